Context: an optimization exercise on an open-source flow, tuned for small area and a short achievable clock period. The choices shown serve that exercise and are no tape-out recipe. Where RTL was checked, it was by simulation tests only, not by an equivalence proof against the original. Order is by start time. A run may have started before the one above it ended, and the first run may already hold edits. Some runs may be left out. An edit can pass the tests and still lose a function that they never use. No functional check of the RTL was part of runs 3 to 9. No activity file was given, so power comes from the tool's default toggle rates.

===== flow/design.v =====
module Programcounter(
  input         clock,
  input         reset,
  input  [31:0] io_in,
  output [31:0] io_pcout,
  output [31:0] io_pc4
);
  reg [31:0] reg_;  
  assign io_pcout = reg_;  
  assign io_pc4 = $signed(reg_) + 32'sh4;  
  always @(posedge clock) begin
    if (reset) begin  
      reg_ <= -32'sh4;  
    end else begin
      reg_ <= io_in;  
    end
  end
endmodule
module InstructionFetch(
  input  [31:0] io_address,
  output [31:0] io_instruction,
  input         io_stall,
  output        io_coreInstrReq_valid,
  output [31:0] io_coreInstrReq_bits_addrRequest,
  output [3:0]  io_coreInstrReq_bits_activeByteLane,
  output        io_coreInstrReq_bits_isWrite,
  output        io_coreInstrResp_ready,
  input  [31:0] io_coreInstrResp_bits_dataResponse
);
  assign io_instruction = io_stall ? 32'h0 : io_coreInstrResp_bits_dataResponse;  
  assign io_coreInstrReq_valid = io_stall ? 1'h0 : 1'h1;  
  assign io_coreInstrReq_bits_addrRequest = io_stall ? 32'h0 : io_address;  
  assign io_coreInstrReq_bits_activeByteLane = io_stall ? 4'h0 : 4'hf;  
  assign io_coreInstrReq_bits_isWrite = 1'h0;  
  assign io_coreInstrResp_ready = io_stall ? 1'h0 : 1'h1;  
endmodule
module Alu(
  input  [31:0] io_op1,
  input  [31:0] io_op2,
  input  [4:0]  io_aluctrl,
  output [31:0] io_aluout
);
  wire [31:0] _io_aluout_T_1 = io_op1 + io_op2;  
  wire [31:0] _io_aluout_T_3 = io_op1 - io_op2;  
  wire [31:0] _io_aluout_T_4 = io_op1 & io_op2;  
  wire [31:0] _io_aluout_T_5 = io_op1 | io_op2;  
  wire [31:0] _io_aluout_T_6 = io_op1 ^ io_op2;  
  wire  _T_16 = io_op1 < io_op2;  
  wire [62:0] _GEN_13 = {{31'd0}, io_op1};  
  wire [62:0] _io_aluout_T_8 = _GEN_13 << io_op2[4:0];  
  wire  _T_24 = io_aluctrl == 5'h5;  
  wire [31:0] shift = io_op1 >> io_op2[4:0];  
  wire [31:0] _GEN_2 = io_aluctrl == 5'h1f ? io_op1 : 32'h0;  
  wire [31:0] _GEN_3 = io_aluctrl == 5'hd | _T_24 ? shift : _GEN_2;  
  wire [31:0] _GEN_4 = io_aluctrl == 5'h5 | io_aluctrl == 5'h5 ? shift : _GEN_3;  
  wire [31:0] _GEN_5 = io_aluctrl == 5'h3 | io_aluctrl == 5'h3 ? {{31'd0}, _T_16} : _GEN_4;  
  wire [62:0] _GEN_6 = io_aluctrl == 5'h1 | io_aluctrl == 5'h1 ? _io_aluout_T_8 : {{31'd0}, _GEN_5};  
  wire [62:0] _GEN_7 = io_aluctrl == 5'h2 | io_aluctrl == 5'h2 ? {{62'd0}, _T_16} : _GEN_6;  
  wire [62:0] _GEN_8 = io_aluctrl == 5'h4 | io_aluctrl == 5'h4 ? {{31'd0}, _io_aluout_T_6} : _GEN_7;  
  wire [62:0] _GEN_9 = io_aluctrl == 5'h6 | io_aluctrl == 5'h6 ? {{31'd0}, _io_aluout_T_5} : _GEN_8;  
  wire [62:0] _GEN_10 = io_aluctrl == 5'h7 | io_aluctrl == 5'h7 ? {{31'd0}, _io_aluout_T_4} : _GEN_9;  
  wire [62:0] _GEN_11 = io_aluctrl == 5'h8 ? {{31'd0}, _io_aluout_T_3} : _GEN_10;  
  wire [62:0] _GEN_12 = io_aluctrl == 5'h0 | io_aluctrl == 5'h0 ? {{31'd0}, _io_aluout_T_1} : _GEN_11;  
  assign io_aluout = _GEN_12[31:0];
endmodule
module Alucontrol(
  input  [2:0] io_Aluop,
  input  [6:0] io_func7,
  input  [2:0] io_func3,
  output [4:0] io_aluctrl
);
  wire [10:0] _io_aluctrl_T = {1'h0,io_func7,io_func3};  
  wire [3:0] _io_aluctrl_T_1 = {1'h0,io_func3};  
  wire [4:0] _io_aluctrl_T_2 = {2'h2,io_func3};  
  wire [4:0] _GEN_1 = io_Aluop == 3'h2 ? _io_aluctrl_T_2 : 5'h0;  
  wire [4:0] _GEN_2 = io_Aluop == 3'h3 ? 5'h1f : _GEN_1;  
  wire [4:0] _GEN_3 = io_Aluop == 3'h5 | io_Aluop == 3'h4 ? 5'h0 : _GEN_2;  
  wire [4:0] _GEN_4 = io_Aluop == 3'h1 ? {{1'd0}, _io_aluctrl_T_1} : _GEN_3;  
  wire [10:0] _GEN_5 = io_Aluop == 3'h0 ? _io_aluctrl_T : {{6'd0}, _GEN_4};  
  assign io_aluctrl = _GEN_5[4:0];
endmodule
module Branchcontrol(
  input  [31:0] io_RS1,
  input  [31:0] io_RS2,
  input  [2:0]  io_func3,
  output        io_branchctrl
);
  wire  _T_1 = $signed(io_RS1) == $signed(io_RS2);  
  wire  _T_3 = $signed(io_RS1) != $signed(io_RS2);  
  wire  _T_5 = $signed(io_RS1) < $signed(io_RS2);  
  wire  _T_7 = $signed(io_RS1) >= $signed(io_RS2);  
  wire  _T_11 = io_RS1 < io_RS2;  
  wire  _T_15 = io_RS1 >= io_RS2;  
  wire  _GEN_6 = io_func3 == 3'h7 & _T_15;  
  wire  _GEN_7 = io_func3 == 3'h6 ? _T_11 : _GEN_6;  
  wire  _GEN_8 = io_func3 == 3'h5 ? _T_7 : _GEN_7;  
  wire  _GEN_9 = io_func3 == 3'h4 ? _T_5 : _GEN_8;  
  wire  _GEN_10 = io_func3 == 3'h1 ? _T_3 : _GEN_9;  
  assign io_branchctrl = io_func3 == 3'h0 ? _T_1 : _GEN_10;  
endmodule
module BranchForwardingUnit(
  input  [4:0] io_RS1,
  input  [4:0] io_RS2
);
endmodule
module ControlDecoder(
  input  [6:0] io_opcode,
  output       io_MemWrite,
  output       io_MemRead,
  output       io_Branch,
  output       io_RegWrite,
  output       io_Mem2Reg,
  output [1:0] io_Ex_sel,
  output [2:0] io_Aluop,
  output [1:0] io_opA,
  output       io_opB
);
  wire [1:0] _GEN_2 = 7'h17 == io_opcode ? 2'h2 : 2'h0;  
  wire [2:0] _GEN_3 = 7'h17 == io_opcode ? 3'h6 : 3'h7;  
  wire  _GEN_5 = 7'h37 == io_opcode | 7'h17 == io_opcode;  
  wire [1:0] _GEN_6 = 7'h37 == io_opcode ? 2'h2 : _GEN_2;  
  wire [2:0] _GEN_7 = 7'h37 == io_opcode ? 3'h6 : _GEN_3;  
  wire  _GEN_9 = 7'h67 == io_opcode | _GEN_5;  
  wire [1:0] _GEN_10 = 7'h67 == io_opcode ? 2'h0 : _GEN_6;  
  wire [2:0] _GEN_11 = 7'h67 == io_opcode ? 3'h3 : _GEN_7;  
  wire [1:0] _GEN_12 = 7'h67 == io_opcode ? 2'h1 : _GEN_6;  
  wire  _GEN_15 = 7'h6f == io_opcode | _GEN_9;  
  wire [1:0] _GEN_16 = 7'h6f == io_opcode ? 2'h0 : _GEN_10;  
  wire [2:0] _GEN_17 = 7'h6f == io_opcode ? 3'h3 : _GEN_11;  
  wire [1:0] _GEN_18 = 7'h6f == io_opcode ? 2'h1 : _GEN_12;  
  wire  _GEN_19 = 7'h6f == io_opcode ? 1'h0 : _GEN_9;  
  wire  _GEN_23 = 7'h63 == io_opcode ? 1'h0 : _GEN_15;  
  wire [1:0] _GEN_24 = 7'h63 == io_opcode ? 2'h0 : _GEN_16;  
  wire [2:0] _GEN_25 = 7'h63 == io_opcode ? 3'h2 : _GEN_17;  
  wire [1:0] _GEN_26 = 7'h63 == io_opcode ? 2'h0 : _GEN_18;  
  wire  _GEN_27 = 7'h63 == io_opcode ? 1'h0 : _GEN_19;  
  wire  _GEN_31 = 7'h3 == io_opcode ? 1'h0 : 7'h63 == io_opcode;  
  wire  _GEN_32 = 7'h3 == io_opcode | _GEN_23;  
  wire [1:0] _GEN_33 = 7'h3 == io_opcode ? 2'h0 : _GEN_24;  
  wire [2:0] _GEN_34 = 7'h3 == io_opcode ? 3'h4 : _GEN_25;  
  wire [1:0] _GEN_35 = 7'h3 == io_opcode ? 2'h0 : _GEN_26;  
  wire  _GEN_36 = 7'h3 == io_opcode | _GEN_27;  
  wire  _GEN_39 = 7'h23 == io_opcode ? 1'h0 : 7'h3 == io_opcode;  
  wire  _GEN_40 = 7'h23 == io_opcode ? 1'h0 : _GEN_31;  
  wire  _GEN_41 = 7'h23 == io_opcode ? 1'h0 : _GEN_32;  
  wire [1:0] _GEN_42 = 7'h23 == io_opcode ? 2'h1 : _GEN_33;  
  wire [2:0] _GEN_43 = 7'h23 == io_opcode ? 3'h5 : _GEN_34;  
  wire [1:0] _GEN_44 = 7'h23 == io_opcode ? 2'h0 : _GEN_35;  
  wire  _GEN_45 = 7'h23 == io_opcode | _GEN_36;  
  wire  _GEN_47 = 7'h13 == io_opcode ? 1'h0 : 7'h23 == io_opcode;  
  wire  _GEN_48 = 7'h13 == io_opcode ? 1'h0 : _GEN_39;  
  wire  _GEN_49 = 7'h13 == io_opcode ? 1'h0 : _GEN_40;  
  wire  _GEN_50 = 7'h13 == io_opcode | _GEN_41;  
  wire [1:0] _GEN_51 = 7'h13 == io_opcode ? 2'h0 : _GEN_42;  
  wire [2:0] _GEN_52 = 7'h13 == io_opcode ? 3'h1 : _GEN_43;  
  wire [1:0] _GEN_53 = 7'h13 == io_opcode ? 2'h0 : _GEN_44;  
  wire  _GEN_54 = 7'h13 == io_opcode | _GEN_45;  
  assign io_MemWrite = 7'h33 == io_opcode ? 1'h0 : _GEN_47;  
  assign io_MemRead = 7'h33 == io_opcode ? 1'h0 : _GEN_48;  
  assign io_Branch = 7'h33 == io_opcode ? 1'h0 : _GEN_49;  
  assign io_RegWrite = 7'h33 == io_opcode | _GEN_50;  
  assign io_Mem2Reg = 7'h33 == io_opcode ? 1'h0 : _GEN_48;  
  assign io_Ex_sel = 7'h33 == io_opcode ? 2'h0 : _GEN_51;  
  assign io_Aluop = 7'h33 == io_opcode ? 3'h0 : _GEN_52;  
  assign io_opA = 7'h33 == io_opcode ? 2'h0 : _GEN_53;  
  assign io_opB = 7'h33 == io_opcode ? 1'h0 : _GEN_54;  
endmodule
module EXMEM(
  input         clock,
  input         reset,
  input  [31:0] io_ALUres,
  input  [31:0] io_ReadData2,
  input  [4:0]  io_RD,
  input         io_MemRead,
  input         io_MemtoReg,
  input         io_MemWrite,
  input         io_RegWrite,
  input  [2:0]  io_func3,
  input  [31:0] io_Instr,
  input  [31:0] io_PC,
  output [31:0] io_ALUresMEM,
  output [31:0] io_ReadData2MEM,
  output [4:0]  io_RDD,
  output        io_MemReadS,
  output        io_MemtoRegS,
  output        io_MemWriteS,
  output        io_RegWriteS,
  output [2:0]  io_func3_EXMEM,
  output [31:0] io_Instr_EXMEM,
  output [31:0] io_PC_EXMEM
);
  reg [31:0] ALUres_reg;  
  reg [31:0] ReadData2_reg;  
  reg [4:0] RD_reg;  
  reg  MemRead_reg;  
  reg  MemtoReg_reg;  
  reg  MemWrite_reg;  
  reg  RegWrite_reg;  
  reg [2:0] func3_REG;  
  reg [31:0] Instr_reg;  
  reg [31:0] PC_REG;  
  assign io_ALUresMEM = ALUres_reg;  
  assign io_ReadData2MEM = ReadData2_reg;  
  assign io_RDD = RD_reg;  
  assign io_MemReadS = MemRead_reg;  
  assign io_MemtoRegS = MemtoReg_reg;  
  assign io_MemWriteS = MemWrite_reg;  
  assign io_RegWriteS = RegWrite_reg;  
  assign io_func3_EXMEM = func3_REG;  
  assign io_Instr_EXMEM = Instr_reg;  
  assign io_PC_EXMEM = PC_REG;  
  always @(posedge clock) begin
    if (reset) begin  
      ALUres_reg <= 32'h0;  
    end else begin
      ALUres_reg <= io_ALUres;  
    end
    if (reset) begin  
      ReadData2_reg <= 32'h0;  
    end else begin
      ReadData2_reg <= io_ReadData2;  
    end
    if (reset) begin  
      RD_reg <= 5'h0;  
    end else begin
      RD_reg <= io_RD;  
    end
    if (reset) begin  
      MemRead_reg <= 1'h0;  
    end else begin
      MemRead_reg <= io_MemRead;  
    end
    if (reset) begin  
      MemtoReg_reg <= 1'h0;  
    end else begin
      MemtoReg_reg <= io_MemtoReg;  
    end
    if (reset) begin  
      MemWrite_reg <= 1'h0;  
    end else begin
      MemWrite_reg <= io_MemWrite;  
    end
    if (reset) begin  
      RegWrite_reg <= 1'h0;  
    end else begin
      RegWrite_reg <= io_RegWrite;  
    end
    if (reset) begin  
      func3_REG <= 3'h0;  
    end else begin
      func3_REG <= io_func3;  
    end
    if (reset) begin  
      Instr_reg <= 32'h0;  
    end else begin
      Instr_reg <= io_Instr;  
    end
    if (reset) begin  
      PC_REG <= 32'h0;  
    end else begin
      PC_REG <= io_PC;  
    end
  end
endmodule
module Forward(
  input  [4:0] io_RS1,
  input  [4:0] io_RS2,
  input        io_MEMWB_RegWrite,
  input  [4:0] io_MEMWB_RD,
  output       io_RS1OUT,
  output       io_RS2OUT
);
  assign io_RS1OUT = io_MEMWB_RegWrite & io_MEMWB_RD == io_RS1;  
  assign io_RS2OUT = io_MEMWB_RegWrite & io_MEMWB_RD == io_RS2;  
endmodule
module ForwardingUnit(
  input  [4:0] io_IDEX_RS1,
  input  [4:0] io_IDEX_RS2,
  input  [4:0] io_EXMEM_RD,
  input  [4:0] io_MEMWB_RD,
  input        io_EXMEM_RegWrite,
  input        io_MEMWB_RegWrite,
  output [1:0] io_ForwardA,
  output [1:0] io_ForwardB
);
  wire  _T_1 = io_EXMEM_RegWrite & io_EXMEM_RD != 5'h0;  
  wire  _T_3 = io_EXMEM_RegWrite & io_EXMEM_RD != 5'h0 & io_EXMEM_RD == io_IDEX_RS1;  
  wire  _T_5 = io_MEMWB_RegWrite & io_MEMWB_RD != 5'h0;  
  wire  _T_6 = io_MEMWB_RD == io_IDEX_RS1;  
  wire  _T_7 = io_MEMWB_RegWrite & io_MEMWB_RD != 5'h0 & _T_6;  
  wire  _T_12 = ~_T_3;  
  wire  _T_13 = _T_7 & _T_12;  
  wire [1:0] _GEN_0 = _T_13 ? 2'h2 : 2'h0;  
  wire  _T_17 = _T_1 & io_EXMEM_RD == io_IDEX_RS2;  
  wire  _T_20 = io_MEMWB_RD == io_IDEX_RS2;  
  wire  _T_21 = _T_5 & _T_20;  
  wire  _T_26 = ~_T_17;  
  wire  _T_27 = _T_21 & _T_26;  
  wire [1:0] _GEN_2 = _T_27 ? 2'h2 : 2'h0;  
  assign io_ForwardA = io_EXMEM_RegWrite & io_EXMEM_RD != 5'h0 & io_EXMEM_RD == io_IDEX_RS1 ? 2'h1 : _GEN_0;  
  assign io_ForwardB = _T_1 & io_EXMEM_RD == io_IDEX_RS2 ? 2'h1 : _GEN_2;  
endmodule
module IDEX(
  input         clock,
  input         reset,
  input  [31:0] io_PC,
  input  [1:0]  io_OpA_s,
  input         io_OpB_s,
  input  [2:0]  io_func3,
  input         io_func7,
  input  [31:0] io_Read1,
  input  [31:0] io_Read2,
  input  [31:0] io_Immd,
  input  [4:0]  io_RD,
  input         io_MemRead,
  input         io_MemtoReg,
  input  [2:0]  io_ALUOp,
  input         io_MemWrite,
  input         io_RegWrite,
  input  [4:0]  io_RS1_S,
  input  [4:0]  io_RS2_S,
  input  [31:0] io_Instr,
  input  [31:0] io_operandA,
  input         io_operandAsel,
  output [31:0] io_PC_IDEX,
  output [1:0]  io_OpA_s_IDEX,
  output        io_OpB_s_IDEX,
  output [2:0]  io_func3_IDEX,
  output        io_func7_IDEX,
  output [31:0] io_Read1_IDEX,
  output [31:0] io_Read2_IDEX,
  output [31:0] io_Immd_IDEX,
  output [4:0]  io_RD_IDEX,
  output        io_MemRead_IDEX,
  output        io_MemtoReg_IDEX,
  output [2:0]  io_ALUOp_IDEX,
  output        io_MemWrite_IDEX,
  output        io_RegWrite_IDEX,
  output [4:0]  io_RS1_S_IDEX,
  output [4:0]  io_RS2_S_IDEX,
  output [31:0] io_Instr_IDEX,
  output [31:0] io_operandAout,
  output        io_operandAselout
);
  reg [31:0] PC_REG;  
  reg [1:0] OpA_s_REG;  
  reg  OpB_s_REG;  
  reg [2:0] func3_REG;  
  reg  func7_REG;  
  reg [31:0] Read1_REG;  
  reg [31:0] Read2_REG;  
  reg [31:0] Immd_REG;  
  reg [4:0] RD_REG;  
  reg  MemRead_REG;  
  reg  MemtoReg_REG;  
  reg [2:0] ALUOp_REG;  
  reg  MemWrite_REG;  
  reg  RegWrite_REG;  
  reg [4:0] RS1_S_REG;  
  reg [4:0] RS2_S_REG;  
  reg [31:0] Instr_reg;  
  reg [31:0] operandA_reg;  
  reg  operandAsel_reg;  
  assign io_PC_IDEX = PC_REG;  
  assign io_OpA_s_IDEX = OpA_s_REG;  
  assign io_OpB_s_IDEX = OpB_s_REG;  
  assign io_func3_IDEX = func3_REG;  
  assign io_func7_IDEX = func7_REG;  
  assign io_Read1_IDEX = Read1_REG;  
  assign io_Read2_IDEX = Read2_REG;  
  assign io_Immd_IDEX = Immd_REG;  
  assign io_RD_IDEX = RD_REG;  
  assign io_MemRead_IDEX = MemRead_REG;  
  assign io_MemtoReg_IDEX = MemtoReg_REG;  
  assign io_ALUOp_IDEX = ALUOp_REG;  
  assign io_MemWrite_IDEX = MemWrite_REG;  
  assign io_RegWrite_IDEX = RegWrite_REG;  
  assign io_RS1_S_IDEX = RS1_S_REG;  
  assign io_RS2_S_IDEX = RS2_S_REG;  
  assign io_Instr_IDEX = Instr_reg;  
  assign io_operandAout = operandA_reg;  
  assign io_operandAselout = operandAsel_reg;  
  always @(posedge clock) begin
    if (reset) begin  
      PC_REG <= 32'h0;  
    end else begin
      PC_REG <= io_PC;  
    end
    if (reset) begin  
      OpA_s_REG <= 2'h0;  
    end else begin
      OpA_s_REG <= io_OpA_s;  
    end
    if (reset) begin  
      OpB_s_REG <= 1'h0;  
    end else begin
      OpB_s_REG <= io_OpB_s;  
    end
    if (reset) begin  
      func3_REG <= 3'h0;  
    end else begin
      func3_REG <= io_func3;  
    end
    if (reset) begin  
      func7_REG <= 1'h0;  
    end else begin
      func7_REG <= io_func7;  
    end
    if (reset) begin  
      Read1_REG <= 32'h0;  
    end else begin
      Read1_REG <= io_Read1;  
    end
    if (reset) begin  
      Read2_REG <= 32'h0;  
    end else begin
      Read2_REG <= io_Read2;  
    end
    if (reset) begin  
      Immd_REG <= 32'h0;  
    end else begin
      Immd_REG <= io_Immd;  
    end
    if (reset) begin  
      RD_REG <= 5'h0;  
    end else begin
      RD_REG <= io_RD;  
    end
    if (reset) begin  
      MemRead_REG <= 1'h0;  
    end else begin
      MemRead_REG <= io_MemRead;  
    end
    if (reset) begin  
      MemtoReg_REG <= 1'h0;  
    end else begin
      MemtoReg_REG <= io_MemtoReg;  
    end
    if (reset) begin  
      ALUOp_REG <= 3'h0;  
    end else begin
      ALUOp_REG <= io_ALUOp;  
    end
    if (reset) begin  
      MemWrite_REG <= 1'h0;  
    end else begin
      MemWrite_REG <= io_MemWrite;  
    end
    if (reset) begin  
      RegWrite_REG <= 1'h0;  
    end else begin
      RegWrite_REG <= io_RegWrite;  
    end
    if (reset) begin  
      RS1_S_REG <= 5'h0;  
    end else begin
      RS1_S_REG <= io_RS1_S;  
    end
    if (reset) begin  
      RS2_S_REG <= 5'h0;  
    end else begin
      RS2_S_REG <= io_RS2_S;  
    end
    if (reset) begin  
      Instr_reg <= 32'h0;  
    end else begin
      Instr_reg <= io_Instr;  
    end
    if (reset) begin  
      operandA_reg <= 32'h0;  
    end else begin
      operandA_reg <= io_operandA;  
    end
    if (reset) begin  
      operandAsel_reg <= 1'h0;  
    end else begin
      operandAsel_reg <= io_operandAsel;  
    end
  end
endmodule
module IFID(
  input         clock,
  input         reset,
  input  [31:0] io_Instr,
  input  [31:0] io_PCout,
  input         io_flush,
  output [31:0] io_Instr_IFID,
  output [31:0] io_PCout_IFID
);
  reg [31:0] Instr_reg;  
  reg [31:0] PCout_reg;  
  assign io_Instr_IFID = Instr_reg;  
  assign io_PCout_IFID = PCout_reg;  
  always @(posedge clock) begin
    if (reset) begin  
      Instr_reg <= 32'h0;  
    end else if (io_flush) begin  
      Instr_reg <= 32'h0;  
    end else begin
      Instr_reg <= io_Instr;  
    end
    if (reset) begin  
      PCout_reg <= 32'h0;  
    end else if (io_flush) begin  
      PCout_reg <= 32'h0;  
    end else begin
      PCout_reg <= io_PCout;  
    end
  end
endmodule
module ImmediateGen(
  input  [31:0] io_instruction,
  input  [31:0] io_pc,
  output [31:0] io_imm_out
);
  wire [6:0] opcode = io_instruction[6:0];  
  wire [19:0] _i_imm_T_2 = io_instruction[31] ? 20'hfffff : 20'h0;  
  wire [31:0] i_imm = {_i_imm_T_2,io_instruction[31:20]};  
  wire [31:0] s_imm = {_i_imm_T_2,io_instruction[31:25],io_instruction[11:7]};  
  wire [18:0] _sb_imm_T_2 = io_instruction[31] ? 19'h7ffff : 19'h0;  
  wire [31:0] _sb_imm_T_8 = {_sb_imm_T_2,io_instruction[31],io_instruction[7],io_instruction[30:25],io_instruction[11:8]
    ,1'h0};  
  wire [31:0] _sb_imm_T_9 = io_pc;  
  wire [31:0] sb_imm = $signed(_sb_imm_T_8) + $signed(io_pc);  
  wire [19:0] u_imm_hi = io_instruction[31:12];  
  wire [31:0] u_imm = {u_imm_hi,12'h0};  
  wire [31:0] auipc_imm = $signed(u_imm) + $signed(io_pc);  
  wire [11:0] _uj_imm_T_2 = io_instruction[31] ? 12'hfff : 12'h0;  
  wire [32:0] _uj_imm_T_8 = {_uj_imm_T_2,io_instruction[31],io_instruction[19:12],io_instruction[20],io_instruction[30:
    21],1'h0};  
  wire [32:0] _GEN_8 = {{1{_sb_imm_T_9[31]}},_sb_imm_T_9};  
  wire [32:0] uj_imm = $signed(_uj_imm_T_8) + $signed(_GEN_8);  
  wire [32:0] _GEN_0 = 7'h6f == opcode ? $signed(uj_imm) : $signed(33'sh0);  
  wire [32:0] _GEN_1 = 7'h17 == opcode ? $signed({{1{auipc_imm[31]}},auipc_imm}) : $signed(_GEN_0);  
  wire [32:0] _GEN_2 = 7'h37 == opcode ? $signed({{1{u_imm[31]}},u_imm}) : $signed(_GEN_1);  
  wire [32:0] _GEN_3 = 7'h63 == opcode ? $signed({{1{sb_imm[31]}},sb_imm}) : $signed(_GEN_2);  
  wire [32:0] _GEN_4 = 7'h23 == opcode ? $signed({{1{s_imm[31]}},s_imm}) : $signed(_GEN_3);  
  wire [32:0] _GEN_5 = 7'h67 == opcode ? $signed({{1{i_imm[31]}},i_imm}) : $signed(_GEN_4);  
  wire [32:0] _GEN_6 = 7'h13 == opcode ? $signed({{1{i_imm[31]}},i_imm}) : $signed(_GEN_5);  
  wire [32:0] _GEN_7 = 7'h3 == opcode ? $signed({{1{i_imm[31]}},i_imm}) : $signed(_GEN_6);  
  assign io_imm_out = _GEN_7[31:0];
endmodule
module MEMWB(
  input         clock,
  input         reset,
  input  [31:0] io_ALUres,
  input  [4:0]  io_RD,
  input         io_MemtoReg,
  input         io_RegWrite,
  input  [31:0] io_Instr,
  input  [31:0] io_memaddress,
  input  [3:0]  io_mask,
  input  [31:0] io_MemWritedata,
  input  [31:0] io_PC,
  output [31:0] io_ALUres_MEMWB,
  output [4:0]  io_RDD_MEMWB,
  output        io_MemtoReg_MEMWB,
  output        io_RegWrite_MEMWB,
  output [31:0] io_Instr_MEMWB,
  output [31:0] io_memaddressD,
  output [3:0]  io_mask_out,
  output [31:0] io_MemWritedata_out,
  output [31:0] io_PC_MEMWB
);
  reg [31:0] ALUres_reg;  
  reg [4:0] RD_reg;  
  reg  MemtoReg_reg;  
  reg  RegWrite_reg;  
  reg [31:0] Instr_reg;  
  reg [31:0] memaddress_reg;  
  reg [3:0] mask_reg;  
  reg [31:0] MemWritedata_reg;  
  reg [31:0] PC_REG;  
  assign io_ALUres_MEMWB = ALUres_reg;  
  assign io_RDD_MEMWB = RD_reg;  
  assign io_MemtoReg_MEMWB = MemtoReg_reg;  
  assign io_RegWrite_MEMWB = RegWrite_reg;  
  assign io_Instr_MEMWB = Instr_reg;  
  assign io_memaddressD = memaddress_reg;  
  assign io_mask_out = mask_reg;  
  assign io_MemWritedata_out = MemWritedata_reg;  
  assign io_PC_MEMWB = PC_REG;  
  always @(posedge clock) begin
    if (reset) begin  
      ALUres_reg <= 32'h0;  
    end else begin
      ALUres_reg <= io_ALUres;  
    end
    if (reset) begin  
      RD_reg <= 5'h0;  
    end else begin
      RD_reg <= io_RD;  
    end
    if (reset) begin  
      MemtoReg_reg <= 1'h0;  
    end else begin
      MemtoReg_reg <= io_MemtoReg;  
    end
    if (reset) begin  
      RegWrite_reg <= 1'h0;  
    end else begin
      RegWrite_reg <= io_RegWrite;  
    end
    if (reset) begin  
      Instr_reg <= 32'h0;  
    end else begin
      Instr_reg <= io_Instr;  
    end
    if (reset) begin  
      memaddress_reg <= 32'h0;  
    end else begin
      memaddress_reg <= io_memaddress;  
    end
    if (reset) begin  
      mask_reg <= 4'h0;  
    end else begin
      mask_reg <= io_mask;  
    end
    if (reset) begin  
      MemWritedata_reg <= 32'h0;  
    end else begin
      MemWritedata_reg <= io_MemWritedata;  
    end
    if (reset) begin  
      PC_REG <= 32'h0;  
    end else begin
      PC_REG <= io_PC;  
    end
  end
endmodule
module RegisterFile(
  input         clock,
  input         reset,
  input         io_RegWrite,
  input  [4:0]  io_rd,
  input  [31:0] io_instruction,
  input  [31:0] io_writeData,
  output [31:0] io_readData1,
  output [31:0] io_readData2
);
  reg [31:0] reg_0;  
  reg [31:0] reg_1;  
  reg [31:0] reg_2;  
  reg [31:0] reg_3;  
  reg [31:0] reg_4;  
  reg [31:0] reg_5;  
  reg [31:0] reg_6;  
  reg [31:0] reg_7;  
  reg [31:0] reg_8;  
  reg [31:0] reg_9;  
  reg [31:0] reg_10;  
  reg [31:0] reg_11;  
  reg [31:0] reg_12;  
  reg [31:0] reg_13;  
  reg [31:0] reg_14;  
  reg [31:0] reg_15;  
  reg [31:0] reg_16;  
  reg [31:0] reg_17;  
  reg [31:0] reg_18;  
  reg [31:0] reg_19;  
  reg [31:0] reg_20;  
  reg [31:0] reg_21;  
  reg [31:0] reg_22;  
  reg [31:0] reg_23;  
  reg [31:0] reg_24;  
  reg [31:0] reg_25;  
  reg [31:0] reg_26;  
  reg [31:0] reg_27;  
  reg [31:0] reg_28;  
  reg [31:0] reg_29;  
  reg [31:0] reg_30;  
  reg [31:0] reg_31;  
  wire [4:0] Rs1 = io_instruction[19:15];  
  wire [4:0] Rs2 = io_instruction[24:20];  
  wire [31:0] _GEN_1 = 5'h1 == Rs1 ? reg_1 : reg_0;  
  wire [31:0] _GEN_2 = 5'h2 == Rs1 ? reg_2 : _GEN_1;  
  wire [31:0] _GEN_3 = 5'h3 == Rs1 ? reg_3 : _GEN_2;  
  wire [31:0] _GEN_4 = 5'h4 == Rs1 ? reg_4 : _GEN_3;  
  wire [31:0] _GEN_5 = 5'h5 == Rs1 ? reg_5 : _GEN_4;  
  wire [31:0] _GEN_6 = 5'h6 == Rs1 ? reg_6 : _GEN_5;  
  wire [31:0] _GEN_7 = 5'h7 == Rs1 ? reg_7 : _GEN_6;  
  wire [31:0] _GEN_8 = 5'h8 == Rs1 ? reg_8 : _GEN_7;  
  wire [31:0] _GEN_9 = 5'h9 == Rs1 ? reg_9 : _GEN_8;  
  wire [31:0] _GEN_10 = 5'ha == Rs1 ? reg_10 : _GEN_9;  
  wire [31:0] _GEN_11 = 5'hb == Rs1 ? reg_11 : _GEN_10;  
  wire [31:0] _GEN_12 = 5'hc == Rs1 ? reg_12 : _GEN_11;  
  wire [31:0] _GEN_13 = 5'hd == Rs1 ? reg_13 : _GEN_12;  
  wire [31:0] _GEN_14 = 5'he == Rs1 ? reg_14 : _GEN_13;  
  wire [31:0] _GEN_15 = 5'hf == Rs1 ? reg_15 : _GEN_14;  
  wire [31:0] _GEN_16 = 5'h10 == Rs1 ? reg_16 : _GEN_15;  
  wire [31:0] _GEN_17 = 5'h11 == Rs1 ? reg_17 : _GEN_16;  
  wire [31:0] _GEN_18 = 5'h12 == Rs1 ? reg_18 : _GEN_17;  
  wire [31:0] _GEN_19 = 5'h13 == Rs1 ? reg_19 : _GEN_18;  
  wire [31:0] _GEN_20 = 5'h14 == Rs1 ? reg_20 : _GEN_19;  
  wire [31:0] _GEN_21 = 5'h15 == Rs1 ? reg_21 : _GEN_20;  
  wire [31:0] _GEN_22 = 5'h16 == Rs1 ? reg_22 : _GEN_21;  
  wire [31:0] _GEN_23 = 5'h17 == Rs1 ? reg_23 : _GEN_22;  
  wire [31:0] _GEN_24 = 5'h18 == Rs1 ? reg_24 : _GEN_23;  
  wire [31:0] _GEN_25 = 5'h19 == Rs1 ? reg_25 : _GEN_24;  
  wire [31:0] _GEN_26 = 5'h1a == Rs1 ? reg_26 : _GEN_25;  
  wire [31:0] _GEN_27 = 5'h1b == Rs1 ? reg_27 : _GEN_26;  
  wire [31:0] _GEN_28 = 5'h1c == Rs1 ? reg_28 : _GEN_27;  
  wire [31:0] _GEN_29 = 5'h1d == Rs1 ? reg_29 : _GEN_28;  
  wire [31:0] _GEN_30 = 5'h1e == Rs1 ? reg_30 : _GEN_29;  
  wire [31:0] _GEN_31 = 5'h1f == Rs1 ? reg_31 : _GEN_30;  
  wire [31:0] _GEN_33 = 5'h1 == Rs2 ? reg_1 : reg_0;  
  wire [31:0] _GEN_34 = 5'h2 == Rs2 ? reg_2 : _GEN_33;  
  wire [31:0] _GEN_35 = 5'h3 == Rs2 ? reg_3 : _GEN_34;  
  wire [31:0] _GEN_36 = 5'h4 == Rs2 ? reg_4 : _GEN_35;  
  wire [31:0] _GEN_37 = 5'h5 == Rs2 ? reg_5 : _GEN_36;  
  wire [31:0] _GEN_38 = 5'h6 == Rs2 ? reg_6 : _GEN_37;  
  wire [31:0] _GEN_39 = 5'h7 == Rs2 ? reg_7 : _GEN_38;  
  wire [31:0] _GEN_40 = 5'h8 == Rs2 ? reg_8 : _GEN_39;  
  wire [31:0] _GEN_41 = 5'h9 == Rs2 ? reg_9 : _GEN_40;  
  wire [31:0] _GEN_42 = 5'ha == Rs2 ? reg_10 : _GEN_41;  
  wire [31:0] _GEN_43 = 5'hb == Rs2 ? reg_11 : _GEN_42;  
  wire [31:0] _GEN_44 = 5'hc == Rs2 ? reg_12 : _GEN_43;  
  wire [31:0] _GEN_45 = 5'hd == Rs2 ? reg_13 : _GEN_44;  
  wire [31:0] _GEN_46 = 5'he == Rs2 ? reg_14 : _GEN_45;  
  wire [31:0] _GEN_47 = 5'hf == Rs2 ? reg_15 : _GEN_46;  
  wire [31:0] _GEN_48 = 5'h10 == Rs2 ? reg_16 : _GEN_47;  
  wire [31:0] _GEN_49 = 5'h11 == Rs2 ? reg_17 : _GEN_48;  
  wire [31:0] _GEN_50 = 5'h12 == Rs2 ? reg_18 : _GEN_49;  
  wire [31:0] _GEN_51 = 5'h13 == Rs2 ? reg_19 : _GEN_50;  
  wire [31:0] _GEN_52 = 5'h14 == Rs2 ? reg_20 : _GEN_51;  
  wire [31:0] _GEN_53 = 5'h15 == Rs2 ? reg_21 : _GEN_52;  
  wire [31:0] _GEN_54 = 5'h16 == Rs2 ? reg_22 : _GEN_53;  
  wire [31:0] _GEN_55 = 5'h17 == Rs2 ? reg_23 : _GEN_54;  
  wire [31:0] _GEN_56 = 5'h18 == Rs2 ? reg_24 : _GEN_55;  
  wire [31:0] _GEN_57 = 5'h19 == Rs2 ? reg_25 : _GEN_56;  
  wire [31:0] _GEN_58 = 5'h1a == Rs2 ? reg_26 : _GEN_57;  
  wire [31:0] _GEN_59 = 5'h1b == Rs2 ? reg_27 : _GEN_58;  
  wire [31:0] _GEN_60 = 5'h1c == Rs2 ? reg_28 : _GEN_59;  
  wire [31:0] _GEN_61 = 5'h1d == Rs2 ? reg_29 : _GEN_60;  
  wire [31:0] _GEN_62 = 5'h1e == Rs2 ? reg_30 : _GEN_61;  
  wire [31:0] _GEN_63 = 5'h1f == Rs2 ? reg_31 : _GEN_62;  
  assign io_readData1 = Rs1 != 5'h0 ? _GEN_31 : 32'h0;  
  assign io_readData2 = Rs2 != 5'h0 ? _GEN_63 : 32'h0;  
  always @(posedge clock) begin
    if (reset) begin  
      reg_0 <= 32'h0;  
    end else if (io_RegWrite & io_rd != 5'h0) begin  
      if (5'h0 == io_rd) begin  
        reg_0 <= io_writeData;  
      end
    end
    if (reset) begin  
      reg_1 <= 32'h0;  
    end else if (io_RegWrite & io_rd != 5'h0) begin  
      if (5'h1 == io_rd) begin  
        reg_1 <= io_writeData;  
      end
    end
    if (reset) begin  
      reg_2 <= 32'h0;  
    end else if (io_RegWrite & io_rd != 5'h0) begin  
      if (5'h2 == io_rd) begin  
        reg_2 <= io_writeData;  
      end
    end
    if (reset) begin  
      reg_3 <= 32'h0;  
    end else if (io_RegWrite & io_rd != 5'h0) begin  
      if (5'h3 == io_rd) begin  
        reg_3 <= io_writeData;  
      end
    end
    if (reset) begin  
      reg_4 <= 32'h0;  
    end else if (io_RegWrite & io_rd != 5'h0) begin  
      if (5'h4 == io_rd) begin  
        reg_4 <= io_writeData;  
      end
    end
    if (reset) begin  
      reg_5 <= 32'h0;  
    end else if (io_RegWrite & io_rd != 5'h0) begin  
      if (5'h5 == io_rd) begin  
        reg_5 <= io_writeData;  
      end
    end
    if (reset) begin  
      reg_6 <= 32'h0;  
    end else if (io_RegWrite & io_rd != 5'h0) begin  
      if (5'h6 == io_rd) begin  
        reg_6 <= io_writeData;  
      end
    end
    if (reset) begin  
      reg_7 <= 32'h0;  
    end else if (io_RegWrite & io_rd != 5'h0) begin  
      if (5'h7 == io_rd) begin  
        reg_7 <= io_writeData;  
      end
    end
    if (reset) begin  
      reg_8 <= 32'h0;  
    end else if (io_RegWrite & io_rd != 5'h0) begin  
      if (5'h8 == io_rd) begin  
        reg_8 <= io_writeData;  
      end
    end
    if (reset) begin  
      reg_9 <= 32'h0;  
    end else if (io_RegWrite & io_rd != 5'h0) begin  
      if (5'h9 == io_rd) begin  
        reg_9 <= io_writeData;  
      end
    end
    if (reset) begin  
      reg_10 <= 32'h0;  
    end else if (io_RegWrite & io_rd != 5'h0) begin  
      if (5'ha == io_rd) begin  
        reg_10 <= io_writeData;  
      end
    end
    if (reset) begin  
      reg_11 <= 32'h0;  
    end else if (io_RegWrite & io_rd != 5'h0) begin  
      if (5'hb == io_rd) begin  
        reg_11 <= io_writeData;  
      end
    end
    if (reset) begin  
      reg_12 <= 32'h0;  
    end else if (io_RegWrite & io_rd != 5'h0) begin  
      if (5'hc == io_rd) begin  
        reg_12 <= io_writeData;  
      end
    end
    if (reset) begin  
      reg_13 <= 32'h0;  
    end else if (io_RegWrite & io_rd != 5'h0) begin  
      if (5'hd == io_rd) begin  
        reg_13 <= io_writeData;  
      end
    end
    if (reset) begin  
      reg_14 <= 32'h0;  
    end else if (io_RegWrite & io_rd != 5'h0) begin  
      if (5'he == io_rd) begin  
        reg_14 <= io_writeData;  
      end
    end
    if (reset) begin  
      reg_15 <= 32'h0;  
    end else if (io_RegWrite & io_rd != 5'h0) begin  
      if (5'hf == io_rd) begin  
        reg_15 <= io_writeData;  
      end
    end
    if (reset) begin  
      reg_16 <= 32'h0;  
    end else if (io_RegWrite & io_rd != 5'h0) begin  
      if (5'h10 == io_rd) begin  
        reg_16 <= io_writeData;  
      end
    end
    if (reset) begin  
      reg_17 <= 32'h0;  
    end else if (io_RegWrite & io_rd != 5'h0) begin  
      if (5'h11 == io_rd) begin  
        reg_17 <= io_writeData;  
      end
    end
    if (reset) begin  
      reg_18 <= 32'h0;  
    end else if (io_RegWrite & io_rd != 5'h0) begin  
      if (5'h12 == io_rd) begin  
        reg_18 <= io_writeData;  
      end
    end
    if (reset) begin  
      reg_19 <= 32'h0;  
    end else if (io_RegWrite & io_rd != 5'h0) begin  
      if (5'h13 == io_rd) begin  
        reg_19 <= io_writeData;  
      end
    end
    if (reset) begin  
      reg_20 <= 32'h0;  
    end else if (io_RegWrite & io_rd != 5'h0) begin  
      if (5'h14 == io_rd) begin  
        reg_20 <= io_writeData;  
      end
    end
    if (reset) begin  
      reg_21 <= 32'h0;  
    end else if (io_RegWrite & io_rd != 5'h0) begin  
      if (5'h15 == io_rd) begin  
        reg_21 <= io_writeData;  
      end
    end
    if (reset) begin  
      reg_22 <= 32'h0;  
    end else if (io_RegWrite & io_rd != 5'h0) begin  
      if (5'h16 == io_rd) begin  
        reg_22 <= io_writeData;  
      end
    end
    if (reset) begin  
      reg_23 <= 32'h0;  
    end else if (io_RegWrite & io_rd != 5'h0) begin  
      if (5'h17 == io_rd) begin  
        reg_23 <= io_writeData;  
      end
    end
    if (reset) begin  
      reg_24 <= 32'h0;  
    end else if (io_RegWrite & io_rd != 5'h0) begin  
      if (5'h18 == io_rd) begin  
        reg_24 <= io_writeData;  
      end
    end
    if (reset) begin  
      reg_25 <= 32'h0;  
    end else if (io_RegWrite & io_rd != 5'h0) begin  
      if (5'h19 == io_rd) begin  
        reg_25 <= io_writeData;  
      end
    end
    if (reset) begin  
      reg_26 <= 32'h0;  
    end else if (io_RegWrite & io_rd != 5'h0) begin  
      if (5'h1a == io_rd) begin  
        reg_26 <= io_writeData;  
      end
    end
    if (reset) begin  
      reg_27 <= 32'h0;  
    end else if (io_RegWrite & io_rd != 5'h0) begin  
      if (5'h1b == io_rd) begin  
        reg_27 <= io_writeData;  
      end
    end
    if (reset) begin  
      reg_28 <= 32'h0;  
    end else if (io_RegWrite & io_rd != 5'h0) begin  
      if (5'h1c == io_rd) begin  
        reg_28 <= io_writeData;  
      end
    end
    if (reset) begin  
      reg_29 <= 32'h0;  
    end else if (io_RegWrite & io_rd != 5'h0) begin  
      if (5'h1d == io_rd) begin  
        reg_29 <= io_writeData;  
      end
    end
    if (reset) begin  
      reg_30 <= 32'h0;  
    end else if (io_RegWrite & io_rd != 5'h0) begin  
      if (5'h1e == io_rd) begin  
        reg_30 <= io_writeData;  
      end
    end
    if (reset) begin  
      reg_31 <= 32'h0;  
    end else if (io_RegWrite & io_rd != 5'h0) begin  
      if (5'h1f == io_rd) begin  
        reg_31 <= io_writeData;  
      end
    end
  end
endmodule
module MemoryFetch(
  input         clock,
  input         reset,
  input  [31:0] io_aluResultIn,
  input  [31:0] io_writeData,
  input         io_writeEnable,
  input         io_readEnable,
  output [31:0] io_readData,
  input  [2:0]  io_f3,
  output [3:0]  io_maskout,
  output        io_dccmReq_valid,
  output [31:0] io_dccmReq_bits_addrRequest,
  output [31:0] io_dccmReq_bits_dataRequest,
  output [3:0]  io_dccmReq_bits_activeByteLane,
  output        io_dccmReq_bits_isWrite,
  input         io_dccmRsp_valid,
  input  [31:0] io_dccmRsp_bits_dataResponse
);
  reg [1:0] offset;  
  reg [2:0] funct3;  
  wire [1:0] offsetSW = io_aluResultIn[1:0];  
  wire  _T_3 = offsetSW == 2'h0;  
  wire  _T_4 = offsetSW == 2'h1;  
  wire [7:0] _GEN_2 = offsetSW == 2'h2 ? io_writeData[15:8] : io_writeData[15:8];  
  wire [7:0] _GEN_3 = offsetSW == 2'h2 ? io_writeData[23:16] : io_writeData[23:16];  
  wire [7:0] _GEN_4 = offsetSW == 2'h2 ? io_writeData[7:0] : io_writeData[31:24];  
  wire [7:0] _GEN_5 = offsetSW == 2'h2 ? io_writeData[31:24] : io_writeData[7:0];  
  wire [3:0] _GEN_6 = offsetSW == 2'h2 ? 4'h4 : 4'h8;  
  wire [7:0] _GEN_7 = offsetSW == 2'h1 ? io_writeData[15:8] : _GEN_2;  
  wire [7:0] _GEN_8 = offsetSW == 2'h1 ? io_writeData[7:0] : _GEN_3;  
  wire [7:0] _GEN_9 = offsetSW == 2'h1 ? io_writeData[23:16] : _GEN_4;  
  wire [7:0] _GEN_10 = offsetSW == 2'h1 ? io_writeData[31:24] : _GEN_5;  
  wire [3:0] _GEN_11 = offsetSW == 2'h1 ? 4'h2 : _GEN_6;  
  wire [3:0] _GEN_12 = offsetSW == 2'h0 ? 4'h1 : _GEN_11;  
  wire [7:0] _GEN_13 = offsetSW == 2'h0 ? io_writeData[7:0] : _GEN_7;  
  wire [7:0] _GEN_14 = offsetSW == 2'h0 ? io_writeData[15:8] : _GEN_8;  
  wire [7:0] _GEN_15 = offsetSW == 2'h0 ? io_writeData[23:16] : _GEN_9;  
  wire [7:0] _GEN_16 = offsetSW == 2'h0 ? io_writeData[31:24] : _GEN_10;  
  wire [3:0] _GEN_17 = _T_4 ? 4'h6 : 4'hc;  
  wire [7:0] _GEN_18 = _T_4 ? io_writeData[23:16] : io_writeData[23:16];  
  wire [7:0] _GEN_19 = _T_4 ? io_writeData[7:0] : io_writeData[31:24];  
  wire [7:0] _GEN_20 = _T_4 ? io_writeData[15:8] : io_writeData[7:0];  
  wire [7:0] _GEN_21 = _T_4 ? io_writeData[31:24] : io_writeData[15:8];  
  wire [3:0] _GEN_22 = _T_3 ? 4'h3 : _GEN_17;  
  wire [7:0] _GEN_23 = _T_3 ? io_writeData[7:0] : _GEN_18;  
  wire [7:0] _GEN_24 = _T_3 ? io_writeData[15:8] : _GEN_19;  
  wire [7:0] _GEN_25 = _T_3 ? io_writeData[23:16] : _GEN_20;  
  wire [7:0] _GEN_26 = _T_3 ? io_writeData[31:24] : _GEN_21;  
  wire [3:0] _io_maskout_T = io_writeEnable ? 4'hf : 4'h0;  
  wire [3:0] _GEN_27 = io_writeEnable & io_f3 == 3'h1 ? _GEN_22 : 4'hf;  
  wire [3:0] _GEN_29 = io_writeEnable & io_f3 == 3'h1 ? _GEN_22 : _io_maskout_T;  
  wire [7:0] _GEN_30 = io_writeEnable & io_f3 == 3'h1 ? _GEN_23 : io_writeData[7:0];  
  wire [7:0] _GEN_31 = io_writeEnable & io_f3 == 3'h1 ? _GEN_24 : io_writeData[15:8];  
  wire [7:0] _GEN_32 = io_writeEnable & io_f3 == 3'h1 ? _GEN_25 : io_writeData[23:16];  
  wire [7:0] _GEN_33 = io_writeEnable & io_f3 == 3'h1 ? _GEN_26 : io_writeData[31:24];  
  wire [7:0] wdata_0 = io_writeEnable & io_f3 == 3'h0 ? _GEN_13 : _GEN_30;  
  wire [7:0] wdata_1 = io_writeEnable & io_f3 == 3'h0 ? _GEN_14 : _GEN_31;  
  wire [7:0] wdata_2 = io_writeEnable & io_f3 == 3'h0 ? _GEN_15 : _GEN_32;  
  wire [7:0] wdata_3 = io_writeEnable & io_f3 == 3'h0 ? _GEN_16 : _GEN_33;  
  reg  readEnable_reg;  
  wire [15:0] io_dccmReq_bits_dataRequest_lo = {wdata_1,wdata_0};  
  wire [15:0] io_dccmReq_bits_dataRequest_hi = {wdata_3,wdata_2};  
  wire [31:0] rdata = io_dccmReq_valid ? io_dccmRsp_bits_dataResponse : 32'h0;  
  wire  _T_13 = offset == 2'h0;  
  wire [23:0] _io_readData_T_2 = rdata[7] ? 24'hffffff : 24'h0;  
  wire [31:0] _io_readData_T_4 = {_io_readData_T_2,rdata[7:0]};  
  wire  _T_14 = offset == 2'h1;  
  wire [23:0] _io_readData_T_7 = rdata[15] ? 24'hffffff : 24'h0;  
  wire [31:0] _io_readData_T_9 = {_io_readData_T_7,rdata[15:8]};  
  wire  _T_15 = offset == 2'h2;  
  wire [23:0] _io_readData_T_12 = rdata[23] ? 24'hffffff : 24'h0;  
  wire [31:0] _io_readData_T_14 = {_io_readData_T_12,rdata[23:16]};  
  wire [23:0] _io_readData_T_17 = rdata[31] ? 24'hffffff : 24'h0;  
  wire [31:0] _io_readData_T_19 = {_io_readData_T_17,rdata[31:24]};  
  wire [31:0] _GEN_42 = offset == 2'h2 ? _io_readData_T_14 : _io_readData_T_19;  
  wire [31:0] _GEN_43 = offset == 2'h1 ? _io_readData_T_9 : _GEN_42;  
  wire [31:0] _GEN_44 = offset == 2'h0 ? _io_readData_T_4 : _GEN_43;  
  wire [31:0] _io_readData_T_22 = {24'h0,rdata[7:0]};  
  wire [31:0] _io_readData_T_25 = {24'h0,rdata[15:8]};  
  wire [31:0] _io_readData_T_28 = {24'h0,rdata[23:16]};  
  wire [31:0] _io_readData_T_31 = {24'h0,rdata[31:24]};  
  wire [31:0] _GEN_46 = _T_15 ? _io_readData_T_28 : _io_readData_T_31;  
  wire [31:0] _GEN_47 = _T_14 ? _io_readData_T_25 : _GEN_46;  
  wire [31:0] _GEN_48 = _T_13 ? _io_readData_T_22 : _GEN_47;  
  wire [31:0] _io_readData_T_34 = {16'h0,rdata[15:0]};  
  wire [31:0] _io_readData_T_37 = {16'h0,rdata[23:8]};  
  wire [31:0] _io_readData_T_40 = {16'h0,rdata[31:16]};  
  wire [31:0] _GEN_50 = _T_14 ? _io_readData_T_37 : _io_readData_T_40;  
  wire [31:0] _GEN_51 = _T_13 ? _io_readData_T_34 : _GEN_50;  
  wire [15:0] _io_readData_T_43 = rdata[15] ? 16'hffff : 16'h0;  
  wire [31:0] _io_readData_T_45 = {_io_readData_T_43,rdata[15:0]};  
  wire [15:0] _io_readData_T_48 = rdata[23] ? 16'hffff : 16'h0;  
  wire [31:0] _io_readData_T_50 = {_io_readData_T_48,rdata[23:8]};  
  wire [15:0] _io_readData_T_53 = rdata[31] ? 16'hffff : 16'h0;  
  wire [31:0] _io_readData_T_55 = {_io_readData_T_53,rdata[31:16]};  
  wire [31:0] _GEN_53 = _T_14 ? _io_readData_T_50 : _io_readData_T_55;  
  wire [31:0] _GEN_54 = _T_13 ? _io_readData_T_45 : _GEN_53;  
  wire [31:0] _GEN_56 = funct3 == 3'h5 ? _GEN_51 : _GEN_54;  
  wire [31:0] _GEN_57 = funct3 == 3'h4 ? _GEN_48 : _GEN_56;  
  wire [31:0] _GEN_58 = funct3 == 3'h0 ? _GEN_44 : _GEN_57;  
  assign io_readData = funct3 == 3'h2 ? rdata : _GEN_58;  
  assign io_maskout = io_writeEnable & io_f3 == 3'h0 ? _GEN_12 : _GEN_29;  
  assign io_dccmReq_valid = io_writeEnable | io_readEnable | readEnable_reg;  
  assign io_dccmReq_bits_addrRequest = io_aluResultIn;  
  assign io_dccmReq_bits_dataRequest = {io_dccmReq_bits_dataRequest_hi,io_dccmReq_bits_dataRequest_lo};  
  assign io_dccmReq_bits_activeByteLane = io_writeEnable & io_f3 == 3'h0 ? _GEN_12 : _GEN_27;  
  assign io_dccmReq_bits_isWrite = io_writeEnable;  
  always @(posedge clock) begin
    if (reset) begin  
      offset <= 2'h0;  
    end else if (~io_dccmRsp_valid) begin  
      offset <= offsetSW;  
    end
    if (reset) begin  
      funct3 <= 3'h0;  
    end else if (~io_dccmRsp_valid) begin  
      funct3 <= io_f3;  
    end
    if (reset) begin  
      readEnable_reg <= 1'h0;  
    end else begin
      readEnable_reg <= io_readEnable;  
    end
  end
endmodule
module Core(
  input         clock,
  input         reset,
  output        io_dmemReq_valid,
  output [31:0] io_dmemReq_bits_addrRequest,
  output [31:0] io_dmemReq_bits_dataRequest,
  output [3:0]  io_dmemReq_bits_activeByteLane,
  output        io_dmemReq_bits_isWrite,
  input         io_dmemRsp_valid,
  input  [31:0] io_dmemRsp_bits_dataResponse,
  output        io_imemReq_valid,
  output [31:0] io_imemReq_bits_addrRequest,
  output [3:0]  io_imemReq_bits_activeByteLane,
  output        io_imemReq_bits_isWrite,
  output        io_imemRsp_ready,
  input  [31:0] io_imemRsp_bits_dataResponse,
  output        io_rvfi_bool,
  output [3:0]  io_rvfi_uint4,
  output [31:0] io_rvfi_uint32_0,
  output [31:0] io_rvfi_uint32_4,
  output [31:0] io_rvfi_uint32_6,
  output [31:0] io_rvfi_uint32_8
);
  wire  pc_module_clock;  
  wire  pc_module_reset;  
  wire [31:0] pc_module_io_in;  
  wire [31:0] pc_module_io_pcout;  
  wire [31:0] pc_module_io_pc4;  
  wire [31:0] InstructionFetch_io_address;  
  wire [31:0] InstructionFetch_io_instruction;  
  wire  InstructionFetch_io_stall;  
  wire  InstructionFetch_io_coreInstrReq_valid;  
  wire [31:0] InstructionFetch_io_coreInstrReq_bits_addrRequest;  
  wire [3:0] InstructionFetch_io_coreInstrReq_bits_activeByteLane;  
  wire  InstructionFetch_io_coreInstrReq_bits_isWrite;  
  wire  InstructionFetch_io_coreInstrResp_ready;  
  wire [31:0] InstructionFetch_io_coreInstrResp_bits_dataResponse;  
  wire [31:0] alu_module_io_op1;  
  wire [31:0] alu_module_io_op2;  
  wire [4:0] alu_module_io_aluctrl;  
  wire [31:0] alu_module_io_aluout;  
  wire [2:0] alucontrol_module_io_Aluop;  
  wire [6:0] alucontrol_module_io_func7;  
  wire [2:0] alucontrol_module_io_func3;  
  wire [4:0] alucontrol_module_io_aluctrl;  
  wire [31:0] Branchcontrol_module_io_RS1;  
  wire [31:0] Branchcontrol_module_io_RS2;  
  wire [2:0] Branchcontrol_module_io_func3;  
  wire  Branchcontrol_module_io_branchctrl;  
  wire [4:0] BranchForward_module_io_RS1;  
  wire [4:0] BranchForward_module_io_RS2;  
  wire [6:0] ControlDecoder_module_io_opcode;  
  wire  ControlDecoder_module_io_MemWrite;  
  wire  ControlDecoder_module_io_MemRead;  
  wire  ControlDecoder_module_io_Branch;  
  wire  ControlDecoder_module_io_RegWrite;  
  wire  ControlDecoder_module_io_Mem2Reg;  
  wire [1:0] ControlDecoder_module_io_Ex_sel;  
  wire [2:0] ControlDecoder_module_io_Aluop;  
  wire [1:0] ControlDecoder_module_io_opA;  
  wire  ControlDecoder_module_io_opB;  
  wire  exmem_module_clock;  
  wire  exmem_module_reset;  
  wire [31:0] exmem_module_io_ALUres;  
  wire [31:0] exmem_module_io_ReadData2;  
  wire [4:0] exmem_module_io_RD;  
  wire  exmem_module_io_MemRead;  
  wire  exmem_module_io_MemtoReg;  
  wire  exmem_module_io_MemWrite;  
  wire  exmem_module_io_RegWrite;  
  wire [2:0] exmem_module_io_func3;  
  wire [31:0] exmem_module_io_Instr;  
  wire [31:0] exmem_module_io_PC;  
  wire [31:0] exmem_module_io_ALUresMEM;  
  wire [31:0] exmem_module_io_ReadData2MEM;  
  wire [4:0] exmem_module_io_RDD;  
  wire  exmem_module_io_MemReadS;  
  wire  exmem_module_io_MemtoRegS;  
  wire  exmem_module_io_MemWriteS;  
  wire  exmem_module_io_RegWriteS;  
  wire [2:0] exmem_module_io_func3_EXMEM;  
  wire [31:0] exmem_module_io_Instr_EXMEM;  
  wire [31:0] exmem_module_io_PC_EXMEM;  
  wire [4:0] Forward_module_io_RS1;  
  wire [4:0] Forward_module_io_RS2;  
  wire  Forward_module_io_MEMWB_RegWrite;  
  wire [4:0] Forward_module_io_MEMWB_RD;  
  wire  Forward_module_io_RS1OUT;  
  wire  Forward_module_io_RS2OUT;  
  wire [4:0] ForwardingUnit_module_io_IDEX_RS1;  
  wire [4:0] ForwardingUnit_module_io_IDEX_RS2;  
  wire [4:0] ForwardingUnit_module_io_EXMEM_RD;  
  wire [4:0] ForwardingUnit_module_io_MEMWB_RD;  
  wire  ForwardingUnit_module_io_EXMEM_RegWrite;  
  wire  ForwardingUnit_module_io_MEMWB_RegWrite;  
  wire [1:0] ForwardingUnit_module_io_ForwardA;  
  wire [1:0] ForwardingUnit_module_io_ForwardB;  
  wire  idex_module_clock;  
  wire  idex_module_reset;  
  wire [31:0] idex_module_io_PC;  
  wire [1:0] idex_module_io_OpA_s;  
  wire  idex_module_io_OpB_s;  
  wire [2:0] idex_module_io_func3;  
  wire  idex_module_io_func7;  
  wire [31:0] idex_module_io_Read1;  
  wire [31:0] idex_module_io_Read2;  
  wire [31:0] idex_module_io_Immd;  
  wire [4:0] idex_module_io_RD;  
  wire  idex_module_io_MemRead;  
  wire  idex_module_io_MemtoReg;  
  wire [2:0] idex_module_io_ALUOp;  
  wire  idex_module_io_MemWrite;  
  wire  idex_module_io_RegWrite;  
  wire [4:0] idex_module_io_RS1_S;  
  wire [4:0] idex_module_io_RS2_S;  
  wire [31:0] idex_module_io_Instr;  
  wire [31:0] idex_module_io_operandA;  
  wire  idex_module_io_operandAsel;  
  wire [31:0] idex_module_io_PC_IDEX;  
  wire [1:0] idex_module_io_OpA_s_IDEX;  
  wire  idex_module_io_OpB_s_IDEX;  
  wire [2:0] idex_module_io_func3_IDEX;  
  wire  idex_module_io_func7_IDEX;  
  wire [31:0] idex_module_io_Read1_IDEX;  
  wire [31:0] idex_module_io_Read2_IDEX;  
  wire [31:0] idex_module_io_Immd_IDEX;  
  wire [4:0] idex_module_io_RD_IDEX;  
  wire  idex_module_io_MemRead_IDEX;  
  wire  idex_module_io_MemtoReg_IDEX;  
  wire [2:0] idex_module_io_ALUOp_IDEX;  
  wire  idex_module_io_MemWrite_IDEX;  
  wire  idex_module_io_RegWrite_IDEX;  
  wire [4:0] idex_module_io_RS1_S_IDEX;  
  wire [4:0] idex_module_io_RS2_S_IDEX;  
  wire [31:0] idex_module_io_Instr_IDEX;  
  wire [31:0] idex_module_io_operandAout;  
  wire  idex_module_io_operandAselout;  
  wire  ifid_module_clock;  
  wire  ifid_module_reset;  
  wire [31:0] ifid_module_io_Instr;  
  wire [31:0] ifid_module_io_PCout;  
  wire  ifid_module_io_flush;  
  wire [31:0] ifid_module_io_Instr_IFID;  
  wire [31:0] ifid_module_io_PCout_IFID;  
  wire [31:0] immgen_module_io_instruction;  
  wire [31:0] immgen_module_io_pc;  
  wire [31:0] immgen_module_io_imm_out;  
  wire  memwb_module_clock;  
  wire  memwb_module_reset;  
  wire [31:0] memwb_module_io_ALUres;  
  wire [4:0] memwb_module_io_RD;  
  wire  memwb_module_io_MemtoReg;  
  wire  memwb_module_io_RegWrite;  
  wire [31:0] memwb_module_io_Instr;  
  wire [31:0] memwb_module_io_memaddress;  
  wire [3:0] memwb_module_io_mask;  
  wire [31:0] memwb_module_io_MemWritedata;  
  wire [31:0] memwb_module_io_PC;  
  wire [31:0] memwb_module_io_ALUres_MEMWB;  
  wire [4:0] memwb_module_io_RDD_MEMWB;  
  wire  memwb_module_io_MemtoReg_MEMWB;  
  wire  memwb_module_io_RegWrite_MEMWB;  
  wire [31:0] memwb_module_io_Instr_MEMWB;  
  wire [31:0] memwb_module_io_memaddressD;  
  wire [3:0] memwb_module_io_mask_out;  
  wire [31:0] memwb_module_io_MemWritedata_out;  
  wire [31:0] memwb_module_io_PC_MEMWB;  
  wire  regfile_module_clock;  
  wire  regfile_module_reset;  
  wire  regfile_module_io_RegWrite;  
  wire [4:0] regfile_module_io_rd;  
  wire [31:0] regfile_module_io_instruction;  
  wire [31:0] regfile_module_io_writeData;  
  wire [31:0] regfile_module_io_readData1;  
  wire [31:0] regfile_module_io_readData2;  
  wire  MEM_clock;  
  wire  MEM_reset;  
  wire [31:0] MEM_io_aluResultIn;  
  wire [31:0] MEM_io_writeData;  
  wire  MEM_io_writeEnable;  
  wire  MEM_io_readEnable;  
  wire [31:0] MEM_io_readData;  
  wire [2:0] MEM_io_f3;  
  wire [3:0] MEM_io_maskout;  
  wire  MEM_io_dccmReq_valid;  
  wire [31:0] MEM_io_dccmReq_bits_addrRequest;  
  wire [31:0] MEM_io_dccmReq_bits_dataRequest;  
  wire [3:0] MEM_io_dccmReq_bits_activeByteLane;  
  wire  MEM_io_dccmReq_bits_isWrite;  
  wire  MEM_io_dccmRsp_valid;  
  wire [31:0] MEM_io_dccmRsp_bits_dataResponse;  
  wire  _T_4 = ifid_module_io_Instr_IFID[6:0] == 7'h6f | ifid_module_io_Instr_IFID[6:0] == 7'h67;  
  wire [31:0] _pc_module_io_in_T_2 = $signed(immgen_module_io_imm_out) - 32'sh4;  
  wire  _T_9 = ifid_module_io_Instr_IFID[6:0] == 7'h63;  
  wire  _T_11 = ifid_module_io_Instr_IFID[6:0] == 7'h3;  
  wire [31:0] _pc_module_io_in_T_5 = $signed(pc_module_io_pc4) - 32'sh8;  
  wire [31:0] _GEN_0 = ifid_module_io_Instr_IFID[6:0] == 7'h63 | ifid_module_io_Instr_IFID[6:0] == 7'h3 ? $signed(
    _pc_module_io_in_T_5) : $signed(pc_module_io_pc4);  
  wire [31:0] _GEN_1 = Branchcontrol_module_io_branchctrl & ControlDecoder_module_io_Branch ? $signed(
    _pc_module_io_in_T_2) : $signed(_GEN_0);  
  wire  _T_23 = _T_4 | _T_9 | idex_module_io_Instr_IDEX[6:0] == 7'h63;  
  wire  _T_37 = _T_23 | _T_11;  
  wire  _T_39 = idex_module_io_Instr_IDEX[6:0] == 7'h3;  
  wire  _T_40 = _T_23 | _T_11 | idex_module_io_Instr_IDEX[6:0] == 7'h3;  
  wire  _T_63 = memwb_module_io_RDD_MEMWB == ifid_module_io_Instr_IFID[19:15];  
  wire  _T_64 = memwb_module_io_RegWrite_MEMWB & _T_63;  
  wire  _T_66 = idex_module_io_RD_IDEX != ifid_module_io_Instr_IFID[19:15];  
  wire  _T_67 = _T_64 & _T_66;  
  wire  _T_69 = exmem_module_io_RDD != ifid_module_io_Instr_IFID[19:15];  
  wire  _T_70 = _T_67 & _T_69;  
  wire [31:0] _GEN_6 = _T_70 ? memwb_module_io_ALUres_MEMWB : 32'h0;  
  wire [31:0] _GEN_11 = BranchForward_module_io_RS1 == 5'ha ? $signed(regfile_module_io_readData1) : $signed(
    regfile_module_io_readData1);  
  wire [31:0] _GEN_13 = BranchForward_module_io_RS1 == 5'h9 ? $signed(regfile_module_io_readData1) : $signed(_GEN_11);  
  wire [31:0] _GEN_15 = BranchForward_module_io_RS1 == 5'h8 ? $signed(regfile_module_io_readData1) : $signed(_GEN_13);  
  wire [31:0] _GEN_17 = BranchForward_module_io_RS1 == 5'h7 ? $signed(regfile_module_io_readData1) : $signed(_GEN_15);  
  wire [31:0] _GEN_19 = BranchForward_module_io_RS1 == 5'h6 ? $signed(regfile_module_io_readData1) : $signed(_GEN_17);  
  wire [31:0] _GEN_20 = BranchForward_module_io_RS1 == 5'h5 ? $signed(regfile_module_io_writeData) : $signed(_GEN_19);  
  wire [31:0] _GEN_22 = BranchForward_module_io_RS1 == 5'h4 ? $signed(MEM_io_readData) : $signed(_GEN_20);  
  wire [31:0] _GEN_24 = BranchForward_module_io_RS1 == 5'h3 ? $signed(regfile_module_io_writeData) : $signed(_GEN_22);  
  wire [31:0] _GEN_26 = BranchForward_module_io_RS1 == 5'h2 ? $signed(exmem_module_io_ALUresMEM) : $signed(_GEN_24);  
  wire [31:0] _GEN_28 = BranchForward_module_io_RS1 == 5'h1 ? $signed(alu_module_io_aluout) : $signed(_GEN_26);  
  wire [31:0] _GEN_32 = BranchForward_module_io_RS2 == 5'h5 ? $signed(regfile_module_io_writeData) : $signed(
    regfile_module_io_readData2);  
  wire [31:0] _GEN_33 = BranchForward_module_io_RS2 == 5'h4 ? $signed(MEM_io_readData) : $signed(_GEN_32);  
  wire [31:0] _GEN_34 = BranchForward_module_io_RS2 == 5'h3 ? $signed(regfile_module_io_writeData) : $signed(_GEN_33);  
  wire [31:0] _GEN_35 = BranchForward_module_io_RS2 == 5'h2 ? $signed(exmem_module_io_ALUresMEM) : $signed(_GEN_34);  
  wire [31:0] _GEN_36 = BranchForward_module_io_RS2 == 5'h1 ? $signed(alu_module_io_aluout) : $signed(_GEN_35);  
  wire  _T_94 = idex_module_io_Instr_IDEX[6:0] == 7'h37;  
  wire [31:0] _GEN_49 = ForwardingUnit_module_io_ForwardA == 2'h2 ? regfile_module_io_writeData :
    idex_module_io_Read1_IDEX;  
  wire [31:0] _GEN_50 = ForwardingUnit_module_io_ForwardA == 2'h1 ? exmem_module_io_ALUresMEM : _GEN_49;  
  wire [31:0] _GEN_51 = ForwardingUnit_module_io_ForwardA == 2'h0 ? idex_module_io_Read1_IDEX : _GEN_50;  
  wire [31:0] _GEN_52 = idex_module_io_OpA_s_IDEX == 2'h2 ? idex_module_io_PC_IDEX : _GEN_51;  
  wire [31:0] _GEN_53 = _T_94 ? 32'h0 : _GEN_52;  
  wire [31:0] _GEN_54 = idex_module_io_Instr_IDEX[19:15] == 5'h0 ? 32'h0 : _GEN_53;  
  wire [31:0] _GEN_55 = idex_module_io_operandAselout ? idex_module_io_operandAout : _GEN_54;  
  wire [31:0] _GEN_57 = ControlDecoder_module_io_Ex_sel == 2'h2 ? immgen_module_io_imm_out : 32'h0;  
  wire [31:0] _GEN_58 = ControlDecoder_module_io_Ex_sel == 2'h1 ? immgen_module_io_imm_out : _GEN_57;  
  wire  _T_109 = ForwardingUnit_module_io_ForwardB == 2'h0;  
  wire  _T_110 = ForwardingUnit_module_io_ForwardB == 2'h1;  
  wire [31:0] _GEN_60 = ForwardingUnit_module_io_ForwardB == 2'h2 ? regfile_module_io_writeData :
    idex_module_io_Read2_IDEX;  
  wire [31:0] _GEN_61 = _T_110 ? exmem_module_io_ALUresMEM : _GEN_60;  
  wire [31:0] _GEN_62 = ForwardingUnit_module_io_ForwardB == 2'h1 & exmem_module_io_MemtoRegS ? MEM_io_readData :
    _GEN_61;  
  wire [31:0] _GEN_63 = ForwardingUnit_module_io_ForwardB == 2'h0 ? idex_module_io_Read2_IDEX : _GEN_62;  
  wire [31:0] _GEN_66 = _T_109 ? idex_module_io_Read2_IDEX : _GEN_61;  
  reg [31:0] ALUresMEM_reg;  
  wire  _T_119 = memwb_module_io_Instr_MEMWB[6:0] == 7'h3;  
  wire [31:0] _GEN_69 = memwb_module_io_Instr_MEMWB[6:0] == 7'h3 ? ALUresMEM_reg : 32'h0;  
  wire  _regfile_module_io_writeData_T = ~memwb_module_io_MemtoReg_MEMWB;  
  wire  _regfile_module_io_writeData_T_1 = memwb_module_io_MemtoReg_MEMWB;  
  wire [31:0] _regfile_module_io_writeData_T_2 = _regfile_module_io_writeData_T_1 ? MEM_io_readData : 32'h0;  
  wire [31:0] _regfile_module_io_writeData_T_3 = _regfile_module_io_writeData_T ? memwb_module_io_ALUres_MEMWB :
    _regfile_module_io_writeData_T_2;  
  Programcounter pc_module (  
    .clock(pc_module_clock),
    .reset(pc_module_reset),
    .io_in(pc_module_io_in),
    .io_pcout(pc_module_io_pcout),
    .io_pc4(pc_module_io_pc4)
  );
  InstructionFetch InstructionFetch (  
    .io_address(InstructionFetch_io_address),
    .io_instruction(InstructionFetch_io_instruction),
    .io_stall(InstructionFetch_io_stall),
    .io_coreInstrReq_valid(InstructionFetch_io_coreInstrReq_valid),
    .io_coreInstrReq_bits_addrRequest(InstructionFetch_io_coreInstrReq_bits_addrRequest),
    .io_coreInstrReq_bits_activeByteLane(InstructionFetch_io_coreInstrReq_bits_activeByteLane),
    .io_coreInstrReq_bits_isWrite(InstructionFetch_io_coreInstrReq_bits_isWrite),
    .io_coreInstrResp_ready(InstructionFetch_io_coreInstrResp_ready),
    .io_coreInstrResp_bits_dataResponse(InstructionFetch_io_coreInstrResp_bits_dataResponse)
  );
  Alu alu_module (  
    .io_op1(alu_module_io_op1),
    .io_op2(alu_module_io_op2),
    .io_aluctrl(alu_module_io_aluctrl),
    .io_aluout(alu_module_io_aluout)
  );
  Alucontrol alucontrol_module (  
    .io_Aluop(alucontrol_module_io_Aluop),
    .io_func7(alucontrol_module_io_func7),
    .io_func3(alucontrol_module_io_func3),
    .io_aluctrl(alucontrol_module_io_aluctrl)
  );
  Branchcontrol Branchcontrol_module (  
    .io_RS1(Branchcontrol_module_io_RS1),
    .io_RS2(Branchcontrol_module_io_RS2),
    .io_func3(Branchcontrol_module_io_func3),
    .io_branchctrl(Branchcontrol_module_io_branchctrl)
  );
  BranchForwardingUnit BranchForward_module (  
    .io_RS1(BranchForward_module_io_RS1),
    .io_RS2(BranchForward_module_io_RS2)
  );
  ControlDecoder ControlDecoder_module (  
    .io_opcode(ControlDecoder_module_io_opcode),
    .io_MemWrite(ControlDecoder_module_io_MemWrite),
    .io_MemRead(ControlDecoder_module_io_MemRead),
    .io_Branch(ControlDecoder_module_io_Branch),
    .io_RegWrite(ControlDecoder_module_io_RegWrite),
    .io_Mem2Reg(ControlDecoder_module_io_Mem2Reg),
    .io_Ex_sel(ControlDecoder_module_io_Ex_sel),
    .io_Aluop(ControlDecoder_module_io_Aluop),
    .io_opA(ControlDecoder_module_io_opA),
    .io_opB(ControlDecoder_module_io_opB)
  );
  EXMEM exmem_module (  
    .clock(exmem_module_clock),
    .reset(exmem_module_reset),
    .io_ALUres(exmem_module_io_ALUres),
    .io_ReadData2(exmem_module_io_ReadData2),
    .io_RD(exmem_module_io_RD),
    .io_MemRead(exmem_module_io_MemRead),
    .io_MemtoReg(exmem_module_io_MemtoReg),
    .io_MemWrite(exmem_module_io_MemWrite),
    .io_RegWrite(exmem_module_io_RegWrite),
    .io_func3(exmem_module_io_func3),
    .io_Instr(exmem_module_io_Instr),
    .io_PC(exmem_module_io_PC),
    .io_ALUresMEM(exmem_module_io_ALUresMEM),
    .io_ReadData2MEM(exmem_module_io_ReadData2MEM),
    .io_RDD(exmem_module_io_RDD),
    .io_MemReadS(exmem_module_io_MemReadS),
    .io_MemtoRegS(exmem_module_io_MemtoRegS),
    .io_MemWriteS(exmem_module_io_MemWriteS),
    .io_RegWriteS(exmem_module_io_RegWriteS),
    .io_func3_EXMEM(exmem_module_io_func3_EXMEM),
    .io_Instr_EXMEM(exmem_module_io_Instr_EXMEM),
    .io_PC_EXMEM(exmem_module_io_PC_EXMEM)
  );
  Forward Forward_module (  
    .io_RS1(Forward_module_io_RS1),
    .io_RS2(Forward_module_io_RS2),
    .io_MEMWB_RegWrite(Forward_module_io_MEMWB_RegWrite),
    .io_MEMWB_RD(Forward_module_io_MEMWB_RD),
    .io_RS1OUT(Forward_module_io_RS1OUT),
    .io_RS2OUT(Forward_module_io_RS2OUT)
  );
  ForwardingUnit ForwardingUnit_module (  
    .io_IDEX_RS1(ForwardingUnit_module_io_IDEX_RS1),
    .io_IDEX_RS2(ForwardingUnit_module_io_IDEX_RS2),
    .io_EXMEM_RD(ForwardingUnit_module_io_EXMEM_RD),
    .io_MEMWB_RD(ForwardingUnit_module_io_MEMWB_RD),
    .io_EXMEM_RegWrite(ForwardingUnit_module_io_EXMEM_RegWrite),
    .io_MEMWB_RegWrite(ForwardingUnit_module_io_MEMWB_RegWrite),
    .io_ForwardA(ForwardingUnit_module_io_ForwardA),
    .io_ForwardB(ForwardingUnit_module_io_ForwardB)
  );
  IDEX idex_module (  
    .clock(idex_module_clock),
    .reset(idex_module_reset),
    .io_PC(idex_module_io_PC),
    .io_OpA_s(idex_module_io_OpA_s),
    .io_OpB_s(idex_module_io_OpB_s),
    .io_func3(idex_module_io_func3),
    .io_func7(idex_module_io_func7),
    .io_Read1(idex_module_io_Read1),
    .io_Read2(idex_module_io_Read2),
    .io_Immd(idex_module_io_Immd),
    .io_RD(idex_module_io_RD),
    .io_MemRead(idex_module_io_MemRead),
    .io_MemtoReg(idex_module_io_MemtoReg),
    .io_ALUOp(idex_module_io_ALUOp),
    .io_MemWrite(idex_module_io_MemWrite),
    .io_RegWrite(idex_module_io_RegWrite),
    .io_RS1_S(idex_module_io_RS1_S),
    .io_RS2_S(idex_module_io_RS2_S),
    .io_Instr(idex_module_io_Instr),
    .io_operandA(idex_module_io_operandA),
    .io_operandAsel(idex_module_io_operandAsel),
    .io_PC_IDEX(idex_module_io_PC_IDEX),
    .io_OpA_s_IDEX(idex_module_io_OpA_s_IDEX),
    .io_OpB_s_IDEX(idex_module_io_OpB_s_IDEX),
    .io_func3_IDEX(idex_module_io_func3_IDEX),
    .io_func7_IDEX(idex_module_io_func7_IDEX),
    .io_Read1_IDEX(idex_module_io_Read1_IDEX),
    .io_Read2_IDEX(idex_module_io_Read2_IDEX),
    .io_Immd_IDEX(idex_module_io_Immd_IDEX),
    .io_RD_IDEX(idex_module_io_RD_IDEX),
    .io_MemRead_IDEX(idex_module_io_MemRead_IDEX),
    .io_MemtoReg_IDEX(idex_module_io_MemtoReg_IDEX),
    .io_ALUOp_IDEX(idex_module_io_ALUOp_IDEX),
    .io_MemWrite_IDEX(idex_module_io_MemWrite_IDEX),
    .io_RegWrite_IDEX(idex_module_io_RegWrite_IDEX),
    .io_RS1_S_IDEX(idex_module_io_RS1_S_IDEX),
    .io_RS2_S_IDEX(idex_module_io_RS2_S_IDEX),
    .io_Instr_IDEX(idex_module_io_Instr_IDEX),
    .io_operandAout(idex_module_io_operandAout),
    .io_operandAselout(idex_module_io_operandAselout)
  );
  IFID ifid_module (  
    .clock(ifid_module_clock),
    .reset(ifid_module_reset),
    .io_Instr(ifid_module_io_Instr),
    .io_PCout(ifid_module_io_PCout),
    .io_flush(ifid_module_io_flush),
    .io_Instr_IFID(ifid_module_io_Instr_IFID),
    .io_PCout_IFID(ifid_module_io_PCout_IFID)
  );
  ImmediateGen immgen_module (  
    .io_instruction(immgen_module_io_instruction),
    .io_pc(immgen_module_io_pc),
    .io_imm_out(immgen_module_io_imm_out)
  );
  MEMWB memwb_module (  
    .clock(memwb_module_clock),
    .reset(memwb_module_reset),
    .io_ALUres(memwb_module_io_ALUres),
    .io_RD(memwb_module_io_RD),
    .io_MemtoReg(memwb_module_io_MemtoReg),
    .io_RegWrite(memwb_module_io_RegWrite),
    .io_Instr(memwb_module_io_Instr),
    .io_memaddress(memwb_module_io_memaddress),
    .io_mask(memwb_module_io_mask),
    .io_MemWritedata(memwb_module_io_MemWritedata),
    .io_PC(memwb_module_io_PC),
    .io_ALUres_MEMWB(memwb_module_io_ALUres_MEMWB),
    .io_RDD_MEMWB(memwb_module_io_RDD_MEMWB),
    .io_MemtoReg_MEMWB(memwb_module_io_MemtoReg_MEMWB),
    .io_RegWrite_MEMWB(memwb_module_io_RegWrite_MEMWB),
    .io_Instr_MEMWB(memwb_module_io_Instr_MEMWB),
    .io_memaddressD(memwb_module_io_memaddressD),
    .io_mask_out(memwb_module_io_mask_out),
    .io_MemWritedata_out(memwb_module_io_MemWritedata_out),
    .io_PC_MEMWB(memwb_module_io_PC_MEMWB)
  );
  RegisterFile regfile_module (  
    .clock(regfile_module_clock),
    .reset(regfile_module_reset),
    .io_RegWrite(regfile_module_io_RegWrite),
    .io_rd(regfile_module_io_rd),
    .io_instruction(regfile_module_io_instruction),
    .io_writeData(regfile_module_io_writeData),
    .io_readData1(regfile_module_io_readData1),
    .io_readData2(regfile_module_io_readData2)
  );
  MemoryFetch MEM (  
    .clock(MEM_clock),
    .reset(MEM_reset),
    .io_aluResultIn(MEM_io_aluResultIn),
    .io_writeData(MEM_io_writeData),
    .io_writeEnable(MEM_io_writeEnable),
    .io_readEnable(MEM_io_readEnable),
    .io_readData(MEM_io_readData),
    .io_f3(MEM_io_f3),
    .io_maskout(MEM_io_maskout),
    .io_dccmReq_valid(MEM_io_dccmReq_valid),
    .io_dccmReq_bits_addrRequest(MEM_io_dccmReq_bits_addrRequest),
    .io_dccmReq_bits_dataRequest(MEM_io_dccmReq_bits_dataRequest),
    .io_dccmReq_bits_activeByteLane(MEM_io_dccmReq_bits_activeByteLane),
    .io_dccmReq_bits_isWrite(MEM_io_dccmReq_bits_isWrite),
    .io_dccmRsp_valid(MEM_io_dccmRsp_valid),
    .io_dccmRsp_bits_dataResponse(MEM_io_dccmRsp_bits_dataResponse)
  );
  assign io_dmemReq_valid = MEM_io_dccmReq_valid;  
  assign io_dmemReq_bits_addrRequest = MEM_io_dccmReq_bits_addrRequest;  
  assign io_dmemReq_bits_dataRequest = MEM_io_dccmReq_bits_dataRequest;  
  assign io_dmemReq_bits_activeByteLane = MEM_io_dccmReq_bits_activeByteLane;  
  assign io_dmemReq_bits_isWrite = MEM_io_dccmReq_bits_isWrite;  
  assign io_imemReq_valid = InstructionFetch_io_coreInstrReq_valid;  
  assign io_imemReq_bits_addrRequest = InstructionFetch_io_coreInstrReq_bits_addrRequest;  
  assign io_imemReq_bits_activeByteLane = InstructionFetch_io_coreInstrReq_bits_activeByteLane;  
  assign io_imemReq_bits_isWrite = InstructionFetch_io_coreInstrReq_bits_isWrite;  
  assign io_imemRsp_ready = InstructionFetch_io_coreInstrResp_ready;  
  assign io_rvfi_bool = memwb_module_io_Instr_MEMWB != 32'h0;  
  assign io_rvfi_uint4 = memwb_module_io_mask_out;  
  assign io_rvfi_uint32_0 = memwb_module_io_Instr_MEMWB;  
  assign io_rvfi_uint32_4 = memwb_module_io_PC_MEMWB;  
  assign io_rvfi_uint32_6 = memwb_module_io_memaddressD;  
  assign io_rvfi_uint32_8 = memwb_module_io_MemWritedata_out;  
  assign pc_module_clock = clock;
  assign pc_module_reset = reset;
  assign pc_module_io_in = ifid_module_io_Instr_IFID[6:0] == 7'h6f | ifid_module_io_Instr_IFID[6:0] == 7'h67 ? $signed(
    immgen_module_io_imm_out) : $signed(_GEN_1);  
  assign InstructionFetch_io_address = {{8'd0}, pc_module_io_pcout[25:2]};  
  assign InstructionFetch_io_stall = _T_4 | _T_9 | idex_module_io_Instr_IDEX[6:0] == 7'h63 | _T_40;  
  assign InstructionFetch_io_coreInstrResp_bits_dataResponse = io_imemRsp_bits_dataResponse;  
  assign alu_module_io_op1 = idex_module_io_Instr_IDEX[6:0] == 7'h17 | idex_module_io_Instr_IDEX[6:0] == 7'h37 ? 32'h0
     : _GEN_55;  
  assign alu_module_io_op2 = idex_module_io_OpB_s_IDEX ? idex_module_io_Immd_IDEX : _GEN_66;  
  assign alu_module_io_aluctrl = alucontrol_module_io_aluctrl;  
  assign alucontrol_module_io_Aluop = idex_module_io_ALUOp_IDEX;  
  assign alucontrol_module_io_func7 = {{6'd0}, idex_module_io_func7_IDEX};  
  assign alucontrol_module_io_func3 = idex_module_io_func3_IDEX;  
  assign Branchcontrol_module_io_RS1 = BranchForward_module_io_RS1 == 5'h0 ? $signed(regfile_module_io_readData1) :
    $signed(_GEN_28);  
  assign Branchcontrol_module_io_RS2 = BranchForward_module_io_RS2 == 5'h0 ? $signed(regfile_module_io_readData2) :
    $signed(_GEN_36);  
  assign Branchcontrol_module_io_func3 = ifid_module_io_Instr_IFID[14:12];  
  assign BranchForward_module_io_RS1 = ifid_module_io_Instr_IFID[19:15];  
  assign BranchForward_module_io_RS2 = ifid_module_io_Instr_IFID[24:20];  
  assign ControlDecoder_module_io_opcode = ifid_module_io_Instr_IFID[6:0];  
  assign exmem_module_clock = clock;
  assign exmem_module_reset = reset;
  assign exmem_module_io_ALUres = alu_module_io_aluout;  
  assign exmem_module_io_ReadData2 = idex_module_io_OpB_s_IDEX ? _GEN_63 : _GEN_66;  
  assign exmem_module_io_RD = idex_module_io_RD_IDEX;  
  assign exmem_module_io_MemRead = idex_module_io_MemRead_IDEX;  
  assign exmem_module_io_MemtoReg = idex_module_io_MemtoReg_IDEX;  
  assign exmem_module_io_MemWrite = idex_module_io_MemWrite_IDEX;  
  assign exmem_module_io_RegWrite = idex_module_io_RegWrite_IDEX;  
  assign exmem_module_io_func3 = idex_module_io_func3_IDEX;  
  assign exmem_module_io_Instr = idex_module_io_Instr_IDEX;  
  assign exmem_module_io_PC = idex_module_io_PC_IDEX;  
  assign Forward_module_io_RS1 = ifid_module_io_Instr_IFID[19:15];  
  assign Forward_module_io_RS2 = ifid_module_io_Instr_IFID[24:20];  
  assign Forward_module_io_MEMWB_RegWrite = memwb_module_io_RegWrite_MEMWB;  
  assign Forward_module_io_MEMWB_RD = memwb_module_io_RDD_MEMWB;  
  assign ForwardingUnit_module_io_IDEX_RS1 = idex_module_io_RS1_S_IDEX;  
  assign ForwardingUnit_module_io_IDEX_RS2 = idex_module_io_RS2_S_IDEX;  
  assign ForwardingUnit_module_io_EXMEM_RD = exmem_module_io_RDD;  
  assign ForwardingUnit_module_io_MEMWB_RD = memwb_module_io_RDD_MEMWB;  
  assign ForwardingUnit_module_io_EXMEM_RegWrite = exmem_module_io_RegWriteS;  
  assign ForwardingUnit_module_io_MEMWB_RegWrite = memwb_module_io_RegWrite_MEMWB;  
  assign idex_module_clock = clock;
  assign idex_module_reset = reset;
  assign idex_module_io_PC = ifid_module_io_PCout_IFID;  
  assign idex_module_io_OpA_s = ControlDecoder_module_io_opA;  
  assign idex_module_io_OpB_s = ControlDecoder_module_io_opB;  
  assign idex_module_io_func3 = ifid_module_io_Instr_IFID[14:12];  
  assign idex_module_io_func7 = ifid_module_io_Instr_IFID[30];  
  assign idex_module_io_Read1 = Forward_module_io_RS1OUT ? regfile_module_io_writeData : regfile_module_io_readData1;  
  assign idex_module_io_Read2 = Forward_module_io_RS2OUT ? regfile_module_io_writeData : regfile_module_io_readData2;  
  assign idex_module_io_Immd = ControlDecoder_module_io_Ex_sel == 2'h0 ? immgen_module_io_imm_out : _GEN_58;  
  assign idex_module_io_RD = ifid_module_io_Instr_IFID[11:7];  
  assign idex_module_io_MemRead = ControlDecoder_module_io_MemRead;  
  assign idex_module_io_MemtoReg = ControlDecoder_module_io_Mem2Reg;  
  assign idex_module_io_ALUOp = ControlDecoder_module_io_Aluop;  
  assign idex_module_io_MemWrite = ControlDecoder_module_io_MemWrite;  
  assign idex_module_io_RegWrite = ControlDecoder_module_io_RegWrite;  
  assign idex_module_io_RS1_S = ifid_module_io_Instr_IFID[19:15];  
  assign idex_module_io_RS2_S = ifid_module_io_Instr_IFID[24:20];  
  assign idex_module_io_Instr = ifid_module_io_Instr_IFID;  
  assign idex_module_io_operandA = ifid_module_io_Instr_IFID[19:15] != 5'h0 ? _GEN_6 : 32'h0;  
  assign idex_module_io_operandAsel = ifid_module_io_Instr_IFID[19:15] != 5'h0 & _T_70;  
  assign ifid_module_clock = clock;
  assign ifid_module_reset = reset;
  assign ifid_module_io_Instr = InstructionFetch_io_instruction;  
  assign ifid_module_io_PCout = pc_module_io_pcout;  
  assign ifid_module_io_flush = _T_37 | _T_39;  
  assign immgen_module_io_instruction = ifid_module_io_Instr_IFID;  
  assign immgen_module_io_pc = ifid_module_io_PCout_IFID;  
  assign memwb_module_clock = clock;
  assign memwb_module_reset = reset;
  assign memwb_module_io_ALUres = exmem_module_io_ALUresMEM;  
  assign memwb_module_io_RD = exmem_module_io_RDD;  
  assign memwb_module_io_MemtoReg = exmem_module_io_MemtoRegS;  
  assign memwb_module_io_RegWrite = exmem_module_io_RegWriteS;  
  assign memwb_module_io_Instr = exmem_module_io_Instr_EXMEM;  
  assign memwb_module_io_memaddress = exmem_module_io_ALUresMEM;  
  assign memwb_module_io_mask = MEM_io_maskout;  
  assign memwb_module_io_MemWritedata = exmem_module_io_ReadData2MEM;  
  assign memwb_module_io_PC = exmem_module_io_PC_EXMEM;  
  assign regfile_module_clock = clock;
  assign regfile_module_reset = reset;
  assign regfile_module_io_RegWrite = _T_119 | memwb_module_io_RegWrite_MEMWB;  
  assign regfile_module_io_rd = memwb_module_io_RDD_MEMWB;  
  assign regfile_module_io_instruction = ifid_module_io_Instr_IFID;  
  assign regfile_module_io_writeData = _T_119 ? MEM_io_readData : _regfile_module_io_writeData_T_3;  
  assign MEM_clock = clock;
  assign MEM_reset = reset;
  assign MEM_io_aluResultIn = exmem_module_io_MemReadS | exmem_module_io_MemWriteS ? exmem_module_io_ALUresMEM : _GEN_69
    ;  
  assign MEM_io_writeData = exmem_module_io_ReadData2MEM;  
  assign MEM_io_writeEnable = exmem_module_io_MemWriteS;  
  assign MEM_io_readEnable = exmem_module_io_MemReadS;  
  assign MEM_io_f3 = exmem_module_io_func3_EXMEM;  
  assign MEM_io_dccmRsp_valid = io_dmemRsp_valid;  
  assign MEM_io_dccmRsp_bits_dataResponse = io_dmemRsp_bits_dataResponse;  
  always @(posedge clock) begin
    if (reset) begin  
      ALUresMEM_reg <= 32'h0;  
    end else begin
      ALUresMEM_reg <= exmem_module_io_ALUresMEM;  
    end
  end
endmodule
module DmemHandshake(
  input   clock,
  input   reset,
  input   io_req_valid,
  output  io_rsp_valid
);
  reg [1:0] state_reg;
  wire  _state_reg_T_3 = state_reg == 2'h0 | state_reg == 2'h2;
  wire  _state_reg_T_5 = state_reg == 2'h1 & io_req_valid;
  assign io_rsp_valid = state_reg == 2'h2;
  always @(posedge clock) begin
    if (reset) begin
      state_reg <= 2'h0;
    end else if (_state_reg_T_3) begin
      state_reg <= 2'h1;
    end else if (_state_reg_T_5) begin
      state_reg <= 2'h2;
    end
  end
endmodule
module RvTop(
  input         clock,
  input         reset,
  output        imem_valid,
  output [31:0] imem_addr,
  input  [31:0] imem_rdata,
  output        dmem_valid,
  output [31:0] dmem_addr,
  output [31:0] dmem_wdata,
  output [3:0]  dmem_wmask,
  output        dmem_we,
  input  [31:0] dmem_rdata,
  output        rvfi_valid,
  output [31:0] rvfi_insn,
  output [31:0] rvfi_pc,
  output [31:0] rvfi_mem_addr,
  output [3:0]  rvfi_mem_wmask,
  output [31:0] rvfi_mem_wdata
);
  wire dmem_rsp_valid;
  wire [3:0] imem_lanes;
  wire imem_iswrite;
  wire imem_rsp_ready;
  Core core (
    .clock(clock),
    .reset(reset),
    .io_dmemReq_valid(dmem_valid),
    .io_dmemReq_bits_addrRequest(dmem_addr),
    .io_dmemReq_bits_dataRequest(dmem_wdata),
    .io_dmemReq_bits_activeByteLane(dmem_wmask),
    .io_dmemReq_bits_isWrite(dmem_we),
    .io_dmemRsp_valid(dmem_rsp_valid),
    .io_dmemRsp_bits_dataResponse(dmem_rdata),
    .io_imemReq_valid(imem_valid),
    .io_imemReq_bits_addrRequest(imem_addr),
    .io_imemReq_bits_activeByteLane(imem_lanes),
    .io_imemReq_bits_isWrite(imem_iswrite),
    .io_imemRsp_ready(imem_rsp_ready),
    .io_imemRsp_bits_dataResponse(imem_rdata),
    .io_rvfi_bool(rvfi_valid),
    .io_rvfi_uint4(rvfi_mem_wmask),
    .io_rvfi_uint32_0(rvfi_insn),
    .io_rvfi_uint32_4(rvfi_pc),
    .io_rvfi_uint32_6(rvfi_mem_addr),
    .io_rvfi_uint32_8(rvfi_mem_wdata)
  );
  DmemHandshake dmem_hs (
    .clock(clock),
    .reset(reset),
    .io_req_valid(dmem_valid),
    .io_rsp_valid(dmem_rsp_valid)
  );
endmodule

===== flow/run.sh =====
#!/bin/bash
# synth_recipe.tcl (not shown) runs the flow's synth.tcl, then flattens the netlist and writes it again
# the make line also repeats each setting of config.mk as NAME=value (left out here)
make -C /OpenROAD-flow-scripts/flow DESIGN_CONFIG=/design/flow/config.mk WORK_HOME=/design/flow/orfs CLKGATE_MAP_FILE= SYNTH_SCRIPT=/design/flow/synth_recipe.tcl finish

===== flow/config.mk =====
export PLATFORM = sky130hd
export DESIGN_NAME = RvTop
export DESIGN_NICKNAME = RvTop
export VERILOG_FILES = /design/flow/design.v
export SDC_FILE = /design/flow/constraint.sdc
export NUM_CORES = 4
export LEC_CHECK = 0
export CAP_MARGIN = 20
export CORE_MARGIN = 2
export CORE_UTILIZATION = 30
export PLACE_DENSITY = 0.45
export SETUP_SLACK_MARGIN = 0.3
export SLEW_MARGIN = 20

===== flow/constraint.sdc =====
create_clock -name core_clock -period 10.0 [get_ports {clock}]
set_input_delay 2.0000 -clock core_clock [delete_from_list [all_inputs] [get_ports {clock}]]
set_output_delay 2.0000 -clock core_clock [all_outputs]
set_load 0.01 [all_outputs]

==> results of run 1 <==
power by group through the flow:
stage	Sequential (uW)	Combinational [uW]	Clock, uW
2_1_floorplan	6790	2420	0
3_3_place_gp	7080	4920	0
3_5_place_dp	7070	4900	0
4_1_cts	6940	5040	7670
5_1_grt	6940	5500	7910
6_report	6950	5350	7610
Yosys cell counts (85+ instances only):
master	n	area [um2]
nand2_1	1889	7090
dfxtp_1	1594	31900
nor2_1	1377	5170
a21oi_1	1297	6490
clkbuf_1	942	3540
a211oi_1	625	4690
o21ai_0	582	2910
nor2b_1	328	2050
o22ai_1	300	1880
nor3_1	236	1180
a22oi_1	235	1760
nand3_1	230	1150
ha_1	186	2330
inv_1	178	668
mux2i_1	153	1530
and3_1	150	938
a31oi_1	123	769
a221oi_1	119	1040
o211ai_1	118	886
a21o_1	117	878
o221ai_1	116	1020
and2_1	101	632
xnor2_1	86	753
buf_1	85	319
metal layers:
metal | vias to the layer above | wire, um | track usage (%)
met5 | - | 244 | 0
met4 | 30 | 47500 | 23.6
met3 | 1715 | 78200 | 12.1
met2 | 7758 | 275000 | 58.9
met1 | 55300 | 264000 | 52.2
li1 | 47500 | - | -
worst max-delay path, delay by kind of cell:
family | cells | cell delay [ps]
compound gates | 18 | 3690
simple gates | 10 | 1780
xor+xnor | 2 | 280
buf+inv | 12 | 2010
fa+ha+maj | 2 | 590
final cells by class:
type                            count  area (um2)
Fill cell                       32100      190000
Multi-Input combinational cell   9605       58000
Sequential cell                  1594       31900
Timing Repair Buffer             1923       16000
Clock buffer                      278        5650
Tap cell                         4120        5150
Clock inverter                     76         996
Inverter                          189         711
Antenna cell                       33        82.6
kinds of logic (layout without fill, tap and decap cells):
kind of cell / Yosys count / in the layout / share of synthesized area [%]
DFF: 1594 / 1594 / 34.4
AOI/OAI and AO/OA: 4413 / 4413 / 31.6
and+or+nand+nor: 4659 / 4659 / 22.4
buffers and inverters: 1312 / 2466 / 5.49
xor gates and xnor gates: 135 / 135 / 1.27
muxes: 199 / 199 / 2.31
adders and majority gates: 191 / 191 / 2.62
other: 1 / 41 / 0.00404
worst min path at each step:
stage	end	cells past startpoint	slack, ps
after global placement	core.exmem_module.Instr_reg[26]$_SDFF_PP0_	1	420
after CTS	core.memwb_module.PC_REG[27]$_SDFF_PP0_	1	420
after global routing	core.memwb_module.PC_REG[27]$_SDFF_PP0_	1	430
after detailed placement	core.memwb_module.PC_REG[13]$_SDFF_PP0_	1	420
after floorplan	core.exmem_module.Instr_reg[25]$_SDFF_PP0_	1	410
final	core.memwb_module.PC_REG[27]$_SDFF_PP0_	1	420
cell usage in the layout (no fill, tap or decap), types with 148 or more instances in the layout:
cell type and instances:
a211oi_1 608, nor2b_1 326, dfxtp_1 1585, nand3_1 227, o21ai_0 550, clkdlybuf4s50_1 267, and3_1 148, mux2i_1 149
inv_1 172, a22oi_1 233, nor2_1 1300, a21oi_1 1258, o22ai_1 296, ha_1 167, buf_4 1533, nand2_1 1876
clkbuf_16 198, nor3_1 204
metrics by stage:
step / util [%] / hold slack [ps] / cells / worst slack [ps]
3_5_place_dp: 35.5 / 420 / 17300 / -2030
3_3_place_gp: 35.5 / 419 / 17300 / -2140
6_report: 38.5 / 421 / 17800 / 358
5_1_grt: 38.4 / 434 / 17800 / 209
2_1_floorplan: - / 414 / 12500 / 337
4_1_cts: 38.1 / 420 / 17800 / 302
what timing repair did:
action / CTS / global route
pin swaps: 112 / 96
resized for setup: 198 / 164
endpoints found under the setup margin: 32 / 32
buffers inserted: 69 / 20
gates cloned: 1 / 1
==> reports/qor.csv, run 1 <==
metric;value;unit
status;finished clean;
dieArea;314000;um2
worstHoldStart;core.exmem_module.PC_REG[27]$_SDFF_PP0_;
power_frac_seq;34.9;%
switching_power;7100;uW
dieHeight;560;um
die_x;560;um
ant_nets;0;
fp.coreArea;308000;um2
comb_power_share;26.9;%
synth-main-ff-cell;dfxtp_1;
seq_area_frac_synth;34.4;%
gp_congestion;1.05;
port_buffers;293;
cts_htree_levels;4;
total_power;19900;uW
hpwl;494000;um
clock_sinks;1594;
startpoint_type;input port;
cts_buffers;195;
cts_hold_buf;0;
floorplan.initialDensity;30.1;%
critPathLaunch;dmem_rdata[2];
crit_type;in2reg;
track_usage;40.3;%
fin_crit_sh;96.4;%
synthArstFlopShare;0;%
period_needed;9640;ps
drt_iter0_markers;17400;
drive_gt1_share;18.2;%
power_leakage;0.0442;uW
grt_pass1_vias;103000;
fin_worst_skew;111;ps
timing.slew.headroom;12.8;%
power_density;168;nW/um2
rows;204;
crit_slowest_cell;o211ai_1;
fin_nets;13800;
rrSetupSlack;420;ps
avgSynthCellArea;7.42;um2
min_path_type;reg2reg;
tightest_slew;1310;ps
regToRegEndpoint;core.pc_module.reg_[31]$_SDFF_PP1_;
path_clk_slew;60;ps
rsz0062_at_grt;true;
tns;0;ps
grt_max_degree;216;
syn_inst;12500;
cts_tree;built;
drc;0;
overflow;0;
synth.distinct_cells;128;
antenna_found_initial;77;
cpPeakStageDelay;520;ps
r2r.worst_path.cells;31;
wl;665000;um
fmax;104;MHz
setup_viol;0;
synth_edf_count;0;
syn_to_final_growth;27.8;%
vias;112000;
synth_seq_cells;1594;
design_area;119000;um2
swShare;35.7;%
syn_area;92800;um2
ys_warn_count;9;
drt_first_pass_iters;10;
worstPathArrival;10390;ps
cts.path.max_buffers;4;
p_int;12800;uW
critPathMostFrequentCell;buf_6;
vias_per_cell;6.30;
critPathMaxFanout;4;
crit_path_end;core.pc_module.reg_[31]$_SDFF_PP1_;
grt_pass1_wl;895000;um
reg2reg_from;core.ifid_module.Instr_reg[15]$_SDFF_PP0_;
num_io_pins;302;
wl_per_cell;37.3;um
slew_viol_final;0;
cap_violations;0;
irDropWorstVdd;0.144;mV
insertion_delay;960;ps
hold_viol_final;0;
root_buffer;clkbuf_16;
worstPathRequired;10750;ps
cp-end-kind;register;
pwr-share-clk;38.2;%
dpl-instance-area;110000;um2
==> run 2, diff against run 1 <==
==> flow/design.v (replaced) <==
module RegFile(
  input         clock,
  input         reset,
  input  [31:1] wen,
  input  [31:0] wdata,
  input  [4:0]  rs1,
  input  [4:0]  rs2,
  output reg [31:0] rd1,
  output reg [31:0] rd2
);
  reg [1023:32] r;
  reg [31:1] vld;
  wire [31:0] dec1 = 32'b1 << rs1;
  wire [31:0] dec2 = 32'b1 << rs2;
  wire [31:1] sel1 = dec1[31:1] & vld;
  wire [31:1] sel2 = dec2[31:1] & vld;
  integer k;
  always @* begin
    rd1 = 32'h0;
    rd2 = 32'h0;
    for (k = 1; k < 32; k = k + 1) begin
      rd1 = rd1 | ({32{sel1[k]}} & r[k*32 +: 32]);
      rd2 = rd2 | ({32{sel2[k]}} & r[k*32 +: 32]);
    end
  end
  always @(posedge clock) begin
    for (k = 1; k < 32; k = k + 1)
      if (wen[k]) r[k*32 +: 32] <= wdata;
  end
  always @(posedge clock) begin
    if (reset) vld <= 31'h0;
    else vld <= vld | wen;
  end
endmodule
module RvTop(
  input         clock,
  input         reset,
  output        imem_valid,
  output [31:0] imem_addr,
  input  [31:0] imem_rdata,
  output        dmem_valid,
  output [31:0] dmem_addr,
  output [31:0] dmem_wdata,
  output [3:0]  dmem_wmask,
  output        dmem_we,
  input  [31:0] dmem_rdata,
  output        rvfi_valid,
  output [31:0] rvfi_insn,
  output [31:0] rvfi_pc,
  output [31:0] rvfi_mem_addr,
  output [3:0]  rvfi_mem_wmask,
  output [31:0] rvfi_mem_wdata
);
  localparam [6:0] OP_R = 7'h33, OP_I = 7'h13, OP_L = 7'h03, OP_S = 7'h23,
                   OP_B = 7'h63, OP_JAL = 7'h6f, OP_JALR = 7'h67,
                   OP_LUI = 7'h37, OP_AUIPC = 7'h17;
  reg [31:0] pc;
  reg [31:0] d_ins, d_pc;
  reg [31:0] e_ins, e_pc, e_r1, e_r2, e_bb;
  reg [31:0] m_ins, m_pc, m_alu, m_rd2;
  reg [31:0] w_ins, w_pc, w_alu, w_wd;
  reg [3:0]  w_mask;
  reg [1:0]  ld_off;
  reg [2:0]  ld_f3;
  reg [1:0]  hs;
  wire [6:0] d_op = d_ins[6:0];
  wire [6:0] e_op = e_ins[6:0];
  wire [6:0] m_op = m_ins[6:0];
  wire [6:0] w_op = w_ins[6:0];
  function automatic rw_of(input [6:0] op);
    rw_of = op == OP_R || op == OP_I || op == OP_L || op == OP_JAL ||
            op == OP_JALR || op == OP_LUI || op == OP_AUIPC;
  endfunction
  wire d_jal  = d_op == OP_JAL;
  wire d_jalr = d_op == OP_JALR;
  wire d_br   = d_op == OP_B;
  wire d_ld   = d_op == OP_L;
  wire e_br   = e_op == OP_B;
  wire e_ld   = e_op == OP_L;
  wire m_ld   = m_op == OP_L;
  wire m_st   = m_op == OP_S;
  wire w_ld   = w_op == OP_L;
  wire m_rw   = rw_of(m_op);
  wire w_rw   = rw_of(w_op);
  wire [4:0] m_rd = m_ins[11:7];
  wire [4:0] w_rd = w_ins[11:7];
  wire       m_acc = m_ld | m_st;
  assign dmem_valid = m_acc | w_ld;
  assign dmem_addr  = m_acc ? m_alu : w_alu;
  assign dmem_we    = m_st;
  wire [1:0] off_sw = m_acc ? m_alu[1:0] : (w_ld ? w_alu[1:0] : 2'b00);
  wire [2:0] m_f3   = m_ins[14:12];
  wire [1:0] so     = m_alu[1:0];
  wire [7:0] b0 = m_rd2[7:0], b1 = m_rd2[15:8], b2 = m_rd2[23:16], b3 = m_rd2[31:24];
  reg  [31:0] wdata_sh;
  reg  [3:0]  lanes;
  always @* begin
    if (m_f3 == 3'd0) begin
      case (so)
        2'd0: begin wdata_sh = {b3, b2, b1, b0}; lanes = 4'h1; end
        2'd1: begin wdata_sh = {b3, b2, b0, b1}; lanes = 4'h2; end
        2'd2: begin wdata_sh = {b3, b0, b2, b1}; lanes = 4'h4; end
        default: begin wdata_sh = {b0, b3, b2, b1}; lanes = 4'h8; end
      endcase
    end else if (m_f3 == 3'd1) begin
      case (so)
        2'd0: begin wdata_sh = {b3, b2, b1, b0}; lanes = 4'h3; end
        2'd1: begin wdata_sh = {b3, b1, b0, b2}; lanes = 4'h6; end
        default: begin wdata_sh = {b1, b0, b3, b2}; lanes = 4'hc; end
      endcase
    end else begin
      wdata_sh = m_rd2;
      lanes = 4'hf;
    end
  end
  assign dmem_wdata = wdata_sh;
  assign dmem_wmask = lanes;
  wire [3:0] m_mask = m_st ? lanes : 4'h0;
  wire [31:0] rdata = dmem_valid ? dmem_rdata : 32'h0;
  wire [7:0]  lb = ld_off == 2'd0 ? rdata[7:0] : ld_off == 2'd1 ? rdata[15:8] :
                   ld_off == 2'd2 ? rdata[23:16] : rdata[31:24];
  wire [15:0] lh = ld_off == 2'd0 ? rdata[15:0] : ld_off == 2'd1 ? rdata[23:8] :
                   rdata[31:16];
  wire ld_w = ld_f3 == 3'd2;
  wire ld_b = ld_f3 == 3'd0 || ld_f3 == 3'd4;
  wire ld_sx = ld_b ? ld_f3 == 3'd0 : ld_f3 != 3'd5;
  wire [31:0] rd_fmt = ld_w ? rdata :
                       ld_b ? {{24{ld_sx & lb[7]}}, lb} : {{16{ld_sx & lh[15]}}, lh};
  wire rsp_valid = hs == 2'd2;
  wire [31:0] wb_data = w_ld ? rd_fmt : w_alu;
  wire [31:0] wen_dec = 32'b1 << w_rd;
  wire [31:1] rf_wen  = w_rw ? wen_dec[31:1] : 31'h0;
  wire [4:0] d_rs1 = d_ins[19:15];
  wire [4:0] d_rs2 = d_ins[24:20];
  wire [31:0] rf1, rf2;
  RegFile regs (
    .clock(clock), .reset(reset), .wen(rf_wen), .wdata(wb_data),
    .rs1(d_rs1), .rs2(d_rs2), .rd1(rf1), .rd2(rf2));
  wire hit1 = w_rw & (w_rd == d_rs1);
  wire hit2 = w_rw & (w_rd == d_rs2);
  wire [31:0] bra = (d_rs1 == 5'd3 || d_rs1 == 5'd5) ? wb_data :
                    d_rs1 == 5'd4 ? rd_fmt : rf1;
  wire [31:0] brb = (d_rs2 == 5'd3 || d_rs2 == 5'd5) ? wb_data :
                    d_rs2 == 5'd4 ? rd_fmt : rf2;
  wire [31:0] rd1_n = d_br ? bra : (hit1 ? w_alu : rf1);
  wire [31:0] rd2_n = hit2 ? wb_data : rf2;
  wire [31:0] d_jimm = {{12{d_ins[31]}}, d_ins[19:12], d_ins[20], d_ins[30:21], 1'b0};
  wire [31:0] d_iimm = {{20{d_ins[31]}}, d_ins[31:20]};
  wire stall = d_jal | d_jalr | d_br | d_ld | e_br | e_ld;
  assign imem_valid = ~stall;
  assign imem_addr  = {8'h0, pc[25:2]};
  wire [4:0] e_rs1 = e_ins[19:15];
  wire [4:0] e_rs2 = e_ins[24:20];
  wire [2:0] e_f3  = e_ins[14:12];
  wire       e_f7  = e_ins[30];
  wire fa1 = m_rw & (m_rd != 5'd0) & (m_rd == e_rs1);
  wire fa2 = ~fa1 & w_rw & (w_rd != 5'd0) & (w_rd == e_rs1);
  wire fb1 = m_rw & (m_rd != 5'd0) & (m_rd == e_rs2);
  wire fb2 = ~fb1 & w_rw & (w_rd != 5'd0) & (w_rd == e_rs2);
  wire [31:0] fwd_a = fa1 ? m_alu : fa2 ? w_alu : e_r1;
  wire [31:0] fwd_b = fb1 ? m_alu : fb2 ? w_alu : e_r2;
  wire e_auipc = e_op == OP_AUIPC;
  wire e_lui   = e_op == OP_LUI;
  wire e_s     = e_op == OP_S;
  wire e_opb   = e_op == OP_I || e_s || e_op == OP_L || e_op == OP_JALR || e_lui || e_auipc;
  wire [31:0] e_imm = (e_lui | e_auipc) ? {e_ins[31:12], 12'h0} :
                      e_s ? {{20{e_ins[31]}}, e_ins[31:25], e_ins[11:7]} :
                      {{20{e_ins[31]}}, e_ins[31:20]};
  wire [31:0] op1 = e_auipc ? e_pc : (e_lui || e_rs1 == 5'd0) ? 32'h0 : fwd_a;
  wire [31:0] op2 = e_opb ? e_imm : fwd_b;
  wire e_R = e_op == OP_R;
  wire e_I = e_op == OP_I;
  wire e_J = e_op == OP_JAL || e_op == OP_JALR;
  wire e_other = ~e_R & ~e_I & ~e_J & ~e_br;
  wire e_base = e_I | (e_R & ~e_f7);
  wire c_add = (e_base & e_f3 == 3'd0) | e_other;
  wire c_sub = e_R & e_f7 & e_f3 == 3'd0;
  wire c_sll = e_base & e_f3 == 3'd1;
  wire c_lt  = e_base & (e_f3 == 3'd2 || e_f3 == 3'd3);
  wire c_xor = e_base & e_f3 == 3'd4;
  wire c_srl = (e_I | e_R) & e_f3 == 3'd5;
  wire c_or  = e_base & e_f3 == 3'd6;
  wire c_and = e_base & e_f3 == 3'd7;
  wire c_pass = e_J;
  wire use_sub = c_sub | c_lt;
  wire [32:0] addsub = {1'b0, op1} + {1'b0, op2 ^ {32{use_sub}}} + {32'h0, use_sub};
  wire lt = ~addsub[32];
  reg [31:0] op1_rev, shr_rev;
  integer i;
  always @* for (i = 0; i < 32; i = i + 1) op1_rev[i] = op1[31 - i];
  wire [31:0] sh_in  = c_sll ? op1_rev : op1;
  wire [31:0] shr    = sh_in >> op2[4:0];
  always @* for (i = 0; i < 32; i = i + 1) shr_rev[i] = shr[31 - i];
  wire [31:0] aluout =
      ({32{c_add | c_sub}} & addsub[31:0]) |
      ({32{c_sll}} & shr_rev) |
      ({32{c_srl}} & shr) |
      ({32{c_lt}}  & {31'h0, lt}) |
      ({32{c_xor}} & (op1 ^ op2)) |
      ({32{c_or}}  & (op1 | op2)) |
      ({32{c_and}} & (op1 & op2)) |
      ({32{c_pass}} & op1);
  wire [31:0] ba = e_rs1 == 5'd1 ? m_alu : e_rs1 == 5'd2 ? w_alu : e_r1;
  wire [31:0] bb = e_rs2 == 5'd1 ? m_alu : e_rs2 == 5'd2 ? w_alu : e_bb;
  wire b_eq  = ba == bb;
  wire b_lt  = $signed(ba) < $signed(bb);
  wire b_ltu = ba < bb;
  reg  b_take;
  always @* begin
    case (e_f3)
      3'd0: b_take = b_eq;
      3'd1: b_take = ~b_eq;
      3'd4: b_take = b_lt;
      3'd5: b_take = ~b_lt;
      3'd6: b_take = b_ltu;
      3'd7: b_take = ~b_ltu;
      default: b_take = 1'b0;
    endcase
  end
  wire taken = e_br & b_take;
  wire [31:0] e_bimm = {{20{e_ins[31]}}, e_ins[7], e_ins[30:25], e_ins[11:8], 1'b0};
  wire [31:0] pc_n = taken ? e_pc + e_bimm :
                     d_jal ? d_pc + d_jimm :
                     d_jalr ? d_iimm :
                     (d_br | d_ld) ? pc - 32'd4 : pc + 32'd4;
  assign rvfi_valid     = w_ins != 32'h0;
  assign rvfi_insn      = w_ins;
  assign rvfi_pc        = w_pc;
  assign rvfi_mem_addr  = w_alu;
  assign rvfi_mem_wmask = w_mask;
  assign rvfi_mem_wdata = w_wd;
  always @(posedge clock) begin
    if (reset) begin
      pc    <= 32'hfffffffc;
      d_ins <= 32'h0;
      e_ins <= 32'h0;
      e_r2  <= 32'h0;
      m_ins <= 32'h0;
      m_alu <= 32'h0;
      w_ins <= 32'h0;
    end else begin
      pc    <= pc_n;
      d_ins <= stall ? 32'h0 : imem_rdata;
      e_ins <= d_ins;
      e_r2  <= rd2_n;
      m_ins <= e_ins;
      m_alu <= aluout;
      w_ins <= m_ins;
    end
    d_pc   <= pc;
    e_pc   <= d_pc;
    e_r1   <= rd1_n;
    e_bb   <= brb;
    m_pc   <= e_pc;
    m_rd2  <= fwd_b;
    w_pc   <= m_pc;
    w_alu  <= m_alu;
    w_wd   <= m_rd2;
    w_mask <= m_mask;
  end
  always @(posedge clock) begin
    if (reset) begin
      ld_off <= 2'h0;
      ld_f3  <= 3'h0;
      hs     <= 2'h0;
    end else begin
      if (~rsp_valid) begin
        ld_off <= off_sw;
        ld_f3  <= m_f3;
      end
      if (hs == 2'd0 || hs == 2'd2) hs <= 2'd1;
      else if (hs == 2'd1 && dmem_valid) hs <= 2'd2;
    end
  end
endmodule
==> run 2 against run 1 <==
  * Still clean on timing, DRC and antenna
  * Combinational power shrank 65%
  * Setup slack gained 2900 ps
  * Hold slack lost 160 ps
  * Synthesized cell count shrank 44%
  * Register-to-register slack gained 2900 ps
  * Non-clock buffer count shrank 1423
  * Critical path type is now reg2reg
  * Critical endpoint is now m_alu[26]$_SDFF_PP0_
  * Largest cell class is now registers
  * Largest power group is now sequential cells
  * Highest routed layer unchanged
==> reports/qor.csv, run 2 <==
metric;value;unit;change
worstPathArrival;7470;ps;-2920 ps
cts-resized-gates;0;;-100%
dieHeight;507;um;-9.5%
hpwl;268000;um;-46%
grt_pass1_vias;63500;;-39%
synth_top_area_share;39.2;%;+4.8 points
grt.busiest_layer;met2;;
hold_viol_final;0;;unchanged
gp_congestion;0.989;;-6.1%
wl;422000;um;-37%
num_io_pins;302;;unchanged
die_x;507;um;-9.5%
rows;184;;-9.8%
crit_type;reg2reg;;
avgSynthCellArea;10.9;um2;+47%
vias_per_cell;6.36;;+0.89%
cts_tree;built;;
status;finished clean;;
globalRouteMet3Util;9.90;%;-2.2 points
min_path_type;reg2reg;;
drive_gt1_share;9.46;%;-8.8 points
cts_htree_levels;4;;unchanged
power_leakage;0.0328;uW;-26%
vias;67300;;-40%
antenna_found_initial;30;;-61%
ff_latch_area;40900;um2;+28%
cts_setup_buffers;0;;-100%
grt_pass1_wl;559000;um;-37%
drt_first_pass_iters;13;;+3
clock_sinks;1546;;-3.0%
syn_area;75900;um2;-18%
cts_hold_buf;0;;unchanged
fmax;149;MHz;+44%
fin_crit_sh;67.2;%;-29 points
insertion_delay;900;ps;-60 ps
design_area;89000;um2;-25%
grt_max_degree;171;;-21%
seq_area_frac_synth;53.8;%;+19 points
tns;0;ps;unchanged
synth.distinct_cells;94;;-27%
power_density;179;nW/um2;+6.4%
grtUsageMet2;47.7;%;-11 points
timing.slew.headroom;19.0;%;+6.3 points
dpl-instance-area;82900;um2;-24%
overflow;0;;unchanged
syn_to_final_growth;17.2;%;
rsz0062_at_grt;false;;
layout_commonest_cell;edfxtp_1;;
fin_worst_skew;105;ps;-6.77 ps
layout_common_cells;992 x edfxtp_1, 551 x dfxtp_1, 449 x a22oi_1, 423 x nor2_1, 416 x nand2_1;;
syn_inst;6947;;-44%
drt_iter0_markers;12000;;-31%
period_needed;6720;ps;-2920 ps
use_met1;38.6;%;-14 points
wl_per_cell;39.9;um;+6.9%
port_buffers;293;;unchanged
worstPathRequired;10750;ps;about the same
regMostFlops;regs.r;;
synth-main-ff-cell;edfxtp_1;;
synth_seq_cells;1546;;-3.0%
fp.coreArea;252000;um2;-18%
setup_viol;0;;unchanged
track_usage;31.5;%;-8.8 points
yosysTopAreaCell;edfxtp_1;;
cap_violations;0;;unchanged
ant_nets;0;;unchanged
floorplan.initialDensity;30.2;%;+0.080 points
path_clk_slew;70;ps;about the same
ys_top_cells_by_count;992 x edfxtp_1, 554 x dfxtp_1, 457 x nor2_1;;
rrSetupSlack;3280;ps;+2860 ps
fin_nets;7355;;-47%
tightest_slew;1180;ps;-124 ps
synth.area.top_cells;edfxtp_1 39%, dfxtp_1 15%, a22oi_1 4.4%, mux2i_1 3.8%, ha_1 3.5%;;
multiInputGateArea;32700;um2;-44%
slew_viol_final;0;;unchanged
startpoint_type;register;;
largest_register_ffs;992;;
root_buffer;clkbuf_16;;
fill_cells;24900;;-23%
ys_warn_count;2;;-7
synthArstFlopShare;0;%;unchanged
drc;0;;unchanged
cp-end-kind;register;;
cts.path.max_buffers;3;;-1
synth_edf_count;992;;+992
yosysMostFrequentCell;edfxtp_1;;
dieArea;257000;um2;-18%
irDropWorstVdd;0.188;mV;+30%
critPathMaxFanout;32;;+28
cts_buffers;178;;-8.7%
==> run 2: changes by cell type in the layout (fill, tap and decap cells not counted), sizes merged, moves of 540 or more <==
cell	delta
nand2	-1472
buf	-1424
dfxtp	-1040
edfxtp	+992
nor2	-926
a21oi	-917
a211oi	-540
==> run 2: worst max-delay path: stages, from the launching register on <==
cell and delay, ps:
dfxtp_1 790, nor2_1 130, and3b_1 290, nor4_4 330
buf_4 590, mux2i_1 200, a211oi_1 850, a21oi_1 160
inv_1 150, ha_1 220, nor2b_1 210, o2111ai_1 150
and4b_1 290, o31ai_1 490, o22ai_1 360, o211ai_1 330
nand2_1 140, nor2_1 150, o21ai_0 90, a2111oi_0 420
o21a_1 190
==> run 2: kinds of logic after synthesis <==
group	share of synthesized area, %
flops	53.8
fa+ha+maj	3.65
xor+xnor	1.81
mux	4.39
simple gates	11.0
compound gates	21.5
buf+inv	3.84
other cells	0.00494
==> run 2: final cells by class <==
cell class / count / area share [%]
multi-input combinational: 4677 / 36.7
clock buffer: 229 / 5.41
antenna: 17 / 0.0478
clock inverter: 100 / 1.40
tap: 3348 / 4.71
timing repair buffer: 500 / 5.12
sequential: 1546 / 45.9
inverter: 167 / 0.704
==> run 2: worst paths after layout <==
kind,from,to,cells after the start
worst min register to register,m_pc[6]$_DFF_P_,w_pc[6]$_DFF_P_,0
worst max-delay path,w_ins[11]$_SDFF_PP0_,m_alu[26]$_SDFF_PP0_,20
worst max register to register,w_ins[11]$_SDFF_PP0_,m_alu[26]$_SDFF_PP0_,20
worst min-delay path,m_pc[6]$_DFF_P_,w_pc[6]$_DFF_P_,0
==> run 2: layer usage <==
layer  vias to the layer above  share of wire [%]
met5                         -              0.043
met4                        18                7.8
met3                      1364                 12
met2                      5199                 43
met1                     33500                 37
li1                      27200                  -
==> run 2: stage by stage <==
step                total power, uW  util (%)  hold WS [ps]  setup slack (ps)  instances
floorplan                      8460         -           310              3500       6954
global placement               9210      32.9           312              3440      10200
detailed placement             9210      32.9           312              3340      10200
CTS                           16000      35.3           260              3290      10600
global route                  16400      35.4           267              2790      10600
finish                        15900      35.4           265              3280      10600
==> run 2: power by group <==
part	total, uW	switching, uW	internal [uW]	leakage, uW
clock	6820	2970	3840	0.00290
combinational	1860	1050	807	0.0162
sequential	7230	263	6970	0.0137
==> run 3, diff against run 2 <==
--- a/flow/design.v
+++ b/flow/design.v
@@ -130,10 +130,15 @@
   wire [31:0] wb_data = w_ld ? rd_fmt : w_alu;
-  wire [31:0] wen_dec = 32'b1 << w_rd;
-  wire [31:1] rf_wen  = w_rw ? wen_dec[31:1] : 31'h0;
+  reg        wb2_we;
+  reg [4:0]  wb2_rd;
+  reg [31:0] wb2_d;
+  wire [31:0] wen_dec = 32'b1 << wb2_rd;
+  wire [31:1] rf_wen  = wb2_we ? wen_dec[31:1] : 31'h0;
   wire [4:0] d_rs1 = d_ins[19:15];
   wire [4:0] d_rs2 = d_ins[24:20];
-  wire [31:0] rf1, rf2;
+  wire [31:0] rfa, rfb;
   RegFile regs (
-    .clock(clock), .reset(reset), .wen(rf_wen), .wdata(wb_data),
-    .rs1(d_rs1), .rs2(d_rs2), .rd1(rf1), .rd2(rf2));
+    .clock(clock), .reset(reset), .wen(rf_wen), .wdata(wb2_d),
+    .rs1(d_rs1), .rs2(d_rs2), .rd1(rfa), .rd2(rfb));
+  wire [31:0] rf1 = (wb2_we && wb2_rd == d_rs1) ? wb2_d : rfa;
+  wire [31:0] rf2 = (wb2_we && wb2_rd == d_rs2) ? wb2_d : rfb;
   wire hit1 = w_rw & (w_rd == d_rs1);
@@ -155,33 +160,78 @@
   wire       e_f7  = e_ins[30];
-  wire fa1 = m_rw & (m_rd != 5'd0) & (m_rd == e_rs1);
-  wire fa2 = ~fa1 & w_rw & (w_rd != 5'd0) & (w_rd == e_rs1);
-  wire fb1 = m_rw & (m_rd != 5'd0) & (m_rd == e_rs2);
-  wire fb2 = ~fb1 & w_rw & (w_rd != 5'd0) & (w_rd == e_rs2);
-  wire [31:0] fwd_a = fa1 ? m_alu : fa2 ? w_alu : e_r1;
-  wire [31:0] fwd_b = fb1 ? m_alu : fb2 ? w_alu : e_r2;
-  wire e_auipc = e_op == OP_AUIPC;
+  reg s1_pc, s1_m, s1_w, s1_r;
+  reg s2_imm, s2_m, s2_w, s2_r;
+  reg fb_m, fb_w;
+  reg c_sum, c_usub, c_sll, c_srl, c_lt, c_xor, c_or, c_and, c_pass;
+  reg ba_m, ba_w, bb_m, bb_w;
+  wire [4:0] e_rd  = e_ins[11:7];
+  wire e_rw  = rw_of(e_op);
+  wire n_fa1 = e_rw & (e_rd != 5'd0) & (e_rd == d_rs1);
+  wire n_fa2 = ~n_fa1 & m_rw & (m_rd != 5'd0) & (m_rd == d_rs1);
+  wire n_fb1 = e_rw & (e_rd != 5'd0) & (e_rd == d_rs2);
+  wire n_fb2 = ~n_fb1 & m_rw & (m_rd != 5'd0) & (m_rd == d_rs2);
+  wire d_auipc = d_op == OP_AUIPC;
+  wire d_lui   = d_op == OP_LUI;
+  wire d_opb   = d_op == OP_I || d_op == OP_S || d_op == OP_L || d_op == OP_JALR || d_lui || d_auipc;
+  wire d_a0    = d_lui | d_auipc;
+  wire [2:0] d_f3 = d_ins[14:12];
+  wire d_f7  = d_ins[30];
+  wire d_R   = d_op == OP_R;
+  wire d_I   = d_op == OP_I;
+  wire d_J   = d_jal | d_jalr;
+  wire d_other = ~d_R & ~d_I & ~d_J & ~d_br;
+  wire d_base  = d_I | (d_R & ~d_f7);
+  wire n_add = (d_base & d_f3 == 3'd0) | d_other;
+  wire n_sub = d_R & d_f7 & d_f3 == 3'd0;
+  wire n_sll = d_base & d_f3 == 3'd1;
+  wire n_lt  = d_base & (d_f3 == 3'd2 || d_f3 == 3'd3);
+  wire n_xor = d_base & d_f3 == 3'd4;
+  wire n_srl = (d_I | d_R) & d_f3 == 3'd5;
+  wire n_or  = d_base & d_f3 == 3'd6;
+  wire n_and = d_base & d_f3 == 3'd7;
+  always @(posedge clock) begin
+    if (reset) begin
+      {s1_pc, s1_m, s1_w, s1_r} <= 4'b0000;
+      {s2_imm, s2_m, s2_w, s2_r} <= 4'b0001;
+      {fb_m, fb_w} <= 2'b00;
+      {c_sum, c_usub, c_sll, c_srl, c_lt, c_xor, c_or, c_and, c_pass} <= 9'b100000000;
+      {ba_m, ba_w, bb_m, bb_w} <= 4'b0000;
+    end else begin
+      s1_pc <= d_auipc | d_br;
+      s1_m  <= n_fa1 & ~d_a0 & ~d_br;
+      s1_w  <= n_fa2 & ~d_a0 & ~d_br;
+      s1_r  <= ~n_fa1 & ~n_fa2 & ~d_a0 & ~d_br & (d_rs1 != 5'd0);
+      s2_imm <= d_opb | d_br;
+      s2_m  <= n_fb1 & ~d_opb & ~d_br;
+      s2_w  <= n_fb2 & ~d_opb & ~d_br;
+      s2_r  <= ~n_fb1 & ~n_fb2 & ~d_opb & ~d_br;
+      fb_m  <= n_fb1;
+      fb_w  <= n_fb2;
+      c_sum <= n_add | n_sub;
+      c_usub <= n_sub | n_lt;
+      c_sll <= n_sll;
+      c_srl <= n_srl;
+      c_lt  <= n_lt;
+      c_xor <= n_xor;
+      c_or  <= n_or;
+      c_and <= n_and;
+      c_pass <= d_J;
+      ba_m <= d_rs1 == 5'd1;
+      ba_w <= d_rs1 == 5'd2;
+      bb_m <= d_rs2 == 5'd1;
+      bb_w <= d_rs2 == 5'd2;
+    end
+  end
+  wire [31:0] fwd_b = fb_m ? m_alu : fb_w ? w_alu : e_r2;
   wire e_lui   = e_op == OP_LUI;
+  wire e_auipc = e_op == OP_AUIPC;
   wire e_s     = e_op == OP_S;
-  wire e_opb   = e_op == OP_I || e_s || e_op == OP_L || e_op == OP_JALR || e_lui || e_auipc;
   wire [31:0] e_imm = (e_lui | e_auipc) ? {e_ins[31:12], 12'h0} :
                       e_s ? {{20{e_ins[31]}}, e_ins[31:25], e_ins[11:7]} :
+                      e_br ? {{20{e_ins[31]}}, e_ins[7], e_ins[30:25], e_ins[11:8], 1'b0} :
                       {{20{e_ins[31]}}, e_ins[31:20]};
-  wire [31:0] op1 = e_auipc ? e_pc : (e_lui || e_rs1 == 5'd0) ? 32'h0 : fwd_a;
-  wire [31:0] op2 = e_opb ? e_imm : fwd_b;
-  wire e_R = e_op == OP_R;
-  wire e_I = e_op == OP_I;
-  wire e_J = e_op == OP_JAL || e_op == OP_JALR;
-  wire e_other = ~e_R & ~e_I & ~e_J & ~e_br;
-  wire e_base = e_I | (e_R & ~e_f7);
-  wire c_add = (e_base & e_f3 == 3'd0) | e_other;
-  wire c_sub = e_R & e_f7 & e_f3 == 3'd0;
-  wire c_sll = e_base & e_f3 == 3'd1;
-  wire c_lt  = e_base & (e_f3 == 3'd2 || e_f3 == 3'd3);
-  wire c_xor = e_base & e_f3 == 3'd4;
-  wire c_srl = (e_I | e_R) & e_f3 == 3'd5;
-  wire c_or  = e_base & e_f3 == 3'd6;
-  wire c_and = e_base & e_f3 == 3'd7;
-  wire c_pass = e_J;
-  wire use_sub = c_sub | c_lt;
-  wire [32:0] addsub = {1'b0, op1} + {1'b0, op2 ^ {32{use_sub}}} + {32'h0, use_sub};
+  wire [31:0] op1 = ({32{s1_pc}} & e_pc) | ({32{s1_m}} & m_alu) |
+                    ({32{s1_w}} & w_alu) | ({32{s1_r}} & e_r1);
+  wire [31:0] op2 = ({32{s2_imm}} & e_imm) | ({32{s2_m}} & m_alu) |
+                    ({32{s2_w}} & w_alu) | ({32{s2_r}} & e_r2);
+  wire [32:0] addsub = {1'b0, op1} + {1'b0, op2 ^ {32{c_usub}}} + {32'h0, c_usub};
   wire lt = ~addsub[32];
@@ -194,3 +244,3 @@
   wire [31:0] aluout =
-      ({32{c_add | c_sub}} & addsub[31:0]) |
+      ({32{c_sum}} & addsub[31:0]) |
       ({32{c_sll}} & shr_rev) |
@@ -202,7 +252,8 @@
       ({32{c_pass}} & op1);
-  wire [31:0] ba = e_rs1 == 5'd1 ? m_alu : e_rs1 == 5'd2 ? w_alu : e_r1;
-  wire [31:0] bb = e_rs2 == 5'd1 ? m_alu : e_rs2 == 5'd2 ? w_alu : e_bb;
+  wire [31:0] ba = ba_m ? m_alu : ba_w ? w_alu : e_r1;
+  wire [31:0] bb = bb_m ? m_alu : bb_w ? w_alu : e_bb;
   wire b_eq  = ba == bb;
-  wire b_lt  = $signed(ba) < $signed(bb);
-  wire b_ltu = ba < bb;
+  wire [32:0] b_diff = {1'b0, ba} + {1'b0, ~bb} + 33'd1;
+  wire b_ltu = ~b_diff[32];
+  wire b_lt  = b_ltu ^ ba[31] ^ bb[31];
   reg  b_take;
@@ -220,7 +271,6 @@
   wire taken = e_br & b_take;
-  wire [31:0] e_bimm = {{20{e_ins[31]}}, e_ins[7], e_ins[30:25], e_ins[11:8], 1'b0};
-  wire [31:0] pc_n = taken ? e_pc + e_bimm :
+  wire [31:0] pc_n = taken ? addsub[31:0] :
                      d_jal ? d_pc + d_jimm :
                      d_jalr ? d_iimm :
-                     (d_br | d_ld) ? pc - 32'd4 : pc + 32'd4;
+                     (d_br | d_ld | e_br | e_ld) ? pc : pc + 32'd4;
   assign rvfi_valid     = w_ins != 32'h0;
@@ -259,2 +309,4 @@
     w_mask <= m_mask;
+    wb2_rd <= w_rd;
+    wb2_d  <= wb_data;
   end
@@ -262,2 +314,3 @@
     if (reset) begin
+      wb2_we <= 1'b0;
       ld_off <= 2'h0;
@@ -266,2 +319,3 @@
     end else begin
+      wb2_we <= w_rw & (w_rd != 5'd0);
       if (~rsp_valid) begin
--- a/flow/config.mk
+++ b/flow/config.mk
@@ -11,3 +11,3 @@
 export PLACE_DENSITY = 0.45
-export SETUP_SLACK_MARGIN = 0.3
+export SETUP_SLACK_MARGIN = 5
 export SLEW_MARGIN = 20
==> run 3 against run 2 <==
  * Critical endpoint is now e_r2[31]$_SDFF_PP0_
  * Power fell by 0.13%
  * Still clean on timing, DRC and antenna
  * Area after synthesis shrank 1.1%
  * Cell area rose by 0.13%
  * Largest power group unchanged
  * Clock skew increased by 3.3 ps
  * Register-to-register slack gained 1600 ps
  * Highest routed layer unchanged
  * Global-route usage hardly changed
  * First-iteration DRC count up 3.5%
  * Cell count decreased by 1.2%
  * Non-clock buffer count rose by 68
==> reports/qor.csv, run 3 <==
metric;value;unit;change
seq_area_frac_synth;56.1;%;+2.2 points
period_needed;5070;ps;-1640 ps
power_density;178;nW/um2;-0.26%
synth.area.top_cells;edfxtp_1 40%, dfxtp_1 16%, a22oi_1 4.1%, a221oi_1 4.0%, a22o_1 3.3%;;
cp-end-kind;register;;
insertion_delay;890;ps;about the same
cap_violations;0;;unchanged
ys_warn_count;2;;unchanged
syn_inst;6796;;-2.2%
gp_congestion;1.01;;+2.3%
timing.slew.headroom;8.36;%;-11 points
tightest_slew;1370;ps;+184 ps
crit_type;reg2reg;;
die_x;504;um;-0.57%
r2r.worst_path.cells;11;;-45%
synthArstFlopShare;0;%;unchanged
dieHeight;504;um;-0.57%
path_clk_slew;60;ps;about the same
drc;0;;unchanged
fin_worst_skew;108;ps;+3.33 ps
hold_end;w_pc[19]$_DFF_P_;;
regToRegEndpoint;e_r2[31]$_SDFF_PP0_;;
drive_gt1_share;11.4;%;+2.0 points
fill_cells;24500;;-1.5%
rrSetupSlack;4930;ps;+1640 ps
worstPathArrival;5850;ps;-1620 ps
critPathMostFrequentCell;nor2_1;;
root_buffer;clkbuf_16;;
startpoint_type;register;;
num_io_pins;302;;unchanged
drt_first_pass_iters;13;;unchanged
avgSynthCellArea;11.0;um2;+1.1%
grt_max_degree;77;;-55%
reg2reg_from;d_ins[22]$_SDFF_PP0_;;
antenna_found_initial;20;;-33%
clock_sinks;1607;;+3.9%
irDropWorstVdd;0.185;mV;-1.4%
fmax;197;MHz;+32%
synth.distinct_cells;86;;-8.5%
yosysTopAreaCell;edfxtp_1;;
crit_slowest_cell;and3_2;;
synth_edf_count;992;;unchanged
floorplan.initialDensity;30.2;%;about the same
fp.coreArea;249000;um2;-1.2%
cts_tree;built;;
rsz0062_at_grt;true;;
hold_ws;313;ps;+47.2 ps
overflow;0;;unchanged
synth_seq_cells;1607;;+3.9%
min_path_type;reg2reg;;
cpPeakStageDelay;830;ps;-20 ps
hold_viol_final;0;;unchanged
cts.path.max_buffers;3;;unchanged
layout_common_cells;992 x edfxtp_1, 584 x dfxtp_1, 495 x nor2_1, 467 x nand2_1, 407 x a22oi_1;;
syn_to_final_growth;18.7;%;
tns;0;ps;unchanged
worstPathRequired;10770;ps;+20 ps
ant_nets;0;;unchanged
fin_nets;7187;;-2.3%
crit_family;simple AND/OR/NAND/NOR gates;;
wl;421000;um;-0.25%
vias;67600;;+0.40%
status;finished clean;;
setup_viol;0;;unchanged
cts_htree_levels;4;;unchanged
cts_buffers;182;;+2.2%
hpwl;266000;um;-0.58%
cts_hold_buf;0;;unchanged
worstHoldStart;m_pc[19]$_DFF_P_;;
synth-main-ff-cell;edfxtp_1;;
slew_viol_final;0;;unchanged
regMostFlops;regs.r;;
fin_util;35.8;%;+0.47 points
grt_pass1_vias;63000;;-0.72%
layout_commonest_cell;edfxtp_1;;
worstHoldPathCells;0;;unchanged
track_usage;31.6;%;about the same
syn_area;75100;um2;-1.1%
grt_pass1_wl;558000;um;-0.16%
wl_per_cell;40.3;um;+0.94%
yosysMostFrequentCell;edfxtp_1;;
crit_buf_inv;2;;unchanged
crit_path_cell_trace;inv_1 > nor2_1 > and2_1 > and3_2 > buf_4 > a221oi_1 > nand4_1 > nor3_1 > a21oi_1 > mux2i_1 > nor2_1;;
drt_iter0_markers;12400;;+3.5%
rows;183;;-0.54%
ys_top_cells_by_count;992 x edfxtp_1, 615 x dfxtp_1, 535 x nor2_1;;
port_buffers;293;;unchanged
critPathMaxFanout;20;;-38%
largest_register_ffs;992;;unchanged
power_leakage;0.0315;uW;-4.1%
fin_crit_sh;50.7;%;-16 points
vias_per_cell;6.46;;+1.6%
synth_top_area_share;39.7;%;+0.45 points
dieArea;254000;um2;-1.1%
-- run 3: cell count changes after synthesis, sizes merged, moves of 43 or more --
cell / change
ha: -57
a22oi: -43
nand2: +51
a221oi: +83
dfxtp: +61
nor2: +78
inv: -59
mux2i: -60
clkbuf: +52
-- run 3: worst max-delay path by stage --
stage / slack, ps / endpoint / cells after the start / from
2_1_floorplan: 5010 / pc[31]$_SDFFE_PP1P_ / 20 / e_ins[5]$_SDFF_PP0_
3_3_place_gp: 4290 / m_alu[0]$_SDFF_PP0_ / 19 / e_ins[5]$_SDFF_PP0_
3_5_place_dp: 4300 / m_alu[0]$_SDFF_PP0_ / 20 / e_ins[3]$_SDFF_PP0_
4_1_cts: 4950 / dmem_valid / 7 / w_ins[5]$_SDFF_PP0_
5_1_grt: 4980 / pc[31]$_SDFFE_PP1P_ / 18 / e_ins[3]$_SDFF_PP0_
6_report: 4930 / e_r2[31]$_SDFF_PP0_ / 11 / d_ins[22]$_SDFF_PP0_
-- run 3: area by class of cell --
cell class / count / area (um2) / share of cell area, %
Clock buffer: 242 / 5040 / 5.65
Clock inverter: 96 / 1250 / 1.40
Multi-Input combinational cell: 4492 / 30900 / 34.6
Timing Repair Buffer: 568 / 5180 / 5.81
Antenna cell: 14 / 35.0 / 0.0393
Tap cell: 3330 / 4170 / 4.67
Inverter: 110 / 423 / 0.474
Sequential cell: 1607 / 42200 / 47.3
-- run 3: cell families (layout without fill, tap and decap cells) --
logic type                 after synthesis  after routing  share of synthesized area (%)
AOI/OAI and AO/OA                     2112           2112                           20.6
xor gates and xnor gates               151            151                           1.76
adders and majority gates              160            160                           2.69
buffers and inverters                  704           1016                           3.72
DFF                                   1607           1607                           56.1
muxes                                  261            261                           3.81
other                                    1             22                        0.00500
and+or+nand+nor                       1800           1800                           11.3
-- run 3: per-stage QoR --
step / setup slack, ps / power [uW] / area (um2) / std cells
after floorplan: 5010 / 8320 / 75100 / 6803
after global placement: 4290 / 8960 / 82100 / 10100
after detailed placement: 4300 / 8950 / 82100 / 10100
after CTS: 4950 / 15900 / 88700 / 10400
after global routing: 4980 / 16300 / 89100 / 10400
final: 4930 / 15900 / 89100 / 10500
-- run 3: what timing repair did --
item | in CTS | in global routing
setup buffers | 14 | 12
pin swaps | 4 | 13
resized for setup | 59 | 40
gates cloned | 1 | 2
endpoints found under the setup margin | 120 | 35
-- run 3: worst register-to-register path, cell delays in order, from the launching register on --
cell	delay, ps
dfxtp_1	760
inv_1	320
nor2_1	550
and2_1	300
and3_2	830
buf_4	700
a221oi_1	180
nand4_1	140
nor3_1	100
a21oi_1	790
mux2i_1	220
nor2_1	160
-- run 3: per-layer routing --
| layer | routed length, um | track usage, % | vias up |
|---|---|---|---|
| li1 | - | - | 26700 |
| met1 | 160000 | 40.0 | 33800 |
| met2 | 177000 | 46.2 | 5750 |
| met3 | 54300 | 10.8 | 1343 |
| met4 | 29900 | 19.2 | 20 |
| met5 | 203 | 0.0751 | - |
-- run 3: power breakdown --
| group | total, uW | switching, uW | internal (uW) | leakage [uW] |
|---|---|---|---|---|
| combinational | 1290 | 711 | 583 | 0.0142 |
| clock | 7050 | 3000 | 4040 | 0.00305 |
| sequential | 7540 | 330 | 7210 | 0.0142 |
==> run 4, diff against run 3 <==
--- a/flow/config.mk
+++ b/flow/config.mk
@@ -11,3 +11,3 @@
 export PLACE_DENSITY = 0.45
-export SETUP_SLACK_MARGIN = 5
+export SETUP_SLACK_MARGIN = 3
 export SLEW_MARGIN = 20
==> run 4 against run 3 <==
  * Sequential power about the same
  * Synthesized cell count unchanged
  * Register-to-register slack worse by 1100 ps
  * Global-route usage up 0.55 points
  * Maximum frequency down 18%
  * Via count down 0.45%
  * Critical path type is now reg2out
  * Largest cell class unchanged
  * Largest power group unchanged
  * Highest routed layer unchanged
==> reports/qor.csv, run 4 <==
metric;value;unit;change
syn_area;75100;um2;unchanged
num_io_pins;302;;unchanged
antenna_found_initial;18;;-10%
fin_crit_sh;61.9;%;+11 points
dpl-instance-area;82300;um2;+0.19%
regToRegEndpoint;m_alu[31]$_SDFF_PP0_;;
cap_violations;0;;unchanged
drt_iter0_markers;12500;;+1.1%
synth_top_area_share;39.7;%;unchanged
ys_top_cells_by_count;992 x edfxtp_1, 615 x dfxtp_1, 535 x nor2_1;;
yosysMostFrequentCell;edfxtp_1;;
grt_pass1_vias;63000;;+0.057%
reg2reg_from;e_ins[5]$_SDFF_PP0_;;
synth-main-ff-cell;edfxtp_1;;
critPathLaunch;m_ins[14]$_SDFF_PP0_;;
grt_pass1_wl;566000;um;+1.3%
power_leakage;0.0313;uW;-0.56%
synth.area.top_cells;edfxtp_1 40%, dfxtp_1 16%, a22oi_1 4.1%, a221oi_1 4.0%, a22o_1 3.3%;;
tightest_slew;1270;ps;-99.1 ps
dieArea;254000;um2;unchanged
drt_first_pass_iters;10;;-3
hold_viol_final;0;;unchanged
wl_per_cell;40.9;um;+1.5%
cts_buffers;181;;-0.55%
min_path_type;reg2reg;;
rows;183;;unchanged
critPathMaxFanout;24;;+20%
fmax;162;MHz;-18%
cp-end-kind;output pin;;
rsz0062_at_grt;false;;
tns;0;ps;unchanged
crit_type;reg2out;;
largest_register_ffs;992;;unchanged
hpwl;270000;um;+1.5%
cts_setup_buffers;0;;-14
cts.path.max_buffers;3;;unchanged
cts_tree;built;;
synthArstFlopShare;0;%;unchanged
avgSynthCellArea;11.0;um2;unchanged
fin_nets;7174;;-0.18%
yosysTopAreaCell;edfxtp_1;;
irDropWorstVdd;0.185;mV;-0.19%
setup_viol;0;;unchanged
synth_seq_cells;1607;;unchanged
track_usage;32.1;%;+0.55 points
grt_max_degree;163;;+110%
worstPathArrival;4190;ps;-1660 ps
worstPathRequired;8000;ps;-2770 ps
dieHeight;504;um;unchanged
die_x;504;um;unchanged
syn_to_final_growth;18.1;%;
vias_per_cell;6.44;;-0.26%
r2r.worst_path.cells;18;;+7
floorplan.initialDensity;30.2;%;unchanged
synth_edf_count;992;;unchanged
crit_path_end;dmem_wdata[17];;
layout_common_cells;992 x edfxtp_1, 589 x dfxtp_1, 499 x nor2_1, 469 x nand2_1, 407 x a22oi_1;;
fin_worst_skew;95.5;ps;-12.4 ps
period_needed;6190;ps;+1110 ps
root_buffer;clkbuf_16;;
startpoint_type;register;;
cts_hold_buf;0;;unchanged
power_density;180;nW/um2;+1.1%
synth.distinct_cells;86;;unchanged
status;finished clean;;
layout_commonest_cell;edfxtp_1;;
timing.slew.headroom;15.4;%;+7.0 points
overflow;0;;unchanged
fp.coreArea;249000;um2;unchanged
insertion_delay;900;ps;about the same
drc;0;;unchanged
rrSetupSlack;3870;ps;-1060 ps
gp_congestion;1.00;;-1.1%
cts_htree_levels;4;;unchanged
path_clk_slew;60;ps;about the same
port_buffers;293;;unchanged
seq_area_frac_synth;56.1;%;unchanged
clock_sinks;1607;;unchanged
cts-resized-gates;0;;-100%
ys_warn_count;2;;unchanged
design_area;88600;um2;-0.55%
drive_gt1_share;10.6;%;-0.88 points
syn_inst;6796;;unchanged
slew_viol_final;0;;unchanged
ant_nets;0;;unchanged
vias;67300;;-0.45%
regMostFlops;regs.r;;
wl;427000;um;+1.3%
run 4: changes by cell type in the layout (fill, tap and decap cells not counted), sizes merged, moves of 5 or more:
cell    change
clkinv     -10
diode       -6
buf         -9
clkbuf      -5
bufinv      +5
run 4: worst max-delay path, stage by stage (launching register included):
cell             delay, ps
dfxtp_1                390
nor2_1                 880
nand2_1                800
nor2_1                 340
a21oi_1                 60
o211ai_1               110
o21ai_0                140
clkdlybuf4s50_1        580
run 4: where the power goes:
group / internal [uW] / total (uW) / switching [uW]
sequential: 7210 / 7540 / 330
clock: 4090 / 7140 / 3050
combinational: 578 / 1290 / 708
run 4: kinds of logic after synthesis:
family,Yosys count,synth area share (%)
xor+xnor,151,1.76
mux,261,3.81
fa+ha+maj,160,2.69
compound gates,2112,20.6
other cells,1,0.00500
flops,1607,56.1
buf+inv,704,3.72
simple gates,1800,11.3
run 4: how the worst min path moves through the flow:
stage                     startpoint          endpoint  slack [ps]  cells after the start
global placement     m_pc[0]$_DFF_P_   w_pc[0]$_DFF_P_         310                      0
global route        m_pc[30]$_DFF_P_  w_pc[30]$_DFF_P_         330                      0
finish              m_pc[28]$_DFF_P_  w_pc[28]$_DFF_P_         320                      0
detailed placement   m_pc[8]$_DFF_P_   w_pc[8]$_DFF_P_         310                      0
CTS                  m_pc[8]$_DFF_P_   w_pc[8]$_DFF_P_         330                      0
floorplan            m_pc[0]$_DFF_P_   w_pc[0]$_DFF_P_         310                      0
run 4: area by class of cell:
| cell class | instances | area [um2] |
|---|---|---|
| Multi-Input combinational cell | 4492 | 30700 |
| Antenna cell | 8 | 20.0 |
| Timing Repair Buffer | 556 | 4940 |
| Clock inverter | 97 | 1400 |
| Inverter | 110 | 415 |
| Clock buffer | 240 | 4910 |
| Sequential cell | 1607 | 42100 |
| Fill cell | 24500 | 160000 |
| Tap cell | 3330 | 4170 |
run 4: layer usage:
layer,routed length (um),up-vias,global-route usage (%)
met5,97,-,0
met4,30300,16,19.0
met3,55300,1354,10.6
met2,178000,5591,46.8
met1,163000,33700,41.2
li1,-,26600,-
run 4: metrics by stage:
| step | instances | utilization [%] | hold slack, ps | setup WS (ps) | power [uW] |
|---|---|---|---|---|---|
| 2_1_floorplan | 6803 | - | 310 | 4890 | 8320 |
| 3_3_place_gp | 10100 | 33.1 | 311 | 4060 | 8950 |
| 3_5_place_dp | 10100 | 33.1 | 312 | 4120 | 8950 |
| 4_1_cts | 10400 | 35.6 | 326 | 3800 | 16000 |
| 6_report | 10400 | 35.6 | 324 | 3810 | 16000 |
| 5_1_grt | 10400 | 35.6 | 333 | 3550 | 16400 |
==> run 5, diff against run 4 <==
--- a/flow/design.v
+++ b/flow/design.v
@@ -73,13 +73,6 @@
   endfunction
-  wire d_jal  = d_op == OP_JAL;
-  wire d_jalr = d_op == OP_JALR;
-  wire d_br   = d_op == OP_B;
-  wire d_ld   = d_op == OP_L;
-  wire e_br   = e_op == OP_B;
-  wire e_ld   = e_op == OP_L;
-  wire m_ld   = m_op == OP_L;
-  wire m_st   = m_op == OP_S;
-  wire w_ld   = w_op == OP_L;
-  wire m_rw   = rw_of(m_op);
-  wire w_rw   = rw_of(w_op);
+  reg d_jal, d_jalr, d_br, d_ld;
+  reg e_br, e_ld, e_st, e_rw, ei_u, ei_s, ei_i;
+  reg m_ld, m_st, m_rw;
+  reg w_ld, w_rw;
   wire [4:0] m_rd = m_ins[11:7];
@@ -166,3 +159,2 @@
   wire [4:0] e_rd  = e_ins[11:7];
-  wire e_rw  = rw_of(e_op);
   wire n_fa1 = e_rw & (e_rd != 5'd0) & (e_rd == d_rs1);
@@ -197,3 +189,22 @@
       {ba_m, ba_w, bb_m, bb_w} <= 4'b0000;
+      {d_jal, d_jalr, d_br, d_ld} <= 4'b0000;
+      {e_br, e_ld, e_st, e_rw, ei_u, ei_s, ei_i} <= 7'b0000001;
+      {m_ld, m_st, m_rw, w_ld, w_rw} <= 5'b00000;
     end else begin
+      d_jal  <= ~stall & (imem_rdata[6:0] == OP_JAL);
+      d_jalr <= ~stall & (imem_rdata[6:0] == OP_JALR);
+      d_br   <= ~stall & (imem_rdata[6:0] == OP_B);
+      d_ld   <= ~stall & (imem_rdata[6:0] == OP_L);
+      e_br <= d_br;
+      e_ld <= d_ld;
+      e_st <= d_op == OP_S;
+      e_rw <= rw_of(d_op);
+      ei_u <= d_a0;
+      ei_s <= d_op == OP_S;
+      ei_i <= ~d_a0 & ~d_br & (d_op != OP_S);
+      m_ld <= e_ld;
+      m_st <= e_st;
+      m_rw <= e_rw;
+      w_ld <= m_ld;
+      w_rw <= m_rw;
       s1_pc <= d_auipc | d_br;
@@ -224,9 +235,7 @@
   wire [31:0] fwd_b = fb_m ? m_alu : fb_w ? w_alu : e_r2;
-  wire e_lui   = e_op == OP_LUI;
-  wire e_auipc = e_op == OP_AUIPC;
-  wire e_s     = e_op == OP_S;
-  wire [31:0] e_imm = (e_lui | e_auipc) ? {e_ins[31:12], 12'h0} :
-                      e_s ? {{20{e_ins[31]}}, e_ins[31:25], e_ins[11:7]} :
-                      e_br ? {{20{e_ins[31]}}, e_ins[7], e_ins[30:25], e_ins[11:8], 1'b0} :
-                      {{20{e_ins[31]}}, e_ins[31:20]};
+  wire [31:0] e_imm =
+      ({32{ei_u}} & {e_ins[31:12], 12'h0}) |
+      ({32{ei_s}} & {{20{e_ins[31]}}, e_ins[31:25], e_ins[11:7]}) |
+      ({32{e_br}} & {{20{e_ins[31]}}, e_ins[7], e_ins[30:25], e_ins[11:8], 1'b0}) |
+      ({32{ei_i}} & {{20{e_ins[31]}}, e_ins[31:20]});
   wire [31:0] op1 = ({32{s1_pc}} & e_pc) | ({32{s1_m}} & m_alu) |
--- a/flow/config.mk
+++ b/flow/config.mk
@@ -11,3 +11,3 @@
 export PLACE_DENSITY = 0.45
-export SETUP_SLACK_MARGIN = 3
+export SETUP_SLACK_MARGIN = 5
 export SLEW_MARGIN = 20
==> run 5 against run 4 <==
  * Non-clock buffer count shrank 38
  * Sequential cell count is 15 higher
  * Sequential share of layout area is 0.26 points higher
  * Area after synthesis rose by 0.33%
  * Power fell by 0.13%
==> reports/qor.csv, run 5 <==
metric;value;unit;change
status;finished clean;;
crit_buf_inv;1;;unchanged
cap_violations;0;;unchanged
dieArea;255000;um2;+0.33%
yosysTopAreaCell;edfxtp_1;;
hold_ws;298;ps;-25.7 ps
tns;0;ps;unchanged
drt_first_pass_iters;9;;-1
hold_viol_final;0;;unchanged
insertion_delay;910;ps;about the same
reg2reg_from;d_ins[23]$_SDFF_PP0_;;
path_clk_slew;60;ps;about the same
drc;0;;unchanged
synth.area.top_cells;edfxtp_1 40%, dfxtp_1 17%, a22oi_1 4.1%, a221oi_1 3.4%, mux2i_1 3.0%;;
synth-main-ff-cell;edfxtp_1;;
dieHeight;505;um;+0.17%
die_x;505;um;+0.17%
min_path_type;reg2reg;;
layout_commonest_cell;edfxtp_1;;
r2r.worst_path.cells;12;;-6
overflow;0;;unchanged
cts.path.max_buffers;3;;unchanged
ys_warn_count;2;;unchanged
crit_path_end;rvfi_valid;;
rrSetupSlack;5140;ps;+1270 ps
route.met3.wl;54400;um;-1.5%
drt_iter0_markers;12800;;+2.2%
crit_slowest_cell;or4_4;;
hpwl;269000;um;-0.69%
grt_max_degree;91;;-44%
fmax;202;MHz;+25%
synth_edf_count;992;;unchanged
syn_area;75300;um2;+0.33%
wl_per_cell;41.5;um;+1.6%
fin_worst_skew;122;ps;+26.5 ps
cts_tree;built;;
cts_hold_buf;0;;unchanged
met1_length;160000;um;-1.7%
floorplan.initialDensity;30.2;%;+0.045 points
antenna_found_initial;23;;+5
period_needed;4940;ps;-1240 ps
avgSynthCellArea;11.3;um2;+2.0%
regToRegEndpoint;e_r2[23]$_SDFF_PP0_;;
fp.coreArea;249000;um2;+0.18%
fin_crit_sh;49.4;%;-12 points
critPathMaxFanout;5;;-79%
num_io_pins;302;;unchanged
grt_pass1_vias;62600;;-0.77%
setup_viol;0;;unchanged
irDropWorstVdd;0.154;mV;-17%
synthArstFlopShare;0;%;unchanged
cpPeakStageDelay;680;ps;-200 ps
grt_pass1_wl;567000;um;+0.19%
synth.distinct_cells;94;;+9.3%
fin_nets;7041;;-1.9%
dr_wl_met2;182000;um;+2.3%
slew_viol_final;0;;unchanged
synth_top_area_share;39.5;%;-0.13 points
cts_buffers;184;;+1.7%
crit_path_cell_trace;or4_4 > or4_1 > clkdlybuf4s50_1;;
regMostFlops;regs.r;;
cts_htree_levels;4;;unchanged
yosysMostFrequentCell;edfxtp_1;;
synth_seq_cells;1622;;+0.93%
drive_gt1_share;12.1;%;+1.5 points
rsz0062_at_grt;true;;
cp.depth;3;;-4
layout_common_cells;992 x edfxtp_1, 595 x dfxtp_1, 521 x nor2_1, 414 x a22oi_1, 397 x nand2_1;;
cp-end-kind;output pin;;
tightest_slew;1280;ps;+15.3 ps
vias;66700;;-0.77%
rows;183;;unchanged
wl;429000;um;+0.40%
power_leakage;0.0312;uW;-0.45%
vias_per_cell;6.47;;+0.41%
syn_to_final_growth;17.9;%;
clock_sinks;1622;;+0.93%
syn_inst;6682;;-1.7%
worstPathRequired;8000;ps;about the same
power_density;180;nW/um2;-0.31%
worstPathArrival;2940;ps;-1250 ps
routed.top_layer;met5;;
port_buffers;293;;unchanged
track_usage;32.2;%;+0.034 points
seq_area_frac_synth;56.3;%;+0.21 points
startpoint_type;register;;
largest_register_ffs;992;;unchanged
ys_top_cells_by_count;992 x edfxtp_1, 630 x dfxtp_1, 558 x nor2_1;;
gp_congestion;0.978;;-2.3%
crit_type;reg2out;;
timing.slew.headroom;14.4;%;-1.0 points
ant_nets;0;;unchanged
crit_family;simple AND/OR/NAND/NOR gates;;
root_buffer;clkbuf_16;;
critPathLaunch;w_ins[9]$_SDFF_PP0_;;
-- run 5: changes by cell type after synthesis, moves of 23 or more --
cell,before,now
clkbuf_1,494,423
nand2_1,470,400
a21oi_1,378,309
buf_2,5,54
mux2_2,15,64
a221oi_1,340,295
xnor2_1,62,99
xor2_1,89,58
a22o_1,286,256
a222oi_1,102,127
a31o_2,2,26
nor2_1,535,558
-- run 5: worst min-delay path by stage --
stage                      from                to  slack [ps]  cells after the start
6_report        d_pc[1]$_DFF_P_   e_pc[1]$_DFF_P_         300                      0
3_3_place_gp   m_pc[24]$_DFF_P_  w_pc[24]$_DFF_P_         310                      0
3_5_place_dp   m_pc[25]$_DFF_P_  w_pc[25]$_DFF_P_         310                      0
4_1_cts         d_pc[1]$_DFF_P_   e_pc[1]$_DFF_P_         300                      0
2_1_floorplan   m_pc[0]$_DFF_P_   w_pc[0]$_DFF_P_         310                      0
5_1_grt         d_pc[1]$_DFF_P_   e_pc[1]$_DFF_P_         310                      0
-- run 5: cells by family after synthesis --
group	after synthesis	share of synthesized area, %
muxes	317	4.76
and+or+nand+nor	1715	10.7
other	1	0.00498
adders and majority gates	160	2.68
AOI/OAI and AO/OA	2015	19.9
xor gates and xnor gates	157	1.83
buffers and inverters	695	3.75
DFF	1622	56.3
-- run 5: repair_timing --
action / 4_1_cts / 5_1_grt
setup endpoints to repair: 88 / 20
pin swaps: 3 / 2
resized for setup: 32 / 19
setup buffers: 4 / 0
-- run 5: cell type report --
class	count	area, um2
Antenna cell	12	30.0
Clock inverter	107	1370
Tap cell	3330	4170
Sequential cell	1622	42400
Timing Repair Buffer	518	4730
Inverter	117	454
Clock buffer	239	4990
Fill cell	24500	160000
Multi-Input combinational cell	4372	30600
-- run 5: where the power goes --
part / leakage, uW / internal (uW) / switching (uW) / total (uW)
logic: 0.0139 / 538 / 665 / 1200
registers: 0.0142 / 7250 / 291 / 7540
clock network: 0.00311 / 4090 / 3110 / 7200
total: 0.0312 / 11900 / 4070 / 15900
-- run 5: metrics by stage --
step / power, uW / cell area (um2) / util (%) / cells / setup slack, ps
2_1_floorplan: 8300 / 75300 / - / 6689 / 5720
3_3_place_gp: 8870 / 82100 / 33.0 / 9951 / 4450
3_5_place_dp: 8870 / 82100 / 33.0 / 9952 / 4500
4_1_cts: 16000 / 88600 / 35.6 / 10300 / 5000
5_1_grt: 16300 / 88800 / 35.6 / 10300 / 4920
6_report: 15900 / 88800 / 35.6 / 10300 / 5060
-- run 5: metal layers --
metal	up-vias	GRT usage (%)
li1	26200	-
met1	33400	40.1
met3	1399	10.9
met4	24	19.7
met2	5698	47.7
met5	-	0.113
==> run 6, diff against run 5 <==
==> flow/flow/run.sh (new file) <==
#!/bin/bash
set -euo pipefail
cp standard.sh standard_copy.log
bash standard.sh SETUP_SLACK_MARGIN=6.5 finish > make_finish.log 2>&1
==> flow/standard.sh (new file) <==
#!/bin/bash
# synth_recipe.tcl (not shown) runs the flow's synth.tcl, then flattens the netlist and writes it again
# the make line also repeats each setting of config.mk as NAME=value (left out here)
make -C /OpenROAD-flow-scripts/flow DESIGN_CONFIG=/design/flow/config.mk WORK_HOME=/design/flow/orfs CLKGATE_MAP_FILE= SYNTH_SCRIPT=/design/flow/synth_recipe.tcl "${@:-finish}"
--- a/flow/config.mk
+++ b/flow/config.mk
@@ -11,3 +11,2 @@
 export PLACE_DENSITY = 0.45
-export SETUP_SLACK_MARGIN = 5
 export SLEW_MARGIN = 20
removed: flow/run.sh
==> run 6 against run 5 <==
  * First-iteration DRC count is 5.1% higher
  * Cell count is 3.7% higher
  * Global-route usage is 1.6 points higher
  * Die area stayed put
  * Maximum frequency is 13% higher
  * Critical endpoint is now dmem_addr[10]
  * Largest cell class unchanged
==> reports/qor.csv, run 6 <==
metric;value;unit;change
power_frac_seq;47.5;%;+0.2 points
fill_cells;24000;;-2.1%
ys_top_cells_by_count;992 x edfxtp_1, 630 x dfxtp_1, 558 x nor2_1;;
vias;69800;;+4.5%
startpoint_type;register;;
power_leakage;0.0349;uW;+12%
syn_to_final_growth;28.0;%;
regMostFlops;regs.r;;
place_ws;4820;ps;+320 ps
track_usage;33.8;%;+1.6 points
irDropWorstVdd;0.209;mV;+36%
finalWorstSetupSlack;5610;ps;+553 ps
overflow;0;;unchanged
grt_pass1_vias;65100;;+4.1%
pwr-share-clk;44.2;%;-0.9 points
grt_pass1_wl;592000;um;+4.4%
fin_worst_skew;112;ps;-9.76 ps
fin_nets;7422;;+5.4%
num_io_pins;302;;unchanged
tightest_slew;1280;ps;-6.48 ps
status;finished clean;;
synth_top_area_share;39.5;%;unchanged
multiInputGateArea;33500;um2;+9.5%
p_int;11800;uW;-0.61%
worstPathArrival;2390;ps;-550 ps
synth_simple_gate_area_share;10.7;%;unchanged
synth_compound_area_share;19.9;%;unchanged
tns;0;ps;unchanged
wl_per_cell;42.3;um;+1.9%
setup_viol;0;;unchanged
hold_viol_final;0;;unchanged
cp-end-kind;output pin;;
layout_common_cells;992 x edfxtp_1, 492 x dfxtp_1, 475 x nor2_1, 405 x a22oi_1, 354 x nand2_1;;
fmax;228;MHz;+13%
seq_area_frac_synth;56.3;%;unchanged
worstHoldPathCells;0;;unchanged
cts.path.max_buffers;3;;unchanged
cts_buffers;181;;-1.6%
power_density;165;nW/um2;-8.1%
yosysMostFrequentCell;edfxtp_1;;
insertion_delay;900;ps;about the same
drt_iter0_markers;13500;;+5.1%
synth.area.top_cells;edfxtp_1 40%, dfxtp_1 17%, a22oi_1 4.1%, a221oi_1 3.4%, mux2i_1 3.0%;;
period_needed;4390;ps;-553 ps
yosysTopAreaCell;edfxtp_1;;
r2r.worst_path.cells;14;;+2
drc;0;;unchanged
cap_violations;0;;unchanged
critPathMaxFanout;8;;+3
drive_gt1_share;25.2;%;+13 points
hpwl;271000;um;+0.93%
synth_mux_area_share;4.76;%;unchanged
switching_power;4100;uW;+0.77%
avgSynthCellArea;11.3;um2;unchanged
synth_top_family_by_area;compound AO/OA/AOI/OAI gates;;
syn_inst;6682;;unchanged
dieHeight;505;um;unchanged
crit_type;reg2out;;
cts_htree_levels;4;;unchanged
largest_register_ffs;992;;unchanged
root_buffer;clkbuf_16;;
rsz0062_at_grt;true;;
fin_crit_sh;43.9;%;-5.5 points
rows;183;;unchanged
synth_edf_count;992;;unchanged
ant_nets;0;;unchanged
vias_per_cell;6.52;;+0.74%
grt_max_degree;69;;-24%
synth.distinct_cells;94;;unchanged
path_clk_slew;60;ps;about the same
fp.coreArea;249000;um2;unchanged
min_path_type;reg2reg;;
timing.slew.headroom;14.8;%;+0.43 points
worstPathRequired;8000;ps;about the same
synth_adder_area_share;2.68;%;unchanged
synthArstFlopShare;0;%;unchanged
synth_xor_area_share;1.83;%;unchanged
cts_tree;built;;
synth-main-ff-cell;edfxtp_1;;
synth_seq_cells;1622;;unchanged
slew_viol_final;0;;unchanged
drt_first_pass_iters;12;;+3
clock_sinks;1622;;unchanged
floorplan.initialDensity;30.2;%;unchanged
gp_congestion;0.990;;+1.2%
port_buffers;293;;unchanged
ys_warn_count;2;;unchanged
antenna_found_initial;27;;+17%
dieArea;255000;um2;unchanged
die_x;505;um;unchanged
hold_ws;250;ps;-48.0 ps
ff_latch_area;42800;um2;+0.73%
wl;453000;um;+5.7%
syn_area;75300;um2;unchanged
layout_commonest_cell;edfxtp_1;;
swShare;25.8;%;+0.26 points
comb_power_share;8.3;%;+0.8 points
==> run 6: cell count changes in the layout (fill, tap and decap cells not counted), sizes merged, moves of 2 or more <==
| cell | change |
|---|---|
| buf | +497 |
| bufbuf | +7 |
| bufinv | -5 |
| clkbuf | +8 |
| clkdlybuf4s15 | +49 |
| clkdlybuf4s50 | -231 |
| clkinv | -6 |
| clkinvlp | +8 |
| diode | +7 |
| dlygate4sd2 | +44 |
| inv | -3 |
| nand2 | +2 |
| nand3 | +2 |
| or2 | +4 |
==> run 6: repair_timing <==
action,CTS,global route
setup endpoints to repair,401,294
pin swaps,179,156
cloned,35,3
hold buffers,0,0
gates resized for setup,1603,321
setup buffers,283,82
endpoints found under the hold margin,0,0
==> run 6: cell type report <==
cell class,instances,area share (%)
clock buffer,243,5.22
timing repair inverter,3,0.0247
sequential,1622,44.3
tap,3330,4.32
multi-input combinational,4383,34.8
timing repair buffer,888,9.46
inverter,117,0.535
clock inverter,98,1.27
antenna,19,0.0493
==> run 6: kinds of logic (layout without fill, tap and decap cells) <==
kind of cell             Yosys count  after routing
AND/OR/NAND/NOR                 1715           1726
adder cells (fa/ha/maj)          160            160
XOR/XNOR                         157            157
buffers and inverters            695           1349
multiplexers                     317            317
AO/OA/AOI/OAI                   2015           2015
flip-flops                      1622           1622
other                              1             27
==> run 6: per-layer routing <==
layer | wire (um) | vias up | global-route usage, %
li1 | - | 27000 | -
met1 | 164000 | 34600 | 41.6
met2 | 188000 | 6378 | 49.1
met3 | 61200 | 1714 | 11.8
met4 | 40100 | 18 | 23.6
met5 | 153 | - | 0.169
==> run 6: metrics by stage <==
stage          utilization (%)  area [um2]  std cells  total power (uW)
5_1_grt                   38.7       96400      10700             16300
4_1_cts                   37.9       94300      10600             15900
3_3_place_gp              33.0       82200       9939              8890
3_5_place_dp              33.0       82200       9940              8890
6_report                  38.7       96400      10700             15900
2_1_floorplan                -       75600       6689              8300
==> run 6: critical path: stages, from the launching register on <==
cell     delay [ps]
dfxtp_2         320
buf_8           140
nor2_4          100
buf_12          120
buf_12          100
buf_12          120
buf_16          150
mux2_4          320
buf_6           120
==> run 6: final timing paths <==
kind                                        endpoint  slack (ps)                  from
worst max register to register  m_alu[24]$_SDFF_PP0_        5890  m_alu[11]$_SDFF_PP0_
worst max-delay path                   dmem_addr[10]        5610       m_st$_SDFF_PP0_
worst min-delay path                 w_pc[4]$_DFF_P_         250       m_pc[4]$_DFF_P_
worst min register to register       w_pc[4]$_DFF_P_         250       m_pc[4]$_DFF_P_
==> run 6: power by group through the flow <==
stage                     Combinational, uW  Sequential, uW  Clock [uW]
after detailed placement               1180            7710           0
after CTS                              1270            7550        7080
after floorplan                         779            7530           0
after global routing                   1430            7560        7330
final                                  1320            7550        7040
after global placement                 1180            7710           0
==> run 7, diff against run 6 <==
--- a/flow/design.v
+++ b/flow/design.v
@@ -1,34 +1,13 @@
-module RegFile(
-  input         clock,
-  input         reset,
-  input  [31:1] wen,
-  input  [31:0] wdata,
-  input  [4:0]  rs1,
-  input  [4:0]  rs2,
-  output reg [31:0] rd1,
-  output reg [31:0] rd2
-);
-  reg [1023:32] r;
-  reg [31:1] vld;
-  wire [31:0] dec1 = 32'b1 << rs1;
-  wire [31:0] dec2 = 32'b1 << rs2;
-  wire [31:1] sel1 = dec1[31:1] & vld;
-  wire [31:1] sel2 = dec2[31:1] & vld;
-  integer k;
-  always @* begin
-    rd1 = 32'h0;
-    rd2 = 32'h0;
-    for (k = 1; k < 32; k = k + 1) begin
-      rd1 = rd1 | ({32{sel1[k]}} & r[k*32 +: 32]);
-      rd2 = rd2 | ({32{sel2[k]}} & r[k*32 +: 32]);
-    end
-  end
-  always @(posedge clock) begin
-    for (k = 1; k < 32; k = k + 1)
-      if (wen[k]) r[k*32 +: 32] <= wdata;
-  end
-  always @(posedge clock) begin
-    if (reset) vld <= 31'h0;
-    else vld <= vld | wen;
-  end
+module AOI222(input a1, input b1, input a2, input b2, input a3, input b3, output y);
+  assign y = ~((a1 & b1) | (a2 & b2) | (a3 & b3));
+endmodule
+module RdBit(input [31:1] sel, input [31:1] d, output y);
+  wire [10:0] t;
+  genvar g;
+  generate for (g = 0; g < 10; g = g + 1) begin : grp
+    AOI222 u (.a1(sel[3*g+1]), .b1(d[3*g+1]), .a2(sel[3*g+2]), .b2(d[3*g+2]),
+              .a3(sel[3*g+3]), .b3(d[3*g+3]), .y(t[g]));
+  end endgenerate
+  assign t[10] = ~(sel[31] & d[31]);
+  assign y = ~(&t);
 endmodule
@@ -79,4 +58,7 @@
   wire [4:0] w_rd = w_ins[11:7];
-  wire       m_acc = m_ld | m_st;
-  assign dmem_valid = m_acc | w_ld;
+  reg        dv, m_acc;
+  reg [3:0]  m_lanes;
+  reg        m_l0_b1, m_l0_b2, m_l1_b0, m_l1_b2, m_l1_b3, m_l2_b0, m_l2_b1,
+             m_l2_b3, m_l3_b0, m_l3_b1;
+  assign dmem_valid = dv;
   assign dmem_addr  = m_acc ? m_alu : w_alu;
@@ -85,28 +67,15 @@
   wire [2:0] m_f3   = m_ins[14:12];
-  wire [1:0] so     = m_alu[1:0];
   wire [7:0] b0 = m_rd2[7:0], b1 = m_rd2[15:8], b2 = m_rd2[23:16], b3 = m_rd2[31:24];
-  reg  [31:0] wdata_sh;
-  reg  [3:0]  lanes;
-  always @* begin
-    if (m_f3 == 3'd0) begin
-      case (so)
-        2'd0: begin wdata_sh = {b3, b2, b1, b0}; lanes = 4'h1; end
-        2'd1: begin wdata_sh = {b3, b2, b0, b1}; lanes = 4'h2; end
-        2'd2: begin wdata_sh = {b3, b0, b2, b1}; lanes = 4'h4; end
-        default: begin wdata_sh = {b0, b3, b2, b1}; lanes = 4'h8; end
-      endcase
-    end else if (m_f3 == 3'd1) begin
-      case (so)
-        2'd0: begin wdata_sh = {b3, b2, b1, b0}; lanes = 4'h3; end
-        2'd1: begin wdata_sh = {b3, b1, b0, b2}; lanes = 4'h6; end
-        default: begin wdata_sh = {b1, b0, b3, b2}; lanes = 4'hc; end
-      endcase
-    end else begin
-      wdata_sh = m_rd2;
-      lanes = 4'hf;
-    end
-  end
-  assign dmem_wdata = wdata_sh;
-  assign dmem_wmask = lanes;
-  wire [3:0] m_mask = m_st ? lanes : 4'h0;
+  wire l0_b0 = ~m_l0_b1 & ~m_l0_b2;
+  wire l1_b1 = ~m_l1_b0 & ~m_l1_b2 & ~m_l1_b3;
+  wire l2_b2 = ~m_l2_b0 & ~m_l2_b1 & ~m_l2_b3;
+  wire l3_b3 = ~m_l3_b0 & ~m_l3_b1;
+  assign dmem_wdata[7:0]   = ({8{l0_b0}} & b0) | ({8{m_l0_b1}} & b1) | ({8{m_l0_b2}} & b2);
+  assign dmem_wdata[15:8]  = ({8{m_l1_b0}} & b0) | ({8{l1_b1}} & b1) | ({8{m_l1_b2}} & b2) |
+                             ({8{m_l1_b3}} & b3);
+  assign dmem_wdata[23:16] = ({8{m_l2_b0}} & b0) | ({8{m_l2_b1}} & b1) | ({8{l2_b2}} & b2) |
+                             ({8{m_l2_b3}} & b3);
+  assign dmem_wdata[31:24] = ({8{m_l3_b0}} & b0) | ({8{m_l3_b1}} & b1) | ({8{l3_b3}} & b3);
+  assign dmem_wmask = m_lanes;
+  wire [3:0] m_mask = m_st ? m_lanes : 4'h0;
   wire [31:0] rdata = dmem_valid ? dmem_rdata : 32'h0;
@@ -130,6 +99,25 @@
   wire [4:0] d_rs2 = d_ins[24:20];
+  reg [1023:32] rf;
+  reg [31:1]    rf_vld;
+  wire [31:0] dec1 = 32'b1 << d_rs1;
+  wire [31:0] dec2 = 32'b1 << d_rs2;
+  wire [31:1] sel1 = dec1[31:1] & rf_vld;
+  wire [31:1] sel2 = dec2[31:1] & rf_vld;
   wire [31:0] rfa, rfb;
-  RegFile regs (
-    .clock(clock), .reset(reset), .wen(rf_wen), .wdata(wb2_d),
-    .rs1(d_rs1), .rs2(d_rs2), .rd1(rfa), .rd2(rfb));
+  genvar gb, gk;
+  generate for (gb = 0; gb < 32; gb = gb + 1) begin : rdb
+    wire [31:1] col;
+    for (gk = 1; gk < 32; gk = gk + 1) begin : c
+      assign col[gk] = rf[gk*32 + gb];
+    end
+    RdBit p1 (.sel(sel1), .d(col), .y(rfa[gb]));
+    RdBit p2 (.sel(sel2), .d(col), .y(rfb[gb]));
+  end endgenerate
+  integer k;
+  always @(posedge clock) begin
+    for (k = 1; k < 32; k = k + 1)
+      if (rf_wen[k]) rf[k*32 +: 32] <= wb2_d;
+    if (reset) rf_vld <= 31'h0;
+    else rf_vld <= rf_vld | rf_wen;
+  end
   wire [31:0] rf1 = (wb2_we && wb2_rd == d_rs1) ? wb2_d : rfa;
@@ -147,3 +135,4 @@
   wire stall = d_jal | d_jalr | d_br | d_ld | e_br | e_ld;
-  assign imem_valid = ~stall;
+  reg iv;
+  assign imem_valid = iv;
   assign imem_addr  = {8'h0, pc[25:2]};
@@ -190,2 +179,6 @@
       {d_jal, d_jalr, d_br, d_ld} <= 4'b0000;
+      {iv, dv, m_acc, w_nz} <= 4'b1000;
+      m_lanes <= 4'hf;
+      {m_l0_b1, m_l0_b2, m_l1_b0, m_l1_b2, m_l1_b3, m_l2_b0, m_l2_b1, m_l2_b3,
+       m_l3_b0, m_l3_b1} <= 10'h0;
       {e_br, e_ld, e_st, e_rw, ei_u, ei_s, ei_i} <= 7'b0000001;
@@ -193,6 +186,21 @@
     end else begin
-      d_jal  <= ~stall & (imem_rdata[6:0] == OP_JAL);
-      d_jalr <= ~stall & (imem_rdata[6:0] == OP_JALR);
-      d_br   <= ~stall & (imem_rdata[6:0] == OP_B);
-      d_ld   <= ~stall & (imem_rdata[6:0] == OP_L);
+      d_jal  <= n_dj;
+      d_jalr <= n_djr;
+      d_br   <= n_db;
+      d_ld   <= n_dl;
+      iv     <= ~n_stall;
+      dv     <= e_ld | e_st | m_ld;
+      m_acc  <= e_ld | e_st;
+      w_nz   <= m_ins != 32'h0;
+      m_lanes <= st_lanes;
+      m_l0_b1 <= st_b & st_off != 2'd0;
+      m_l0_b2 <= st_h & st_off != 2'd0;
+      m_l1_b0 <= (st_b | st_h) & st_off == 2'd1;
+      m_l1_b2 <= st_b & st_off[1];
+      m_l1_b3 <= st_h & st_off[1];
+      m_l2_b0 <= (st_b & st_off == 2'd2) | (st_h & st_off[1]);
+      m_l2_b1 <= st_h & st_off == 2'd1;
+      m_l2_b3 <= st_b & st_off == 2'd3;
+      m_l3_b0 <= st_b & st_off == 2'd3;
+      m_l3_b1 <= st_h & st_off[1];
       e_br <= d_br;
@@ -261,2 +269,18 @@
       ({32{c_pass}} & op1);
+  wire [1:0] st_off = op1[1:0] + e_imm[1:0];
+  wire [2:0] e_f3s  = e_ins[14:12];
+  wire st_b = e_f3s == 3'd0;
+  wire st_h = e_f3s == 3'd1;
+  reg  [3:0] st_lanes;
+  always @* begin
+    if (st_b) st_lanes = 4'b0001 << st_off;
+    else if (st_h) st_lanes = st_off == 2'd0 ? 4'h3 : st_off == 2'd1 ? 4'h6 : 4'hc;
+    else st_lanes = 4'hf;
+  end
+  wire [6:0] if_op = imem_rdata[6:0];
+  wire n_dj   = ~stall & (if_op == OP_JAL);
+  wire n_djr  = ~stall & (if_op == OP_JALR);
+  wire n_db   = ~stall & (if_op == OP_B);
+  wire n_dl   = ~stall & (if_op == OP_L);
+  wire n_stall = n_dj | n_djr | n_db | n_dl | d_br | d_ld;
   wire [31:0] ba = ba_m ? m_alu : ba_w ? w_alu : e_r1;
@@ -284,3 +308,4 @@
                      (d_br | d_ld | e_br | e_ld) ? pc : pc + 32'd4;
-  assign rvfi_valid     = w_ins != 32'h0;
+  reg w_nz;
+  assign rvfi_valid     = w_nz;
   assign rvfi_insn      = w_ins;
==> flow/flow/run.sh (replaced) <==
#!/bin/bash
set -euo pipefail
bash standard.sh SETUP_SLACK_MARGIN=6.5 \
  "BUFFER_PORTS_ARGS=-buffer_cell sky130_fd_sc_hd__buf_2" finish > make_finish.log 2>&1
--- a/flow/config.mk
+++ b/flow/config.mk
@@ -9,4 +9,7 @@
 export CORE_MARGIN = 2
-export CORE_UTILIZATION = 30
-export PLACE_DENSITY = 0.45
+export CORE_UTILIZATION = 50
+export CTS_BUF_LIST = sky130_fd_sc_hd__clkbuf_8
+export PLACE_DENSITY = 0.6
 export SLEW_MARGIN = 20
+export SYNTH_HIERARCHICAL = 1
+export SYNTH_MINIMUM_KEEP_SIZE = 0
==> run 7 against run 6 <==
  * Still clean on timing, DRC and antenna
  * Core utilization increased by 23 points
  * Cell area shrank 7.6%
  * Clock skew down 6.0 ps
  * Maximum frequency is 5.3% higher
  * Synthesized cell count fell by 9.8%
  * Sequential share of layout area rose by 4.0 points
  * Die area is 42% lower
  * Area after synthesis decreased by 3.3%
  * Hold slack better by 73 ps
  * Power fell by 6.6%
  * Critical path depth increased by 8
  * Critical endpoint is now m_alu[28]$_SDFF_PP0_
  * Largest power group unchanged
==> reports/qor.csv, run 7 <==
metric;value;unit;change
grt_pass1_vias;58200;;-11%
fin_worst_skew;106;ps;-6.04 ps
floorplan.initialDensity;50.2;%;+20 points
syn_area;72800;um2;-3.3%
grt.busiest_layer;met2;;
crit_slowest_cell;a222oi_1;;
synth_compound_area_share;19.0;%;-0.90 points
hold_viol_final;0;;unchanged
drt_first_pass_iters;12;;unchanged
synth_top_area_share;40.9;%;+1.4 points
critPathMaxFanout;5;;-3
synth.area.top_cells;edfxtp_1 41%, dfxtp_1 18%, a222oi_1 9.4%, mux2i_1 3.3%, nand2_1 2.9%;;
critPathMostFrequentCell;xnor2_1;;
yosysMostFrequentCell;edfxtp_1;;
swShare;25.3;%;-0.42 points
ant_nets;0;;unchanged
ys_warn_count;7;;+5
comb_power_share;8.4;%;about the same
synth_xor_area_share;1.86;%;+0.039 points
insertion_delay;1030;ps;+130 ps
crit_buf_inv;2;;-4
placed_cells;8088;;-19%
cts.path.max_buffers;4;;+1
crit_family;compound AO/OA/AOI/OAI gates;;
syn_inst;6025;;-9.8%
crit_type;reg2reg;;
cap_violations;0;;unchanged
layout_common_cells;992 x edfxtp_1, 687 x a222oi_1, 527 x nand2_1, 486 x dfxtp_1, 337 x nor2_1;;
synth_mux_area_share;5.17;%;+0.40 points
power_density;167;nW/um2;+0.99%
use_met1;52.4;%;+11 points
cp-end-kind;register;;
fin_crit_sh;41.7;%;-2.2 points
path_clk_slew;70;ps;about the same
power_leakage;0.0336;uW;-3.6%
synth-main-ff-cell;edfxtp_1;;
drive_gt1_share;25.4;%;+0.20 points
wl;329000;um;-27%
hpwl;212000;um;-22%
grt_pass1_wl;441000;um;-26%
globalRouteMet3Util;9.26;%;-2.5 points
fp.coreArea;145000;um2;-42%
num_io_pins;302;;unchanged
p_int;11100;uW;-6.1%
overflow;0;;unchanged
fin_nets;6995;;-5.8%
dieArea;149000;um2;-42%
switching_power;3760;uW;-8.2%
slew_viol_final;0;;unchanged
pwr-share-clk;40.5;%;-3.7 points
grtUsageMet2;66.3;%;+17 points
cts_hold_buf;0;;unchanged
antenna_found_initial;18;;-33%
period_needed;4170;ps;-221 ps
min_path_type;reg2reg;;
root_buffer;clkbuf_8;;
tns;0;ps;unchanged
fmax;240;MHz;+5.3%
synth.distinct_cells;87;;-7.4%
cpPeakStageDelay;710;ps;+390 ps
wl_per_cell;37.0;um;-13%
crit_path_cell_trace;buf_8 > a222oi_1 > nand3_1 > xnor2_1 > ha_2 > buf_6 > nand2_2 > o211ai_1 > a211oi_4 > a2111oi_4 > o21ai_2 > a21boi_1 > nor2_1 > xnor2_1 > nand2_1 > a41oi_2;;
cts_htree_levels;5;;+1
vias;62900;;-9.9%
die_x;386;um;-24%
seq_area_frac_synth;58.7;%;+2.4 points
cts_buffers;291;;+61%
synth_adder_area_share;2.79;%;+0.11 points
avgSynthCellArea;12.1;um2;+7.2%
yosysTopAreaCell;edfxtp_1;;
irDropWorstVdd;0.132;mV;-37%
drt_iter0_markers;12200;;-9.1%
startpoint_type;register;;
drc;0;;unchanged
largest_register_ffs;992;;unchanged
total_power;14800;uW;-6.6%
gp_congestion;1.07;;+8.2%
synth_edf_count;992;;unchanged
port_buffers;293;;unchanged
worstPathRequired;10860;ps;+2860 ps
regMostFlops;rf;;
vias_per_cell;7.08;;+8.6%
synthArstFlopShare;0;%;unchanged
timing.slew.headroom;21.9;%;+7.1 points
grt_max_degree;71;;+2.9%
tightest_slew;1160;ps;-117 ps
dieHeight;386;um;-24%
layout_commonest_cell;edfxtp_1;;
clock_sinks;1638;;+0.99%
synth_seq_cells;1638;;+0.99%
cts_tree;built;;
synth_simple_gate_area_share;9.91;%;-0.82 points
synth_top_family_by_area;compound AO/OA/AOI/OAI gates;;
rsz0062_at_grt;true;;
ys_top_cells_by_count;992 x edfxtp_1, 687 x a222oi_1, 646 x dfxtp_1;;
stdcell_count;8881;;-17%
worstPathArrival;5030;ps;+2640 ps
power_frac_seq;51.0;%;+3.5 points
rows;140;;-23%
track_usage;41.8;%;+8.0 points
status;finished clean;;
syn_to_final_growth;22.4;%;
setup_viol;0;;unchanged
## run 7: changes by cell type after synthesis, sizes merged, moves of 61 or more
| cell | change |
|---|---|
| a2111o | +61 |
| a21oi | -79 |
| a221oi | -242 |
| a222oi | +560 |
| a22o | -245 |
| a22oi | -318 |
| buf | -62 |
| clkbuf | -194 |
| nand2 | +164 |
| nand3 | -109 |
| nor2 | -177 |
| o21ai | +95 |
## run 7: layout make-up
class	count	area (um2)
antenna	7	17.5
clock buffer	330	4540
clock inverter	152	878
fill	11600	55900
inverter	118	492
multi-input combinational	3956	30800
sequential	1638	43100
tap	1917	2400
timing repair buffer	762	6900
timing repair inverter	1	8.76
## run 7: per-layer routing
layer	routed length, um	part of all wire [%]	vias up
met5	94	0.029	-
met4	26500	8.1	14
met3	37600	11	1068
met2	149000	45	4946
met1	116000	35	30800
li1	-	-	26000
## run 7: what timing repair did
action | in CTS | in global routing
resized for setup | 616 | 301
pin swaps | 154 | 158
setup endpoints to repair | 293 | 231
buffers inserted | 188 | 82
cloned | 14 | 20
## run 7: kinds of logic after synthesis
logic type | Yosys count
xor gates and xnor gates | 155
other | 1
DFF | 1638
muxes | 335
AOI/OAI and AO/OA | 1749
buffers and inverters | 440
adders and majority gates | 161
and+or+nand+nor | 1546
## run 7: through the flow
step | util [%] | hold slack, ps | setup slack [ps] | cell area [um2]
2_1_floorplan | - | 310 | 6340 | 73300
3_3_place_gp | 53.2 | 310 | 4490 | 77200
3_5_place_dp | 53.2 | 312 | 5080 | 77200
4_1_cts | 59.8 | 325 | 5930 | 86700
5_1_grt | 61.5 | 331 | 5810 | 89100
6_report | 61.5 | 324 | 5830 | 89100
## run 7: per-module statistics from Yosys (local to each module, per instance)
module	flops+latches	cells inside	times used	cell area, um2
RdBit	0	4	64	27.5
AOI222	0	1	640	10.0
RvTop	1638	5129	1	64700
## run 7: final timing paths
kind	slack (ps)	to	startpoint	depth (start not counted)
max	5830	m_alu[28]$_SDFF_PP0_	s2_m$_SDFF_PP0_	16
min	320	w_pc[28]$_DFF_P_	m_pc[28]$_DFF_P_	0
max reg2reg	5830	m_alu[28]$_SDFF_PP0_	s2_m$_SDFF_PP0_	16
min reg2reg	320	w_pc[28]$_DFF_P_	m_pc[28]$_DFF_P_	0
## run 7: power by group through the flow
stage	Sequential (uW)	Clock [uW]	Combinational [uW]
global placement	7740	0	1020
detailed placement	7740	0	1030
CTS	7570	6040	1200
global route	7580	6340	1350
finish	7580	6020	1250
floorplan	7580	0	740
==> run 8, diff against run 7 <==
--- a/flow/design.v
+++ b/flow/design.v
@@ -13,2 +13,5 @@
 endmodule
+module WMux(input we, input nwe, input d, input q, output y);
+  assign y = (we & d) | (nwe & q);
+endmodule
 module RvTop(
@@ -92,7 +95,4 @@
   wire [31:0] wb_data = w_ld ? rd_fmt : w_alu;
-  reg        wb2_we;
-  reg [4:0]  wb2_rd;
-  reg [31:0] wb2_d;
-  wire [31:0] wen_dec = 32'b1 << wb2_rd;
-  wire [31:1] rf_wen  = wb2_we ? wen_dec[31:1] : 31'h0;
+  wire [31:0] wen_dec = 32'b1 << w_rd;
+  wire [31:1] rf_wen  = w_rw ? wen_dec[31:1] : 31'h0;
   wire [4:0] d_rs1 = d_ins[19:15];
@@ -115,6 +115,12 @@
   end endgenerate
-  integer k;
+  wire [1023:32] rf_d;
+  generate for (gk = 1; gk < 32; gk = gk + 1) begin : wr
+    wire nwe = ~rf_wen[gk];
+    for (gb = 0; gb < 32; gb = gb + 1) begin : b
+      WMux m (.we(rf_wen[gk]), .nwe(nwe), .d(wb_data[gb]), .q(rf[gk*32 + gb]),
+              .y(rf_d[gk*32 + gb]));
+    end
+  end endgenerate
   always @(posedge clock) begin
-    for (k = 1; k < 32; k = k + 1)
-      if (rf_wen[k]) rf[k*32 +: 32] <= wb2_d;
+    rf <= rf_d;
     if (reset) rf_vld <= 31'h0;
@@ -122,4 +128,4 @@
   end
-  wire [31:0] rf1 = (wb2_we && wb2_rd == d_rs1) ? wb2_d : rfa;
-  wire [31:0] rf2 = (wb2_we && wb2_rd == d_rs2) ? wb2_d : rfb;
+  wire [31:0] rf1 = rfa;
+  wire [31:0] rf2 = rfb;
   wire hit1 = w_rw & (w_rd == d_rs1);
@@ -343,4 +349,2 @@
     w_mask <= m_mask;
-    wb2_rd <= w_rd;
-    wb2_d  <= wb_data;
   end
@@ -348,3 +352,2 @@
     if (reset) begin
-      wb2_we <= 1'b0;
       ld_off <= 2'h0;
@@ -353,3 +356,2 @@
     end else begin
-      wb2_we <= w_rw & (w_rd != 5'd0);
       if (~rsp_valid) begin
==> flow/flow/run.sh (replaced) <==
#!/bin/bash
set -euo pipefail
bash standard.sh SETUP_SLACK_MARGIN=6.0 \
  "BUFFER_PORTS_ARGS=-buffer_cell sky130_fd_sc_hd__buf_2" finish > make_finish.log 2>&1
==> run 8 against run 7 <==
  * Via count is 15% higher
  * Still clean on timing, DRC and antenna
  * Sequential cell count down 38
  * First-iteration DRC count is 44% higher
  * Sequential share of layout area down 10 points
  * Critical endpoint is now m_alu[24]$_SDFF_PP0_
  * Clock skew decreased by 27 ps
  * Non-clock buffer count is 71 lower
  * Combinational power decreased by 13%
  * Clock-buffer cell count grew 26
  * Critical path type unchanged
==> reports/qor.csv, run 8 <==
metric;value;unit;change
status;finished clean;;
irDropWorstVdd;0.173;mV;+30%
wl_per_cell;37.4;um;+1.2%
swShare;26.4;%;+1.1 points
fin_nets;7759;;+11%
drive_gt1_share;19.4;%;-6.1 points
syn_to_final_growth;20.1;%;
startpoint_type;register;;
wl;360000;um;+9.4%
critPathMostFrequentCell;buf_12;;
fin_worst_skew;79.2;ps;-27.0 ps
synth_edf_count;0;;-100%
p_int;10500;uW;-5.7%
power_frac_seq;48.4;%;-2.6 points
worstPathRequired;10850;ps;about the same
layout_common_cells;1542 x dfxtp_1, 995 x a22o_1, 688 x a222oi_1, 538 x nand2_1, 357 x clkbuf_8;;
crit_path_cell_trace;buf_12 > a222oi_1 > nand2_1 > xnor2_1 > ha_1 > nand2_2 > nor2_4 > and2_4 > o311ai_4 > buf_12 > a311oi_4 > o211ai_1 > a31oi_1 > xor2_1 > buf_4 > a221oi_2 > nor2_1;;
grt_max_degree;87;;+23%
fin_crit_sh;45.1;%;+3.4 points
crit_family;compound AO/OA/AOI/OAI gates;;
r2r.worst_path.cells;17;;+1
total_power;14200;uW;-4.3%
gp_congestion;1.10;;+2.4%
switching_power;3760;uW;-0.11%
cp-end-kind;register;;
fin_util;60.5;%;-1.0 points
drc;0;;unchanged
track_usage;47.4;%;+5.6 points
avgSynthCellArea;10.2;um2;-15%
slew_viol_final;0;;unchanged
ys_warn_count;7;;unchanged
cts.path.max_buffers;4;;unchanged
grt_pass1_vias;64900;;+12%
cpPeakStageDelay;1020;ps;+310 ps
crit_type;reg2reg;;
synth.distinct_cells;101;;+16%
fp.coreArea;139000;um2;-3.9%
antenna_found_initial;27;;+9
root_buffer;clkbuf_8;;
dieArea;143000;um2;-3.6%
fmax;222;MHz;-7.6%
pwr-share-clk;43.9;%;+3.4 points
hold_viol_final;0;;unchanged
min_path_type;reg2reg;;
cts_tree;built;;
cp.depth;17;;+1
cts_htree_levels;5;;unchanged
timing.slew.headroom;14.2;%;-7.7 points
die_x;379;um;-1.8%
largest_register_ffs;992;;unchanged
comb_power_share;7.7;%;-0.7 points
crit_slowest_cell;a222oi_1;;
synth_seq_cells;1600;;-2.3%
setup_viol;0;;unchanged
synth_top_area_share;45.6;%;+4.7 points
overflow;0;;unchanged
grt_pass1_wl;491000;um;+12%
tightest_slew;1290;ps;+126 ps
rsz0062_at_grt;true;;
rows;137;;-2.1%
yosysTopAreaCell;dfxtp_1;;
layout_commonest_cell;dfxtp_1;;
vias;72200;;+15%
critPathMaxFanout;5;;unchanged
syn_inst;6856;;+14%
port_buffers;293;;unchanged
seq_area_frac_synth;45.6;%;-13 points
worstHoldPathCells;0;;unchanged
floorplan.initialDensity;50.3;%;+0.14 points
cap_violations;0;;unchanged
path_clk_slew;70;ps;about the same
tns;0;ps;unchanged
yosysMostFrequentCell;dfxtp_1;;
power_density;169;nW/um2;+1.3%
insertion_delay;1040;ps;about the same
clock_sinks;1600;;-2.3%
regMostFlops;rf;;
synthArstFlopShare;0;%;unchanged
cts_buffers;284;;-2.4%
synth.area.top_cells;dfxtp_1 46%, a22o_1 12%, a222oi_1 9.8%, mux2i_1 3.1%, nand2_1 3.0%;;
dieHeight;379;um;-1.8%
synth-main-ff-cell;dfxtp_1;;
ys_top_cells_by_count;1600 x dfxtp_1, 996 x a22o_1, 688 x a222oi_1;;
num_io_pins;302;;unchanged
vias_per_cell;7.51;;+6.1%
crit_buf_inv;3;;+1
syn_area;70200;um2;-3.6%
hpwl;229000;um;+8.2%
power_leakage;0.0336;uW;-0.24%
worstPathArrival;5370;ps;+340 ps
drt_iter0_markers;17600;;+44%
period_needed;4510;ps;+345 ps
drt_first_pass_iters;13;;+1
ant_nets;0;;unchanged
[run 8: changes by cell type after synthesis, sizes merged, moves of 21 or more]
cell,previous run,this run
a21oi,231,270
a22o,11,996
dfxtp,646,1600
edfxtp,992,0
inv,116,147
mux2,71,46
mux2i,241,216
nor2,382,332
o21ai,330,240
o22ai,19,40
[run 8: per-stage QoR]
stage                     setup WS (ps)  hold WS [ps]  cell area, um2  instances
after floorplan                    6000           310           70400       6863
after global placement             4660           310           74700       8952
after CTS                          5800           323           82500       9523
after detailed placement           4640           312           74800       8957
after global routing               5470           325           84200       9595
final                              5490           322           84200       9606
[run 8: power groups by stage]
| stage | Sequential, uW | Clock, uW | Combinational (uW) |
|---|---|---|---|
| after CTS | 6860 | 6240 | 1040 |
| after global routing | 6890 | 6500 | 1180 |
| final | 6890 | 6240 | 1090 |
| after detailed placement | 7000 | 0 | 1010 |
| after floorplan | 6860 | 0 | 733 |
| after global placement | 7000 | 0 | 1000 |
[run 8: kinds of logic after synthesis]
logic type | count (synthesis) | synth area share (%)
other | 1 | 0.00534
AO/OA/AOI/OAI | 2686 | 31.9
multiplexers | 297 | 4.96
flip-flops | 1600 | 45.6
XOR/XNOR | 145 | 1.81
adder cells (fa/ha/maj) | 161 | 2.89
AND/OR/NAND/NOR | 1508 | 10.1
buffers and inverters | 458 | 2.71
[run 8: final timing paths]
path / start / to / slack, ps
max: m_alu[7]$_SDFF_PP0_ / m_alu[24]$_SDFF_PP0_ / 5490
min: m_pc[4]$_DFF_P_ / w_pc[4]$_DFF_P_ / 320
min reg2reg: m_pc[4]$_DFF_P_ / w_pc[4]$_DFF_P_ / 320
max reg2reg: m_alu[7]$_SDFF_PP0_ / m_alu[24]$_SDFF_PP0_ / 5490
[run 8: layer usage]
| layer | up-vias | global-route usage, % | wire length, um |
|---|---|---|---|
| li1 | 29300 | - | - |
| met1 | 35000 | 63.5 | 137000 |
| met2 | 6573 | 62.9 | 138000 |
| met3 | 1219 | 21.9 | 62600 |
| met4 | 24 | 23.9 | 21700 |
| met5 | - | 0 | 164 |
[run 8: per-module statistics from Yosys (local to each module, per instance)]
module,area [um2],copies in the design,flops+latches,cells inside
RdBit,27.5,64,0,4
AOI222,10.0,640,0,1
RvTop,53300,1,1600,4968
WMux,8.76,992,0,1
[run 8: timing repair]
item                       4_1_cts  5_1_grt
pin swaps                      112       88
gates cloned                     4        4
gates resized for setup        278      218
setup endpoints to repair      163      211
setup buffers                   90       60
hold buffers                     0        0
[run 8: worst reg2reg max path, stage by stage, from the launching register on]
cell and delay [ps]:
dfxtp_4 350, buf_12 130, a222oi_1 1030, nand2_1 250
xnor2_1 210, ha_1 400, nand2_2 100, nor2_4 130
and2_4 160, o311ai_4 100, buf_12 160, a311oi_4 310
o211ai_1 150, a31oi_1 230, xor2_1 160, buf_4 170
a221oi_2 270, nor2_1 70
[run 8: final cells by class]
cell class / count / area, um2
repair buffers: 691 / 5470
inverters: 148 / 616
fillers: 11800 / 55100
multi-input cells: 4806 / 38000
well taps: 1876 / 2350
flip-flops and latches: 1600 / 32200
clock buffers: 356 / 4900
diodes: 12 / 30.0
repair inverters: 1 / 11.3
clock inverters: 116 / 741
==> run 9, diff against run 8 <==
--- a/flow/design.v
+++ b/flow/design.v
@@ -40,3 +40,3 @@
   reg [31:0] d_ins, d_pc;
-  reg [31:0] e_ins, e_pc, e_r1, e_r2, e_bb;
+  reg [31:0] e_ins, e_pc, e_a, e_b, e_r2;
   reg [31:0] m_ins, m_pc, m_alu, m_rd2;
@@ -56,3 +56,3 @@
   reg d_jal, d_jalr, d_br, d_ld;
-  reg e_br, e_ld, e_st, e_rw, ei_u, ei_s, ei_i;
+  reg e_br, e_ld, e_st, e_rw;
   reg m_ld, m_st, m_rw;
@@ -105,3 +105,3 @@
   wire [31:1] sel2 = dec2[31:1] & rf_vld;
-  wire [31:0] rfa, rfb;
+  wire [31:0] rf1, rf2;
   genvar gb, gk;
@@ -112,4 +112,4 @@
     end
-    RdBit p1 (.sel(sel1), .d(col), .y(rfa[gb]));
-    RdBit p2 (.sel(sel2), .d(col), .y(rfb[gb]));
+    RdBit p1 (.sel(sel1), .d(col), .y(rf1[gb]));
+    RdBit p2 (.sel(sel2), .d(col), .y(rf2[gb]));
   end endgenerate
@@ -128,12 +128,27 @@
   end
-  wire [31:0] rf1 = rfa;
-  wire [31:0] rf2 = rfb;
+  wire [4:0] e_rd  = e_ins[11:7];
+  wire n_fa1 = e_rw & (e_rd != 5'd0) & (e_rd == d_rs1);
+  wire n_fa2 = ~n_fa1 & m_rw & (m_rd != 5'd0) & (m_rd == d_rs1);
+  wire n_fb1 = e_rw & (e_rd != 5'd0) & (e_rd == d_rs2);
+  wire n_fb2 = ~n_fb1 & m_rw & (m_rd != 5'd0) & (m_rd == d_rs2);
   wire hit1 = w_rw & (w_rd == d_rs1);
   wire hit2 = w_rw & (w_rd == d_rs2);
-  wire [31:0] bra = (d_rs1 == 5'd3 || d_rs1 == 5'd5) ? wb_data :
+  wire d_auipc = d_op == OP_AUIPC;
+  wire d_lui   = d_op == OP_LUI;
+  wire d_s     = d_op == OP_S;
+  wire d_opb   = d_op == OP_I || d_s || d_op == OP_L || d_jalr || d_lui || d_auipc;
+  wire [31:0] d_imm = (d_lui | d_auipc) ? {d_ins[31:12], 12'h0} :
+                      d_s ? {{20{d_ins[31]}}, d_ins[31:25], d_ins[11:7]} :
+                      {{20{d_ins[31]}}, d_ins[31:20]};
+  wire [31:0] bra = d_rs1 == 5'd2 ? m_alu : (d_rs1 == 5'd3 || d_rs1 == 5'd5) ? wb_data :
                     d_rs1 == 5'd4 ? rd_fmt : rf1;
-  wire [31:0] brb = (d_rs2 == 5'd3 || d_rs2 == 5'd5) ? wb_data :
+  wire [31:0] brb = d_rs2 == 5'd2 ? m_alu : (d_rs2 == 5'd3 || d_rs2 == 5'd5) ? wb_data :
                     d_rs2 == 5'd4 ? rd_fmt : rf2;
-  wire [31:0] rd1_n = d_br ? bra : (hit1 ? w_alu : rf1);
-  wire [31:0] rd2_n = hit2 ? wb_data : rf2;
+  wire [31:0] rd2_n = n_fb2 ? m_alu : hit2 ? wb_data : rf2;
+  wire [31:0] ea_n = d_br ? bra :
+                     d_auipc ? d_pc :
+                     (d_lui || d_rs1 == 5'd0) ? 32'h0 :
+                     n_fa2 ? m_alu :
+                     hit1 ? w_alu : rf1;
+  wire [31:0] eb_n = d_br ? brb : d_opb ? d_imm : rd2_n;
   wire [31:0] d_jimm = {{12{d_ins[31]}}, d_ins[19:12], d_ins[20], d_ins[30:21], 1'b0};
@@ -144,20 +159,2 @@
   assign imem_addr  = {8'h0, pc[25:2]};
-  wire [4:0] e_rs1 = e_ins[19:15];
-  wire [4:0] e_rs2 = e_ins[24:20];
-  wire [2:0] e_f3  = e_ins[14:12];
-  wire       e_f7  = e_ins[30];
-  reg s1_pc, s1_m, s1_w, s1_r;
-  reg s2_imm, s2_m, s2_w, s2_r;
-  reg fb_m, fb_w;
-  reg c_sum, c_usub, c_sll, c_srl, c_lt, c_xor, c_or, c_and, c_pass;
-  reg ba_m, ba_w, bb_m, bb_w;
-  wire [4:0] e_rd  = e_ins[11:7];
-  wire n_fa1 = e_rw & (e_rd != 5'd0) & (e_rd == d_rs1);
-  wire n_fa2 = ~n_fa1 & m_rw & (m_rd != 5'd0) & (m_rd == d_rs1);
-  wire n_fb1 = e_rw & (e_rd != 5'd0) & (e_rd == d_rs2);
-  wire n_fb2 = ~n_fb1 & m_rw & (m_rd != 5'd0) & (m_rd == d_rs2);
-  wire d_auipc = d_op == OP_AUIPC;
-  wire d_lui   = d_op == OP_LUI;
-  wire d_opb   = d_op == OP_I || d_op == OP_S || d_op == OP_L || d_op == OP_JALR || d_lui || d_auipc;
-  wire d_a0    = d_lui | d_auipc;
   wire [2:0] d_f3 = d_ins[14:12];
@@ -177,84 +174,9 @@
   wire n_and = d_base & d_f3 == 3'd7;
-  always @(posedge clock) begin
-    if (reset) begin
-      {s1_pc, s1_m, s1_w, s1_r} <= 4'b0000;
-      {s2_imm, s2_m, s2_w, s2_r} <= 4'b0001;
-      {fb_m, fb_w} <= 2'b00;
-      {c_sum, c_usub, c_sll, c_srl, c_lt, c_xor, c_or, c_and, c_pass} <= 9'b100000000;
-      {ba_m, ba_w, bb_m, bb_w} <= 4'b0000;
-      {d_jal, d_jalr, d_br, d_ld} <= 4'b0000;
-      {iv, dv, m_acc, w_nz} <= 4'b1000;
-      m_lanes <= 4'hf;
-      {m_l0_b1, m_l0_b2, m_l1_b0, m_l1_b2, m_l1_b3, m_l2_b0, m_l2_b1, m_l2_b3,
-       m_l3_b0, m_l3_b1} <= 10'h0;
-      {e_br, e_ld, e_st, e_rw, ei_u, ei_s, ei_i} <= 7'b0000001;
-      {m_ld, m_st, m_rw, w_ld, w_rw} <= 5'b00000;
-    end else begin
-      d_jal  <= n_dj;
-      d_jalr <= n_djr;
-      d_br   <= n_db;
-      d_ld   <= n_dl;
-      iv     <= ~n_stall;
-      dv     <= e_ld | e_st | m_ld;
-      m_acc  <= e_ld | e_st;
-      w_nz   <= m_ins != 32'h0;
-      m_lanes <= st_lanes;
-      m_l0_b1 <= st_b & st_off != 2'd0;
-      m_l0_b2 <= st_h & st_off != 2'd0;
-      m_l1_b0 <= (st_b | st_h) & st_off == 2'd1;
-      m_l1_b2 <= st_b & st_off[1];
-      m_l1_b3 <= st_h & st_off[1];
-      m_l2_b0 <= (st_b & st_off == 2'd2) | (st_h & st_off[1]);
-      m_l2_b1 <= st_h & st_off == 2'd1;
-      m_l2_b3 <= st_b & st_off == 2'd3;
-      m_l3_b0 <= st_b & st_off == 2'd3;
-      m_l3_b1 <= st_h & st_off[1];
-      e_br <= d_br;
-      e_ld <= d_ld;
-      e_st <= d_op == OP_S;
-      e_rw <= rw_of(d_op);
-      ei_u <= d_a0;
-      ei_s <= d_op == OP_S;
-      ei_i <= ~d_a0 & ~d_br & (d_op != OP_S);
-      m_ld <= e_ld;
-      m_st <= e_st;
-      m_rw <= e_rw;
-      w_ld <= m_ld;
-      w_rw <= m_rw;
-      s1_pc <= d_auipc | d_br;
-      s1_m  <= n_fa1 & ~d_a0 & ~d_br;
-      s1_w  <= n_fa2 & ~d_a0 & ~d_br;
-      s1_r  <= ~n_fa1 & ~n_fa2 & ~d_a0 & ~d_br & (d_rs1 != 5'd0);
-      s2_imm <= d_opb | d_br;
-      s2_m  <= n_fb1 & ~d_opb & ~d_br;
-      s2_w  <= n_fb2 & ~d_opb & ~d_br;
-      s2_r  <= ~n_fb1 & ~n_fb2 & ~d_opb & ~d_br;
-      fb_m  <= n_fb1;
-      fb_w  <= n_fb2;
-      c_sum <= n_add | n_sub;
-      c_usub <= n_sub | n_lt;
-      c_sll <= n_sll;
-      c_srl <= n_srl;
-      c_lt  <= n_lt;
-      c_xor <= n_xor;
-      c_or  <= n_or;
-      c_and <= n_and;
-      c_pass <= d_J;
-      ba_m <= d_rs1 == 5'd1;
-      ba_w <= d_rs1 == 5'd2;
-      bb_m <= d_rs2 == 5'd1;
-      bb_w <= d_rs2 == 5'd2;
-    end
-  end
-  wire [31:0] fwd_b = fb_m ? m_alu : fb_w ? w_alu : e_r2;
-  wire [31:0] e_imm =
-      ({32{ei_u}} & {e_ins[31:12], 12'h0}) |
-      ({32{ei_s}} & {{20{e_ins[31]}}, e_ins[31:25], e_ins[11:7]}) |
-      ({32{e_br}} & {{20{e_ins[31]}}, e_ins[7], e_ins[30:25], e_ins[11:8], 1'b0}) |
-      ({32{ei_i}} & {{20{e_ins[31]}}, e_ins[31:20]});
-  wire [31:0] op1 = ({32{s1_pc}} & e_pc) | ({32{s1_m}} & m_alu) |
-                    ({32{s1_w}} & w_alu) | ({32{s1_r}} & e_r1);
-  wire [31:0] op2 = ({32{s2_imm}} & e_imm) | ({32{s2_m}} & m_alu) |
-                    ({32{s2_w}} & w_alu) | ({32{s2_r}} & e_r2);
+  reg s1_m, s2_m, fb_m;
+  reg c_sum, c_usub, c_sll, c_srl, c_lt, c_xor, c_or, c_and, c_pass;
+  wire [31:0] op1 = s1_m ? m_alu : e_a;
+  wire [31:0] op2 = s2_m ? m_alu : e_b;
+  wire [31:0] fwd_b = fb_m ? m_alu : e_r2;
   wire [32:0] addsub = {1'b0, op1} + {1'b0, op2 ^ {32{c_usub}}} + {32'h0, c_usub};
+  wire [31:0] xr = op1 ^ op2;
   wire lt = ~addsub[32];
@@ -271,3 +193,3 @@
       ({32{c_lt}}  & {31'h0, lt}) |
-      ({32{c_xor}} & (op1 ^ op2)) |
+      ({32{c_xor}} & xr) |
       ({32{c_or}}  & (op1 | op2)) |
@@ -275,24 +197,6 @@
       ({32{c_pass}} & op1);
-  wire [1:0] st_off = op1[1:0] + e_imm[1:0];
-  wire [2:0] e_f3s  = e_ins[14:12];
-  wire st_b = e_f3s == 3'd0;
-  wire st_h = e_f3s == 3'd1;
-  reg  [3:0] st_lanes;
-  always @* begin
-    if (st_b) st_lanes = 4'b0001 << st_off;
-    else if (st_h) st_lanes = st_off == 2'd0 ? 4'h3 : st_off == 2'd1 ? 4'h6 : 4'hc;
-    else st_lanes = 4'hf;
-  end
-  wire [6:0] if_op = imem_rdata[6:0];
-  wire n_dj   = ~stall & (if_op == OP_JAL);
-  wire n_djr  = ~stall & (if_op == OP_JALR);
-  wire n_db   = ~stall & (if_op == OP_B);
-  wire n_dl   = ~stall & (if_op == OP_L);
-  wire n_stall = n_dj | n_djr | n_db | n_dl | d_br | d_ld;
-  wire [31:0] ba = ba_m ? m_alu : ba_w ? w_alu : e_r1;
-  wire [31:0] bb = bb_m ? m_alu : bb_w ? w_alu : e_bb;
-  wire b_eq  = ba == bb;
-  wire [32:0] b_diff = {1'b0, ba} + {1'b0, ~bb} + 33'd1;
-  wire b_ltu = ~b_diff[32];
-  wire b_lt  = b_ltu ^ ba[31] ^ bb[31];
+  wire [2:0] e_f3 = e_ins[14:12];
+  wire b_eq  = ~|xr;
+  wire b_ltu = lt;
+  wire b_lt  = lt ^ op1[31] ^ op2[31];
   reg  b_take;
@@ -310,7 +214,24 @@
   wire taken = e_br & b_take;
-  wire [31:0] pc_n = taken ? addsub[31:0] :
-                     d_jal ? d_pc + d_jimm :
-                     d_jalr ? d_iimm :
-                     (d_br | d_ld | e_br | e_ld) ? pc : pc + 32'd4;
-  reg w_nz;
+  wire [1:0] st_off = op1[1:0] + e_b[1:0];
+  wire st_b = e_f3 == 3'd0;
+  wire st_h = e_f3 == 3'd1;
+  reg  [3:0] st_lanes;
+  always @* begin
+    if (st_b) st_lanes = 4'b0001 << st_off;
+    else if (st_h) st_lanes = st_off == 2'd0 ? 4'h3 : st_off == 2'd1 ? 4'h6 : 4'hc;
+    else st_lanes = 4'hf;
+  end
+  wire [6:0] if_op = imem_rdata[6:0];
+  wire n_dj   = ~stall & (if_op == OP_JAL);
+  wire n_djr  = ~stall & (if_op == OP_JALR);
+  wire n_db   = ~stall & (if_op == OP_B);
+  wire n_dl   = ~stall & (if_op == OP_L);
+  wire n_stall = n_dj | n_djr | n_db | n_dl | d_br | d_ld;
+  wire [31:0] tgt = (e_br ? e_pc : d_pc) +
+                    (e_br ? {{20{e_ins[31]}}, e_ins[7], e_ins[30:25], e_ins[11:8], 1'b0} : d_jimm);
+  wire [31:0] pc_seq = d_jal ? tgt :
+                       d_jalr ? d_iimm :
+                       (d_br | d_ld | e_br | e_ld) ? pc : pc + 32'd4;
+  wire [31:0] pc_n = taken ? tgt : pc_seq;
+  reg e_nz, m_nz, w_nz;    
   assign rvfi_valid     = w_nz;
@@ -325,7 +246,13 @@
       d_ins <= 32'h0;
-      e_ins <= 32'h0;
-      e_r2  <= 32'h0;
-      m_ins <= 32'h0;
       m_alu <= 32'h0;
-      w_ins <= 32'h0;
+      {e_nz, m_nz} <= 2'b00;
+      {d_jal, d_jalr, d_br, d_ld} <= 4'b0000;
+      {e_br, e_ld, e_st, e_rw} <= 4'b0000;
+      {m_ld, m_st, m_rw, w_ld, w_rw} <= 5'b00000;
+      {iv, dv, m_acc, w_nz} <= 4'b1000;
+      {s1_m, s2_m, fb_m} <= 3'b000;
+      {c_sum, c_usub, c_sll, c_srl, c_lt, c_xor, c_or, c_and, c_pass} <= 9'b000000000;
+      m_lanes <= 4'hf;
+      {m_l0_b1, m_l0_b2, m_l1_b0, m_l1_b2, m_l1_b3, m_l2_b0, m_l2_b1, m_l2_b3,
+       m_l3_b0, m_l3_b1} <= 10'h0;
     end else begin
@@ -333,12 +260,54 @@
       d_ins <= stall ? 32'h0 : imem_rdata;
-      e_ins <= d_ins;
-      e_r2  <= rd2_n;
-      m_ins <= e_ins;
       m_alu <= aluout;
-      w_ins <= m_ins;
+      e_nz  <= d_ins != 32'h0;
+      m_nz  <= e_nz;
+      d_jal  <= n_dj;
+      d_jalr <= n_djr;
+      d_br   <= n_db;
+      d_ld   <= n_dl;
+      e_br <= d_br;
+      e_ld <= d_ld;
+      e_st <= d_s;
+      e_rw <= rw_of(d_op);
+      m_ld <= e_ld;
+      m_st <= e_st;
+      m_rw <= e_rw;
+      w_ld <= m_ld;
+      w_rw <= m_rw;
+      iv     <= ~n_stall;
+      dv     <= e_ld | e_st | m_ld;
+      m_acc  <= e_ld | e_st;
+      w_nz   <= m_nz;
+      s1_m  <= d_br ? d_rs1 == 5'd1 : n_fa1 & ~d_lui & ~d_auipc;
+      s2_m  <= d_br ? d_rs2 == 5'd1 : n_fb1 & ~d_opb;
+      fb_m  <= n_fb1;
+      c_sum <= n_add | n_sub;
+      c_usub <= n_sub | n_lt | d_br;
+      c_sll <= n_sll;
+      c_srl <= n_srl;
+      c_lt  <= n_lt;
+      c_xor <= n_xor;
+      c_or  <= n_or;
+      c_and <= n_and;
+      c_pass <= d_J;
+      m_lanes <= st_lanes;
+      m_l0_b1 <= st_b & st_off != 2'd0;
+      m_l0_b2 <= st_h & st_off != 2'd0;
+      m_l1_b0 <= (st_b | st_h) & st_off == 2'd1;
+      m_l1_b2 <= st_b & st_off[1];
+      m_l1_b3 <= st_h & st_off[1];
+      m_l2_b0 <= (st_b & st_off == 2'd2) | (st_h & st_off[1]);
+      m_l2_b1 <= st_h & st_off == 2'd1;
+      m_l2_b3 <= st_b & st_off == 2'd3;
+      m_l3_b0 <= st_b & st_off == 2'd3;
+      m_l3_b1 <= st_h & st_off[1];
     end
+    e_ins  <= d_ins;
+    e_a    <= ea_n;
+    e_b    <= eb_n;
+    e_r2   <= rd2_n;
+    m_ins  <= e_ins;
+    w_ins  <= m_ins;
     d_pc   <= pc;
     e_pc   <= d_pc;
-    e_r1   <= rd1_n;
-    e_bb   <= brb;
     m_pc   <= e_pc;
==> flow/flow/run.sh (replaced) <==
#!/bin/bash
set -euo pipefail
bash standard.sh SETUP_SLACK_MARGIN=6.5 \
  "BUFFER_PORTS_ARGS=-buffer_cell sky130_fd_sc_hd__buf_2" finish > make_finish.log 2>&1
==> run 9 against run 8 <==
  * Register-to-register slack gained 450 ps
  * Setup slack better by 220 ps
  * Core utilization grew 4.7 points
  * Sequential power up 1%
  * Power grew 4.7%
  * Cell count up 0.11%
  * Clock-buffer cell count rose by 4
  * Clock skew fell by 16 ps
==> reports/qor.csv, run 9 <==
metric;value;unit;change
status;finished clean;;
tightest_slew;1340;ps;+54.8 ps
fin_util;65.1;%;+4.7 points
hpwl;216000;um;-5.8%
layout_common_cells;1450 x dfxtp_1, 1000 x a22o_1, 656 x a222oi_1, 447 x nand2_1, 381 x buf_4;;
dieArea;142000;um2;-0.75%
synth.distinct_cells;108;;+6.9%
insertion_delay;1060;ps;+20 ps
vias;75400;;+4.5%
ys_top_cells_by_count;1589 x dfxtp_1, 1000 x a22o_1, 656 x a222oi_1;;
synth-main-ff-cell;dfxtp_1;;
period_needed;4300;ps;-216 ps
die_x;377;um;-0.38%
power_frac_seq;46.8;%;-1.6 points
slew_viol_final;0;;unchanged
power_leakage;0.0360;uW;+7.3%
cts_tree;built;;
hold_viol_final;0;;unchanged
cts_buffers;286;;+0.70%
synth_seq_cells;1589;;-0.69%
wl_per_cell;40.7;um;+8.6%
syn_to_final_growth;28.9;%;
yosysTopAreaCell;dfxtp_1;;
grt_max_degree;90;;+3.4%
fin_crit_sh;43.0;%;-2.2 points
hold_ws;314;ps;-7.92 ps
cts_htree_levels;5;;unchanged
fp.coreArea;138000;um2;-1.1%
num_io_pins;302;;unchanged
ys_warn_count;7;;unchanged
fin_nets;7813;;+0.70%
clock_sinks;1589;;-0.69%
gp_congestion;1.04;;-5.0%
drive_gt1_share;27.1;%;+7.7 points
fin_worst_skew;63.6;ps;-15.6 ps
wl;391000;um;+8.8%
setup_viol;0;;unchanged
floorplan.initialDensity;50.5;%;+0.17 points
port_buffers;293;;unchanged
syn_inst;6652;;-3.0%
yosysMostFrequentCell;dfxtp_1;;
grt_pass1_wl;518000;um;+5.5%
critPathMaxFanout;5;;unchanged
dpl-instance-area;74000;um2;-1.1%
fmax;233;MHz;+5.0%
power_density;166;nW/um2;-1.7%
worstPathRequired;8000;ps;-2850 ps
root_buffer;clkbuf_8;;
seq_area_frac_synth;45.7;%;about the same
min_path_type;reg2reg;;
antenna_found_initial;29;;+7.4%
switching_power;4110;uW;+9.4%
ant_nets;0;;unchanged
irDropWorstVdd;0.253;mV;+46%
drt_first_pass_iters;22;;+9
largest_register_ffs;992;;unchanged
synthArstFlopShare;0;%;unchanged
rows;136;;-0.73%
rsz0062_at_grt;true;;
regMostFlops;rf;;
cap_violations;0;;unchanged
layout_commonest_cell;dfxtp_1;;
crit_type;reg2out;;
dieHeight;377;um;-0.38%
cp-end-kind;output pin;;
worstPathArrival;2300;ps;-3070 ps
vias_per_cell;7.84;;+4.4%
track_usage;50.9;%;+3.5 points
total_power;14900;uW;+4.7%
avgSynthCellArea;10.5;um2;+2.3%
path_clk_slew;60;ps;about the same
synth_top_area_share;45.7;%;about the same
timing.slew.headroom;10.0;%;-4.2 points
synth_edf_count;0;;unchanged
pwr-share-clk;42.6;%;-1.3 points
tns;0;ps;unchanged
startpoint_type;register;;
design_area;89700;um2;+6.5%
grt_pass1_vias;68700;;+5.8%
drc;0;;unchanged
drt_iter0_markers;18300;;+3.7%
p_int;10800;uW;+3.0%
comb_power_share;10.6;%;+2.9 points
cts.path.max_buffers;4;;unchanged
syn_area;69600;um2;-0.76%
overflow;0;;unchanged
synth.area.top_cells;dfxtp_1 46%, a22o_1 13%, a222oi_1 9.4%, mux2i_1 2.7%, nand2_1 2.6%;;
swShare;27.6;%;+1.2 points
-- run 9: cells by family after synthesis --
| logic type | synth area share, % |
|---|---|
| xor gates and xnor gates | 1.71 |
| buffers and inverters | 2.80 |
| and+or+nand+nor | 9.00 |
| muxes | 6.03 |
| DFF | 45.7 |
| AOI/OAI and AO/OA | 32.4 |
| other | 0.00539 |
| adders and majority gates | 2.35 |
-- run 9: what timing repair did --
action                                  CTS  global route
pin swaps                               185           318
gates cloned                             51            22
resized for setup                       847           442
hold buffers                              0             0
endpoints found under the setup margin  948           431
buffers inserted                        233           144
-- run 9: power groups by stage --
stage                     Combinational, uW  Clock, uW  Sequential [uW]
after floorplan                         882          0             6860
after CTS                              1440       6280             6930
after global routing                   1660       6580             6970
after detailed placement               1200          0             7080
after global placement                 1200          0             7080
final                                  1570       6340             6970
-- run 9: cell type report --
cell class | instances | area [um2]
fill | 10800 | 48100
timing repair inverter | 1 | 8.76
antenna | 16 | 40.0
multi-input combinational | 4654 | 38800
tap | 1794 | 2240
sequential | 1589 | 32200
inverter | 151 | 657
clock buffer | 360 | 4950
clock inverter | 117 | 783
timing repair buffer | 935 | 10000
-- run 9: final timing paths --
path / from / to / slack (ps) / depth (start not counted)
worst min register to register: m_pc[24]$_DFF_P_ / w_pc[24]$_DFF_P_ / 310 / 0
worst max register to register: s2_m$_SDFF_PP0_ / pc[22]$_SDFFE_PP1P_ / 5940 / 15
worst max-delay path: m_acc$_SDFF_PP0_ / dmem_addr[5] / 5700 / 4
worst min-delay path: m_pc[24]$_DFF_P_ / w_pc[24]$_DFF_P_ / 310 / 0
-- run 9: per-module statistics from Yosys, one instance, submodules excluded --
module,flops+latches,times used
AOI222,0,640
RdBit,0,64
RvTop,1589,1
WMux,0,992
-- run 9: metal layers --
layer	share of wire [%]	vias up	global-route usage [%]
met2	37	7876	65.9
met3	19	2015	28.4
li1	-	29500	-
met5	0.46	-	4.84
met1	35	36000	63.3
met4	8.3	60	32.9
-- run 9: through the flow --
stage	setup WS, ps	cells
after global placement	4660	8670
after detailed placement	4610	8674
after floorplan	5760	6659
after CTS	5730	9435
after global routing	5700	9610
final	5700	9617
-- run 9: critical path: stages, from the launching register on --
cell	delay, ps
dfxtp_4	390
buf_12	180
buf_16	190
mux2_4	340
buf_6	130
==> run 10, diff against run 9 <==
--- a/flow/design.v
+++ b/flow/design.v
@@ -13,5 +13,2 @@
 endmodule
-module WMux(input we, input nwe, input d, input q, output y);
-  assign y = (we & d) | (nwe & q);
-endmodule
 module RvTop(
@@ -40,3 +37,3 @@
   reg [31:0] d_ins, d_pc;
-  reg [31:0] e_ins, e_pc, e_a, e_b, e_r2;
+  reg [31:0] e_ins, e_pc, e_r1, e_r2, e_bb;
   reg [31:0] m_ins, m_pc, m_alu, m_rd2;
@@ -56,3 +53,3 @@
   reg d_jal, d_jalr, d_br, d_ld;
-  reg e_br, e_ld, e_st, e_rw;
+  reg e_br, e_ld, e_st, e_rw, ei_u, ei_s, ei_i;
   reg m_ld, m_st, m_rw;
@@ -105,3 +102,3 @@
   wire [31:1] sel2 = dec2[31:1] & rf_vld;
-  wire [31:0] rf1, rf2;
+  wire [31:0] rfa, rfb;
   genvar gb, gk;
@@ -112,15 +109,9 @@
     end
-    RdBit p1 (.sel(sel1), .d(col), .y(rf1[gb]));
-    RdBit p2 (.sel(sel2), .d(col), .y(rf2[gb]));
-  end endgenerate
-  wire [1023:32] rf_d;
-  generate for (gk = 1; gk < 32; gk = gk + 1) begin : wr
-    wire nwe = ~rf_wen[gk];
-    for (gb = 0; gb < 32; gb = gb + 1) begin : b
-      WMux m (.we(rf_wen[gk]), .nwe(nwe), .d(wb_data[gb]), .q(rf[gk*32 + gb]),
-              .y(rf_d[gk*32 + gb]));
-    end
+    RdBit p1 (.sel(sel1), .d(col), .y(rfa[gb]));
+    RdBit p2 (.sel(sel2), .d(col), .y(rfb[gb]));
   end endgenerate
+  integer k;
   always @(posedge clock) begin
-    rf <= rf_d;
+    for (k = 1; k < 32; k = k + 1)
+      if (rf_wen[k]) rf[k*32 +: 32] <= wb_data;
     if (reset) rf_vld <= 31'h0;
@@ -128,27 +119,12 @@
   end
-  wire [4:0] e_rd  = e_ins[11:7];
-  wire n_fa1 = e_rw & (e_rd != 5'd0) & (e_rd == d_rs1);
-  wire n_fa2 = ~n_fa1 & m_rw & (m_rd != 5'd0) & (m_rd == d_rs1);
-  wire n_fb1 = e_rw & (e_rd != 5'd0) & (e_rd == d_rs2);
-  wire n_fb2 = ~n_fb1 & m_rw & (m_rd != 5'd0) & (m_rd == d_rs2);
+  wire [31:0] rf1 = rfa;
+  wire [31:0] rf2 = rfb;
   wire hit1 = w_rw & (w_rd == d_rs1);
   wire hit2 = w_rw & (w_rd == d_rs2);
-  wire d_auipc = d_op == OP_AUIPC;
-  wire d_lui   = d_op == OP_LUI;
-  wire d_s     = d_op == OP_S;
-  wire d_opb   = d_op == OP_I || d_s || d_op == OP_L || d_jalr || d_lui || d_auipc;
-  wire [31:0] d_imm = (d_lui | d_auipc) ? {d_ins[31:12], 12'h0} :
-                      d_s ? {{20{d_ins[31]}}, d_ins[31:25], d_ins[11:7]} :
-                      {{20{d_ins[31]}}, d_ins[31:20]};
-  wire [31:0] bra = d_rs1 == 5'd2 ? m_alu : (d_rs1 == 5'd3 || d_rs1 == 5'd5) ? wb_data :
+  wire [31:0] bra = (d_rs1 == 5'd3 || d_rs1 == 5'd5) ? wb_data :
                     d_rs1 == 5'd4 ? rd_fmt : rf1;
-  wire [31:0] brb = d_rs2 == 5'd2 ? m_alu : (d_rs2 == 5'd3 || d_rs2 == 5'd5) ? wb_data :
+  wire [31:0] brb = (d_rs2 == 5'd3 || d_rs2 == 5'd5) ? wb_data :
                     d_rs2 == 5'd4 ? rd_fmt : rf2;
-  wire [31:0] rd2_n = n_fb2 ? m_alu : hit2 ? wb_data : rf2;
-  wire [31:0] ea_n = d_br ? bra :
-                     d_auipc ? d_pc :
-                     (d_lui || d_rs1 == 5'd0) ? 32'h0 :
-                     n_fa2 ? m_alu :
-                     hit1 ? w_alu : rf1;
-  wire [31:0] eb_n = d_br ? brb : d_opb ? d_imm : rd2_n;
+  wire [31:0] rd1_n = d_br ? bra : (hit1 ? w_alu : rf1);
+  wire [31:0] rd2_n = hit2 ? wb_data : rf2;
   wire [31:0] d_jimm = {{12{d_ins[31]}}, d_ins[19:12], d_ins[20], d_ins[30:21], 1'b0};
@@ -159,2 +135,20 @@
   assign imem_addr  = {8'h0, pc[25:2]};
+  wire [4:0] e_rs1 = e_ins[19:15];
+  wire [4:0] e_rs2 = e_ins[24:20];
+  wire [2:0] e_f3  = e_ins[14:12];
+  wire       e_f7  = e_ins[30];
+  reg s1_pc, s1_m, s1_w, s1_r;
+  reg s2_imm, s2_m, s2_w, s2_r;
+  reg fb_m, fb_w;
+  reg c_sum, c_usub, c_sll, c_srl, c_lt, c_xor, c_or, c_and, c_pass;
+  reg ba_m, ba_w, bb_m, bb_w;
+  wire [4:0] e_rd  = e_ins[11:7];
+  wire n_fa1 = e_rw & (e_rd != 5'd0) & (e_rd == d_rs1);
+  wire n_fa2 = ~n_fa1 & m_rw & (m_rd != 5'd0) & (m_rd == d_rs1);
+  wire n_fb1 = e_rw & (e_rd != 5'd0) & (e_rd == d_rs2);
+  wire n_fb2 = ~n_fb1 & m_rw & (m_rd != 5'd0) & (m_rd == d_rs2);
+  wire d_auipc = d_op == OP_AUIPC;
+  wire d_lui   = d_op == OP_LUI;
+  wire d_opb   = d_op == OP_I || d_op == OP_S || d_op == OP_L || d_op == OP_JALR || d_lui || d_auipc;
+  wire d_a0    = d_lui | d_auipc;
   wire [2:0] d_f3 = d_ins[14:12];
@@ -174,9 +168,84 @@
   wire n_and = d_base & d_f3 == 3'd7;
-  reg s1_m, s2_m, fb_m;
-  reg c_sum, c_usub, c_sll, c_srl, c_lt, c_xor, c_or, c_and, c_pass;
-  wire [31:0] op1 = s1_m ? m_alu : e_a;
-  wire [31:0] op2 = s2_m ? m_alu : e_b;
-  wire [31:0] fwd_b = fb_m ? m_alu : e_r2;
+  always @(posedge clock) begin
+    if (reset) begin
+      {s1_pc, s1_m, s1_w, s1_r} <= 4'b0000;
+      {s2_imm, s2_m, s2_w, s2_r} <= 4'b0001;
+      {fb_m, fb_w} <= 2'b00;
+      {c_sum, c_usub, c_sll, c_srl, c_lt, c_xor, c_or, c_and, c_pass} <= 9'b100000000;
+      {ba_m, ba_w, bb_m, bb_w} <= 4'b0000;
+      {d_jal, d_jalr, d_br, d_ld} <= 4'b0000;
+      {iv, dv, m_acc, w_nz} <= 4'b1000;
+      m_lanes <= 4'hf;
+      {m_l0_b1, m_l0_b2, m_l1_b0, m_l1_b2, m_l1_b3, m_l2_b0, m_l2_b1, m_l2_b3,
+       m_l3_b0, m_l3_b1} <= 10'h0;
+      {e_br, e_ld, e_st, e_rw, ei_u, ei_s, ei_i} <= 7'b0000001;
+      {m_ld, m_st, m_rw, w_ld, w_rw} <= 5'b00000;
+    end else begin
+      d_jal  <= n_dj;
+      d_jalr <= n_djr;
+      d_br   <= n_db;
+      d_ld   <= n_dl;
+      iv     <= ~n_stall;
+      dv     <= e_ld | e_st | m_ld;
+      m_acc  <= e_ld | e_st;
+      w_nz   <= m_ins != 32'h0;
+      m_lanes <= st_lanes;
+      m_l0_b1 <= st_b & st_off != 2'd0;
+      m_l0_b2 <= st_h & st_off != 2'd0;
+      m_l1_b0 <= (st_b | st_h) & st_off == 2'd1;
+      m_l1_b2 <= st_b & st_off[1];
+      m_l1_b3 <= st_h & st_off[1];
+      m_l2_b0 <= (st_b & st_off == 2'd2) | (st_h & st_off[1]);
+      m_l2_b1 <= st_h & st_off == 2'd1;
+      m_l2_b3 <= st_b & st_off == 2'd3;
+      m_l3_b0 <= st_b & st_off == 2'd3;
+      m_l3_b1 <= st_h & st_off[1];
+      e_br <= d_br;
+      e_ld <= d_ld;
+      e_st <= d_op == OP_S;
+      e_rw <= rw_of(d_op);
+      ei_u <= d_a0;
+      ei_s <= d_op == OP_S;
+      ei_i <= ~d_a0 & ~d_br & (d_op != OP_S);
+      m_ld <= e_ld;
+      m_st <= e_st;
+      m_rw <= e_rw;
+      w_ld <= m_ld;
+      w_rw <= m_rw;
+      s1_pc <= d_auipc | d_br;
+      s1_m  <= n_fa1 & ~d_a0 & ~d_br;
+      s1_w  <= n_fa2 & ~d_a0 & ~d_br;
+      s1_r  <= ~n_fa1 & ~n_fa2 & ~d_a0 & ~d_br & (d_rs1 != 5'd0);
+      s2_imm <= d_opb | d_br;
+      s2_m  <= n_fb1 & ~d_opb & ~d_br;
+      s2_w  <= n_fb2 & ~d_opb & ~d_br;
+      s2_r  <= ~n_fb1 & ~n_fb2 & ~d_opb & ~d_br;
+      fb_m  <= n_fb1;
+      fb_w  <= n_fb2;
+      c_sum <= n_add | n_sub;
+      c_usub <= n_sub | n_lt;
+      c_sll <= n_sll;
+      c_srl <= n_srl;
+      c_lt  <= n_lt;
+      c_xor <= n_xor;
+      c_or  <= n_or;
+      c_and <= n_and;
+      c_pass <= d_J;
+      ba_m <= d_rs1 == 5'd1;
+      ba_w <= d_rs1 == 5'd2;
+      bb_m <= d_rs2 == 5'd1;
+      bb_w <= d_rs2 == 5'd2;
+    end
+  end
+  wire [31:0] fwd_b = fb_m ? m_alu : fb_w ? w_alu : e_r2;
+  wire [31:0] e_imm =
+      ({32{ei_u}} & {e_ins[31:12], 12'h0}) |
+      ({32{ei_s}} & {{20{e_ins[31]}}, e_ins[31:25], e_ins[11:7]}) |
+      ({32{e_br}} & {{20{e_ins[31]}}, e_ins[7], e_ins[30:25], e_ins[11:8], 1'b0}) |
+      ({32{ei_i}} & {{20{e_ins[31]}}, e_ins[31:20]});
+  wire [31:0] op1 = ({32{s1_pc}} & e_pc) | ({32{s1_m}} & m_alu) |
+                    ({32{s1_w}} & w_alu) | ({32{s1_r}} & e_r1);
+  wire [31:0] op2 = ({32{s2_imm}} & e_imm) | ({32{s2_m}} & m_alu) |
+                    ({32{s2_w}} & w_alu) | ({32{s2_r}} & e_r2);
   wire [32:0] addsub = {1'b0, op1} + {1'b0, op2 ^ {32{c_usub}}} + {32'h0, c_usub};
-  wire [31:0] xr = op1 ^ op2;
   wire lt = ~addsub[32];
@@ -193,3 +262,3 @@
       ({32{c_lt}}  & {31'h0, lt}) |
-      ({32{c_xor}} & xr) |
+      ({32{c_xor}} & (op1 ^ op2)) |
       ({32{c_or}}  & (op1 | op2)) |
@@ -197,6 +266,24 @@
       ({32{c_pass}} & op1);
-  wire [2:0] e_f3 = e_ins[14:12];
-  wire b_eq  = ~|xr;
-  wire b_ltu = lt;
-  wire b_lt  = lt ^ op1[31] ^ op2[31];
+  wire [1:0] st_off = op1[1:0] + e_imm[1:0];
+  wire [2:0] e_f3s  = e_ins[14:12];
+  wire st_b = e_f3s == 3'd0;
+  wire st_h = e_f3s == 3'd1;
+  reg  [3:0] st_lanes;
+  always @* begin
+    if (st_b) st_lanes = 4'b0001 << st_off;
+    else if (st_h) st_lanes = st_off == 2'd0 ? 4'h3 : st_off == 2'd1 ? 4'h6 : 4'hc;
+    else st_lanes = 4'hf;
+  end
+  wire [6:0] if_op = imem_rdata[6:0];
+  wire n_dj   = ~stall & (if_op == OP_JAL);
+  wire n_djr  = ~stall & (if_op == OP_JALR);
+  wire n_db   = ~stall & (if_op == OP_B);
+  wire n_dl   = ~stall & (if_op == OP_L);
+  wire n_stall = n_dj | n_djr | n_db | n_dl | d_br | d_ld;
+  wire [31:0] ba = ba_m ? m_alu : ba_w ? w_alu : e_r1;
+  wire [31:0] bb = bb_m ? m_alu : bb_w ? w_alu : e_bb;
+  wire b_eq  = ba == bb;
+  wire [32:0] b_diff = {1'b0, ba} + {1'b0, ~bb} + 33'd1;
+  wire b_ltu = ~b_diff[32];
+  wire b_lt  = b_ltu ^ ba[31] ^ bb[31];
   reg  b_take;
@@ -214,24 +301,7 @@
   wire taken = e_br & b_take;
-  wire [1:0] st_off = op1[1:0] + e_b[1:0];
-  wire st_b = e_f3 == 3'd0;
-  wire st_h = e_f3 == 3'd1;
-  reg  [3:0] st_lanes;
-  always @* begin
-    if (st_b) st_lanes = 4'b0001 << st_off;
-    else if (st_h) st_lanes = st_off == 2'd0 ? 4'h3 : st_off == 2'd1 ? 4'h6 : 4'hc;
-    else st_lanes = 4'hf;
-  end
-  wire [6:0] if_op = imem_rdata[6:0];
-  wire n_dj   = ~stall & (if_op == OP_JAL);
-  wire n_djr  = ~stall & (if_op == OP_JALR);
-  wire n_db   = ~stall & (if_op == OP_B);
-  wire n_dl   = ~stall & (if_op == OP_L);
-  wire n_stall = n_dj | n_djr | n_db | n_dl | d_br | d_ld;
-  wire [31:0] tgt = (e_br ? e_pc : d_pc) +
-                    (e_br ? {{20{e_ins[31]}}, e_ins[7], e_ins[30:25], e_ins[11:8], 1'b0} : d_jimm);
-  wire [31:0] pc_seq = d_jal ? tgt :
-                       d_jalr ? d_iimm :
-                       (d_br | d_ld | e_br | e_ld) ? pc : pc + 32'd4;
-  wire [31:0] pc_n = taken ? tgt : pc_seq;
-  reg e_nz, m_nz, w_nz;    
+  wire [31:0] pc_n = taken ? addsub[31:0] :
+                     d_jal ? d_pc + d_jimm :
+                     d_jalr ? d_iimm :
+                     (d_br | d_ld | e_br | e_ld) ? pc : pc + 32'd4;
+  reg w_nz;
   assign rvfi_valid     = w_nz;
@@ -246,13 +316,7 @@
       d_ins <= 32'h0;
+      e_ins <= 32'h0;
+      e_r2  <= 32'h0;
+      m_ins <= 32'h0;
       m_alu <= 32'h0;
-      {e_nz, m_nz} <= 2'b00;
-      {d_jal, d_jalr, d_br, d_ld} <= 4'b0000;
-      {e_br, e_ld, e_st, e_rw} <= 4'b0000;
-      {m_ld, m_st, m_rw, w_ld, w_rw} <= 5'b00000;
-      {iv, dv, m_acc, w_nz} <= 4'b1000;
-      {s1_m, s2_m, fb_m} <= 3'b000;
-      {c_sum, c_usub, c_sll, c_srl, c_lt, c_xor, c_or, c_and, c_pass} <= 9'b000000000;
-      m_lanes <= 4'hf;
-      {m_l0_b1, m_l0_b2, m_l1_b0, m_l1_b2, m_l1_b3, m_l2_b0, m_l2_b1, m_l2_b3,
-       m_l3_b0, m_l3_b1} <= 10'h0;
+      w_ins <= 32'h0;
     end else begin
@@ -260,54 +324,12 @@
       d_ins <= stall ? 32'h0 : imem_rdata;
+      e_ins <= d_ins;
+      e_r2  <= rd2_n;
+      m_ins <= e_ins;
       m_alu <= aluout;
-      e_nz  <= d_ins != 32'h0;
-      m_nz  <= e_nz;
-      d_jal  <= n_dj;
-      d_jalr <= n_djr;
-      d_br   <= n_db;
-      d_ld   <= n_dl;
-      e_br <= d_br;
-      e_ld <= d_ld;
-      e_st <= d_s;
-      e_rw <= rw_of(d_op);
-      m_ld <= e_ld;
-      m_st <= e_st;
-      m_rw <= e_rw;
-      w_ld <= m_ld;
-      w_rw <= m_rw;
-      iv     <= ~n_stall;
-      dv     <= e_ld | e_st | m_ld;
-      m_acc  <= e_ld | e_st;
-      w_nz   <= m_nz;
-      s1_m  <= d_br ? d_rs1 == 5'd1 : n_fa1 & ~d_lui & ~d_auipc;
-      s2_m  <= d_br ? d_rs2 == 5'd1 : n_fb1 & ~d_opb;
-      fb_m  <= n_fb1;
-      c_sum <= n_add | n_sub;
-      c_usub <= n_sub | n_lt | d_br;
-      c_sll <= n_sll;
-      c_srl <= n_srl;
-      c_lt  <= n_lt;
-      c_xor <= n_xor;
-      c_or  <= n_or;
-      c_and <= n_and;
-      c_pass <= d_J;
-      m_lanes <= st_lanes;
-      m_l0_b1 <= st_b & st_off != 2'd0;
-      m_l0_b2 <= st_h & st_off != 2'd0;
-      m_l1_b0 <= (st_b | st_h) & st_off == 2'd1;
-      m_l1_b2 <= st_b & st_off[1];
-      m_l1_b3 <= st_h & st_off[1];
-      m_l2_b0 <= (st_b & st_off == 2'd2) | (st_h & st_off[1]);
-      m_l2_b1 <= st_h & st_off == 2'd1;
-      m_l2_b3 <= st_b & st_off == 2'd3;
-      m_l3_b0 <= st_b & st_off == 2'd3;
-      m_l3_b1 <= st_h & st_off[1];
+      w_ins <= m_ins;
     end
-    e_ins  <= d_ins;
-    e_a    <= ea_n;
-    e_b    <= eb_n;
-    e_r2   <= rd2_n;
-    m_ins  <= e_ins;
-    w_ins  <= m_ins;
     d_pc   <= pc;
     e_pc   <= d_pc;
+    e_r1   <= rd1_n;
+    e_bb   <= brb;
     m_pc   <= e_pc;
==> run 10 against run 9 <==
  * Sequential share of layout area is 11 points higher
  * Cell count is 8.2% lower
  * Die area is 2.3% higher
  * Largest power group unchanged
  * Still clean on timing, DRC and antenna
==> reports/qor.csv, run 10 <==
metric;value;unit;change
status;finished clean;;
antenna_found_initial;26;;-10%
dieHeight;382;um;+1.1%
tns;0;ps;unchanged
syn_to_final_growth;26.2;%;
cap_violations;0;;unchanged
grt_pass1_wl;484000;um;-6.7%
fmax;238;MHz;+2.1%
synth_mux_area_share;4.15;%;-1.9 points
wl_per_cell;42.1;um;+3.6%
globalRouteMet3Util;26.8;%;-1.7 points
worstPathArrival;2210;ps;-90 ps
rrSetupSlack;5890;ps;-50 ps
total_power;14500;uW;-2.3%
fin_util;63.5;%;-1.6 points
ys_warn_count;7;;unchanged
design_area;89900;um2;+0.17%
cpPeakStageDelay;410;ps;+20 ps
regMostFlops;rf;;
synth_compound_area_share;19.7;%;-13 points
cts_htree_levels;5;;unchanged
synth_simple_gate_area_share;9.94;%;+0.94 points
dpl-instance-area;75700;um2;+2.2%
synth.distinct_cells;104;;-3.7%
drt_first_pass_iters;17;;-23%
irDropWorstVdd;0.146;mV;-42%
worstPathRequired;8000;ps;about the same
critPathMaxFanout;4;;-1
rsz0062_at_grt;true;;
crit_family;buffers and inverters;;
drc;0;;unchanged
yosysTopAreaCell;edfxtp_1;;
crit_path_cell_trace;buf_12 > buf_12 > mux2_4 > buf_6;;
fin_nets;6965;;-11%
power_leakage;0.0334;uW;-7.3%
synthArstFlopShare;0;%;unchanged
hpwl;222000;um;+2.8%
startpoint_type;register;;
yosysMostFrequentCell;edfxtp_1;;
critPathMostFrequentCell;buf_12;;
fin_crit_sh;42.1;%;-0.89 points
seq_area_frac_synth;58.9;%;+13 points
grt_pass1_vias;59800;;-13%
largest_register_ffs;992;;unchanged
synth_xor_area_share;1.85;%;+0.14 points
min_path_type;reg2reg;;
ant_nets;0;;unchanged
setup_viol;0;;unchanged
synth-main-ff-cell;edfxtp_1;;
synth.area.top_cells;edfxtp_1 42%, dfxtp_1 17%, a222oi_1 9.7%, nand2_1 3.0%, ha_1 2.8%;;
fp.coreArea;142000;um2;+2.7%
synth_edf_count;992;;+992
port_buffers;293;;unchanged
syn_inst;5852;;-12%
cts.path.max_buffers;4;;unchanged
crit_buf_inv;3;;unchanged
avgSynthCellArea;12.2;um2;+16%
grt_max_degree;68;;-24%
vias;67000;;-11%
hold_viol_final;0;;unchanged
rows;138;;+1.5%
period_needed;4210;ps;-89.1 ps
drt_iter0_markers;17400;;-4.7%
die_x;382;um;+1.1%
grtUsageMet2;62.5;%;-3.4 points
syn_area;71300;um2;+2.3%
ys_top_cells_by_count;992 x edfxtp_1, 690 x a222oi_1, 608 x dfxtp_1;;
cts_tree;built;;
crit_slowest_cell;dfxtp_4;;
cp-end-kind;output pin;;
tightest_slew;1340;ps;-0.897 ps
layout_common_cells;992 x edfxtp_1, 690 x a222oi_1, 496 x nand2_1, 482 x dfxtp_1, 385 x buf_4;;
wl;372000;um;-4.9%
synth_top_family_by_area;compound AO/OA/AOI/OAI gates;;
crit_type;reg2out;;
track_usage;48.1;%;-2.8 points
dieArea;146000;um2;+2.3%
timing.slew.headroom;9.71;%;-0.33 points
overflow;0;;unchanged
fin_worst_skew;122;ps;+58.8 ps
floorplan.initialDensity;50.3;%;-0.19 points
power_density;162;nW/um2;-2.5%
clock_sinks;1600;;+0.69%
grt.busiest_layer;met2;;
root_buffer;clkbuf_8;;
synth_adder_area_share;2.85;%;+0.49 points
use_met1;62.3;%;-0.97 points
synth_seq_cells;1600;;+0.69%
gp_congestion;1.07;;+2.7%
num_io_pins;302;;unchanged
path_clk_slew;70;ps;about the same
insertion_delay;1050;ps;about the same
layout_commonest_cell;edfxtp_1;;
slew_viol_final;0;;unchanged
vias_per_cell;7.58;;-3.3%
drive_gt1_share;28.3;%;+1.2 points
synth_top_area_share;41.8;%;-3.9 points
cts_buffers;284;;-0.70%
==> run 10: worst paths after layout <==
kind,endpoint,depth (start not counted),from
hold reg to reg,w_pc[14]$_DFF_P_,0,m_pc[14]$_DFF_P_
hold / removal,w_pc[14]$_DFF_P_,0,m_pc[14]$_DFF_P_
setup reg to reg,m_alu[0]$_SDFF_PP0_,12,s2_m$_SDFF_PP0_
setup / recovery,dmem_addr[5],4,m_acc$_SDFF_PP0_
==> run 10: kinds of logic (layout without fill, tap and decap cells) <==
logic type,Yosys count,after routing
AND/OR/NAND/NOR,1508,1509
other,1,27
flip-flops,1600,1600
adder cells (fa/ha/maj),161,161
multiplexers,256,256
AO/OA/AOI/OAI,1752,1775
XOR/XNOR,150,150
buffers and inverters,424,1465
==> run 10: final cells by class <==
type | instances | area, um2
Sequential cell | 1600 | 42300
Timing Repair inverter | 4 | 28.8
Antenna cell | 19 | 47.5
Clock buffer | 318 | 4380
Multi-Input combinational cell | 3859 | 31000
Fill cell | 11100 | 51700
Tap cell | 1890 | 2360
Clock inverter | 154 | 778
Inverter | 110 | 474
Timing Repair Buffer | 879 | 8460
==> run 10: modules after synthesis, one instance, submodules excluded <==
module	cells inside	cell area, um2	copies in the design	flip-flops and latches
AOI222	1	10.0	640	0
RdBit	4	27.5	64	0
RvTop	4956	63100	1	1600
==> run 10: repair_timing <==
item / in CTS / in global routing
pin swaps: 186 / 207
cloned: 36 / 16
resized for setup: 827 / 342
endpoints found under the setup margin: 1013 / 813
buffers inserted: 245 / 146
hold buffers: 0 / 0
==> run 10: power by group <==
group	switching, uW	internal, uW	total [uW]
registers	293	7170	7460
logic	764	564	1330
clock network	2730	3020	5750
==> run 10: layer usage <==
metal  up-vias  wire, um
met2      7309    140000
met4        28     27700
li1      25700         -
met1     32200    130000
met5         -       408
met3      1669     74400
==> run 10: stage by stage <==
stage | instances | worst slack (ps) | hold WS (ps)
2_1_floorplan | 5859 | 5880 | 310
3_3_place_gp | 7899 | 4660 | 312
3_5_place_dp | 7899 | 4710 | 312
4_1_cts | 8652 | 5800 | 322
5_1_grt | 8815 | 5770 | 323
6_report | 8833 | 5790 | 321
==> run 11, diff against run 10 <==
==> flow/design.v (replaced) <==
module AOI222(input a1, input b1, input a2, input b2, input a3, input b3, output y);
  assign y = ~((a1 & b1) | (a2 & b2) | (a3 & b3));
endmodule
module RdBit(input [31:1] sel, input [31:1] d, output y);
  wire [10:0] t;
  genvar g;
  generate for (g = 0; g < 10; g = g + 1) begin : grp
    AOI222 u (.a1(sel[3*g+1]), .b1(d[3*g+1]), .a2(sel[3*g+2]), .b2(d[3*g+2]),
              .a3(sel[3*g+3]), .b3(d[3*g+3]), .y(t[g]));
  end endgenerate
  assign t[10] = ~(sel[31] & d[31]);
  assign y = ~(&t);
endmodule
module WMux(input we, input nwe, input d, input q, output y);
  assign y = (we & d) | (nwe & q);
endmodule
module RvTop(
  input         clock,
  input         reset,
  output        imem_valid,
  output [31:0] imem_addr,
  input  [31:0] imem_rdata,
  output        dmem_valid,
  output [31:0] dmem_addr,
  output [31:0] dmem_wdata,
  output [3:0]  dmem_wmask,
  output        dmem_we,
  input  [31:0] dmem_rdata,
  output        rvfi_valid,
  output [31:0] rvfi_insn,
  output [31:0] rvfi_pc,
  output [31:0] rvfi_mem_addr,
  output [3:0]  rvfi_mem_wmask,
  output [31:0] rvfi_mem_wdata
);
  localparam [6:0] OP_R = 7'h33, OP_I = 7'h13, OP_L = 7'h03, OP_S = 7'h23,
                   OP_B = 7'h63, OP_JAL = 7'h6f, OP_JALR = 7'h67,
                   OP_LUI = 7'h37, OP_AUIPC = 7'h17;
  reg [31:0] pc;
  reg [31:0] d_ins, d_pc;
  reg [31:0] e_ins, e_pc, e_a, e_b, e_r2;
  reg [31:0] m_ins, m_pc, m_alu, m_rd2;
  reg [31:0] w_ins, w_pc, w_alu, w_wd;
  reg [3:0]  w_mask;
  reg [1:0]  ld_off;
  reg [2:0]  ld_f3;
  reg [1:0]  hs;
  wire [6:0] d_op = d_ins[6:0];
  wire [6:0] e_op = e_ins[6:0];
  wire [6:0] m_op = m_ins[6:0];
  wire [6:0] w_op = w_ins[6:0];
  function automatic rw_of(input [6:0] op);
    rw_of = op == OP_R || op == OP_I || op == OP_L || op == OP_JAL ||
            op == OP_JALR || op == OP_LUI || op == OP_AUIPC;
  endfunction
  reg d_jal, d_jalr, d_br, d_ld;
  reg e_br, e_ld, e_st, e_rw;
  reg m_ld, m_st, m_rw;
  reg w_ld, w_rw;
  wire [4:0] m_rd = m_ins[11:7];
  wire [4:0] w_rd = w_ins[11:7];
  reg        dv, m_acc;
  reg [3:0]  m_lanes;
  reg        m_l0_b1, m_l0_b2, m_l1_b0, m_l1_b2, m_l1_b3, m_l2_b0, m_l2_b1,
             m_l2_b3, m_l3_b0, m_l3_b1;
  assign dmem_valid = dv;
  assign dmem_addr  = m_acc ? m_alu : w_alu;
  assign dmem_we    = m_st;
  wire [1:0] off_sw = m_acc ? m_alu[1:0] : (w_ld ? w_alu[1:0] : 2'b00);
  wire [2:0] m_f3   = m_ins[14:12];
  wire [7:0] b0 = m_rd2[7:0], b1 = m_rd2[15:8], b2 = m_rd2[23:16], b3 = m_rd2[31:24];
  wire l0_b0 = ~m_l0_b1 & ~m_l0_b2;
  wire l1_b1 = ~m_l1_b0 & ~m_l1_b2 & ~m_l1_b3;
  wire l2_b2 = ~m_l2_b0 & ~m_l2_b1 & ~m_l2_b3;
  wire l3_b3 = ~m_l3_b0 & ~m_l3_b1;
  assign dmem_wdata[7:0]   = ({8{l0_b0}} & b0) | ({8{m_l0_b1}} & b1) | ({8{m_l0_b2}} & b2);
  assign dmem_wdata[15:8]  = ({8{m_l1_b0}} & b0) | ({8{l1_b1}} & b1) | ({8{m_l1_b2}} & b2) |
                             ({8{m_l1_b3}} & b3);
  assign dmem_wdata[23:16] = ({8{m_l2_b0}} & b0) | ({8{m_l2_b1}} & b1) | ({8{l2_b2}} & b2) |
                             ({8{m_l2_b3}} & b3);
  assign dmem_wdata[31:24] = ({8{m_l3_b0}} & b0) | ({8{m_l3_b1}} & b1) | ({8{l3_b3}} & b3);
  assign dmem_wmask = m_lanes;
  wire [3:0] m_mask = m_st ? m_lanes : 4'h0;
  wire [31:0] rdata = dmem_valid ? dmem_rdata : 32'h0;
  wire [7:0]  lb = ld_off == 2'd0 ? rdata[7:0] : ld_off == 2'd1 ? rdata[15:8] :
                   ld_off == 2'd2 ? rdata[23:16] : rdata[31:24];
  wire [15:0] lh = ld_off == 2'd0 ? rdata[15:0] : ld_off == 2'd1 ? rdata[23:8] :
                   rdata[31:16];
  wire ld_w = ld_f3 == 3'd2;
  wire ld_b = ld_f3 == 3'd0 || ld_f3 == 3'd4;
  wire ld_sx = ld_b ? ld_f3 == 3'd0 : ld_f3 != 3'd5;
  wire [31:0] rd_fmt = ld_w ? rdata :
                       ld_b ? {{24{ld_sx & lb[7]}}, lb} : {{16{ld_sx & lh[15]}}, lh};
  wire rsp_valid = hs == 2'd2;
  wire [31:0] wb_data = w_ld ? rd_fmt : w_alu;
  wire [31:0] wen_dec = 32'b1 << w_rd;
  wire [31:1] rf_wen  = w_rw ? wen_dec[31:1] : 31'h0;
  wire [4:0] d_rs1 = d_ins[19:15];
  wire [4:0] d_rs2 = d_ins[24:20];
  reg [1023:32] rf;
  reg [31:1]    rf_vld;
  wire [31:0] dec1 = 32'b1 << d_rs1;
  wire [31:0] dec2 = 32'b1 << d_rs2;
  wire [31:1] sel1 = dec1[31:1] & rf_vld;
  wire [31:1] sel2 = dec2[31:1] & rf_vld;
  wire [31:0] rf1, rf2;
  genvar gb, gk;
  generate for (gb = 0; gb < 32; gb = gb + 1) begin : rdb
    wire [31:1] col;
    for (gk = 1; gk < 32; gk = gk + 1) begin : c
      assign col[gk] = rf[gk*32 + gb];
    end
    RdBit p1 (.sel(sel1), .d(col), .y(rf1[gb]));
    RdBit p2 (.sel(sel2), .d(col), .y(rf2[gb]));
  end endgenerate
  wire [1023:32] rf_d;
  generate for (gk = 1; gk < 32; gk = gk + 1) begin : wr
    wire nwe = ~rf_wen[gk];
    for (gb = 0; gb < 32; gb = gb + 1) begin : b
      WMux m (.we(rf_wen[gk]), .nwe(nwe), .d(wb_data[gb]), .q(rf[gk*32 + gb]),
              .y(rf_d[gk*32 + gb]));
    end
  end endgenerate
  always @(posedge clock) begin
    rf <= rf_d;
    if (reset) rf_vld <= 31'h0;
    else rf_vld <= rf_vld | rf_wen;
  end
  wire [4:0] e_rd  = e_ins[11:7];
  wire n_fa1 = e_rw & (e_rd != 5'd0) & (e_rd == d_rs1);
  wire n_fa2 = ~n_fa1 & m_rw & (m_rd != 5'd0) & (m_rd == d_rs1);
  wire n_fb1 = e_rw & (e_rd != 5'd0) & (e_rd == d_rs2);
  wire n_fb2 = ~n_fb1 & m_rw & (m_rd != 5'd0) & (m_rd == d_rs2);
  wire hit1 = w_rw & (w_rd == d_rs1);
  wire hit2 = w_rw & (w_rd == d_rs2);
  wire d_auipc = d_op == OP_AUIPC;
  wire d_lui   = d_op == OP_LUI;
  wire d_s     = d_op == OP_S;
  wire d_opb   = d_op == OP_I || d_s || d_op == OP_L || d_jalr || d_lui || d_auipc;
  wire [31:0] d_imm = (d_lui | d_auipc) ? {d_ins[31:12], 12'h0} :
                      d_s ? {{20{d_ins[31]}}, d_ins[31:25], d_ins[11:7]} :
                      {{20{d_ins[31]}}, d_ins[31:20]};
  wire [31:0] bra = d_rs1 == 5'd2 ? m_alu : (d_rs1 == 5'd3 || d_rs1 == 5'd5) ? wb_data :
                    d_rs1 == 5'd4 ? rd_fmt : rf1;
  wire [31:0] brb = d_rs2 == 5'd2 ? m_alu : (d_rs2 == 5'd3 || d_rs2 == 5'd5) ? wb_data :
                    d_rs2 == 5'd4 ? rd_fmt : rf2;
  wire [31:0] rd2_n = n_fb2 ? m_alu : hit2 ? wb_data : rf2;
  wire [31:0] ea_n = d_br ? bra :
                     d_auipc ? d_pc :
                     (d_lui || d_rs1 == 5'd0) ? 32'h0 :
                     n_fa2 ? m_alu :
                     hit1 ? w_alu : rf1;
  wire [31:0] eb_n = d_br ? brb : d_opb ? d_imm : rd2_n;
  wire [31:0] d_jimm = {{12{d_ins[31]}}, d_ins[19:12], d_ins[20], d_ins[30:21], 1'b0};
  wire [31:0] d_iimm = {{20{d_ins[31]}}, d_ins[31:20]};
  wire stall = d_jal | d_jalr | d_br | d_ld | e_br | e_ld;
  reg iv;
  assign imem_valid = iv;
  assign imem_addr  = {8'h0, pc[25:2]};
  wire [2:0] d_f3 = d_ins[14:12];
  wire d_f7  = d_ins[30];
  wire d_R   = d_op == OP_R;
  wire d_I   = d_op == OP_I;
  wire d_J   = d_jal | d_jalr;
  wire d_other = ~d_R & ~d_I & ~d_J & ~d_br;
  wire d_base  = d_I | (d_R & ~d_f7);
  wire n_add = (d_base & d_f3 == 3'd0) | d_other;
  wire n_sub = d_R & d_f7 & d_f3 == 3'd0;
  wire n_sll = d_base & d_f3 == 3'd1;
  wire n_lt  = d_base & (d_f3 == 3'd2 || d_f3 == 3'd3);
  wire n_xor = d_base & d_f3 == 3'd4;
  wire n_srl = (d_I | d_R) & d_f3 == 3'd5;
  wire n_or  = d_base & d_f3 == 3'd6;
  wire n_and = d_base & d_f3 == 3'd7;
  reg s1_m, s2_m, fb_m;
  reg c_sum, c_usub, c_sll, c_srl, c_lt, c_xor, c_or, c_and, c_pass;
  wire [31:0] op1 = s1_m ? m_alu : e_a;
  wire [31:0] op2 = s2_m ? m_alu : e_b;
  wire [31:0] fwd_b = fb_m ? m_alu : e_r2;
  wire [32:0] addsub = {1'b0, op1} + {1'b0, op2 ^ {32{c_usub}}} + {32'h0, c_usub};
  wire [31:0] xr = op1 ^ op2;
  wire lt = ~addsub[32];
  reg [31:0] op1_rev, shr_rev;
  integer i;
  always @* for (i = 0; i < 32; i = i + 1) op1_rev[i] = op1[31 - i];
  wire [31:0] sh_in  = c_sll ? op1_rev : op1;
  wire [31:0] shr    = sh_in >> op2[4:0];
  always @* for (i = 0; i < 32; i = i + 1) shr_rev[i] = shr[31 - i];
  wire [31:0] aluout =
      ({32{c_sum}} & addsub[31:0]) |
      ({32{c_sll}} & shr_rev) |
      ({32{c_srl}} & shr) |
      ({32{c_lt}}  & {31'h0, lt}) |
      ({32{c_xor}} & xr) |
      ({32{c_or}}  & (op1 | op2)) |
      ({32{c_and}} & (op1 & op2)) |
      ({32{c_pass}} & op1);
  wire [2:0] e_f3 = e_ins[14:12];
  wire b_eq  = ~|xr;
  wire b_ltu = lt;
  wire b_lt  = lt ^ op1[31] ^ op2[31];
  reg  b_take;
  always @* begin
    case (e_f3)
      3'd0: b_take = b_eq;
      3'd1: b_take = ~b_eq;
      3'd4: b_take = b_lt;
      3'd5: b_take = ~b_lt;
      3'd6: b_take = b_ltu;
      3'd7: b_take = ~b_ltu;
      default: b_take = 1'b0;
    endcase
  end
  wire taken = e_br & b_take;
  wire [1:0] st_off = op1[1:0] + e_b[1:0];
  wire st_b = e_f3 == 3'd0;
  wire st_h = e_f3 == 3'd1;
  reg  [3:0] st_lanes;
  always @* begin
    if (st_b) st_lanes = 4'b0001 << st_off;
    else if (st_h) st_lanes = st_off == 2'd0 ? 4'h3 : st_off == 2'd1 ? 4'h6 : 4'hc;
    else st_lanes = 4'hf;
  end
  wire [6:0] if_op = imem_rdata[6:0];
  wire n_dj   = ~stall & (if_op == OP_JAL);
  wire n_djr  = ~stall & (if_op == OP_JALR);
  wire n_db   = ~stall & (if_op == OP_B);
  wire n_dl   = ~stall & (if_op == OP_L);
  wire n_stall = n_dj | n_djr | n_db | n_dl | d_br | d_ld;
  wire [31:0] d_bimm = {{20{d_ins[31]}}, d_ins[7], d_ins[30:25], d_ins[11:8], 1'b0};
  wire [31:0] tgt = d_pc + (d_br ? d_bimm : d_jimm);
  wire [31:0] pc_n = e_br ? (taken ? pc : d_pc) :
                     (d_jal | d_br) ? tgt :
                     d_jalr ? d_iimm :
                     (d_ld | e_ld) ? pc : pc + 32'd4;
  reg e_nz, m_nz, w_nz;    
  assign rvfi_valid     = w_nz;
  assign rvfi_insn      = w_ins;
  assign rvfi_pc        = w_pc;
  assign rvfi_mem_addr  = w_alu;
  assign rvfi_mem_wmask = w_mask;
  assign rvfi_mem_wdata = w_wd;
  always @(posedge clock) begin
    if (reset) begin
      pc    <= 32'hfffffffc;
      d_ins <= 32'h0;
      m_alu <= 32'h0;
      {e_nz, m_nz} <= 2'b00;
      {d_jal, d_jalr, d_br, d_ld} <= 4'b0000;
      {e_br, e_ld, e_st, e_rw} <= 4'b0000;
      {m_ld, m_st, m_rw, w_ld, w_rw} <= 5'b00000;
      {iv, dv, m_acc, w_nz} <= 4'b1000;
      {s1_m, s2_m, fb_m} <= 3'b000;
      {c_sum, c_usub, c_sll, c_srl, c_lt, c_xor, c_or, c_and, c_pass} <= 9'b000000000;
      m_lanes <= 4'hf;
      {m_l0_b1, m_l0_b2, m_l1_b0, m_l1_b2, m_l1_b3, m_l2_b0, m_l2_b1, m_l2_b3,
       m_l3_b0, m_l3_b1} <= 10'h0;
    end else begin
      pc    <= pc_n;
      d_ins <= stall ? 32'h0 : imem_rdata;
      m_alu <= aluout;
      e_nz  <= d_ins != 32'h0;
      m_nz  <= e_nz;
      d_jal  <= n_dj;
      d_jalr <= n_djr;
      d_br   <= n_db;
      d_ld   <= n_dl;
      e_br <= d_br;
      e_ld <= d_ld;
      e_st <= d_s;
      e_rw <= rw_of(d_op);
      m_ld <= e_ld;
      m_st <= e_st;
      m_rw <= e_rw;
      w_ld <= m_ld;
      w_rw <= m_rw;
      iv     <= ~n_stall;
      dv     <= e_ld | e_st | m_ld;
      m_acc  <= e_ld | e_st;
      w_nz   <= m_nz;
      s1_m  <= d_br ? d_rs1 == 5'd1 : n_fa1 & ~d_lui & ~d_auipc;
      s2_m  <= d_br ? d_rs2 == 5'd1 : n_fb1 & ~d_opb;
      fb_m  <= n_fb1;
      c_sum <= n_add | n_sub;
      c_usub <= n_sub | n_lt | d_br;
      c_sll <= n_sll;
      c_srl <= n_srl;
      c_lt  <= n_lt;
      c_xor <= n_xor;
      c_or  <= n_or;
      c_and <= n_and;
      c_pass <= d_J;
      m_lanes <= st_lanes;
      m_l0_b1 <= st_b & st_off != 2'd0;
      m_l0_b2 <= st_h & st_off != 2'd0;
      m_l1_b0 <= (st_b | st_h) & st_off == 2'd1;
      m_l1_b2 <= st_b & st_off[1];
      m_l1_b3 <= st_h & st_off[1];
      m_l2_b0 <= (st_b & st_off == 2'd2) | (st_h & st_off[1]);
      m_l2_b1 <= st_h & st_off == 2'd1;
      m_l2_b3 <= st_b & st_off == 2'd3;
      m_l3_b0 <= st_b & st_off == 2'd3;
      m_l3_b1 <= st_h & st_off[1];
    end
    e_ins  <= d_ins;
    e_a    <= ea_n;
    e_b    <= eb_n;
    e_r2   <= rd2_n;
    m_ins  <= e_ins;
    w_ins  <= m_ins;
    d_pc   <= pc;
    e_pc   <= d_pc;
    m_pc   <= e_pc;
    m_rd2  <= fwd_b;
    w_pc   <= m_pc;
    w_alu  <= m_alu;
    w_wd   <= m_rd2;
    w_mask <= m_mask;
  end
  always @(posedge clock) begin
    if (reset) begin
      ld_off <= 2'h0;
      ld_f3  <= 3'h0;
      hs     <= 2'h0;
    end else begin
      if (~rsp_valid) begin
        ld_off <= off_sw;
        ld_f3  <= m_f3;
      end
      if (hs == 2'd0 || hs == 2'd2) hs <= 2'd1;
      else if (hs == 2'd1 && dmem_valid) hs <= 2'd2;
    end
  end
endmodule
--- a/flow/config.mk
+++ b/flow/config.mk
@@ -9,5 +9,7 @@
 export CORE_MARGIN = 2
-export CORE_UTILIZATION = 50
-export CTS_BUF_LIST = sky130_fd_sc_hd__clkbuf_8
-export PLACE_DENSITY = 0.6
+export CORE_UTILIZATION = 45
+export CTS_BUF_LIST = sky130_fd_sc_hd__clkbuf_16
+export CTS_CLUSTER_DIAMETER = 80
+export CTS_CLUSTER_SIZE = 20
+export PLACE_DENSITY = 0.55
 export SLEW_MARGIN = 20
@@ -15 +17,2 @@
 export SYNTH_MINIMUM_KEEP_SIZE = 0
+export TNS_END_PERCENT = 0
==> run 11 against run 10 <==
  * Still clean
  * Cell area is 12% lower
  * Core utilization fell by 12 points
  * Routed wire length shrank 0.85%
  * Synthesized cell count is 15% higher
  * Critical path depth up 6
  * Cell count increased by 4.2%
  * Power is 12% lower
  * Register-to-register slack worse by 210 ps
==> reports/qor.csv, run 11 <==
metric;value;unit;change
status;finished clean;;
min_path_type;reg2reg;;
cp-end-kind;register;;
layout_commonest_cell;dfxtp_1;;
total_power;12800;uW;-12%
drc;0;;unchanged
cap_violations;0;;unchanged
largest_register_ffs;992;;unchanged
setup_viol;0;;unchanged
fp.coreArea;154000;um2;+8.4%
synthArstFlopShare;0;%;unchanged
seq_area_frac_synth;45.8;%;-13 points
wl;369000;um;-0.85%
fin_worst_skew;62.9;ps;-59.5 ps
gp_congestion;1.03;;-3.6%
avgSynthCellArea;10.3;um2;-15%
worstPathArrival;4980;ps;+2770 ps
synth.distinct_cells;100;;-3.8%
place_ws;4680;ps;-27.2 ps
tns;0;ps;unchanged
root_buffer;clkbuf_16;;
syn_inst;6704;;+15%
layout_common_cells;1562 x dfxtp_1, 994 x a22o_1, 656 x a222oi_1, 447 x nand2_1, 366 x nor2_1;;
grt_max_degree;94;;+38%
clock_sinks;1589;;-0.69%
crit_slowest_cell;o31ai_1;;
worstPathRequired;10660;ps;+2660 ps
antenna_found_initial;22;;-15%
startpoint_type;input port;;
rows;144;;+4.3%
tightest_slew;1210;ps;-127 ps
period_needed;4320;ps;+105 ps
cts.path.max_buffers;3;;-1
fin_crit_sh;43.2;%;+1.1 points
crit_family;compound AO/OA/AOI/OAI gates;;
wl_per_cell;40.0;um;-4.9%
crit_type;in2reg;;
ant_nets;0;;unchanged
syn_to_final_growth;14.4;%;
drt_first_pass_iters;13;;-4
syn_area;69400;um2;-2.6%
irDropWorstVdd;0.265;mV;+82%
placed_cells;8943;;+13%
hpwl;227000;um;+2.4%
fmax;232;MHz;-2.4%
dieArea;157000;um2;+8.1%
regMostFlops;rf;;
hold_viol_final;0;;unchanged
crit_path_cell_trace;buf_2 > mux2_2 > mux2i_1 > o31ai_1 > a21oi_1 > a21oi_4 > buf_4 > mux2i_1 > a221o_1 > o21ai_0;;
drive_gt1_share;15.6;%;-13 points
finalWorstSetupSlack;5680;ps;-105 ps
grt_pass1_vias;64000;;+7.0%
synth_seq_cells;1589;;-0.69%
die_x;397;um;+4.0%
yosysMostFrequentCell;dfxtp_1;;
worstHoldPathCells;0;;unchanged
num_io_pins;302;;unchanged
track_usage;44.5;%;-3.6 points
synth_edf_count;0;;-100%
cts_htree_levels;3;;-2
path_clk_slew;90;ps;+20 ps
synth_top_area_share;45.8;%;+4.0 points
synth.area.top_cells;dfxtp_1 46%, a22o_1 13%, a222oi_1 9.5%, nand2_1 2.4%, ha_1 2.3%;;
yosysTopAreaCell;dfxtp_1;;
critPathMostFrequentCell;mux2i_1;;
ys_top_cells_by_count;1589 x dfxtp_1, 994 x a22o_1, 656 x a222oi_1;;
vias_per_cell;7.50;;-1.1%
overflow;0;;unchanged
stdcell_count;9208;;+4.2%
port_buffers;293;;unchanged
power_leakage;0.0310;uW;-7.0%
timing.slew.headroom;19.0;%;+9.3 points
grt_pass1_wl;503000;um;+3.9%
floorplan.initialDensity;45.2;%;-5.1 points
fin_nets;7296;;+4.8%
ys_warn_count;7;;unchanged
vias;69100;;+3.1%
cts_buffers;104;;-63%
crit_buf_inv;2;;-1
dieHeight;397;um;+4.0%
critPathMaxFanout;34;;+30
synth-main-ff-cell;dfxtp_1;;
slew_viol_final;0;;unchanged
drt_iter0_markers;14800;;-15%
rsz0062_at_grt;true;;
insertion_delay;800;ps;-250 ps
cp.depth;10;;+6
r2r.worst_path.cells;13;;+1
cpPeakStageDelay;710;ps;+300 ps
power_density;161;nW/um2;-0.26%
cts_tree;built;;
-- run 11: cell types whose count changed in the layout (fill, tap and decap cells not counted), sizes merged, moves of 36 or more --
| cell | delta |
|---|---|
| a221oi | +36 |
| a22o | +981 |
| a22oi | -50 |
| buf | -276 |
| clkbuf | -223 |
| clkinv | -47 |
| dfxtp | +981 |
| edfxtp | -992 |
| mux2 | +44 |
| nand2 | -116 |
| nor2b | -99 |
-- run 11: layout make-up --
cell class / instances / area [um2]
inverter: 147 / 563
clock inverter: 53 / 693
tap: 2044 / 2560
timing repair buffer: 588 / 4170
clock buffer: 106 / 2650
multi-input combinational: 4671 / 36800
sequential: 1589 / 31900
fill: 14100 / 74200
antenna: 10 / 25.0
-- run 11: where the power goes --
group,leakage [uW],total (uW),switching [uW],internal (uW)
clock,0.00163,4670,2490,2180
sequential,0.0129,6910,347,6560
combinational,0.0165,1210,731,483
total,0.0310,12800,3570,9230
-- run 11: kinds of logic (layout without fill, tap and decap cells) --
group	count (synthesis)	in the layout	synth area share, %
muxes	297	298	5.27
xor gates and xnor gates	140	140	1.77
DFF	1589	1589	45.8
AOI/OAI and AO/OA	2755	2770	32.8
adders and majority gates	129	129	2.35
and+or+nand+nor	1326	1326	8.98
other	1	18	0.00540
buffers and inverters	467	894	2.99
-- run 11: worst paths after layout --
kind         slack [ps]                   to                 from
max                5680      e_b[15]$_DFF_P_       dmem_rdata[23]
min reg2reg         320     m_ins[0]$_DFF_P_     e_ins[0]$_DFF_P_
min                 320     m_ins[0]$_DFF_P_     e_ins[0]$_DFF_P_
max reg2reg        5680  pc[26]$_SDFFE_PP1P_  m_alu[7]$_SDFF_PP0_
-- run 11: timing repair --
| action | CTS | global route |
|---|---|---|
| gates resized for setup | 125 | 63 |
| hold buffers | 0 | 0 |
| pin swaps | 25 | 19 |
| setup endpoints to repair | 1109 | 1145 |
| setup buffers | 41 | 28 |
| cloned | 22 | 4 |
-- run 11: per-module statistics from Yosys (local to each module, per instance) --
module | copies in the design | cells inside | cell area, um2 | flops+latches
RvTop | 1 | 4816 | 52500 | 1589
WMux | 992 | 1 | 8.76 | 0
AOI222 | 640 | 1 | 10.0 | 0
RdBit | 64 | 4 | 27.5 | 0
-- run 11: routing by layer --
| metal | vias up | track usage, % | wire length, um |
|---|---|---|---|
| li1 | 28200 | - | - |
| met1 | 33900 | 55.7 | 134000 |
| met2 | 5648 | 64.0 | 152000 |
| met3 | 1288 | 12.9 | 48400 |
| met4 | 22 | 34.6 | 34100 |
| met5 | - | 0.339 | 195 |
-- run 11: per-stage QoR --
stage | area (um2) | hold WS [ps] | utilization [%]
3_5_place_dp | 74000 | 312 | 48.2
6_report | 79300 | 318 | 51.7
4_1_cts | 78600 | 321 | 51.2
5_1_grt | 79300 | 324 | 51.7
3_3_place_gp | 73900 | 310 | 48.1
2_1_floorplan | 69700 | 310 | -
==> run 12, diff against run 11 <==
--- a/flow/config.mk
+++ b/flow/config.mk
@@ -9,3 +9,3 @@
 export CORE_MARGIN = 2
-export CORE_UTILIZATION = 45
+export CORE_UTILIZATION = 60
 export CTS_BUF_LIST = sky130_fd_sc_hd__clkbuf_16
@@ -13,3 +13,3 @@
 export CTS_CLUSTER_SIZE = 20
-export PLACE_DENSITY = 0.55
+export PLACE_DENSITY = 0.7
 export SLEW_MARGIN = 20
==> run 12 against run 11 <==
  * Cell area fell by 1.7%
  * Sequential share of layout area rose by 0.69 points
  * Die area fell by 25%
  * Setup slack got worse by 92 ps
  * Sequential cell count did not move
  * Via count rose by 4.2%
  * Synthesized cell count did not move
  * Clock-buffer cell count fell by 13
==> reports/qor.csv, run 12 <==
metric;value;unit;change
min_path_type;reg2reg;;
critPathMostFrequentCell;buf_4;;
reg2reg_from;d_ins[24]$_SDFF_PP0_;;
num_io_pins;302;;unchanged
cap_violations;0;;unchanged
synthArstFlopShare;0;%;unchanged
clock_sinks;1589;;unchanged
synth_top_area_share;45.8;%;unchanged
yosysTopAreaCell;dfxtp_1;;
timing.slew.headroom;9.05;%;-9.9 points
slew_viol_final;0;;unchanged
cts_buffers;92;;-12%
dieArea;118000;um2;-25%
dieHeight;344;um;-13%
overflow;0;;unchanged
ff_latch_area;31900;um2;about the same
rsz0062_at_grt;true;;
synth.distinct_cells;100;;unchanged
startpoint_type;register;;
grt_max_degree;99;;+5.3%
design_area;78000;um2;-1.7%
seq_area_frac_synth;45.8;%;unchanged
yosysMostFrequentCell;dfxtp_1;;
fmax;227;MHz;-2.1%
die_x;344;um;-13%
dpl-instance-area;73000;um2;-1.3%
tightest_slew;1360;ps;+149 ps
placed_cells;8384;;-6.3%
rrSetupSlack;5590;ps;-90 ps
vias_per_cell;8.32;;+11%
ant_nets;0;;unchanged
crit_path_end;e_b[11]$_DFF_P_;;
wl;348000;um;-5.7%
gp_congestion;1.12;;+8.9%
critPathLaunch;d_ins[24]$_SDFF_PP0_;;
wl_per_cell;40.2;um;+0.40%
root_buffer;clkbuf_16;;
power_density;156;nW/um2;-3.6%
insertion_delay;780;ps;-20 ps
hpwl;207000;um;-8.9%
fin_worst_skew;53.8;ps;-9.01 ps
setup_viol;0;;unchanged
fin_crit_sh;44.1;%;+0.92 points
ys_warn_count;7;;unchanged
cts_tree;built;;
fp.coreArea;115000;um2;-25%
grt_pass1_vias;65300;;+2.1%
crit_type;reg2reg;;
hold_viol_final;0;;unchanged
synth-main-ff-cell;dfxtp_1;;
layout_commonest_cell;dfxtp_1;;
regToRegEndpoint;e_b[11]$_DFF_P_;;
critPathMaxFanout;32;;-5.9%
fin_util;68.1;%;+16 points
worstPathArrival;5080;ps;+100 ps
syn_inst;6704;;unchanged
floorplan.initialDensity;60.6;%;+15 points
vias;72000;;+4.2%
crit_slowest_cell;nor3_1;;
multiInputGateArea;36800;um2;-0.20%
rows;124;;-14%
antenna_found_initial;26;;+18%
cp-end-kind;register;;
port_buffers;293;;unchanged
drt_iter0_markers;19400;;+31%
synth_edf_count;0;;unchanged
path_clk_slew;90;ps;about the same
cts.path.max_buffers;3;;unchanged
stdcell_count;8651;;-6.0%
grt_pass1_wl;479000;um;-4.7%
drive_gt1_share;14.9;%;-0.62 points
ys_top_cells_by_count;1589 x dfxtp_1, 994 x a22o_1, 656 x a222oi_1;;
drt_first_pass_iters;22;;+9
period_needed;4410;ps;+91.8 ps
cpPeakStageDelay;980;ps;+270 ps
drc;0;;unchanged
r2r.worst_path.cells;11;;-2
tns;0;ps;unchanged
track_usage;55.8;%;+11 points
irDropWorstVdd;0.270;mV;+1.9%
synth.area.top_cells;dfxtp_1 46%, a22o_1 13%, a222oi_1 9.5%, nand2_1 2.4%, ha_1 2.3%;;
cts_htree_levels;3;;unchanged
fin_nets;7295;;-0.014%
worstPathRequired;10670;ps;about the same
power_leakage;0.0307;uW;-1.0%
syn_area;69400;um2;unchanged
regMostFlops;rf;;
largest_register_ffs;992;;unchanged
crit_path_cell_trace;buf_4 > nor3_1 > and3_1 > buf_4 > a222oi_1 > nand4_1 > a2111o_1 > nor2_1 > o311ai_0 > o21ai_0 > o22ai_1;;
syn_to_final_growth;12.4;%;
layout_common_cells;1562 x dfxtp_1, 994 x a22o_1, 656 x a222oi_1, 449 x nand2_1, 365 x nor2_1;;
status;finished clean;;
avgSynthCellArea;10.3;um2;unchanged
fill_cells;8951;;-36%
synth_seq_cells;1589;;unchanged
-- run 12: cell types whose count changed in the layout (fill, tap and decap cells not counted), sizes merged --
cell	delta
a21oi	+3
buf	+4
diode	+13
clkinvlp	-1
clkbuf	-13
inv	-16
clkinv	-10
bufinv	-7
bufbuf	+2
-- run 12: logic make-up (layout without fill, tap and decap cells) --
family / count (synthesis) / count (layout) / synth area share [%]
flip-flops: 1589 / 1589 / 45.8
multiplexers: 297 / 298 / 5.27
XOR/XNOR: 140 / 140 / 1.77
AO/OA/AOI/OAI: 2755 / 2773 / 32.8
other: 1 / 31 / 0.00540
buffers and inverters: 467 / 853 / 2.99
AND/OR/NAND/NOR: 1326 / 1326 / 8.98
adder cells (fa/ha/maj): 129 / 129 / 2.35
-- run 12: cell type report --
cell class	count	area share, %
diodes	23	0.0738
clock inverters	17	0.276
well taps	1512	2.43
multi-input cells	4674	47.1
flip-flops and latches	1589	40.8
inverters	147	0.728
clock buffers	93	2.98
repair buffers	594	5.53
repair inverters	2	0.0160
-- run 12: report_power, final --
part | switching, uW | internal, uW | total (uW)
clock | 2270 | 1720 | 3990
combinational | 710 | 493 | 1200
sequential | 378 | 6570 | 6940
total | 3360 | 8780 | 12100
-- run 12: what timing repair did --
item,in CTS,in global routing
resized for setup,146,51
hold buffers,0,0
buffers inserted,70,25
setup endpoints to repair,1129,1165
pin swaps,43,15
gates cloned,28,5
-- run 12: worst min path at each step --
stage | startpoint | to | slack [ps] | depth (start not counted)
floorplan | e_ins[0]$_DFF_P_ | m_ins[0]$_DFF_P_ | 310 | 0
global placement | e_ins[16]$_DFF_P_ | m_ins[16]$_DFF_P_ | 310 | 0
detailed placement | m_pc[25]$_DFF_P_ | w_pc[25]$_DFF_P_ | 310 | 0
CTS | e_pc[6]$_DFF_P_ | m_pc[6]$_DFF_P_ | 320 | 0
global route | m_pc[14]$_DFF_P_ | w_pc[14]$_DFF_P_ | 320 | 0
finish | e_pc[6]$_DFF_P_ | m_pc[6]$_DFF_P_ | 320 | 0
-- run 12: modules after synthesis, one instance, submodules excluded --
module / cells inside / area (um2) / times used
AOI222: 1 / 10.0 / 640
WMux: 1 / 8.76 / 992
RvTop: 4816 / 52500 / 1
RdBit: 4 / 27.5 / 64
-- run 12: metal layers --
| metal | vias to the layer above | wire, um | GRT usage [%] |
|---|---|---|---|
| li1 | 28200 | - | - |
| met4 | 32 | 39800 | 46.1 |
| met1 | 33800 | 113000 | 64.9 |
| met5 | - | 777 | 3.93 |
| met2 | 7687 | 134000 | 76.2 |
| met3 | 2223 | 61100 | 27.5 |
-- run 12: critical path: cells and delay by family, from the launching register on --
kind / cells / cell delay (ps)
compound gates: 5 / 1340
buf+inv: 2 / 680
flops: 1 / 310
simple gates: 4 / 1940
-- run 12: stage by stage --
| step | setup WS [ps] | hold slack (ps) | total power (uW) |
|---|---|---|---|
| 2_1_floorplan | 5920 | 310 | 7660 |
| 3_3_place_gp | 4730 | 310 | 8130 |
| 3_5_place_dp | 4650 | 312 | 8160 |
| 4_1_cts | 5830 | 316 | 12000 |
| 5_1_grt | 5710 | 319 | 12400 |
| 6_report | 5590 | 319 | 12100 |
==> run 13, diff against run 12 <==
--- a/flow/config.mk
+++ b/flow/config.mk
@@ -9,7 +9,7 @@
 export CORE_MARGIN = 2
-export CORE_UTILIZATION = 60
+export CORE_UTILIZATION = 45
 export CTS_BUF_LIST = sky130_fd_sc_hd__clkbuf_16
 export CTS_CLUSTER_DIAMETER = 80
-export CTS_CLUSTER_SIZE = 20
-export PLACE_DENSITY = 0.7
+export CTS_CLUSTER_SIZE = 24
+export PLACE_DENSITY = 0.55
 export SLEW_MARGIN = 20
==> run 13 against run 12 <==
  * Still clean
  * Core utilization decreased by 16 points
  * Via count decreased by 4.1%
  * Area after synthesis unchanged
  * Non-clock buffer count increased by 2
  * Combinational power about the same
  * Sequential power about the same
  * Clock skew decreased by 3.7 ps
  * Largest cell class unchanged
==> reports/qor.csv, run 13 <==
metric;value;unit;change
status;finished clean;;
gp_congestion;1.03;;-8.1%
clock_sinks;1589;;unchanged
overflow;0;;unchanged
power_leakage;0.0311;uW;+1.3%
crit_family;simple AND/OR/NAND/NOR gates;;
regMostFlops;rf;;
worstPathArrival;5000;ps;-80 ps
dieArea;157000;um2;+33%
drive_gt1_share;16.0;%;+1.1 points
insertion_delay;800;ps;+20 ps
layout_common_cells;1560 x dfxtp_1, 994 x a22o_1, 656 x a222oi_1, 448 x nand2_1, 364 x nor2_1;;
yosysTopAreaCell;dfxtp_1;;
fin_worst_skew;50.2;ps;-3.67 ps
crit_path_cell_trace;inv_1 > nor3_2 > and3_1 > buf_4 > a222oi_1 > nand4_1 > a2111o_1 > nor2_1 > a211oi_1 > a21oi_1 > nand2_1 > o21ai_0 > a21oi_1;;
cap_violations;0;;unchanged
dieHeight;397;um;+15%
syn_to_final_growth;14.6;%;
timing.slew.headroom;19.4;%;+10 points
ant_nets;0;;unchanged
synth-main-ff-cell;dfxtp_1;;
min_path_type;reg2reg;;
fmax;231;MHz;+1.8%
synth_edf_count;0;;unchanged
port_buffers;293;;unchanged
cpPeakStageDelay;600;ps;-380 ps
synth_top_area_share;45.8;%;unchanged
grt_pass1_wl;502000;um;+4.8%
die_x;397;um;+15%
grt_max_degree;94;;-5.1%
critPathMaxFanout;32;;unchanged
hpwl;227000;um;+9.8%
grt_pass1_vias;63900;;-2.2%
cts_tree;built;;
num_io_pins;302;;unchanged
syn_area;69400;um2;unchanged
rows;144;;+16%
place_ws;4680;ps;+35.6 ps
synth_seq_cells;1589;;unchanged
slew_viol_final;0;;unchanged
cts_hold_buf;0;;unchanged
path_clk_slew;90;ps;about the same
fin_crit_sh;43.3;%;-0.77 points
cts_buffers;99;;+7.6%
fill_cells;14100;;+57%
synth.distinct_cells;100;;unchanged
root_buffer;clkbuf_16;;
cts.path.max_buffers;3;;unchanged
ys_warn_count;7;;unchanged
crit_buf_inv;2;;unchanged
crit_type;reg2reg;;
power_density;161;nW/um2;+3.7%
wl;369000;um;+6.1%
synth.area.top_cells;dfxtp_1 46%, a22o_1 13%, a222oi_1 9.5%, nand2_1 2.4%, ha_1 2.3%;;
floorplan.initialDensity;45.2;%;-15 points
yosysMostFrequentCell;dfxtp_1;;
cp-end-kind;register;;
cts_htree_levels;3;;unchanged
ys_top_cells_by_count;1589 x dfxtp_1, 994 x a22o_1, 656 x a222oi_1;;
fin_util;51.8;%;-16 points
antenna_found_initial;19;;-27%
track_usage;44.4;%;-11 points
period_needed;4330;ps;-76.8 ps
vias;69000;;-4.1%
drt_first_pass_iters;14;;-36%
fp.coreArea;154000;um2;+34%
placed_cells;8943;;+6.7%
avgSynthCellArea;10.3;um2;unchanged
fin_nets;7299;;+0.055%
finalWorstSetupSlack;5670;ps;+76.8 ps
startpoint_type;register;;
critPathMostFrequentCell;a21oi_1;;
tns;0;ps;unchanged
layout_commonest_cell;dfxtp_1;;
drc;0;;unchanged
seq_area_frac_synth;45.8;%;unchanged
worstPathRequired;10670;ps;about the same
crit_slowest_cell;nor3_2;;
synthArstFlopShare;0;%;unchanged
syn_inst;6704;;unchanged
setup_viol;0;;unchanged
vias_per_cell;7.48;;-10%
hold_viol_final;0;;unchanged
wl_per_cell;40.0;um;-0.55%
largest_register_ffs;992;;unchanged
irDropWorstVdd;0.191;mV;-29%
tightest_slew;1210;ps;-156 ps
stdcell_count;9227;;+6.7%
drt_iter0_markers;14700;;-24%
rsz0062_at_grt;true;;
## run 13: cell types whose count changed in the layout (fill, tap and decap cells not counted), sizes merged
| cell | before | now |
|---|---|---|
| clkinv | 12 | 24 |
| bufbuf | 4 | 1 |
| clkbuf | 96 | 105 |
| a21oi | 291 | 288 |
| inv | 148 | 185 |
| buf | 587 | 592 |
| diode | 23 | 12 |
| clkinvlp | 5 | 2 |
| bufinv | 1 | 2 |
## run 13: final cells by class
cell class	instances	area [um2]	share of cell area, %
multi-input cells	4671	36900	46.4
flip-flops and latches	1589	31900	40.1
repair buffers	596	4250	5.35
well taps	2044	2560	3.22
clock buffers	102	2550	3.21
clock inverters	66	806	1.01
inverters	147	563	0.708
diodes	12	30.0	0.0378
## run 13: cells by family after synthesis
kind of cell | synth area share, %
AOI/OAI and AO/OA | 32.8
xor gates and xnor gates | 1.77
adders and majority gates | 2.35
buffers and inverters | 2.99
DFF | 45.8
muxes | 5.27
other | 0.00540
and+or+nand+nor | 8.98
## run 13: what timing repair did
action / 4_1_cts / 5_1_grt
buffers inserted: 45 / 32
resized for setup: 128 / 83
pin swaps: 25 / 25
gates cloned: 22 / 4
endpoints found under the setup margin: 1113 / 1141
## run 13: power by group
part           internal, uW  switching (uW)  leakage (uW)
combinational           493             738        0.0166
clock                  2040            2620       0.00166
sequential             6570             353        0.0129
total                  9100            3710        0.0311
## run 13: per-layer routing
layer	global-route usage [%]	wire length [um]	up-vias
met5	0.216	105	-
met4	33.0	32400	16
met3	12.8	49000	1233
met2	64.6	153000	5768
met1	55.7	134000	33700
li1	-	-	28300
## run 13: per-module statistics from Yosys (local to each module, per instance)
| module | cells | times used | area (um2) | flip-flops and latches |
|---|---|---|---|---|
| RvTop | 4816 | 1 | 52500 | 1589 |
| WMux | 1 | 992 | 8.76 | 0 |
| RdBit | 4 | 64 | 27.5 | 0 |
| AOI222 | 1 | 640 | 10.0 | 0 |
## run 13: path summary, 6_finish.rpt
kind / from / endpoint / slack (ps) / depth (start not counted)
worst min-delay path: e_ins[26]$_DFF_P_ / m_ins[26]$_DFF_P_ / 330 / 0
worst max-delay path: d_ins[15]$_SDFF_PP0_ / e_a[15]$_DFF_P_ / 5670 / 13
worst min register to register: e_ins[26]$_DFF_P_ / m_ins[26]$_DFF_P_ / 330 / 0
worst max register to register: d_ins[15]$_SDFF_PP0_ / e_a[15]$_DFF_P_ / 5670 / 13
## run 13: through the flow
stage | power, uW | hold WS (ps) | cell area, um2
after floorplan | 7660 | 310 | 69700
after global placement | 8200 | 310 | 73900
after detailed placement | 8200 | 312 | 74000
after CTS | 12800 | 330 | 78700
after global routing | 13200 | 335 | 79500
final | 12800 | 327 | 79500

re-timing with driven ports:
The results above use ideal ports. As a check the final layouts listed here were re-extracted and re-timed, cells and wires unchanged.
Step 1 (the two cells are an assumption about what drives the block):
set clk [get_ports {clock}]
set_driving_cell -lib_cell sky130_fd_sc_hd__clkbuf_16 $clk
set_driving_cell -lib_cell sky130_fd_sc_hd__buf_2 [delete_from_list [all_inputs] $clk]
Step 2 moves the port delays by t, midway between the first and last clock arrival at a register: inputs arrive t later, outputs are due t later. That takes back most of the time a late clock gives input paths.
a / b / c = ideal ports / drivers / drivers and shift; a / b = the first two.
| run | t, ns | setup WS [ns] | worst register clock-pin slew, ns | worst data-port slew with drivers (ns) |
|---|---|---|---|---|
| run 1 | 1.018 | 0.358 / 0.416 / -0.572 | 0.10 / 0.10 | 0.09 |
| run 2 | 0.943 | 3.283 / 3.283 / 3.283 | 0.07 / 0.07 | 0.26 |
| run 3 | 0.931 | 4.925 / 4.925 / 4.345 | 0.07 / 0.07 | 0.12 |
| run 4 | 0.950 | 3.815 / 3.717 / 3.866 | 0.07 / 0.07 | 0.15 |
| run 5 | 0.950 | 5.056 / 4.957 / 4.837 | 0.07 / 0.07 | 0.14 |
| run 6 | 0.952 | 5.609 / 5.511 / 5.607 | 0.07 / 0.07 | 0.13 |
| run 7 | 1.052 | 5.830 / 5.792 / 5.524 | 0.08 / 0.08 | 0.07 |
| run 8 | 1.080 | 5.486 / 5.486 / 4.995 | 0.08 / 0.08 | 0.04 |
| run 9 | 1.104 | 5.701 / 5.616 / 5.324 | 0.08 / 0.08 | 0.04 |
| run 10 | 1.079 | 5.790 / 5.703 / 5.183 | 0.07 / 0.07 | 0.10 |
| run 11 | 0.857 | 5.685 / 5.693 / 4.891 | 0.09 / 0.09 | 0.10 |
| run 12 | 0.839 | 5.593 / 5.593 / 4.927 | 0.10 / 0.10 | 0.04 |
| run 13 | 0.859 | 5.670 / 5.670 / 4.892 | 0.11 / 0.11 | 0.10 |
With both steps, setup timing fails in run 1, where it was met with ideal ports. For run 1, which loses most, drivers alone change the setup slack by +0.058 ns; drivers and shift together by -0.930 ns.
